This design comes from an exercise in tuning for small area, a short achievable clock period and few clock cycles per item on the open sky130 flow, not from production work.
Where RTL was checked, it was by simulation tests only, not by an equivalence proof against the original.
Runs are listed by start time; runs that overlapped did not see each other's results, and the first one shown may already differ from the original design.
The series may have gaps, and a smaller design here may also do less where the tests do not look.
For run 8, only the layout was checked, not whether the RTL still works.

File: constraint.sdc
create_clock -name core_clock -period 15.0 [get_ports {clock}]
set_input_delay 3.0000 -clock core_clock [delete_from_list [all_inputs] [get_ports {clock}]]
set_output_delay 3.0000 -clock core_clock [all_outputs]
set_load 0.01 [all_outputs]
File: config.mk
export PLATFORM = sky130hd
export DESIGN_NAME = Det
export DESIGN_NICKNAME = Det
export VERILOG_FILES = /design/flow/design.v
export SDC_FILE = /design/flow/constraint.sdc
export NUM_CORES = 4
export LEC_CHECK = 0
export CAP_MARGIN = 20
export CORE_MARGIN = 2
export CORE_UTILIZATION = 40
export SLEW_MARGIN = 20
File: design.v
module Det (clock, reset,go,readAddress, writeAddress,
	    WE,readbus,writebus,overflow,finished);
	input clock;
	input reset;
	input go;
	input 	   [31:0] 	readbus;         
	output reg [31:0]	writebus;  	     
	output reg [6:0] 	readAddress; 	 
	output     [6:0]	writeAddress; 	 
	output reg WE;
	output     overflow; 	 
	output reg finished;	 
    localparam WRITE_ADDRESS_POSITION = 7'd14;
    localparam COUNTER_INIT_VALUE     = 3'd4;
    reg [2:0] counter;   
    reg signed  [15:0] A, B, C;
    wire signed [31:0] BC, subtrahend, minuend, diff;
    reg signed  [31:0] FnMinusOne, FnMinusTwo;
    reg [2:0]  state;
    localparam WAIT          = 0;
    localparam ODD_A         = 1;    
    localparam ODD_B         = 2;    
    localparam EVEN_A        = 3;    
    localparam EVEN_B        = 4;    
    localparam WRITE_TO_SRAM = 5;
    localparam DONE          = 6;
    assign writeAddress = WRITE_ADDRESS_POSITION;
    always@(posedge clock) begin
        if(!reset) begin
            state       <= WAIT;
            WE          <= 0;
            finished    <= 0;
            readAddress <= 0;
        end
        else begin
            case(state)
                WAIT, DONE: begin
                    WE          <= 0;
                    finished    <= 0;
                    readAddress <= 0;
                    A           <= 0;
                    B           <= 0;
                    C           <= 0;
                    FnMinusOne  <= 1;
                    FnMinusTwo  <= 0;
                    counter     <= COUNTER_INIT_VALUE;
                    if(go) state <= ODD_A;
                    else   state <= WAIT;
                end
                ODD_A: begin
                    A           <= readbus[31:16];
                    state       <= ODD_B;
                end
                ODD_B: begin
                    B           <= readbus[15:0];
                    FnMinusOne  <= diff;
                    FnMinusTwo  <= FnMinusOne;
                    readAddress <= readAddress + 1;
                    state       <= EVEN_A;
                end
                EVEN_A: begin
                    C           <= readbus[31:16];
                    A           <= readbus[15:0];
                    readAddress <= readAddress + 1;
                    state       <= EVEN_B;
                end
                EVEN_B: begin
                    B           <= readbus[31:16];
                    C           <= readbus[15:0];
                    FnMinusOne  <= diff;
                    FnMinusTwo  <= FnMinusOne;
                    readAddress <= readAddress + 1;
                    counter     <= counter - 1;
                    if (counter == 0) begin
                        writebus <= diff;
                        WE       <= 1;
                        state    <= WRITE_TO_SRAM;
                    end
                    else begin
                        state    <= ODD_A;
                    end
                end
                WRITE_TO_SRAM: begin
                    WE       <= 0;
                    finished <= 1;
                    state    <= DONE;
                end
                default: state <= WAIT;
            endcase
        end
    end
    assign BC           = B * C;
    assign minuend      = FnMinusOne * A;
    assign subtrahend   = BC * FnMinusTwo;
    assign diff         = minuend - subtrahend;
    assign overflow     = 0;
endmodule
File: run.sh
#!/bin/bash
# synth_recipe.tcl (not shown) runs the flow's synth.tcl, then flattens the netlist and writes it again
# the make line also repeats each setting of config.mk as NAME=value (left out here)
make -C /OpenROAD-flow-scripts/flow DESIGN_CONFIG=/design/flow/config.mk WORK_HOME=/design/flow/orfs CLKGATE_MAP_FILE= SYNTH_SCRIPT=/design/flow/synth_recipe.tcl finish
==> metrics.md, run 1 <==
| Metric | Value |
|---|---|
| Final ANT Viol Nets | `0` |
| Hold Crit Class | `register to register` |
| Iter 0 DRT Violations | `slightly below 2k` |
| Root Buffer Master | `clkbuf_16` |
| Distinct cells, synth | `65` |
| CTS buffer count | `17` |
| Hold Path Sink | `finished` |
| Detailed-route via count | `just under 30k` |
| Worst rel slew slack | `roughly 31%` |
| Die area | `0.1112 mm2` |
| Area leader, netlist | `fa_1` |
| Overall routed net length | `~120,000 um` |
| RD Place Congestion | `slightly below 0.9` |
| Asr flop ratio synth | `0%` |
| Critical R2R Capture | `FnMinusOne[31]` |
| Vias/cell | `~5.0` |
| Final worst path period share | `between 90% and 100%` |
| Fraction of layout cells with a size suffix above 1 | `roughly 4.3%` |
| Synthesized flop and latch total | `159` |
| CTS clk-pin slew, worst paths | `about 0.08 ns` |
| Synth Warn # | `1` |
| Clock latency (worst-skew pair) | `between 0.5 and 0.6 ns` |
| Post-synth top flop | `edfxtp_1` |
| Crit. End Element | `register` |
| GR peak layer | `met2` |
| Die width | `333.4 um` |
| HP Start | `finished` |
| Largest stage delay, worst path | `between 0.5 and 0.6 ns` |
| # H-tree levels | `4` |
| Final Non-Filler Cells | `5,912` |
| CP max-delay cell | `fa_1` |
| Area grow syn2layout | `7.897%` |
| Setup TNS | `0 ns` |
| Vias in the first global route | `31.43k` |
| Yosys top cell area share | `between 40 and 50%` |
| All-Layer GR Usage | `between 20% and 30%` |
| Placed Area | `between 0.04 and 0.05 mm2` |
| Critical Path AT | `roughly 15 ns` |
| Post-synth EDFFs | `~150` |
| Remaining Overflow, GRT | `0` |
| CTS sink cnt | `159` |
| Clk_skew | `0.02820 ns` |
| CP Launch Type | `register` |
| Wirelength per Cell | `19.98 um` |
| Most common cell after layout, fill and taps aside | `inv_1` |
| Total of max-cap violations | `0` |
| Post-synthesis average cell area | `approximately 9.7 um2` |
| Core box area | `between 0.1 and 0.15 mm2` |
| # setup viols final | `0` |
| Most frequent cells in the layout | `inv_1 (1,074), fa_1 (1,030), nand2_1 (635)` |
| # IOs | `84` |
| Die Ht | `~330 um` |
| Met1 Usage GRT | `32.80%` |
| FF-to-FF path depth | `47` |
| Reg-to-reg slack, setup | `0.54 ns` |
| Pin count of the biggest net entering global routing | `slightly below 50` |
| Post-Syn Instances | `~4.5k` |
| Cells after DPL | `5,839` |
| Hold Slack | `about 0.50 ns` |
| CP Class | `register to register` |
| DRC Markers | `0` |
| Worst slew pin tran | `1.035 ns` |
| TritonCTS clock tree | `done` |
| Area contributors post-synth | `fa_1 (48%), edfxtp_1 (10%), inv_1 (9.3%), ha_1 (8.1%), and2_1 (6.8%)` |
| # nets final | `5,840` |
| Outcome | `finished clean` |
| CP Max Fanout | `10` |
| Antenna violations before repair | `5` |
| Initial Util | `about 40%` |
| Port buffer count | `75` |
| Cell mode on critical path | `fa_1` |
| Post-layout instance area | `~0.047 mm2` |
| Row count | `120` |
| GR Util met2 | `between 30% and 40%` |
| Hold Fails Final Rpt | `0` |
| Met3 Use GR | `approximately 3.6%` |
| Hold depth | `2` |
| Fillers | `roughly 10k` |
| TritonRoute pass-1 iters | `8` |
| Tmin final | `approximately 14 ns` |
| Post-Syn Area | `~0.043 mm2` |
| Fmax | `69.14 MHz` |
| Final slew viol count | `0` |
| Max Buffers Root-to-Sink | `2` |
| Critical Path RT | `about 15 ns` |
| First-pass GRT wire length | `188,100 um` |
| HPWL Detailed | `a little under 100,000 um` |
| Reg-to-reg startpoint | `C[5]` |
| Seq/Total Area, Yosys | `a little over a tenth` |
==> how the worst max path moves through the flow <==
stage | start | endpoint | slack, ns
final | C[5] | FnMinusOne[31] | 0.54
after CTS | C[1] | FnMinusOne[31] | 0.27
after floorplan | C[1] | FnMinusOne[31] | 1.30
after global placement | C[2] | FnMinusOne[31] | 0.45
after global routing | C[1] | FnMinusOne[31] | -0.01
after detailed placement | B[9] | FnMinusOne[31] | 0.28
==> Yosys cell counts, types with 38 or more instances <==
cell,count
ha_1,280
a22o_1,48
inv_1,1075
fa_1,1031
xnor2_1,108
nor2b_1,90
nor2_1,41
clkbuf_1,197
and2_1,470
nand2_1,636
edfxtp_1,147
a21oi_1,47
and3_1,38
==> critical path, delay by kind of cell, from the launching register on <==
kind,cells,cell delay [ns]
adder cells (fa/ha/maj),16,7.81
XOR/XNOR,14,3.42
AO/OA/AOI/OAI,5,1.18
buffers and inverters,10,1.04
flip-flops,1,0.58
AND/OR/NAND/NOR,2,0.16
==> metal layers <==
metal  routed length [um]  vias up
li1                     -    13060
met1                53550    15680
met2                53940     1005
met3                 8913       72
met4                 1745        0
met5                    0        -
==> cell families (layout without fill, tap and decap cells) <==
logic type                 Yosys count  count (layout)  synth area share, %
and+or+nand+nor                   1354            1354                15.59
other                                2              10              0.01730
xor gates and xnor gates           147             147                3.239
buffers and inverters             1288            1312                11.23
AOI/OAI and AO/OA                  212             212                3.502
DFF                                159             159                10.72
muxes                                3               3              0.06917
adders and majority gates         1312            1312                55.63
==> per-stage QoR <==
stage                     util [%]  setup WS [ns]
after floorplan                  -          1.302
after global placement       42.73         0.4451
after detailed placement     42.73         0.2777
after CTS                    43.27         0.2702
after global routing         43.63       -0.01002
final                        43.63         0.5359
==> area by class of cell <==
class                           instances  area (um2)  share of cell area [%]
Timing Repair Buffer                  205        1762                   3.761
Clock inverter                         11       85.08                  0.1816
Tap cell                             1403        1755                   3.748
Sequential cell                       159        4654                   9.936
Antenna cell                            2       5.005                 0.01068
Inverter                             1075        4039                   8.622
Multi-Input combinational cell       3036       34050                   72.69
Clock buffer                           21       493.0                   1.052
==> sequential cells by signal, summed over array words and instances (netlist names) <==
name and flops:
state 3, WE 1, readAddress 7, C 16, A 16, counter 3
FnMinusTwo 32, writebus 32, B 16, finished 1, FnMinusOne 32
==> repair_timing <==
action,CTS,global route
hold buffers,0,0
hold endpoints to repair,0,0
setup buffers,0,39
setup endpoints to repair,0,2
resized for setup,0,12
Testbench counts, summed over its fixed seeds: cycles 7,048, dets 320.
Power of run 1 is left out: the tool's default activity adds up to more than one toggle a clock period on the data nets, which glitch-free logic cannot reach.
==> run 2, diff against run 1 <==
==> design.v (replaced) <==
module Det (clock, reset, go, readAddress, writeAddress,
            WE, readbus, writebus, overflow, finished);
    input clock;
    input reset;
    input go;
    input      [31:0] readbus;
    output     [31:0] writebus;
    output     [6:0]  readAddress;
    output     [6:0]  writeAddress;
    output reg WE;
    output     overflow;
    output reg finished;
    assign writeAddress = 7'd14;
    assign overflow     = 1'b0;
    reg  [3:0] cnt;
    reg        pA, pB, pC;           
    wire       start = (cnt == 4'd0) & go;
    wire       last  = (cnt == 4'd15);
    assign readAddress = {3'd0, cnt};
    always @(posedge clock) begin
        if (!reset) begin
            cnt      <= 4'd0;
            pA       <= 1'b0;
            pB       <= 1'b0;
            pC       <= 1'b0;
            WE       <= 1'b0;
            finished <= 1'b0;
        end else begin
            if (start || cnt != 4'd0) cnt <= cnt + 4'd1;
            pA       <= start | (pC & ~last);
            pB       <= pA;
            pC       <= pB;
            WE       <= last;
            finished <= last;
        end
    end
    reg [31:0] H;
    reg [15:0] G;
    reg [23:0] OP1, OP2;             
    function [23:0] benc;            
        input [15:0] y;
        input        ng;
        integer i;
        reg y0, y1, y2;
        begin
            for (i = 0; i < 8; i = i + 1) begin
                y2 = y[2*i+1];
                y1 = y[2*i];
                y0 = (i == 0) ? 1'b0 : y[2*i-1];
                benc[3*i]   = y1 ^ y0;
                benc[3*i+1] = (y2 & ~y1 & ~y0) | (~y2 & y1 & y0);
                benc[3*i+2] = y2 ^ ng;
            end
        end
    endfunction
    wire ldA = start | pC;           
    always @(posedge clock) begin
        if (!reset) begin
            H <= 32'd0;
        end else begin
            if (ldA) begin
                OP1 <= benc(H[31:16], 1'b0);         
                OP2 <= benc(readbus[15:0], 1'b0);    
                G   <= readbus[31:16];               
                if (last) H <= 32'd0;
            end
            if (pA) begin
                OP1 <= benc(H[15:0], 1'b1);          
                OP2 <= benc(G, 1'b0);                
                H   <= readbus;                      
            end
            if (pB) begin
                OP1 <= benc(H[31:16], 1'b1);         
                OP2 <= benc(H[15:0], 1'b0);          
                H   <= readbus;                      
            end
        end
    end
    reg [31:0] F1, F2, Xb;
    wire [31:0] s1, c1, s2, c2;
    boothtree u1 (.op(OP1), .x(F2), .s(s1), .c(c1));
    boothtree u2 (.op(OP2), .x(F1), .s(s2), .c(c2));
    wire        g   = ~pA;
    wire [31:0] t2s = s2 & {32{g}};
    wire [31:0] t2c = c2 & {32{g}};
    wire [31:0] ua  = s1 ^ c1 ^ t2s;
    wire [31:0] ub  = {((s1 & c1) | (s1 & t2s) | (c1 & t2s)), 1'b0};
    wire [31:0] va  = ua ^ ub ^ t2c;
    wire [31:0] vb  = {((ua & ub) | (ua & t2c) | (ub & t2c)), 1'b0};
    wire [31:0] R1  = va + vb;
    wire [31:0] R2  = s2 + c2;
    assign writebus = F1;
    always @(posedge clock) begin
        if (start) begin
            F1 <= 32'd1;
            F2 <= 32'd0;
        end else begin
            if (pA) begin
                F2 <= R1;
                Xb <= R2;
            end
            if (pB) begin
                F1 <= R1;
                F2 <= Xb;
            end
            if (pC) begin
                F1 <= R1;
                F2 <= F1;
            end
        end
    end
endmodule
module boothtree (op, x, s, c);
    input  [23:0] op;
    input  [31:0] x;
    output [31:0] s, c;
    wire [31:0] r [0:8];
    genvar i;
    generate
        for (i = 0; i < 8; i = i + 1) begin : rows
            wire one = op[3*i];
            wire two = op[3*i+1];
            wire neg = op[3*i+2];
            wire [31:0] m = ({32{one}} & x) | ({32{two}} & {x[30:0], 1'b0});
            wire [31:0] p = (m ^ {32{neg}}) << (2*i);
            if (i == 0) begin : r0
                assign r[0] = p;
            end else begin : rn
                assign r[i] = p | ({31'd0, op[3*(i-1)+2]} << (2*i-2));
            end
        end
    endgenerate
    assign r[8] = {31'd0, op[23]} << 14;
    function [63:0] csa;
        input [31:0] a, b, d;
        begin
            csa[31:0]  = a ^ b ^ d;
            csa[63:32] = {((a & b) | (a & d) | (b & d)), 1'b0};
        end
    endfunction
    wire [63:0] l1a = csa(r[0], r[1], r[2]);
    wire [63:0] l1b = csa(r[3], r[4], r[5]);
    wire [63:0] l1c = csa(r[6], r[7], r[8]);
    wire [63:0] l2a = csa(l1a[31:0], l1a[63:32], l1b[31:0]);
    wire [63:0] l2b = csa(l1b[63:32], l1c[31:0], l1c[63:32]);
    wire [63:0] l3  = csa(l2a[31:0], l2a[63:32], l2b[31:0]);
    wire [63:0] l4  = csa(l3[31:0], l3[63:32], l2b[63:32]);
    assign s = l4[31:0];
    assign c = l4[63:32];
endmodule
==> run 2 against run 1 <==
Still clean on timing, DRC and antenna; final cell count is 32% lower; synthesized cell count is 28% lower; die area is 34% lower; global-route usage is 1.6 points higher; clock skew is 0.011 ns lower; via count is 25% lower; hold slack worse by 0.019 ns.
==> metrics.md, run 2 <==
| Metric | Value |
|---|---|
| Final worst path period share | `49.57% (-47 points)` |
| CTS buffer count | `17 (unchanged)` |
| Worst Setup SP | `OP2[13]` |
| Max Buffers Root-to-Sink | `2 (unchanged)` |
| First-pass GRT wire length | `135,800 um (-28%)` |
| Reg-to-reg slack, setup | `7.56 ns (+7.03 ns)` |
| Post-synth top flop | `dfxtp_1` |
| CTS clk-pin slew, worst paths | `0.09 ns (about the same)` |
| Port buffer count | `72 (-4.0%)` |
| Clk_skew | `0.01722 ns (-0.01099 ns)` |
| Antenna violations before repair | `0 (-5)` |
| Hold Crit Class | `register to register` |
| All-Layer GR Usage | `23.73% (+1.6 points)` |
| Synthesized flop and latch total | `200 (+26%)` |
| Post-synth EDFFs | `96 (-35%)` |
| Yosys top cell area share | `22.44% (-25 points)` |
| CP Max Fanout | `23 (+13)` |
| Die width | `270.7 um (-19%)` |
| Fmax | `134.5 MHz (+95%)` |
| Root Buffer Master | `clkbuf_16` |
| TritonCTS clock tree | `done` |
| Count leader, synth | `inv_1` |
| # H-tree levels | `4 (unchanged)` |
| Row count | `97 (-19%)` |
| CP Launch Type | `register` |
| Postcts setup bufs | `0 (unchanged)` |
| Critical Path AT | `7.83 ns (-6.90 ns)` |
| # setup viols final | `0 (unchanged)` |
| Cell mode on critical path | `fa_1` |
| FF-to-FF path depth | `23 (-51%)` |
| Worst slew pin tran | `1.108 ns (+0.07318 ns)` |
| # nets final | `3,539 (-39%)` |
| Critical R2R Capture | `F2[31]` |
| Area leader, netlist | `fa_1` |
| Total of max-cap violations | `0 (unchanged)` |
| Detailed-route via count | `22.49k (-25%)` |
| Footprint of the multi-input gates | `0.02056 mm2 (-40%)` |
| Tmin final | `7.436 ns (-7.028 ns)` |
| Distinct cells, synth | `69 (+6.2%)` |
| Diode count | `0 (-2)` |
| Final ANT Viol Nets | `0 (unchanged)` |
| Iter 0 DRT Violations | `2,252 (+13%)` |
| Outcome | `finished clean` |
| Crit-path cells | `a22oi_1, xnor2_1, fa_1, inv_1, fa_1, inv_1, fa_1, inv_1, fa_1, or2_2, fa_1, inv_1, fa_1, ha_1, a211o_1, a21oi_1, o31a_1, o211ai_1, o21a_1, a311oi_2, xnor2_1, o31ai_1, o2bb2ai_1` |
| TritonRoute pass-1 iters | `7 (-1)` |
| Most common cell after layout, fill and taps aside | `inv_1` |
| Final slew viol count | `0 (unchanged)` |
| Core box area | `0.07027 mm2 (-35%)` |
| Overall routed net length | `87,150 um (-26%)` |
| Asr flop ratio synth | `0% (unchanged)` |
| Setup TNS | `0 ns (unchanged)` |
| Synth cell count leaders | `inv_1 (451), a22oi_1 (417), xnor2_1 (407), fa_1 (319), clkbuf_1 (224)` |
| Vias/cell | `5.626 (+12%)` |
| Area contributors post-synth | `fa_1 (22%), xnor2_1 (13%), a22oi_1 (11%), edfxtp_1 (10%), dfxtp_1 (7.3%)` |
| Die Ht | `270.7 um (-19%)` |
| Seq/Total Area, Yosys | `17.45% (+6.7 points)` |
| Clock latency (worst-skew pair) | `0.47 ns (-0.05 ns)` |
| # IOs | `84 (unchanged)` |
| Post-cts resize count | `0 (unchanged)` |
| Initial Util | `40.49% (+0.054 points)` |
| Post-Syn Instances | `3,208 (-28%)` |
| Fillers | `6,951 (-33%)` |
| Wirelength per Cell | `21.80 um (+9.1%)` |
| HPWL Detailed | `63,440 um (-35%)` |
| Post-Syn Area | `0.02846 mm2 (-34%)` |
| Most frequent cells in the layout | `inv_1 (450), a22oi_1 (417), xnor2_1 (407)` |
| Setup crit end | `F2[31]` |
| Largest stage delay, worst path | `1.08 ns (+0.49 ns)` |
| CP max-delay cell | `edfxtp_1` |
| Reg-to-reg startpoint | `OP2[13]` |
| Critical Path RT | `15.39 ns (+0.13 ns)` |
| DRC Markers | `0 (unchanged)` |
| RD Place Congestion | `0.8778 (-1.5%)` |
| Die area | `0.07329 mm2 (-34%)` |
| Hold Fails Final Rpt | `0 (unchanged)` |
| RSZ-0062 raised after global routing | `false` |
| Vias in the first global route | `22.47k (-29%)` |
| Hold-fix buffers, CTS | `0 (unchanged)` |
| Synth Warn # | `2 (+1)` |
| Remaining Overflow, GRT | `0 (unchanged)` |
| Area grow syn2layout | `5.936%` |
| Register area | `0.004970 mm2 (+6.8%)` |
| Pin count of the biggest net entering global routing | `76 (+55%)` |
| Crit. End Element | `register` |
| Worst rel slew slack | `26.11% (-4.5 points)` |
| CP Class | `register to register` |
| Fraction of layout cells with a size suffix above 1 | `4.547% (+0.22 points)` |
| Post-synthesis average cell area | `8.870 um2 (-8.5%)` |
| CTS sink cnt | `200 (+26%)` |
==> run 2: cell count changes in the layout (fill, tap and decap cells not counted), sizes merged, moves of 63 or more <==
| cell | previous run | this run |
|---|---|---|
| dfxtp | 12 | 104 |
| nor2 | 41 | 104 |
| fa | 1031 | 319 |
| inv | 1083 | 455 |
| a22oi | 0 | 418 |
| ha | 280 | 141 |
| nand2 | 636 | 201 |
| xnor2 | 109 | 407 |
| buf | 129 | 52 |
| and2 | 470 | 12 |
==> run 2: cell type report <==
| class | count | share of cell area, % |
|---|---|---|
| clock buffer | 18 | 1.424 |
| multi-input combinational | 2248 | 68.22 |
| tap | 940 | 3.902 |
| timing repair buffer | 124 | 3.736 |
| clock inverter | 14 | 0.5935 |
| inverter | 453 | 5.641 |
| sequential | 200 | 16.49 |
==> run 2: routing by layer <==
metal / up-vias / global-route usage, % / part of all wire (%)
met2: 975 / 38.98 / 47
met4: 0 / 6.514 / 2.7
li1: 10210 / - / -
met3: 124 / 3.133 / 7.3
met1: 11180 / 32.78 / 43
met5: - / 0 / 0
==> run 2: worst min path at each step <==
stage	startpoint	endpoint	slack, ns	depth (start not counted)
6_report	F1[9]	F1[9]	0.48	2
5_1_grt	F1[9]	F1[9]	0.52	2
4_1_cts	F1[9]	F1[9]	0.48	2
3_5_place_dp	F1[9]	F1[9]	0.47	2
3_3_place_gp	F1[9]	F1[9]	0.44	2
2_1_floorplan	Xb[26]	F2[26]	0.45	2
==> run 2: worst max-delay path, delay by kind of cell, from the launching register on <==
family	cells	cell delay [ns]
xor gates and xnor gates	2	0.35
buffers and inverters	4	0.22
DFF	1	1.08
adders and majority gates	7	3.35
and+or+nand+nor	1	0.31
AOI/OAI and AO/OA	9	2.03
==> run 2: stage by stage <==
step	utilization (%)	setup WS [ns]	instance area (um2)	instances	hold slack [ns]
after floorplan	-	8.210	28490	3217	0.4533
after global placement	41.99	7.757	29510	3963	0.4414
after detailed placement	41.99	7.709	29510	3963	0.4667
after CTS	42.86	7.643	30120	3995	0.4786
after global routing	42.90	7.261	30150	3997	0.5175
final	42.90	7.564	30150	3997	0.4807
==> run 2: cell families (layout without fill, tap and decap cells) <==
logic type,count (synthesis),in the layout,share of synthesized area [%]
xor gates and xnor gates,502,502,15.65
DFF,200,200,17.45
muxes,34,34,1.214
buffers and inverters,769,609,10.47
adders and majority gates,460,460,28.64
AOI/OAI and AO/OA,749,749,18.41
and+or+nand+nor,492,492,8.148
other,2,11,0.02639
Testbench counts for the RTL of run 2, summed over its fixed seeds: cycles 5,128, dets 320.
Power of run 2 is left out for the same reason.
--- run 3: outline of the changes from run 2 ---
design.v: 150 -> 1950 lines; modules unchanged: 0
  Det: edited, 112 -> 1938 lines, shown in part
  fa: new, 6 lines
  ha: new, 6 lines
  removed: boothtree
==> module Det, changes in run 3, first 60 of 1987 lines <==
@@ -7,35 +7,35 @@
     output     [31:0] writebus;
     output     [6:0]  readAddress;
     output     [6:0]  writeAddress;
-    output reg WE;
+    output     WE;
     output     overflow;
-    output reg finished;
+    output     finished;
     assign writeAddress = 7'd14;
     assign overflow     = 1'b0;
     reg  [3:0] cnt;
     reg        pA, pB, pC;           
+    reg        done;                 
     wire       start = (cnt == 4'd0) & go;
     wire       last  = (cnt == 4'd15);
     assign readAddress = {3'd0, cnt};
+    assign WE          = done;
+    assign finished    = done;
     always @(posedge clock) begin
         if (!reset) begin
-            cnt      <= 4'd0;
-            pA       <= 1'b0;
-            pB       <= 1'b0;
-            pC       <= 1'b0;
-            WE       <= 1'b0;
-            finished <= 1'b0;
+            cnt  <= 4'd0;
+            pA   <= 1'b0;
+            pB   <= 1'b0;
+            pC   <= 1'b0;
+            done <= 1'b0;
         end else begin
             if (start || cnt != 4'd0) cnt <= cnt + 4'd1;
-            pA       <= start | (pC & ~last);
-            pB       <= pA;
-            pC       <= pB;
-            WE       <= last;
-            finished <= last;
+            pA   <= start | (pC & ~last);
+            pB   <= pA;
+            pC   <= pB;
+            done <= last;
         end
     end
-    reg [31:0] H;
-    reg [15:0] G;
+    reg [31:0] P;
     reg [23:0] OP1, OP2;             
     function [23:0] benc;            
         input [15:0] y;
@@ -53,60 +53,1886 @@
             end
         end
     endfunction
-    wire ldA = start | pC;           
     always @(posedge clock) begin
-        if (!reset) begin
-            H <= 32'd0;
+        P[31:16] <= readbus[31:16];
==> module fa as of run 3 <==
module fa (a, b, c, s, co);
    input  a, b, c;
    output s, co;
    assign s  = a ^ b ^ c;
    assign co = (a & b) | (a & c) | (b & c);
endmodule
==> module ha as of run 3 <==
module ha (a, b, s, co);
    input  a, b;
    output s, co;
    assign s  = a ^ b;
    assign co = a & b;
endmodule
--- a/config.mk
+++ b/config.mk
@@ -9,3 +9,4 @@
 export CORE_MARGIN = 2
 export CORE_UTILIZATION = 40
 export SLEW_MARGIN = 20
+export SYNTH_HIERARCHICAL = 1
==> run 3 against run 2 <==
Still clean; count of clock-buffer cells in the layout down 1; sequential cell count fell by 16; non-clock buffer count grew 3; clock skew up 0.0015 ns; hold slack worse by 0.021 ns; routed wire length is 6.3% lower; worst setup slack improved by 0.37 ns; critical path depth fell by 4; final cell count fell by 17%; critical endpoint is now F2[31].
==> metrics.md, run 3 <==
| Metric | Value |
|---|---|
| Initial Util | `40.56% (+0.064 points)` |
| Synth Warn # | `7 (+5)` |
| Die Ht | `254.4 um (-6.0%)` |
| CP Max Fanout | `19 (-17%)` |
| Worst rel slew slack | `29.85% (+3.7 points)` |
| RSZ-0062 raised after global routing | `false` |
| Max Buffers Root-to-Sink | `2 (unchanged)` |
| CTS clk-pin slew, worst paths | `0.08 ns (about the same)` |
| Uppermost layer routed | `met4` |
| Postcts setup bufs | `0 (unchanged)` |
| Vias/cell | `6.099 (+8.4%)` |
| Yosys top cell area share | `26.90% (+4.5 points)` |
| Port buffer count | `72 (unchanged)` |
| Wirelength per Cell | `24.53 um (+13%)` |
| Vias in the first global route | `21.13k (-5.9%)` |
| Hold-fix buffers, CTS | `0 (unchanged)` |
| Hold Crit Class | `register to register` |
| HPWL Detailed | `59,210 um (-6.7%)` |
| Post-synth top flop | `dfxtp_1` |
| Footprint of the multi-input gates | `0.02003 mm2 (-2.6%)` |
| Clk_skew | `0.01867 ns (+0.001455 ns)` |
| WL met2 | `36,460 um (-11%)` |
| TritonRoute pass-1 iters | `6 (-1)` |
| Total of max-cap violations | `0 (unchanged)` |
| Crit. End Element | `register` |
| Fillers | `5,925 (-15%)` |
| All-Layer GR Usage | `25.43% (+1.7 points)` |
| Root Buffer Master | `clkbuf_16` |
| Pin count of the biggest net entering global routing | `82 (+7.9%)` |
| Antenna violations before repair | `1 (+1)` |
| Row count | `91 (-6.2%)` |
| Setup WS pre-CTS | `8.059 ns (+0.3501 ns)` |
| Setup TNS | `0 ns (unchanged)` |
| Final worst-path setup slack | `7.935 ns (+0.3713 ns)` |
| Most frequent cells in the layout | `xnor2_1 (454), a22oi_1 (385), fa_1 (337)` |
| Fmax | `141.5 MHz (+5.3%)` |
| Final ANT Viol Nets | `0 (unchanged)` |
| TritonCTS clock tree | `done` |
| Die area | `0.06471 mm2 (-12%)` |
| CTS buffer count | `17 (unchanged)` |
| DRC Markers | `0 (unchanged)` |
| Diode count | `0 (unchanged)` |
| Seq/Total Area, Yosys | `15.33% (-2.1 points)` |
| Synth cell count leaders | `xnor2_1 (454), a22oi_1 (385), fa_1 (337), clkbuf_1 (228), dfxtp_1 (168)` |
| Area grow syn2layout | `6.701%` |
| Hold Slack | `0.4595 ns (-0.02113 ns)` |
| Met1 wire length | `37,400 um (-0.68%)` |
| # nets final | `2,977 (-16%)` |
| Met3 wire length | `6269 um (-0.85%)` |
| Critical Path AT | `7.39 ns (-0.44 ns)` |
| Worst slew pin tran | `1.051 ns (-0.05766 ns)` |
| Post-layout instance area | `0.02676 mm2 (-11%)` |
| Clock latency (worst-skew pair) | `0.46 ns (about the same)` |
| Count leader, synth | `xnor2_1` |
| Die width | `254.4 um (-6.0%)` |
| Asr flop ratio synth | `0% (unchanged)` |
| # H-tree levels | `4 (unchanged)` |
| Post-synthesis average cell area | `9.563 um2 (+7.8%)` |
| Remaining Overflow, GRT | `0 (unchanged)` |
| Distinct cells, synth | `64 (-7.2%)` |
| Register area | `0.003859 mm2 (-22%)` |
| # IOs | `84 (unchanged)` |
| Post-Syn Instances | `2,622 (-18%)` |
| Area contributors post-synth | `fa_1 (27%), xnor2_1 (16%), dfxtp_1 (13%), a22oi_1 (12%), ha_1 (6.3%)` |
| CP Class | `register to register` |
| First-pass GRT wire length | `127,000 um (-6.5%)` |
| Placed Area | `0.02614 mm2 (-11%)` |
| Hold Fails Final Rpt | `0 (unchanged)` |
| Synthesized flop and latch total | `184 (-8.0%)` |
| # setup viols final | `0 (unchanged)` |
| RD Place Congestion | `0.9424 (+7.4%)` |
| Most common cell after layout, fill and taps aside | `xnor2_1` |
| Tmin final | `7.065 ns (-0.3713 ns)` |
| Critical Path RT | `15.33 ns (-0.06 ns)` |
| Overall routed net length | `81,660 um (-6.3%)` |
| Post-synth EDFFs | `16 (-83%)` |
| CTS sink cnt | `184 (-8.0%)` |
| CP Launch Type | `register` |
| Post-Syn Area | `0.02508 mm2 (-12%)` |
| Post-cts resize count | `0 (unchanged)` |
| Final worst path period share | `47.10% (-2.5 points)` |
| Area leader, netlist | `fa_1` |
| Fraction of layout cells with a size suffix above 1 | `4.655% (+0.11 points)` |
| Detailed-route via count | `20.30k (-9.7%)` |
| Core box area | `0.06183 mm2 (-12%)` |
| Outcome | `finished clean` |
| Iter 0 DRT Violations | `2,249 (-0.13%)` |
| Final slew viol count | `0 (unchanged)` |
run 3: changes by cell type in the layout (fill, tap and decap cells not counted), sizes merged, moves of 23 or more:
cell / previous run / this run
nand2: 201 / 148
edfxtp: 96 / 16
inv: 455 / 27
xnor2: 407 / 454
dfxtp: 104 / 168
or2: 23 / 0
nor2: 104 / 63
a22oi: 418 / 386
a211oi: 5 / 31
xor2: 91 / 29
nor2b: 57 / 89
run 3: area by class of cell:
class / count / share of cell area (%)
Multi-Input combinational cell: 2131 / 74.86
Sequential cell: 184 / 14.42
Timing Repair Buffer: 127 / 4.237
Tap cell: 837 / 3.914
Clock buffer: 17 / 1.590
Clock inverter: 15 / 0.7248
Inverter: 18 / 0.2525
run 3: cell families (layout without fill, tap and decap cells):
| family | Yosys count | after routing | synth area share (%) |
|---|---|---|---|
| compound gates | 719 | 719 | 19.65 |
| xor+xnor | 483 | 483 | 16.87 |
| fa+ha+maj | 463 | 463 | 33.19 |
| simple gates | 411 | 411 | 8.213 |
| buf+inv | 316 | 177 | 4.935 |
| flops | 184 | 184 | 15.33 |
| mux | 44 | 44 | 1.781 |
| other cells | 2 | 11 | 0.02995 |
run 3: worst paths after layout:
kind              startpoint     end  slack (ns)  cells after the start
setup reg to reg      F1[16]  F2[31]        7.94                     19
hold reg to reg           pC      pA        0.46                      2
hold / removal            pC      pA        0.46                      2
setup / recovery      F1[16]  F2[31]        7.94                     19
run 3: stage by stage:
step,util [%],cells
after floorplan,-,2631
after global placement,42.27,3297
after detailed placement,42.27,3297
after CTS,43.28,3329
after global routing,43.28,3329
final,43.28,3329
run 3: Yosys stat by module (local to each module, per instance):
module | flip-flops and latches | cells inside | copies in the design | cell area (um2)
fa | 0 | 1 | 336 | 20.02
Det | 184 | 2224 | 1 | 17570
ha | 0 | 1 | 62 | 12.51
run 3: critical path, cell delays in order, from the launching register on:
cell,delay [ns]
dfxtp_1,1.02
a22oi_1,0.25
xnor2_1,0.28
fa_1,0.49
fa_1,0.42
fa_1,0.52
fa_1,0.43
ha_1,0.24
nor2b_1,0.16
fa_1,0.53
fa_1,0.43
ha_1,0.37
a21o_1,0.22
a21o_1,0.17
a21o_1,0.21
a31o_2,0.27
or4b_1,0.50
o21bai_1,0.20
xnor2_1,0.14
o21ai_1,0.07
run 3: routing by layer:
metal	global-route usage (%)	vias up
met4	7.412	0
met5	0	-
met3	3.695	133
met2	38.93	1088
li1	-	8785
met1	37.15	10300
Testbench counts for the RTL of run 3, summed over its fixed seeds: cycles 5,128, dets 320.
Power of run 3 is left out for the same reason.
==> run 4, diff against run 3 <==
--- a/config.mk
+++ b/config.mk
@@ -5,6 +5,7 @@
 export SDC_FILE = /design/flow/constraint.sdc
 export NUM_CORES = 4
 export LEC_CHECK = 0
+export ABC_CLOCK_PERIOD_IN_PS = 5000
 export CAP_MARGIN = 20
 export CORE_MARGIN = 2
 export CORE_UTILIZATION = 40
==> run 4 against run 3 <==
Area after synthesis stayed put; via count unchanged; clock skew unchanged; routed wire length unchanged; final cell count did not move; critical endpoint unchanged; non-clock buffer count unchanged; global-route usage unchanged; still clean; maximum frequency unchanged.
==> metrics.md, run 4 <==
| Metric | Value |
|---|---|
| Outcome | `finished clean` |
| Fraction of layout cells with a size suffix above 1 | `4.655% (unchanged)` |
| Register area | `0.003859 mm2 (unchanged)` |
| Post-cts resize count | `0 (unchanged)` |
| CP Launch Type | `register` |
| # setup viols final | `0 (unchanged)` |
| Crit-path cells | `a22oi_1, xnor2_1, fa_1, fa_1, fa_1, fa_1, ha_1, nor2b_1, fa_1, fa_1, ha_1, a21o_1, a21o_1, a21o_1, a31o_2, or4b_1, o21bai_1, xnor2_1, o21ai_1` |
| Worst Setup SP | `F1[16]` |
| Vias in the first global route | `21.13k (unchanged)` |
| Total of max-cap violations | `0 (unchanged)` |
| CP Max Fanout | `19 (unchanged)` |
| Asr flop ratio synth | `0% (unchanged)` |
| Fmax | `141.5 MHz (unchanged)` |
| Tmin final | `7.065 ns (unchanged)` |
| CP bufs+invs | `0 (unchanged)` |
| Worst rel slew slack | `29.85% (unchanged)` |
| Top delay family on crit path | `adder cells` |
| Most frequent cells in the layout | `xnor2_1 (454), a22oi_1 (385), fa_1 (337)` |
| Row count | `91 (unchanged)` |
| Initial Util | `40.56% (unchanged)` |
| First-pass GRT wire length | `127,000 um (unchanged)` |
| Distinct cells, synth | `64 (unchanged)` |
| Detailed-route via count | `20.30k (unchanged)` |
| Synthesized flop and latch total | `184 (unchanged)` |
| Post-Syn Instances | `2,622 (unchanged)` |
| Remaining Overflow, GRT | `0 (unchanged)` |
| Critical Path RT | `15.33 ns (about the same)` |
| Hold-fix buffers, CTS | `0 (unchanged)` |
| Seq/Total Area, Yosys | `15.33% (unchanged)` |
| Hold depth | `2 (unchanged)` |
| Overall routed net length | `81,660 um (unchanged)` |
| Final slew viol count | `0 (unchanged)` |
| TritonCTS clock tree | `done` |
| CP Class | `register to register` |
| # nets final | `2,977 (unchanged)` |
| DRC Markers | `0 (unchanged)` |
| Hold Slack | `0.4595 ns (unchanged)` |
| Footprint of the multi-input gates | `0.02003 mm2 (unchanged)` |
| Post-synth top flop | `dfxtp_1` |
| Antenna violations before repair | `1 (unchanged)` |
| Postcts setup bufs | `0 (unchanged)` |
| Post-synthesis average cell area | `9.563 um2 (unchanged)` |
| Diode count | `0 (unchanged)` |
| Critical R2R Capture | `F2[31]` |
| Iter 0 DRT Violations | `2,249 (unchanged)` |
| Area contributors post-synth | `fa_1 (27%), xnor2_1 (16%), dfxtp_1 (13%), a22oi_1 (12%), ha_1 (6.3%)` |
| Wirelength per Cell | `24.53 um (unchanged)` |
| RD Place Congestion | `0.9424 (unchanged)` |
| CTS sink cnt | `184 (unchanged)` |
| Die width | `254.4 um (unchanged)` |
| Root Buffer Master | `clkbuf_16` |
| Final worst path period share | `47.10% (unchanged)` |
| Most common cell after layout, fill and taps aside | `xnor2_1` |
| Clk_skew | `0.01867 ns (unchanged)` |
| Reg-to-reg startpoint | `F1[16]` |
| Largest stage delay, worst path | `1.02 ns (about the same)` |
| Post-synth EDFFs | `16 (unchanged)` |
| WP depth | `19 (unchanged)` |
| Yosys top cell area share | `26.90% (unchanged)` |
| All-Layer GR Usage | `25.43% (unchanged)` |
| Area leader, netlist | `fa_1` |
| Reg-to-reg slack, setup | `7.94 ns (about the same)` |
| Count leader, synth | `xnor2_1` |
| Core box area | `0.06183 mm2 (unchanged)` |
| FF-to-FF path depth | `19 (unchanged)` |
| RSZ-0062 raised after global routing | `false` |
| Critical Path AT | `7.39 ns (about the same)` |
| Hold Fails Final Rpt | `0 (unchanged)` |
| # H-tree levels | `4 (unchanged)` |
| Clock latency (worst-skew pair) | `0.46 ns (about the same)` |
| Vias/cell | `6.099 (unchanged)` |
| Fillers | `5,925 (unchanged)` |
| CTS clk-pin slew, worst paths | `0.08 ns (about the same)` |
| Pin count of the biggest net entering global routing | `82 (unchanged)` |
| Setup TNS | `0 ns (unchanged)` |
| Post-Syn Area | `0.02508 mm2 (unchanged)` |
| Synth Warn # | `7 (unchanged)` |
| Max Buffers Root-to-Sink | `2 (unchanged)` |
| # IOs | `84 (unchanged)` |
| Setup crit end | `F2[31]` |
| Synth cell count leaders | `xnor2_1 (454), a22oi_1 (385), fa_1 (337), clkbuf_1 (228), dfxtp_1 (168)` |
| Die Ht | `254.4 um (unchanged)` |
| Hold Crit Class | `register to register` |
| Cell mode on critical path | `fa_1` |
| Port buffer count | `72 (unchanged)` |
| Worst slew pin tran | `1.051 ns (unchanged)` |
| CP max-delay cell | `dfxtp_1` |
| Final ANT Viol Nets | `0 (unchanged)` |
| Area grow syn2layout | `6.701% (unchanged)` |
| Placed Area | `0.02614 mm2 (unchanged)` |
| Die area | `0.06471 mm2 (unchanged)` |
| Post-layout instance area | `0.02676 mm2 (unchanged)` |
| HPWL Detailed | `59,210 um (unchanged)` |
| TritonRoute pass-1 iters | `6 (unchanged)` |
| CTS buffer count | `17 (unchanged)` |
| Crit. End Element | `register` |
## run 4: cells by family after synthesis
family | share of synthesized area, %
mux | 1.781
fa+ha+maj | 33.19
compound gates | 19.65
flops | 15.33
other cells | 0.02995
buf+inv | 4.935
simple gates | 8.213
xor+xnor | 16.87
## run 4: metrics by stage
step	utilization, %	setup slack (ns)	cells
CTS	43.28	8.053	3329
floorplan	-	8.408	2631
global placement	42.27	8.175	3297
finish	43.28	7.935	3329
detailed placement	42.27	8.059	3297
global route	43.28	7.733	3329
## run 4: metal layers
layer  GRT usage (%)  part of all wire, %  up-vias
met5               0                    0        -
met4           7.412                  1.9        0
met3           3.695                  7.7      133
met2           38.93                   45     1088
met1           37.15                   46    10300
li1                -                    -     8785
## run 4: area by class of cell
cell class / count / area share, %
clock inverter: 15 / 0.7248
inverter: 18 / 0.2525
multi-input combinational: 2131 / 74.86
timing repair buffer: 127 / 4.237
clock buffer: 17 / 1.590
sequential: 184 / 14.42
tap: 837 / 3.914
## run 4: tightest hold or removal path: stages (launching register included)
cell and delay (ns):
dfxtp_1 0.32, nand2_1 0.05, a21oi_1 0.05
## run 4: worst min path at each step
stage | startpoint | to | slack [ns]
final | pC | pA | 0.46
after global routing | pC | pA | 0.49
after CTS | pC | pA | 0.47
after detailed placement | pC | pA | 0.45
after global placement | pC | pA | 0.44
after floorplan | P[16] | OP2[0] | 0.43
## run 4: modules after synthesis (local to each module, per instance)
module	copies in the design	flip-flops and latches	cell area [um2]
Det	1	184	17570
ha	62	0	12.51
fa	336	0	20.02
Power of run 4 is left out for the same reason.
==> run 5, diff against run 4 <==
==> flow/run.sh (new file) <==
#!/bin/bash
# Standard ORFS layout, with repair_timing aiming for extra setup slack
# (the clock period and constraints are the design's own).
set -euo pipefail
export SETUP_SLACK_MARGIN=${FLOW_SETUP_MARGIN:-10}
bash standard.sh > standard.log 2>&1
==> standard.sh (new file) <==
#!/bin/bash
# synth_recipe.tcl (not shown) runs the flow's synth.tcl, then flattens the netlist and writes it again
# the make line also repeats each setting of config.mk as NAME=value (left out here)
make -C /OpenROAD-flow-scripts/flow DESIGN_CONFIG=/design/flow/config.mk WORK_HOME=/design/flow/orfs CLKGATE_MAP_FILE= SYNTH_SCRIPT=/design/flow/synth_recipe.tcl "${@:-finish}"
--- a/config.mk
+++ b/config.mk
@@ -5,7 +5,6 @@
 export SDC_FILE = /design/flow/constraint.sdc
 export NUM_CORES = 4
 export LEC_CHECK = 0
-export ABC_CLOCK_PERIOD_IN_PS = 5000
 export CAP_MARGIN = 20
 export CORE_MARGIN = 2
 export CORE_UTILIZATION = 40
removed: run.sh
==> run 5 against run 4 <==
Maximum frequency grew 13%; register-to-register slack gained 0.81 ns; non-clock buffer count grew 152; worst setup slack gained 0.81 ns; still clean; first-iteration DRC count shrank 0.98%; synthesized cell count is the same; final cell count grew 4.6%; area after synthesis is the same; hold slack gained 0.048 ns; via count grew 5.4%.
==> metrics.md, run 5 <==
| Metric | Value |
|---|---|
| Yosys top cell area share | `26.90% (unchanged)` |
| Vias/cell | `6.147 (+0.80%)` |
| Worst slew pin tran | `0.8831 ns (-0.1676 ns)` |
| CP Class | `register to register` |
| Antenna violations before repair | `1 (unchanged)` |
| CP bufs+invs | `1 (+1)` |
| Fillers | `5,498 (-7.2%)` |
| DRC Markers | `0 (unchanged)` |
| Count leader, synth | `xnor2_1` |
| Worst Setup SP | `F1[8]` |
| Wirelength per Cell | `26.78 um (+9.2%)` |
| Final ANT Viol Nets | `0 (unchanged)` |
| Distinct cells, synth | `64 (unchanged)` |
| Final slew viol count | `0 (unchanged)` |
| Core box area | `0.06183 mm2 (unchanged)` |
| First-pass GRT wire length | `139,100 um (+9.6%)` |
| Critical Path AT | `6.61 ns (-0.78 ns)` |
| Hold Crit Class | `register to register` |
| Post-Syn Area | `0.02508 mm2 (unchanged)` |
| Die area | `0.06471 mm2 (unchanged)` |
| Die width | `254.4 um (unchanged)` |
| Max Buffers Root-to-Sink | `2 (unchanged)` |
| CP Max Fanout | `7 (-12)` |
| Cell mode on critical path | `fa_1` |
| # nets final | `3,129 (+5.1%)` |
| Hold Fails Final Rpt | `0 (unchanged)` |
| Footprint of the multi-input gates | `0.02191 mm2 (+9.4%)` |
| Register area | `0.004073 mm2 (+5.5%)` |
| Crit. End Element | `register` |
| Post-synthesis average cell area | `9.563 um2 (unchanged)` |
| CP max-delay cell | `fa_1` |
| RD Place Congestion | `0.9745 (+3.4%)` |
| Top delay family on crit path | `adder cells` |
| Total of max-cap violations | `0 (unchanged)` |
| Worst rel slew slack | `40.98% (+11 points)` |
| Port buffer count | `72 (unchanged)` |
| Initial Util | `40.56% (unchanged)` |
| Final worst path period share | `41.68% (-5.4 points)` |
| Synth Warn # | `7 (unchanged)` |
| Fraction of layout cells with a size suffix above 1 | `23.79% (+19 points)` |
| Clk_skew | `0.02166 ns (+0.002992 ns)` |
| CTS sink cnt | `184 (unchanged)` |
| Tmin final | `6.252 ns (-0.8127 ns)` |
| Critical Path RT | `15.36 ns (+0.03 ns)` |
| CTS clk-pin slew, worst paths | `0.10 ns (+0.02 ns)` |
| Area grow syn2layout | `23.39%` |
| Largest stage delay, worst path | `0.57 ns (-0.45 ns)` |
| Fmax | `159.9 MHz (+13%)` |
| Pin count of the biggest net entering global routing | `78 (-4.9%)` |
| Iter 0 DRT Violations | `2,227 (-0.98%)` |
| Setup TNS | `0 ns (unchanged)` |
| Most frequent cells in the layout | `xnor2_1 (433), a22oi_1 (340), fa_1 (296)` |
| Vias in the first global route | `22.13k (+4.7%)` |
| Post-synth EDFFs | `16 (unchanged)` |
| Reg-to-reg startpoint | `F1[8]` |
| Remaining Overflow, GRT | `0 (unchanged)` |
| Area leader, netlist | `fa_1` |
| CTS buffer count | `17 (unchanged)` |
| All-Layer GR Usage | `28.69% (+3.3 points)` |
| # H-tree levels | `4 (unchanged)` |
| Detailed-route via count | `21.40k (+5.4%)` |
| Row count | `91 (unchanged)` |
| CP Launch Type | `register` |
| RSZ-0062 raised after global routing | `true` |
| # IOs | `84 (unchanged)` |
| Most common cell after layout, fill and taps aside | `xnor2_1` |
| Clock latency (worst-skew pair) | `0.50 ns (+0.04 ns)` |
| Synthesized flop and latch total | `184 (unchanged)` |
| HPWL Detailed | `62,020 um (+4.8%)` |
| Overall routed net length | `93,220 um (+14%)` |
| Diode count | `0 (unchanged)` |
| Root Buffer Master | `clkbuf_16` |
| Asr flop ratio synth | `0% (unchanged)` |
| Post-synth top flop | `dfxtp_1` |
| TritonRoute pass-1 iters | `6 (unchanged)` |
| TritonCTS clock tree | `done` |
| Crit-path cells | `buf_4, a22oi_2, xnor2_2, fa_1, fa_2, fa_1, fa_1, ha_2, nor2b_4, fa_1, fa_1, ha_4, a21o_1, a21o_1, a21o_1, a31o_4, or4b_4, o21bai_1, xnor2_1, o21ai_1` |
| Seq/Total Area, Yosys | `15.33% (unchanged)` |
| Hold-fix buffers, CTS | `0 (unchanged)` |
| Die Ht | `254.4 um (unchanged)` |
| HP Start | `P[16]` |
| Synth cell count leaders | `xnor2_1 (454), a22oi_1 (385), fa_1 (337), clkbuf_1 (228), dfxtp_1 (168)` |
| Area contributors post-synth | `fa_1 (27%), xnor2_1 (16%), dfxtp_1 (13%), a22oi_1 (12%), ha_1 (6.3%)` |
| Post-Syn Instances | `2,622 (unchanged)` |
| Outcome | `finished clean` |
| # setup viols final | `0 (unchanged)` |
==> run 5: cell counts after synthesis <==
Identical to the previous run, type by type.
==> run 5: timing repair <==
| item | 4_1_cts | 5_1_grt |
|---|---|---|
| endpoints found under the setup margin | 81 | 56 |
| buffers inserted | 99 | 50 |
| pin swaps | 115 | 112 |
| gates resized for setup | 430 | 127 |
| gates cloned | 12 | 1 |
==> run 5: area by class of cell <==
type,count,share of cell area (%)
clock buffer,17,1.375
sequential,184,13.16
timing repair buffer,279,10.28
tap,837,3.385
inverter,18,0.2184
clock inverter,15,0.7643
multi-input combinational,2131,70.82
==> run 5: final timing paths <==
| check | slack (ns) | cells past startpoint | endpoint |
|---|---|---|---|
| worst max-delay path | 8.75 | 20 | F2[31] |
| worst min-delay path | 0.51 | 2 | OP2[0] |
| worst max register to register | 8.75 | 20 | F2[31] |
| worst min register to register | 0.51 | 2 | OP2[0] |
==> run 5: modules after synthesis (local to each module, per instance) <==
module,flops+latches,cell area [um2],cells inside
Det,184,17570,2224
fa,0,20.02,1
ha,0,12.51,1
==> run 5: routing by layer <==
layer	part of all wire [%]	wire [um]	track usage, %	up-vias
met2	47	43570	45.97	1168
met1	40	37370	37.15	10880
li1	-	-	-	9121
met4	5.1	4769	14.07	0
met3	8.1	7515	5.532	235
met5	0	0	0	-
==> run 5: worst min-delay path, stage by stage, from the launching register on <==
cell and delay [ns]:
dfxtp_1 0.34, nand2_1 0.06, o21ai_0 0.07
==> run 5: cells by family after synthesis <==
kind of cell,share of synthesized area (%)
buffers and inverters,4.935
xor gates and xnor gates,16.87
and+or+nand+nor,8.213
AOI/OAI and AO/OA,19.65
other,0.02995
adders and majority gates,33.19
muxes,1.781
DFF,15.33
==> run 5: metrics by stage <==
step	util, %	hold WS [ns]	setup slack, ns	area (um2)	std cells
2_1_floorplan	-	0.4283	8.966	25810	2631
3_3_place_gp	42.47	0.4544	7.960	26260	3286
3_5_place_dp	42.52	0.4729	8.001	26290	3287
4_1_cts	48.35	0.5026	8.802	29890	3430
5_1_grt	50.05	0.5237	8.599	30940	3481
6_report	50.05	0.5076	8.748	30940	3481
Power of run 5 is left out for the same reason.
==> run 6, diff against run 5 <==
==> flow/run.sh (replaced) <==
#!/bin/bash
# Standard ORFS layout, with repair_timing aiming for extra setup slack
# (the clock period and constraints are the design's own).
set -euo pipefail
export SETUP_SLACK_MARGIN=${FLOW_SETUP_MARGIN:-9.5}
bash standard.sh > standard.log 2>&1
==> run 6 against run 5 <==
Still clean; critical path depth unchanged; worst setup slack lost 0.0020 ns; routed wire length shrank 5.0%; final cell count is 1.9% lower; maximum frequency about the same; register-to-register slack is essentially flat; clock skew shrank 0.0010 ns; critical path type unchanged.
==> metrics.md, run 6 <==
| Metric | Value |
|---|---|
| Outcome | `finished clean` |
| Post-synth EDFFs | `16 (unchanged)` |
| Clock latency (worst-skew pair) | `0.48 ns (-0.02 ns)` |
| Reg-to-reg startpoint | `OP2[3]` |
| Reg-to-reg slack, setup | `8.75 ns (about the same)` |
| CTS sink cnt | `184 (unchanged)` |
| Simple-gate share of the synthesized area | `8.213% (unchanged)` |
| CP bufs+invs | `1 (unchanged)` |
| Post-layout instance area | `0.02936 mm2 (-5.1%)` |
| Vias in the first global route | `21.78k (-1.6%)` |
| Synth cell count leaders | `xnor2_1 (454), a22oi_1 (385), fa_1 (337), clkbuf_1 (228), dfxtp_1 (168)` |
| Portion of netlist area occupied by mux cells | `1.781% (unchanged)` |
| Area leader, netlist | `fa_1` |
| Most common cell after layout, fill and taps aside | `xnor2_1` |
| Detailed-route via count | `20.98k (-2.0%)` |
| Vias/cell | `6.141 (-0.10%)` |
| HP Start | `P[16]` |
| Critical R2R Capture | `F2[31]` |
| Synth Warn # | `7 (unchanged)` |
| Initial Util | `40.56% (unchanged)` |
| First-pass GRT wire length | `133,700 um (-3.9%)` |
| Total of max-cap violations | `0 (unchanged)` |
| Wirelength per Cell | `25.92 um (-3.2%)` |
| # H-tree levels | `4 (unchanged)` |
| Setup TNS | `0 ns (unchanged)` |
| Tmin final | `6.254 ns (+0.001990 ns)` |
| Post-Synth Adder-Cell Area | `33.19% (unchanged)` |
| Final ANT Viol Nets | `0 (unchanged)` |
| Compound-cell area share of the yosys netlist | `19.65% (unchanged)` |
| CP Class | `register to register` |
| Final worst path period share | `41.69% (about the same)` |
| Die area | `0.06471 mm2 (unchanged)` |
| Root Buffer Master | `clkbuf_16` |
| Overall routed net length | `88,540 um (-5.0%)` |
| Hold Crit Class | `register to register` |
| Final slew viol count | `0 (unchanged)` |
| # setup viols final | `0 (unchanged)` |
| Synthesized flop and latch total | `184 (unchanged)` |
| Fraction of layout cells with a size suffix above 1 | `17.80% (-6.0 points)` |
| Hold Path Sink | `OP2[0]` |
| RSZ-0062 raised after global routing | `true` |
| CP Max Fanout | `10 (+3)` |
| Port buffer count | `72 (unchanged)` |
| # IOs | `84 (unchanged)` |
| DRC Markers | `0 (unchanged)` |
| Critical Path AT | `6.60 ns (about the same)` |
| Seq/Total Area, Yosys | `15.33% (unchanged)` |
| CP Launch Type | `register` |
| Worst slew pin tran | `0.8273 ns (-0.05578 ns)` |
| Area grow syn2layout | `17.09%` |
| Die width | `254.4 um (unchanged)` |
| Iter 0 DRT Violations | `2,102 (-5.6%)` |
| Crit. End Element | `register` |
| Remaining Overflow, GRT | `0 (unchanged)` |
| Hold Fails Final Rpt | `0 (unchanged)` |
| RD Place Congestion | `0.9293 (-4.6%)` |
| CTS clk-pin slew, worst paths | `0.07 ns (-0.03 ns)` |
| Worst rel slew slack | `44.84% (+3.9 points)` |
| Yosys top cell area share | `26.90% (unchanged)` |
| Antenna violations before repair | `1 (unchanged)` |
| Count leader, synth | `xnor2_1` |
| Most frequent cells in the layout | `xnor2_1 (438), a22oi_1 (348), fa_1 (299)` |
| Top delay family on crit path | `adder cells` |
| Core box area | `0.06183 mm2 (unchanged)` |
| Largest family of logic cells by synthesized area | `adder cells` |
| Post-synth top flop | `dfxtp_1` |
| Asr flop ratio synth | `0% (unchanged)` |
| Fillers | `5,720 (+4.0%)` |
| Fmax | `159.9 MHz (about the same)` |
| CTS buffer count | `17 (unchanged)` |
| TritonRoute pass-1 iters | `6 (unchanged)` |
| Die Ht | `254.4 um (unchanged)` |
| Xor and xnor area share after synthesis | `16.87% (unchanged)` |
| Clk_skew | `0.02064 ns (-0.001022 ns)` |
| Hold Slack | `0.4687 ns (-0.03885 ns)` |
| Critical Path RT | `15.35 ns (about the same)` |
| Placed Area | `0.02622 mm2 (-0.28%)` |
| Post-synthesis average cell area | `9.563 um2 (unchanged)` |
| TritonCTS clock tree | `done` |
| FF-to-FF path depth | `20 (unchanged)` |
| Post-Syn Instances | `2,622 (unchanged)` |
| Distinct cells, synth | `64 (unchanged)` |
| HPWL Detailed | `58,770 um (-5.3%)` |
| Largest stage delay, worst path | `0.55 ns (-0.02 ns)` |
| Max Buffers Root-to-Sink | `2 (unchanged)` |
| All-Layer GR Usage | `27.43% (-1.3 points)` |
| Hold depth | `2 (unchanged)` |
| Crit-path cells | `buf_12, a22oi_1, xnor2_1, fa_2, fa_2, fa_2, fa_1, ha_1, nor2b_2, fa_1, fa_1, ha_2, a21o_1, a21o_1, a21o_1, a31o_4, or4b_1, o21bai_1, xnor2_1, o21ai_1` |
| Pin count of the biggest net entering global routing | `181 (+130%)` |
| Row count | `91 (unchanged)` |
| # nets final | `3,063 (-2.1%)` |
| Area contributors post-synth | `fa_1 (27%), xnor2_1 (16%), dfxtp_1 (13%), a22oi_1 (12%), ha_1 (6.3%)` |
| CP max-delay cell | `fa_2` |
| Post-Syn Area | `0.02508 mm2 (unchanged)` |
==> run 6: worst max-delay path by stage <==
stage,startpoint,to,slack (ns),cells after the start
after floorplan,F1[17],F2[31],8.97,21
final,OP2[3],F2[31],8.75,20
after global placement,OP1[12],F2[27],8.09,18
after global routing,OP2[0],F2[27],8.52,22
after detailed placement,OP1[12],F2[27],8.06,18
after CTS,OP2[0],F2[31],8.81,20
==> run 6: per-layer routing <==
layer | global-route usage (%) | vias to the layer above | part of all wire (%)
met5 | 0 | - | 0
met4 | 11.48 | 0 | 4.3
met3 | 5.297 | 220 | 8.2
met2 | 45.36 | 1105 | 48
met1 | 35.07 | 10660 | 40
li1 | - | 8990 | -
==> run 6: tightest hold or removal path, cell delays in order (launching register included) <==
cell	delay, ns
dfxtp_1	0.33
nand2_1	0.05
o21ai_0	0.05
==> run 6: stage by stage <==
step           setup slack, ns  utilization (%)  cells
2_1_floorplan            8.966                -   2631
3_3_place_gp             8.089            42.40   3292
3_5_place_dp             8.059            42.40   3292
4_1_cts                  8.809            46.40   3390
5_1_grt                  8.519            47.49   3415
6_report                 8.746            47.49   3416
==> run 6: kinds of logic (layout without fill, tap and decap cells) <==
group	count (synthesis)	in the layout
simple gates	411	411
mux	44	44
compound gates	719	719
flops	184	184
buf+inv	316	263
fa+ha+maj	463	463
other cells	2	12
xor+xnor	483	483
==> run 6: Yosys stat by module (local to each module, per instance) <==
module	cell area, um2	flops+latches
Det	17570	184
fa	20.02	0
ha	12.51	0
==> run 6: what timing repair did <==
item / in CTS / in global routing
endpoints found under the hold margin: 0 / 0
resized for setup: 310 / 107
pin swaps: 66 / 53
setup buffers: 55 / 25
gates cloned: 11 / 0
setup endpoints to repair: 53 / 47
hold buffers: 0 / 0
==> run 6: final cells by class <==
cell class	count	area, um2	share of cell area, %
diodes	1	2.502	0.008523
flip-flops and latches	184	4053	13.80
clock buffers	19	452.9	1.543
well taps	837	1047	3.567
multi-input cells	2131	21160	72.07
inverters	18	67.56	0.2301
clock inverters	13	135.1	0.4602
repair buffers	213	2441	8.314
Power of run 6 is left out for the same reason.
==> run 7, diff against run 6 <==
==> flow/run.sh (replaced) <==
#!/bin/bash
# Standard ORFS layout, with repair_timing aiming for extra setup slack
# (the clock period and constraints are the design's own).
set -euo pipefail
export SETUP_SLACK_MARGIN=${FLOW_SETUP_MARGIN:-8.5}
bash standard.sh > standard.log 2>&1
==> run 7 against run 6 <==
Still clean on timing, DRC and antenna; via count shrank 0.91%; utilization down 2.5 points; hold slack got worse by 0.013 ns; clock skew fell by 0.0084 ns; synthesized cell count stayed put; critical path type unchanged.
==> metrics.md, run 7 <==
| Metric | Value |
|---|---|
| Yosys top cell area share | `26.90% (unchanged)` |
| Row count | `91 (unchanged)` |
| All-Layer GR Usage | `25.45% (-2.0 points)` |
| Worst rel slew slack | `43.40% (-1.4 points)` |
| Post-layout instance area | `0.02779 mm2 (-5.3%)` |
| Die width | `254.4 um (unchanged)` |
| Root Buffer Master | `clkbuf_16` |
| # IOs | `84 (unchanged)` |
| Crit. End Element | `register` |
| Tmin final | `6.435 ns (+0.1807 ns)` |
| CP bufs+invs | `1 (unchanged)` |
| CP Launch Type | `register` |
| Reg-to-reg startpoint | `OP2[0]` |
| DRC Markers | `0 (unchanged)` |
| Uppermost layer routed | `met4` |
| Core box area | `0.06183 mm2 (unchanged)` |
| Hold-fix buffers, CTS | `0 (unchanged)` |
| Critical Path AT | `6.76 ns (+0.16 ns)` |
| Met3 wire length | `8154 um (+12%)` |
| Die area | `0.06471 mm2 (unchanged)` |
| HP Start | `pC` |
| Cells after DPL | `3,297 (+0.15%)` |
| CTS sink cnt | `184 (unchanged)` |
| Cell mode on critical path | `fa_1` |
| Post-synth EDFFs | `16 (unchanged)` |
| TritonCTS clock tree | `done` |
| Met1 wire length | `37,170 um (+6.3%)` |
| Fmax | `155.4 MHz (-2.8%)` |
| Overall routed net length | `86,000 um (-2.9%)` |
| Largest stage delay, worst path | `0.57 ns (+0.02 ns)` |
| HPWL Detailed | `59,190 um (+0.73%)` |
| Area grow syn2layout | `10.83%` |
| Post-synth top flop | `dfxtp_1` |
| Hold Crit Class | `register to register` |
| CTS buffer count | `17 (unchanged)` |
| Critical R2R Capture | `F2[31]` |
| Port buffer count | `72 (unchanged)` |
| Outcome | `finished clean` |
| Most frequent cells in the layout | `xnor2_1 (453), a22oi_1 (372), fa_1 (328)` |
| Hold depth | `2 (unchanged)` |
| Iter 0 DRT Violations | `2,600 (+24%)` |
| Final ANT Viol Nets | `0 (unchanged)` |
| Final worst path period share | `42.90% (+1.2 points)` |
| Fillers | `5,807 (+1.5%)` |
| Total of max-cap violations | `0 (unchanged)` |
| Clock latency (worst-skew pair) | `0.46 ns (-0.02 ns)` |
| Crit-path cells | `buf_12, a22oi_1, xnor2_1, fa_1, fa_1, fa_1, fa_1, ha_1, nor2b_2, fa_1, fa_1, ha_2, a21o_1, a21o_1, a21o_1, a31o_2, or4b_1, o21bai_1, xnor2_1, o21ai_1` |
| FF-to-FF path depth | `20 (unchanged)` |
| Synth cell count leaders | `xnor2_1 (454), a22oi_1 (385), fa_1 (337), clkbuf_1 (228), dfxtp_1 (168)` |
| Detailed-route via count | `20.79k (-0.91%)` |
| Reg-to-reg slack, setup | `8.57 ns (-0.18 ns)` |
| # setup viols final | `0 (unchanged)` |
| CP Class | `register to register` |
| Remaining Overflow, GRT | `0 (unchanged)` |
| Max Buffers Root-to-Sink | `2 (unchanged)` |
| Critical Path RT | `15.33 ns (-0.02 ns)` |
| Pin count of the biggest net entering global routing | `118 (-35%)` |
| Setup TNS | `0 ns (unchanged)` |
| Distinct cells, synth | `64 (unchanged)` |
| Post-Syn Instances | `2,622 (unchanged)` |
| Clk_skew | `0.01223 ns (-0.008415 ns)` |
| Seq/Total Area, Yosys | `15.33% (unchanged)` |
| WL met2 | `38,460 um (-9.5%)` |
| Post-Syn Area | `0.02508 mm2 (unchanged)` |
| Final slew viol count | `0 (unchanged)` |
| Antenna violations before repair | `5 (+4)` |
| Setup WS pre-CTS | `8.031 ns (-0.02784 ns)` |
| Asr flop ratio synth | `0% (unchanged)` |
| Initial Util | `40.56% (unchanged)` |
| Worst slew pin tran | `0.8469 ns (+0.01954 ns)` |
| Count leader, synth | `xnor2_1` |
| TritonRoute pass-1 iters | `7 (+1)` |
| First-pass GRT wire length | `127,100 um (-4.9%)` |
| Synth Warn # | `7 (unchanged)` |
| Final worst-path setup slack | `8.565 ns (-0.1807 ns)` |
| Synthesized flop and latch total | `184 (unchanged)` |
| Top delay family on crit path | `adder cells` |
| Fraction of layout cells with a size suffix above 1 | `9.617% (-8.2 points)` |
| # nets final | `2,991 (-2.4%)` |
| Vias in the first global route | `21.33k (-2.0%)` |
| # H-tree levels | `4 (unchanged)` |
| CP max-delay cell | `fa_1` |
| CTS clk-pin slew, worst paths | `0.08 ns (about the same)` |
| Vias/cell | `6.215 (+1.2%)` |
| Most common cell after layout, fill and taps aside | `xnor2_1` |
| Hold Path Sink | `pA` |
| Final Non-Filler Cells | `3,345 (-2.1%)` |
| Placed Area | `0.02615 mm2 (-0.25%)` |
| Area contributors post-synth | `fa_1 (27%), xnor2_1 (16%), dfxtp_1 (13%), a22oi_1 (12%), ha_1 (6.3%)` |
| Post-synthesis average cell area | `9.563 um2 (unchanged)` |
| Die Ht | `254.4 um (unchanged)` |
| RSZ-0062 raised after global routing | `true` |
| RD Place Congestion | `0.9269 (-0.26%)` |
| Wirelength per Cell | `25.71 um (-0.81%)` |
| Area leader, netlist | `fa_1` |
| Hold Fails Final Rpt | `0 (unchanged)` |
| CP Max Fanout | `16 (+6)` |
[run 7: tightest hold or removal path, delay by kind of cell (launching register included)]
kind,cells,cell delay (ns)
compound gates,1,0.05
flops,1,0.32
simple gates,1,0.05
[run 7: stage by stage]
step	util, %	hold slack, ns
final	44.95	0.4558
after global routing	44.94	0.4826
after CTS	43.84	0.4539
after detailed placement	42.29	0.4402
after global placement	42.29	0.4388
after floorplan	-	0.4283
[run 7: area by class of cell]
class	instances	area, um2	area share (%)
Clock inverter	15	196.4	0.7069
Multi-Input combinational cell	2131	20300	73.05
Clock buffer	17	425.4	1.531
Sequential cell	184	4036	14.52
Tap cell	837	1047	3.768
Timing Repair Buffer	141	1710	6.155
Inverter	18	67.56	0.2431
Antenna cell	2	5.005	0.01801
[run 7: repair_timing]
| action | CTS | global route |
|---|---|---|
| setup endpoints to repair | 21 | 16 |
| setup buffers | 1 | 3 |
| resized for setup | 112 | 125 |
| pin swaps | 1 | 12 |
| cloned | 1 | 9 |
[run 7: cell families (layout without fill, tap and decap cells)]
logic type	Yosys count	count (layout)	share of synthesized area, %
flip-flops	184	184	15.33
adder cells (fa/ha/maj)	463	463	33.19
buffers and inverters	316	191	4.935
multiplexers	44	44	1.781
XOR/XNOR	483	483	16.87
AO/OA/AOI/OAI	719	719	19.65
AND/OR/NAND/NOR	411	411	8.213
other	2	13	0.02995
[run 7: per-layer routing]
metal	GRT usage [%]	up-vias
met2	39.11	1222
met1	36.90	10550
li1	-	8825
met4	6.891	0
met5	0	-
met3	4.256	189
[run 7: worst max-delay path by stage]
stage,startpoint,endpoint,slack [ns],cells after the start
after floorplan,OP1[8],F1[31],8.49,19
after CTS,OP1[4],F1[31],8.49,19
after global routing,OP2[0],F2[31],8.45,20
after detailed placement,F1[13],F1[31],8.03,18
after global placement,F1[13],F1[31],8.15,19
final,OP2[0],F2[31],8.57,20
[run 7: per-module statistics from Yosys, one instance, submodules excluded]
module / area [um2] / cells / flip-flops and latches / copies in the design
Det: 17570 / 2224 / 184 / 1
fa: 20.02 / 1 / 0 / 336
ha: 12.51 / 1 / 0 / 62
Power of run 7 is left out for the same reason.
==> run 8, diff against run 7 <==
--- a/design.v
+++ b/design.v
@@ -1924,7 +1924,437 @@
     assign mmb[30] = m_fs333;
     assign mma[31] = m_fc333;
     assign mmb[31] = m_fs335;
-    assign R1 = mma + mmb;
+    wire [31:0] R1_p, R1_g;
+    ha R1_h0 (.a(mma[0]), .b(mmb[0]), .s(R1_p[0]), .co(R1_g[0]));
+    ha R1_h1 (.a(mma[1]), .b(mmb[1]), .s(R1_p[1]), .co(R1_g[1]));
+    ha R1_h2 (.a(mma[2]), .b(mmb[2]), .s(R1_p[2]), .co(R1_g[2]));
+    ha R1_h3 (.a(mma[3]), .b(mmb[3]), .s(R1_p[3]), .co(R1_g[3]));
+    ha R1_h4 (.a(mma[4]), .b(mmb[4]), .s(R1_p[4]), .co(R1_g[4]));
+    ha R1_h5 (.a(mma[5]), .b(mmb[5]), .s(R1_p[5]), .co(R1_g[5]));
+    ha R1_h6 (.a(mma[6]), .b(mmb[6]), .s(R1_p[6]), .co(R1_g[6]));
+    ha R1_h7 (.a(mma[7]), .b(mmb[7]), .s(R1_p[7]), .co(R1_g[7]));
+    ha R1_h8 (.a(mma[8]), .b(mmb[8]), .s(R1_p[8]), .co(R1_g[8]));
+    ha R1_h9 (.a(mma[9]), .b(mmb[9]), .s(R1_p[9]), .co(R1_g[9]));
+    ha R1_h10 (.a(mma[10]), .b(mmb[10]), .s(R1_p[10]), .co(R1_g[10]));
+    ha R1_h11 (.a(mma[11]), .b(mmb[11]), .s(R1_p[11]), .co(R1_g[11]));
+    ha R1_h12 (.a(mma[12]), .b(mmb[12]), .s(R1_p[12]), .co(R1_g[12]));
+    ha R1_h13 (.a(mma[13]), .b(mmb[13]), .s(R1_p[13]), .co(R1_g[13]));
+    ha R1_h14 (.a(mma[14]), .b(mmb[14]), .s(R1_p[14]), .co(R1_g[14]));
+    ha R1_h15 (.a(mma[15]), .b(mmb[15]), .s(R1_p[15]), .co(R1_g[15]));
+    ha R1_h16 (.a(mma[16]), .b(mmb[16]), .s(R1_p[16]), .co(R1_g[16]));
+    ha R1_h17 (.a(mma[17]), .b(mmb[17]), .s(R1_p[17]), .co(R1_g[17]));
+    ha R1_h18 (.a(mma[18]), .b(mmb[18]), .s(R1_p[18]), .co(R1_g[18]));
+    ha R1_h19 (.a(mma[19]), .b(mmb[19]), .s(R1_p[19]), .co(R1_g[19]));
+    ha R1_h20 (.a(mma[20]), .b(mmb[20]), .s(R1_p[20]), .co(R1_g[20]));
+    ha R1_h21 (.a(mma[21]), .b(mmb[21]), .s(R1_p[21]), .co(R1_g[21]));
+    ha R1_h22 (.a(mma[22]), .b(mmb[22]), .s(R1_p[22]), .co(R1_g[22]));
+    ha R1_h23 (.a(mma[23]), .b(mmb[23]), .s(R1_p[23]), .co(R1_g[23]));
+    ha R1_h24 (.a(mma[24]), .b(mmb[24]), .s(R1_p[24]), .co(R1_g[24]));
+    ha R1_h25 (.a(mma[25]), .b(mmb[25]), .s(R1_p[25]), .co(R1_g[25]));
+    ha R1_h26 (.a(mma[26]), .b(mmb[26]), .s(R1_p[26]), .co(R1_g[26]));
+    ha R1_h27 (.a(mma[27]), .b(mmb[27]), .s(R1_p[27]), .co(R1_g[27]));
+    ha R1_h28 (.a(mma[28]), .b(mmb[28]), .s(R1_p[28]), .co(R1_g[28]));
+    ha R1_h29 (.a(mma[29]), .b(mmb[29]), .s(R1_p[29]), .co(R1_g[29]));
+    ha R1_h30 (.a(mma[30]), .b(mmb[30]), .s(R1_p[30]), .co(R1_g[30]));
+    ha R1_h31 (.a(mma[31]), .b(mmb[31]), .s(R1_p[31]), .co(R1_g[31]));
+    wire R1_G0;
+    gk_n R1_k0 (.gh(R1_g[1]), .ph(R1_p[1]), .gl(R1_g[0]), .go(R1_G0));
+    wire R1_G1;
+    wire R1_P1;
+    pk_n R1_k1 (.gh(R1_g[2]), .ph(R1_p[2]), .gl(R1_g[1]), .pl(R1_p[1]), .go(R1_G1), .po(R1_P1));
+    wire R1_G2;
+    wire R1_P2;
+    pk_n R1_k2 (.gh(R1_g[3]), .ph(R1_p[3]), .gl(R1_g[2]), .pl(R1_p[2]), .go(R1_G2), .po(R1_P2));
+    wire R1_G3;
+    wire R1_P3;
+    pk_n R1_k3 (.gh(R1_g[4]), .ph(R1_p[4]), .gl(R1_g[3]), .pl(R1_p[3]), .go(R1_G3), .po(R1_P3));
+    wire R1_G4;
+    wire R1_P4;
+    pk_n R1_k4 (.gh(R1_g[5]), .ph(R1_p[5]), .gl(R1_g[4]), .pl(R1_p[4]), .go(R1_G4), .po(R1_P4));
+    wire R1_G5;
+    wire R1_P5;
+    pk_n R1_k5 (.gh(R1_g[6]), .ph(R1_p[6]), .gl(R1_g[5]), .pl(R1_p[5]), .go(R1_G5), .po(R1_P5));
+    wire R1_G6;
+    wire R1_P6;
+    pk_n R1_k6 (.gh(R1_g[7]), .ph(R1_p[7]), .gl(R1_g[6]), .pl(R1_p[6]), .go(R1_G6), .po(R1_P6));
+    wire R1_G7;
+    wire R1_P7;
+    pk_n R1_k7 (.gh(R1_g[8]), .ph(R1_p[8]), .gl(R1_g[7]), .pl(R1_p[7]), .go(R1_G7), .po(R1_P7));
+    wire R1_G8;
+    wire R1_P8;
+    pk_n R1_k8 (.gh(R1_g[9]), .ph(R1_p[9]), .gl(R1_g[8]), .pl(R1_p[8]), .go(R1_G8), .po(R1_P8));
+    wire R1_G9;
+    wire R1_P9;
+    pk_n R1_k9 (.gh(R1_g[10]), .ph(R1_p[10]), .gl(R1_g[9]), .pl(R1_p[9]), .go(R1_G9), .po(R1_P9));
+    wire R1_G10;
+    wire R1_P10;
+    pk_n R1_k10 (.gh(R1_g[11]), .ph(R1_p[11]), .gl(R1_g[10]), .pl(R1_p[10]), .go(R1_G10), .po(R1_P10));
+    wire R1_G11;
+    wire R1_P11;
+    pk_n R1_k11 (.gh(R1_g[12]), .ph(R1_p[12]), .gl(R1_g[11]), .pl(R1_p[11]), .go(R1_G11), .po(R1_P11));
+    wire R1_G12;
+    wire R1_P12;
+    pk_n R1_k12 (.gh(R1_g[13]), .ph(R1_p[13]), .gl(R1_g[12]), .pl(R1_p[12]), .go(R1_G12), .po(R1_P12));
+    wire R1_G13;
+    wire R1_P13;
+    pk_n R1_k13 (.gh(R1_g[14]), .ph(R1_p[14]), .gl(R1_g[13]), .pl(R1_p[13]), .go(R1_G13), .po(R1_P13));
+    wire R1_G14;
+    wire R1_P14;
+    pk_n R1_k14 (.gh(R1_g[15]), .ph(R1_p[15]), .gl(R1_g[14]), .pl(R1_p[14]), .go(R1_G14), .po(R1_P14));
+    wire R1_G15;
+    wire R1_P15;
+    pk_n R1_k15 (.gh(R1_g[16]), .ph(R1_p[16]), .gl(R1_g[15]), .pl(R1_p[15]), .go(R1_G15), .po(R1_P15));
+    wire R1_G16;
+    wire R1_P16;
+    pk_n R1_k16 (.gh(R1_g[17]), .ph(R1_p[17]), .gl(R1_g[16]), .pl(R1_p[16]), .go(R1_G16), .po(R1_P16));
+    wire R1_G17;
+    wire R1_P17;
+    pk_n R1_k17 (.gh(R1_g[18]), .ph(R1_p[18]), .gl(R1_g[17]), .pl(R1_p[17]), .go(R1_G17), .po(R1_P17));
+    wire R1_G18;
+    wire R1_P18;
+    pk_n R1_k18 (.gh(R1_g[19]), .ph(R1_p[19]), .gl(R1_g[18]), .pl(R1_p[18]), .go(R1_G18), .po(R1_P18));
+    wire R1_G19;
+    wire R1_P19;
+    pk_n R1_k19 (.gh(R1_g[20]), .ph(R1_p[20]), .gl(R1_g[19]), .pl(R1_p[19]), .go(R1_G19), .po(R1_P19));
+    wire R1_G20;
+    wire R1_P20;
+    pk_n R1_k20 (.gh(R1_g[21]), .ph(R1_p[21]), .gl(R1_g[20]), .pl(R1_p[20]), .go(R1_G20), .po(R1_P20));
+    wire R1_G21;
+    wire R1_P21;
+    pk_n R1_k21 (.gh(R1_g[22]), .ph(R1_p[22]), .gl(R1_g[21]), .pl(R1_p[21]), .go(R1_G21), .po(R1_P21));
+    wire R1_G22;
+    wire R1_P22;
+    pk_n R1_k22 (.gh(R1_g[23]), .ph(R1_p[23]), .gl(R1_g[22]), .pl(R1_p[22]), .go(R1_G22), .po(R1_P22));
+    wire R1_G23;
+    wire R1_P23;
+    pk_n R1_k23 (.gh(R1_g[24]), .ph(R1_p[24]), .gl(R1_g[23]), .pl(R1_p[23]), .go(R1_G23), .po(R1_P23));
+    wire R1_G24;
+    wire R1_P24;
+    pk_n R1_k24 (.gh(R1_g[25]), .ph(R1_p[25]), .gl(R1_g[24]), .pl(R1_p[24]), .go(R1_G24), .po(R1_P24));
+    wire R1_G25;
+    wire R1_P25;
+    pk_n R1_k25 (.gh(R1_g[26]), .ph(R1_p[26]), .gl(R1_g[25]), .pl(R1_p[25]), .go(R1_G25), .po(R1_P25));
+    wire R1_G26;
+    wire R1_P26;
+    pk_n R1_k26 (.gh(R1_g[27]), .ph(R1_p[27]), .gl(R1_g[26]), .pl(R1_p[26]), .go(R1_G26), .po(R1_P26));
+    wire R1_G27;
+    wire R1_P27;
+    pk_n R1_k27 (.gh(R1_g[28]), .ph(R1_p[28]), .gl(R1_g[27]), .pl(R1_p[27]), .go(R1_G27), .po(R1_P27));
+    wire R1_G28;
+    wire R1_P28;
+    pk_n R1_k28 (.gh(R1_g[29]), .ph(R1_p[29]), .gl(R1_g[28]), .pl(R1_p[28]), .go(R1_G28), .po(R1_P28));
+    wire R1_G29;
+    wire R1_P29;
+    pk_n R1_k29 (.gh(R1_g[30]), .ph(R1_p[30]), .gl(R1_g[29]), .pl(R1_p[29]), .go(R1_G29), .po(R1_P29));
+    wire R1_G30;
+    wire R1_P30;
+    pk_n R1_k30 (.gh(R1_g[31]), .ph(R1_p[31]), .gl(R1_g[30]), .pl(R1_p[30]), .go(R1_G30), .po(R1_P30));
+    wire R1_i31g = ~R1_g[0];
+    wire R1_G31;
+    gk_p R1_k31 (.gh(R1_G1), .ph(R1_P1), .gl(R1_i31g), .go(R1_G31));
+    wire R1_G32;
+    gk_p R1_k32 (.gh(R1_G2), .ph(R1_P2), .gl(R1_G0), .go(R1_G32));
+    wire R1_G33;
+    wire R1_P33;
+    pk_p R1_k33 (.gh(R1_G3), .ph(R1_P3), .gl(R1_G1), .pl(R1_P1), .go(R1_G33), .po(R1_P33));
+    wire R1_G34;
+    wire R1_P34;
+    pk_p R1_k34 (.gh(R1_G4), .ph(R1_P4), .gl(R1_G2), .pl(R1_P2), .go(R1_G34), .po(R1_P34));
+    wire R1_G35;
+    wire R1_P35;
+    pk_p R1_k35 (.gh(R1_G5), .ph(R1_P5), .gl(R1_G3), .pl(R1_P3), .go(R1_G35), .po(R1_P35));
+    wire R1_G36;
+    wire R1_P36;
+    pk_p R1_k36 (.gh(R1_G6), .ph(R1_P6), .gl(R1_G4), .pl(R1_P4), .go(R1_G36), .po(R1_P36));
+    wire R1_G37;
+    wire R1_P37;
+    pk_p R1_k37 (.gh(R1_G7), .ph(R1_P7), .gl(R1_G5), .pl(R1_P5), .go(R1_G37), .po(R1_P37));
+    wire R1_G38;
+    wire R1_P38;
+    pk_p R1_k38 (.gh(R1_G8), .ph(R1_P8), .gl(R1_G6), .pl(R1_P6), .go(R1_G38), .po(R1_P38));
+    wire R1_G39;
+    wire R1_P39;
+    pk_p R1_k39 (.gh(R1_G9), .ph(R1_P9), .gl(R1_G7), .pl(R1_P7), .go(R1_G39), .po(R1_P39));
+    wire R1_G40;
+    wire R1_P40;
+    pk_p R1_k40 (.gh(R1_G10), .ph(R1_P10), .gl(R1_G8), .pl(R1_P8), .go(R1_G40), .po(R1_P40));
+    wire R1_G41;
+    wire R1_P41;
+    pk_p R1_k41 (.gh(R1_G11), .ph(R1_P11), .gl(R1_G9), .pl(R1_P9), .go(R1_G41), .po(R1_P41));
+    wire R1_G42;
+    wire R1_P42;
+    pk_p R1_k42 (.gh(R1_G12), .ph(R1_P12), .gl(R1_G10), .pl(R1_P10), .go(R1_G42), .po(R1_P42));
+    wire R1_G43;
+    wire R1_P43;
+    pk_p R1_k43 (.gh(R1_G13), .ph(R1_P13), .gl(R1_G11), .pl(R1_P11), .go(R1_G43), .po(R1_P43));
+    wire R1_G44;
+    wire R1_P44;
+    pk_p R1_k44 (.gh(R1_G14), .ph(R1_P14), .gl(R1_G12), .pl(R1_P12), .go(R1_G44), .po(R1_P44));
+    wire R1_G45;
+    wire R1_P45;
+    pk_p R1_k45 (.gh(R1_G15), .ph(R1_P15), .gl(R1_G13), .pl(R1_P13), .go(R1_G45), .po(R1_P45));
+    wire R1_G46;
+    wire R1_P46;
+    pk_p R1_k46 (.gh(R1_G16), .ph(R1_P16), .gl(R1_G14), .pl(R1_P14), .go(R1_G46), .po(R1_P46));
+    wire R1_G47;
+    wire R1_P47;
+    pk_p R1_k47 (.gh(R1_G17), .ph(R1_P17), .gl(R1_G15), .pl(R1_P15), .go(R1_G47), .po(R1_P47));
+    wire R1_G48;
+    wire R1_P48;
+    pk_p R1_k48 (.gh(R1_G18), .ph(R1_P18), .gl(R1_G16), .pl(R1_P16), .go(R1_G48), .po(R1_P48));
+    wire R1_G49;
+    wire R1_P49;
+    pk_p R1_k49 (.gh(R1_G19), .ph(R1_P19), .gl(R1_G17), .pl(R1_P17), .go(R1_G49), .po(R1_P49));
+    wire R1_G50;
+    wire R1_P50;
+    pk_p R1_k50 (.gh(R1_G20), .ph(R1_P20), .gl(R1_G18), .pl(R1_P18), .go(R1_G50), .po(R1_P50));
+    wire R1_G51;
+    wire R1_P51;
+    pk_p R1_k51 (.gh(R1_G21), .ph(R1_P21), .gl(R1_G19), .pl(R1_P19), .go(R1_G51), .po(R1_P51));
+    wire R1_G52;
+    wire R1_P52;
+    pk_p R1_k52 (.gh(R1_G22), .ph(R1_P22), .gl(R1_G20), .pl(R1_P20), .go(R1_G52), .po(R1_P52));
+    wire R1_G53;
+    wire R1_P53;
+    pk_p R1_k53 (.gh(R1_G23), .ph(R1_P23), .gl(R1_G21), .pl(R1_P21), .go(R1_G53), .po(R1_P53));
+    wire R1_G54;
+    wire R1_P54;
+    pk_p R1_k54 (.gh(R1_G24), .ph(R1_P24), .gl(R1_G22), .pl(R1_P22), .go(R1_G54), .po(R1_P54));
+    wire R1_G55;
+    wire R1_P55;
+    pk_p R1_k55 (.gh(R1_G25), .ph(R1_P25), .gl(R1_G23), .pl(R1_P23), .go(R1_G55), .po(R1_P55));
+    wire R1_G56;
+    wire R1_P56;
+    pk_p R1_k56 (.gh(R1_G26), .ph(R1_P26), .gl(R1_G24), .pl(R1_P24), .go(R1_G56), .po(R1_P56));
+    wire R1_G57;
+    wire R1_P57;
+    pk_p R1_k57 (.gh(R1_G27), .ph(R1_P27), .gl(R1_G25), .pl(R1_P25), .go(R1_G57), .po(R1_P57));
+    wire R1_G58;
+    wire R1_P58;
+    pk_p R1_k58 (.gh(R1_G28), .ph(R1_P28), .gl(R1_G26), .pl(R1_P26), .go(R1_G58), .po(R1_P58));
+    wire R1_G59;
+    wire R1_P59;
+    pk_p R1_k59 (.gh(R1_G29), .ph(R1_P29), .gl(R1_G27), .pl(R1_P27), .go(R1_G59), .po(R1_P59));
+    wire R1_G60;
+    wire R1_P60;
+    pk_p R1_k60 (.gh(R1_G30), .ph(R1_P30), .gl(R1_G28), .pl(R1_P28), .go(R1_G60), .po(R1_P60));
+    wire R1_G61;
+    gk_n R1_k61 (.gh(R1_G33), .ph(R1_P33), .gl(R1_g[0]), .go(R1_G61));
+    wire R1_i62g = ~R1_G0;
+    wire R1_G62;
+    gk_n R1_k62 (.gh(R1_G34), .ph(R1_P34), .gl(R1_i62g), .go(R1_G62));
+    wire R1_G63;
+    gk_n R1_k63 (.gh(R1_G35), .ph(R1_P35), .gl(R1_G31), .go(R1_G63));
+    wire R1_G64;
+    gk_n R1_k64 (.gh(R1_G36), .ph(R1_P36), .gl(R1_G32), .go(R1_G64));
+    wire R1_G65;
+    wire R1_P65;
+    pk_n R1_k65 (.gh(R1_G37), .ph(R1_P37), .gl(R1_G33), .pl(R1_P33), .go(R1_G65), .po(R1_P65));
+    wire R1_G66;
+    wire R1_P66;
+    pk_n R1_k66 (.gh(R1_G38), .ph(R1_P38), .gl(R1_G34), .pl(R1_P34), .go(R1_G66), .po(R1_P66));
+    wire R1_G67;
+    wire R1_P67;
+    pk_n R1_k67 (.gh(R1_G39), .ph(R1_P39), .gl(R1_G35), .pl(R1_P35), .go(R1_G67), .po(R1_P67));
+    wire R1_G68;
+    wire R1_P68;
+    pk_n R1_k68 (.gh(R1_G40), .ph(R1_P40), .gl(R1_G36), .pl(R1_P36), .go(R1_G68), .po(R1_P68));
+    wire R1_G69;
+    wire R1_P69;
+    pk_n R1_k69 (.gh(R1_G41), .ph(R1_P41), .gl(R1_G37), .pl(R1_P37), .go(R1_G69), .po(R1_P69));
+    wire R1_G70;
+    wire R1_P70;
+    pk_n R1_k70 (.gh(R1_G42), .ph(R1_P42), .gl(R1_G38), .pl(R1_P38), .go(R1_G70), .po(R1_P70));
+    wire R1_G71;
+    wire R1_P71;
+    pk_n R1_k71 (.gh(R1_G43), .ph(R1_P43), .gl(R1_G39), .pl(R1_P39), .go(R1_G71), .po(R1_P71));
+    wire R1_G72;
+    wire R1_P72;
+    pk_n R1_k72 (.gh(R1_G44), .ph(R1_P44), .gl(R1_G40), .pl(R1_P40), .go(R1_G72), .po(R1_P72));
+    wire R1_G73;
+    wire R1_P73;
+    pk_n R1_k73 (.gh(R1_G45), .ph(R1_P45), .gl(R1_G41), .pl(R1_P41), .go(R1_G73), .po(R1_P73));
+    wire R1_G74;
+    wire R1_P74;
+    pk_n R1_k74 (.gh(R1_G46), .ph(R1_P46), .gl(R1_G42), .pl(R1_P42), .go(R1_G74), .po(R1_P74));
+    wire R1_G75;
+    wire R1_P75;
+    pk_n R1_k75 (.gh(R1_G47), .ph(R1_P47), .gl(R1_G43), .pl(R1_P43), .go(R1_G75), .po(R1_P75));
+    wire R1_G76;
+    wire R1_P76;
+    pk_n R1_k76 (.gh(R1_G48), .ph(R1_P48), .gl(R1_G44), .pl(R1_P44), .go(R1_G76), .po(R1_P76));
+    wire R1_G77;
+    wire R1_P77;
+    pk_n R1_k77 (.gh(R1_G49), .ph(R1_P49), .gl(R1_G45), .pl(R1_P45), .go(R1_G77), .po(R1_P77));
+    wire R1_G78;
+    wire R1_P78;
+    pk_n R1_k78 (.gh(R1_G50), .ph(R1_P50), .gl(R1_G46), .pl(R1_P46), .go(R1_G78), .po(R1_P78));
+    wire R1_G79;
+    wire R1_P79;
+    pk_n R1_k79 (.gh(R1_G51), .ph(R1_P51), .gl(R1_G47), .pl(R1_P47), .go(R1_G79), .po(R1_P79));
+    wire R1_G80;
+    wire R1_P80;
+    pk_n R1_k80 (.gh(R1_G52), .ph(R1_P52), .gl(R1_G48), .pl(R1_P48), .go(R1_G80), .po(R1_P80));
+    wire R1_G81;
+    wire R1_P81;
+    pk_n R1_k81 (.gh(R1_G53), .ph(R1_P53), .gl(R1_G49), .pl(R1_P49), .go(R1_G81), .po(R1_P81));
+    wire R1_G82;
+    wire R1_P82;
+    pk_n R1_k82 (.gh(R1_G54), .ph(R1_P54), .gl(R1_G50), .pl(R1_P50), .go(R1_G82), .po(R1_P82));
+    wire R1_G83;
+    wire R1_P83;
+    pk_n R1_k83 (.gh(R1_G55), .ph(R1_P55), .gl(R1_G51), .pl(R1_P51), .go(R1_G83), .po(R1_P83));
+    wire R1_G84;
+    wire R1_P84;
+    pk_n R1_k84 (.gh(R1_G56), .ph(R1_P56), .gl(R1_G52), .pl(R1_P52), .go(R1_G84), .po(R1_P84));
+    wire R1_G85;
+    wire R1_P85;
+    pk_n R1_k85 (.gh(R1_G57), .ph(R1_P57), .gl(R1_G53), .pl(R1_P53), .go(R1_G85), .po(R1_P85));
+    wire R1_G86;
+    wire R1_P86;
+    pk_n R1_k86 (.gh(R1_G58), .ph(R1_P58), .gl(R1_G54), .pl(R1_P54), .go(R1_G86), .po(R1_P86));
+    wire R1_G87;
+    wire R1_P87;
+    pk_n R1_k87 (.gh(R1_G59), .ph(R1_P59), .gl(R1_G55), .pl(R1_P55), .go(R1_G87), .po(R1_P87));
+    wire R1_G88;
+    wire R1_P88;
+    pk_n R1_k88 (.gh(R1_G60), .ph(R1_P60), .gl(R1_G56), .pl(R1_P56), .go(R1_G88), .po(R1_P88));
+    wire R1_i89g = ~R1_g[0];
+    wire R1_G89;
+    gk_p R1_k89 (.gh(R1_G65), .ph(R1_P65), .gl(R1_i89g), .go(R1_G89));
+    wire R1_G90;
+    gk_p R1_k90 (.gh(R1_G66), .ph(R1_P66), .gl(R1_G0), .go(R1_G90));
+    wire R1_i91g = ~R1_G31;
+    wire R1_G91;
+    gk_p R1_k91 (.gh(R1_G67), .ph(R1_P67), .gl(R1_i91g), .go(R1_G91));
+    wire R1_i92g = ~R1_G32;
+    wire R1_G92;
+    gk_p R1_k92 (.gh(R1_G68), .ph(R1_P68), .gl(R1_i92g), .go(R1_G92));
+    wire R1_G93;
+    gk_p R1_k93 (.gh(R1_G69), .ph(R1_P69), .gl(R1_G61), .go(R1_G93));
+    wire R1_G94;
+    gk_p R1_k94 (.gh(R1_G70), .ph(R1_P70), .gl(R1_G62), .go(R1_G94));
+    wire R1_G95;
+    gk_p R1_k95 (.gh(R1_G71), .ph(R1_P71), .gl(R1_G63), .go(R1_G95));
+    wire R1_G96;
+    gk_p R1_k96 (.gh(R1_G72), .ph(R1_P72), .gl(R1_G64), .go(R1_G96));
+    wire R1_G97;
+    wire R1_P97;
+    pk_p R1_k97 (.gh(R1_G73), .ph(R1_P73), .gl(R1_G65), .pl(R1_P65), .go(R1_G97), .po(R1_P97));
+    wire R1_G98;
+    wire R1_P98;
+    pk_p R1_k98 (.gh(R1_G74), .ph(R1_P74), .gl(R1_G66), .pl(R1_P66), .go(R1_G98), .po(R1_P98));
+    wire R1_G99;
+    wire R1_P99;
+    pk_p R1_k99 (.gh(R1_G75), .ph(R1_P75), .gl(R1_G67), .pl(R1_P67), .go(R1_G99), .po(R1_P99));
+    wire R1_G100;
+    wire R1_P100;
+    pk_p R1_k100 (.gh(R1_G76), .ph(R1_P76), .gl(R1_G68), .pl(R1_P68), .go(R1_G100), .po(R1_P100));
+    wire R1_G101;
+    wire R1_P101;
+    pk_p R1_k101 (.gh(R1_G77), .ph(R1_P77), .gl(R1_G69), .pl(R1_P69), .go(R1_G101), .po(R1_P101));
+    wire R1_G102;
+    wire R1_P102;
+    pk_p R1_k102 (.gh(R1_G78), .ph(R1_P78), .gl(R1_G70), .pl(R1_P70), .go(R1_G102), .po(R1_P102));
+    wire R1_G103;
+    wire R1_P103;
+    pk_p R1_k103 (.gh(R1_G79), .ph(R1_P79), .gl(R1_G71), .pl(R1_P71), .go(R1_G103), .po(R1_P103));
+    wire R1_G104;
+    wire R1_P104;
+    pk_p R1_k104 (.gh(R1_G80), .ph(R1_P80), .gl(R1_G72), .pl(R1_P72), .go(R1_G104), .po(R1_P104));
+    wire R1_G105;
+    wire R1_P105;
+    pk_p R1_k105 (.gh(R1_G81), .ph(R1_P81), .gl(R1_G73), .pl(R1_P73), .go(R1_G105), .po(R1_P105));
+    wire R1_G106;
+    wire R1_P106;
+    pk_p R1_k106 (.gh(R1_G82), .ph(R1_P82), .gl(R1_G74), .pl(R1_P74), .go(R1_G106), .po(R1_P106));
+    wire R1_G107;
+    wire R1_P107;
+    pk_p R1_k107 (.gh(R1_G83), .ph(R1_P83), .gl(R1_G75), .pl(R1_P75), .go(R1_G107), .po(R1_P107));
+    wire R1_G108;
+    wire R1_P108;
+    pk_p R1_k108 (.gh(R1_G84), .ph(R1_P84), .gl(R1_G76), .pl(R1_P76), .go(R1_G108), .po(R1_P108));
+    wire R1_G109;
+    wire R1_P109;
+    pk_p R1_k109 (.gh(R1_G85), .ph(R1_P85), .gl(R1_G77), .pl(R1_P77), .go(R1_G109), .po(R1_P109));
+    wire R1_G110;
+    wire R1_P110;
+    pk_p R1_k110 (.gh(R1_G86), .ph(R1_P86), .gl(R1_G78), .pl(R1_P78), .go(R1_G110), .po(R1_P110));
+    wire R1_G111;
+    wire R1_P111;
+    pk_p R1_k111 (.gh(R1_G87), .ph(R1_P87), .gl(R1_G79), .pl(R1_P79), .go(R1_G111), .po(R1_P111));
+    wire R1_G112;
+    wire R1_P112;
+    pk_p R1_k112 (.gh(R1_G88), .ph(R1_P88), .gl(R1_G80), .pl(R1_P80), .go(R1_G112), .po(R1_P112));
+    wire R1_G113;
+    gk_n R1_k113 (.gh(R1_G97), .ph(R1_P97), .gl(R1_g[0]), .go(R1_G113));
+    wire R1_i114g = ~R1_G0;
+    wire R1_G114;
+    gk_n R1_k114 (.gh(R1_G98), .ph(R1_P98), .gl(R1_i114g), .go(R1_G114));
+    wire R1_G115;
+    gk_n R1_k115 (.gh(R1_G99), .ph(R1_P99), .gl(R1_G31), .go(R1_G115));
+    wire R1_G116;
+    gk_n R1_k116 (.gh(R1_G100), .ph(R1_P100), .gl(R1_G32), .go(R1_G116));
+    wire R1_i117g = ~R1_G61;
+    wire R1_G117;
+    gk_n R1_k117 (.gh(R1_G101), .ph(R1_P101), .gl(R1_i117g), .go(R1_G117));
+    wire R1_i118g = ~R1_G62;
+    wire R1_G118;
+    gk_n R1_k118 (.gh(R1_G102), .ph(R1_P102), .gl(R1_i118g), .go(R1_G118));
+    wire R1_i119g = ~R1_G63;
+    wire R1_G119;
+    gk_n R1_k119 (.gh(R1_G103), .ph(R1_P103), .gl(R1_i119g), .go(R1_G119));
+    wire R1_i120g = ~R1_G64;
+    wire R1_G120;
+    gk_n R1_k120 (.gh(R1_G104), .ph(R1_P104), .gl(R1_i120g), .go(R1_G120));
+    wire R1_G121;
+    gk_n R1_k121 (.gh(R1_G105), .ph(R1_P105), .gl(R1_G89), .go(R1_G121));
+    wire R1_G122;
+    gk_n R1_k122 (.gh(R1_G106), .ph(R1_P106), .gl(R1_G90), .go(R1_G122));
+    wire R1_G123;
+    gk_n R1_k123 (.gh(R1_G107), .ph(R1_P107), .gl(R1_G91), .go(R1_G123));
+    wire R1_G124;
+    gk_n R1_k124 (.gh(R1_G108), .ph(R1_P108), .gl(R1_G92), .go(R1_G124));
+    wire R1_G125;
+    gk_n R1_k125 (.gh(R1_G109), .ph(R1_P109), .gl(R1_G93), .go(R1_G125));
+    wire R1_G126;
+    gk_n R1_k126 (.gh(R1_G110), .ph(R1_P110), .gl(R1_G94), .go(R1_G126));
+    wire R1_G127;
+    gk_n R1_k127 (.gh(R1_G111), .ph(R1_P111), .gl(R1_G95), .go(R1_G127));
+    wire R1_G128;
+    gk_n R1_k128 (.gh(R1_G112), .ph(R1_P112), .gl(R1_G96), .go(R1_G128));
+    assign R1[0] = R1_p[0];
+    assign R1[1] = R1_p[1] ^ R1_g[0];
+    assign R1[2] = ~(R1_p[2] ^ R1_G0);
+    assign R1[3] = R1_p[3] ^ R1_G31;
+    assign R1[4] = R1_p[4] ^ R1_G32;
+    assign R1[5] = ~(R1_p[5] ^ R1_G61);
+    assign R1[6] = ~(R1_p[6] ^ R1_G62);
+    assign R1[7] = ~(R1_p[7] ^ R1_G63);
+    assign R1[8] = ~(R1_p[8] ^ R1_G64);
+    assign R1[9] = R1_p[9] ^ R1_G89;
+    assign R1[10] = R1_p[10] ^ R1_G90;
+    assign R1[11] = R1_p[11] ^ R1_G91;
+    assign R1[12] = R1_p[12] ^ R1_G92;
+    assign R1[13] = R1_p[13] ^ R1_G93;
+    assign R1[14] = R1_p[14] ^ R1_G94;
+    assign R1[15] = R1_p[15] ^ R1_G95;
+    assign R1[16] = R1_p[16] ^ R1_G96;
+    assign R1[17] = ~(R1_p[17] ^ R1_G113);
+    assign R1[18] = ~(R1_p[18] ^ R1_G114);
+    assign R1[19] = ~(R1_p[19] ^ R1_G115);
+    assign R1[20] = ~(R1_p[20] ^ R1_G116);
+    assign R1[21] = ~(R1_p[21] ^ R1_G117);
+    assign R1[22] = ~(R1_p[22] ^ R1_G118);
+    assign R1[23] = ~(R1_p[23] ^ R1_G119);
+    assign R1[24] = ~(R1_p[24] ^ R1_G120);
+    assign R1[25] = ~(R1_p[25] ^ R1_G121);
+    assign R1[26] = ~(R1_p[26] ^ R1_G122);
+    assign R1[27] = ~(R1_p[27] ^ R1_G123);
+    assign R1[28] = ~(R1_p[28] ^ R1_G124);
+    assign R1[29] = ~(R1_p[29] ^ R1_G125);
+    assign R1[30] = ~(R1_p[30] ^ R1_G126);
+    assign R1[31] = ~(R1_p[31] ^ R1_G127);
     assign R2 = t2a + t2b;
     assign writebus = F1;
     always @(posedge clock) begin
@@ -1948,3 +2378,25 @@
     assign s  = a ^ b;
     assign co = a & b;
 endmodule
+module pk_n (gh, ph, gl, pl, go, po);
+    input  gh, ph, gl, pl;
+    output go, po;
+    assign go = ~(gh | (ph & gl));
+    assign po = ~(ph & pl);
+endmodule
+module pk_p (gh, ph, gl, pl, go, po);
+    input  gh, ph, gl, pl;
+    output go, po;
+    assign go = ~(gh & (ph | gl));
+    assign po = ~(ph | pl);
+endmodule
+module gk_n (gh, ph, gl, go);
+    input  gh, ph, gl;
+    output go;
+    assign go = ~(gh | (ph & gl));
+endmodule
+module gk_p (gh, ph, gl, go);
+    input  gh, ph, gl;
+    output go;
+    assign go = ~(gh & (ph | gl));
+endmodule
==> run 8 against run 7 <==
Sequential share of layout area down 0.25 points; non-clock buffer count fell by 17; via count is 0.27% lower; critical path depth shrank 1; first-iteration DRC count is 13% lower; area after synthesis grew 2.5%; die area up 2.5%; hold slack gained 0.0036 ns; sequential cell count unchanged; largest cell class unchanged.
==> metrics.md, run 8 <==
| Metric | Value |
|---|---|
| Distinct cells, synth | `64 (unchanged)` |
| Vias in the first global route | `21.32k (-0.056%)` |
| DRC Markers | `0 (unchanged)` |
| RSZ-0062 raised after global routing | `true` |
| CTS buffer count | `17 (unchanged)` |
| Final worst path period share | `41.80% (-1.1 points)` |
| Crit. End Element | `register` |
| CP Class | `register to register` |
| # nets final | `3,062 (+2.4%)` |
| CP Max Fanout | `19 (+3)` |
| Top delay family on crit path | `adder cells` |
| Post-synth EDFFs | `16 (unchanged)` |
| Final slew viol count | `0 (unchanged)` |
| Core box area | `0.06331 mm2 (+2.4%)` |
| Synth Warn # | `7 (unchanged)` |
| Iter 0 DRT Violations | `2,268 (-13%)` |
| Hold Fails Final Rpt | `0 (unchanged)` |
| Post-Syn Instances | `2,702 (+3.1%)` |
| Post-Syn Area | `0.02571 mm2 (+2.5%)` |
| First-pass GRT wire length | `133,700 um (+5.2%)` |
| Die width | `257.5 um (+1.2%)` |
| Final ANT Viol Nets | `0 (unchanged)` |
| Tmin final | `6.269 ns (-0.1654 ns)` |
| # IOs | `84 (unchanged)` |
| Synth cell count leaders | `xnor2_1 (450), a22oi_1 (383), fa_1 (336), clkbuf_1 (221), nand2_1 (181)` |
| WP depth | `19 (-5.0%)` |
| Row count | `92 (+1.1%)` |
| TritonRoute pass-1 iters | `7 (unchanged)` |
| Worst Setup SP | `F1[12]` |
| All-Layer GR Usage | `26.06% (+0.61 points)` |
| Die area | `0.06632 mm2 (+2.5%)` |
| Max Buffers Root-to-Sink | `2 (unchanged)` |
| Seq/Total Area, Yosys | `14.95% (-0.38 points)` |
| Outcome | `finished clean` |
| Most common cell after layout, fill and taps aside | `xnor2_1` |
| Met1 Usage GRT | `38.76% (+1.9 points)` |
| Crit-path cells | `a22oi_1, xnor2_1, fa_1, fa_1, fa_1, fa_1, ha_1, nor2b_1, fa_1, fa_1, ha_1, nand2_1, nor2_1, nand2_1, nor2_1, a21oi_2, xnor2_2, nand2_1, o21ai_0` |
| Overall routed net length | `86,590 um (+0.69%)` |
| Vias/cell | `6.055 (-2.6%)` |
| Cell mode on critical path | `fa_1` |
| Fraction of layout cells with a size suffix above 1 | `10.94% (+1.3 points)` |
| Die Ht | `257.5 um (+1.2%)` |
| Critical Path AT | `6.60 ns (-0.16 ns)` |
| # setup viols final | `0 (unchanged)` |
| HP Start | `pC` |
| Area contributors post-synth | `fa_1 (26%), xnor2_1 (15%), dfxtp_1 (13%), a22oi_1 (11%), ha_1 (6.2%)` |
| HPWL Detailed | `65,270 um (+10%)` |
| CTS sink cnt | `184 (unchanged)` |
| Post-layout instance area | `0.02756 mm2 (-0.84%)` |
| Count leader, synth | `xnor2_1` |
| Clock latency (worst-skew pair) | `0.47 ns (about the same)` |
| CP bufs+invs | `0 (-1)` |
| Port buffer count | `72 (unchanged)` |
| CP Launch Type | `register` |
| Largest stage delay, worst path | `0.62 ns (+0.05 ns)` |
| Total of max-cap violations | `0 (unchanged)` |
| Root Buffer Master | `clkbuf_16` |
| Most frequent cells in the layout | `xnor2_1 (447), a22oi_1 (383), fa_1 (336)` |
| Clk_skew | `0.01946 ns (+0.007236 ns)` |
| Yosys top cell area share | `26.16% (-0.74 points)` |
| Area grow syn2layout | `7.173%` |
| Synthesized flop and latch total | `184 (unchanged)` |
| Hold-fix buffers, CTS | `0 (unchanged)` |
| Placed Area | `0.02676 mm2 (+2.3%)` |
| Post-synth top flop | `dfxtp_1` |
| Area leader, netlist | `fa_1` |
| Antenna violations before repair | `3 (-2)` |
| RD Place Congestion | `0.9031 (-2.6%)` |
| Hold depth | `2 (unchanged)` |
| CTS clk-pin slew, worst paths | `0.09 ns (about the same)` |
| Critical Path RT | `15.33 ns (about the same)` |
| Pin count of the biggest net entering global routing | `100 (-15%)` |
| Reg-to-reg startpoint | `F1[12]` |
| TritonCTS clock tree | `done` |
| # H-tree levels | `4 (unchanged)` |
| CP max-delay cell | `dfxtp_2` |
| Postcts setup bufs | `0 (-1)` |
| Worst rel slew slack | `32.80% (-11 points)` |
| Initial Util | `40.61% (+0.054 points)` |
| Detailed-route via count | `20.73k (-0.27%)` |
| Worst slew pin tran | `1.008 ns (+0.1611 ns)` |
| Hold Crit Class | `register to register` |
| Setup TNS | `0 ns (unchanged)` |
| Remaining Overflow, GRT | `0 (unchanged)` |
| GR peak layer | `met2` |
| Wirelength per Cell | `25.29 um (-1.6%)` |
| FF-to-FF path depth | `19 (-5.0%)` |
| Post-synthesis average cell area | `9.516 um2 (-0.50%)` |
| GR Util met2 | `39.65% (+0.54 points)` |
| Asr flop ratio synth | `0% (unchanged)` |
| Met3 Use GR | `3.887% (-0.37 points)` |
| Fmax | `159.5 MHz (+2.6%)` |
## run 8: changes by cell type in the layout (fill, tap and decap cells not counted), moves of 22 or more
cell	change
dfxtp_2	+22
nand2_1	+34
a21oi_1	-28
o21ai_2	+42
nor2_1	+33
a21oi_2	+71
dfxtp_4	-35
## run 8: path summary, 6_finish.rpt
check | endpoint | slack, ns
worst min-delay path | pA | 0.46
worst max register to register | F2[27] | 8.73
worst max-delay path | F2[27] | 8.73
worst min register to register | pA | 0.46
## run 8: layout make-up
| type | instances | area, um2 |
|---|---|---|
| fill | 6117 | 35750 |
| multi-input combinational | 2213 | 20680 |
| sequential | 184 | 3933 |
| antenna | 1 | 2.502 |
| timing repair buffer | 124 | 1177 |
| clock buffer | 18 | 439.2 |
| tap | 846 | 1059 |
| inverter | 24 | 90.09 |
| clock inverter | 14 | 172.7 |
## run 8: stage by stage
stage                     setup WS, ns  util, %  hold slack (ns)  cells
after global placement           8.116    42.26           0.4501   3391
after detailed placement         8.174    42.27           0.4509   3391
after CTS                        8.501    43.31           0.4659   3423
after global routing             8.496    43.52           0.4955   3423
final                            8.731    43.53           0.4594   3424
after floorplan                  9.128        -           0.4283   2711
## run 8: cell families (layout without fill, tap and decap cells)
logic type                 count (synthesis)  after routing  share of synthesized area [%]
muxes                                     43             43                          1.674
and+or+nand+nor                          457            457                          8.467
xor gates and xnor gates                 481            481                          16.41
AOI/OAI and AO/OA                        758            758                          21.21
DFF                                      184            184                          14.95
adders and majority gates                463            463                          32.34
buffers and inverters                    314            180                          4.915
other                                      2             12                        0.02921
## run 8: repair_timing
action	in CTS	in global routing
endpoints found under the setup margin	27	27
endpoints found under the hold margin	0	0
gates resized for setup	36	44
## run 8: routing by layer
layer	part of all wire (%)	routed length [um]	up-vias
li1	-	-	9025
met1	46	39760	10500
met2	44	38100	1073
met3	7.9	6833	132
met4	2.2	1895	2
met5	0.0092	8	-
## run 8: per-module statistics from Yosys (local to each module, per instance)
module / flops+latches / times used
Det: 184 / 1
fa: 0 / 336
gk_n: 0 / 20
gk_p: 0 / 10
ha: 0 / 94
pk_n: 0 / 52
pk_p: 0 / 42
## run 8: tightest hold or removal path, cell delays in order, from the launching register on
cell	delay (ns)
dfxtp_1	0.32
nand2_1	0.05
a21oi_1	0.05
Power of run 8 is left out for the same reason.
==> run 9: too many edits to list; what changed since run 8 <==
design.v: 2402 -> 2281 lines; modules unchanged: 6
  Det: edited, 2368 -> 2247 lines, shown in part
==> module Det, changes in run 9, first 51 of 3196 lines <==
@@ -15,7 +15,8 @@
     reg  [3:0] cnt;
     reg        pA, pB, pC;           
     reg        done;                 
-    wire       start = (cnt == 4'd0) & go;
+    wire       idle  = (cnt == 4'd0);
+    wire       start = idle & go;
     wire       last  = (cnt == 4'd15);
     assign readAddress = {3'd0, cnt};
     assign WE          = done;
@@ -28,7 +29,7 @@
             pC   <= 1'b0;
             done <= 1'b0;
         end else begin
-            if (start || cnt != 4'd0) cnt <= cnt + 4'd1;
+            if (start || !idle) cnt <= cnt + 4'd1;
             pA   <= start | (pC & ~last);
             pB   <= pA;
             pC   <= pB;
@@ -36,7 +37,7 @@
         end
     end
     reg [31:0] P;
-    reg [23:0] OP1, OP2;             
+    reg [23:0] OPm, OPn;             
     function [23:0] benc;            
         input [15:0] y;
         input        ng;
@@ -53,1877 +54,1758 @@
             end
         end
     endfunction
+    wire zop = ~reset | last | (idle & ~go);
     always @(posedge clock) begin
         P[31:16] <= readbus[31:16];
         if (!pC) P[15:0] <= readbus[15:0];
-        if (pA) begin
-            OP1 <= benc(P[15:0], 1'b1);                  
-            OP2 <= benc(P[31:16], 1'b0);                 
+        if (zop) begin
+            OPm <= 24'd0;
+            OPn <= 24'd0;
+        end else if (pA) begin
+            OPm <= benc(P[15:0], 1'b1);                  
+            OPn <= benc(P[31:16], 1'b0);                 
         end else if (pB) begin
-            OP1 <= benc(P[31:16], 1'b1);                 
-            OP2 <= benc(P[15:0], 1'b0);                  
+            OPm <= benc(P[15:0], 1'b0);                  
+            OPn <= benc(P[31:16], 1'b1);                 
         end else begin
==> flow/run.sh (replaced) <==
#!/bin/bash
# Standard ORFS layout, with repair_timing aiming for extra setup slack
# (the clock period and constraints are the design's own).
set -euo pipefail
export SETUP_SLACK_MARGIN=${FLOW_SETUP_MARGIN:-9}
bash standard.sh > standard.log 2>&1
==> run 9 against run 8 <==
Clock skew increased by 0.00069 ns; register-to-register slack improved by 0.41 ns; global-route usage decreased by 1.4 points; final cell count decreased by 8.8%; via count decreased by 8.9%; area after synthesis decreased by 5.5%; largest cell class unchanged; highest routed layer is now met4.
==> metrics.md, run 9 <==
| Metric | Value |
|---|---|
| TritonCTS clock tree | `done` |
| Iter 0 DRT Violations | `1,503 (-34%)` |
| Setup WS pre-CTS | `8.573 ns (+0.3990 ns)` |
| Vias in the first global route | `19.86k (-6.9%)` |
| Hold Crit Class | `register to register` |
| # nets final | `2,797 (-8.7%)` |
| Seq/Total Area, Yosys | `15.82% (+0.87 points)` |
| Vias/cell | `6.048 (-0.11%)` |
| # setup viols final | `0 (unchanged)` |
| # H-tree levels | `4 (unchanged)` |
| First-pass GRT wire length | `119,500 um (-11%)` |
| Placed Area | `0.02520 mm2 (-5.8%)` |
| Area contributors post-synth | `fa_1 (28%), xnor2_1 (17%), dfxtp_1 (14%), a22oi_1 (12%), ha_1 (4.9%)` |
| Worst Setup SP | `M[3]` |
| Reg-to-reg slack, setup | `9.14 ns (+0.41 ns)` |
| Tmin final | `5.856 ns (-0.4135 ns)` |
| Max Buffers Root-to-Sink | `2 (unchanged)` |
| Synth Warn # | `7 (unchanged)` |
| Clk_skew | `0.02015 ns (+0.0006875 ns)` |
| CP Max Fanout | `18 (-1)` |
| Synthesized flop and latch total | `184 (unchanged)` |
| CTS clk-pin slew, worst paths | `0.09 ns (about the same)` |
| Distinct cells, synth | `58 (-9.4%)` |
| Critical R2R Capture | `M[31]` |
| CTS buffer count | `17 (unchanged)` |
| Setup TNS | `0 ns (unchanged)` |
| Final slew viol count | `0 (unchanged)` |
| Worst rel slew slack | `23.35% (-9.5 points)` |
| Total of max-cap violations | `0 (unchanged)` |
| Reg-to-reg startpoint | `M[3]` |
| Die Ht | `250.4 um (-2.8%)` |
| Antenna violations before repair | `0 (-3)` |
| Fraction of layout cells with a size suffix above 1 | `11.66% (+0.72 points)` |
| Root Buffer Master | `clkbuf_16` |
| # IOs | `84 (unchanged)` |
| Diode count | `0 (-1)` |
| FF-to-FF path depth | `17 (-2)` |
| CP Launch Type | `register` |
| Remaining Overflow, GRT | `0 (unchanged)` |
| Postcts setup bufs | `0 (unchanged)` |
| Row count | `90 (-2.2%)` |
| Most frequent cells in the layout | `xnor2_1 (462), a22oi_1 (384), fa_1 (338)` |
| Post-Syn Area | `0.02429 mm2 (-5.5%)` |
| Pin count of the biggest net entering global routing | `65 (-35%)` |
| Post-synth EDFFs | `16 (unchanged)` |
| Post-layout instance area | `0.02601 mm2 (-5.6%)` |
| Detailed-route via count | `18.89k (-8.9%)` |
| Overall routed net length | `76,930 um (-11%)` |
| Area grow syn2layout | `7.093% (about the same)` |
| Critical Path RT | `15.37 ns (+0.04 ns)` |
| DRC Markers | `0 (unchanged)` |
| Synth cell count leaders | `xnor2_1 (462), a22oi_1 (384), fa_1 (338), clkbuf_1 (202), dfxtp_1 (168)` |
| Final design utilization | `43.18% (-0.35 points)` |
| Post-synthesis average cell area | `9.842 um2 (+3.4%)` |
| Die area | `0.06272 mm2 (-5.4%)` |
| Final worst-path setup slack | `9.144 ns (+0.4135 ns)` |
| RSZ-0062 raised after global routing | `true` |
| Clock latency (worst-skew pair) | `0.50 ns (+0.03 ns)` |
| Critical Path AT | `6.23 ns (-0.37 ns)` |
| Hold-fix buffers, CTS | `0 (unchanged)` |
| Area leader, netlist | `fa_1` |
| TritonRoute pass-1 iters | `6 (-1)` |
| Wirelength per Cell | `24.63 um (-2.6%)` |
| CP Class | `register to register` |
| All-Layer GR Usage | `24.70% (-1.4 points)` |
| Post-Syn Instances | `2,468 (-8.7%)` |
| Final ANT Viol Nets | `0 (unchanged)` |
| Asr flop ratio synth | `0% (unchanged)` |
| Final worst path period share | `39.04% (-2.8 points)` |
| Outcome | `finished clean` |
| HPWL Detailed | `56,700 um (-13%)` |
| Port buffer count | `72 (unchanged)` |
| Core box area | `0.06025 mm2 (-4.8%)` |
| Fmax | `170.8 MHz (+7.1%)` |
| RD Place Congestion | `0.9969 (+10%)` |
| Setup crit end | `M[31]` |
| Post-synth top flop | `dfxtp_1` |
| Crit. End Element | `register` |
| Yosys top cell area share | `27.86% (+1.7 points)` |
| Most common cell after layout, fill and taps aside | `xnor2_1` |
| CTS sink cnt | `184 (unchanged)` |
| Worst slew pin tran | `1.145 ns (+0.1366 ns)` |
| Count leader, synth | `xnor2_1` |
| Die width | `250.4 um (-2.8%)` |
| Initial Util | `40.32% (-0.29 points)` |
| Hold Fails Final Rpt | `0 (unchanged)` |
run 9: cell families after synthesis:
logic type	share of synthesized area, %
adder cells (fa/ha/maj)	32.80
AND/OR/NAND/NOR	6.943
multiplexers	1.566
flip-flops	15.82
AO/OA/AOI/OAI	20.28
buffers and inverters	4.775
XOR/XNOR	17.78
other	0.03092
run 9: routing by layer:
metal | global-route usage, % | routed length [um] | vias up
met5 | 0 | 0 | -
met4 | 9.547 | 2484 | 0
met3 | 4.666 | 6054 | 169
met2 | 39.78 | 35930 | 938
met1 | 32.88 | 32460 | 9620
li1 | - | - | 8160
run 9: worst max-delay path, cell delays in order, from the launching register on:
cell	delay, ns
dfxtp_2	0.66
a22oi_1	0.16
xnor2_1	0.30
fa_1	0.49
fa_1	0.51
fa_1	0.41
ha_1	0.19
ha_1	0.24
nor2b_1	0.17
fa_1	0.54
fa_1	0.42
ha_1	0.42
nand2_1	0.15
nor2_1	0.31
nand2_1	0.16
o21ai_1	0.34
a21oi_2	0.10
xnor2_1	0.14
run 9: what timing repair did:
item | 4_1_cts | 5_1_grt
setup endpoints to repair | 16 | 16
gates resized for setup | 30 | 46
pin swaps | 0 | 0
run 9: worst min-delay path by stage:
stage               start      to  cells past startpoint
floorplan           P[16]  OPn[1]                      1
global placement    P[16]  OPn[1]                      1
detailed placement  P[16]  OPn[1]                      1
CTS                 P[16]  OPn[1]                      1
global route        P[16]  OPn[1]                      1
finish              P[16]  OPn[1]                      1
run 9: Yosys stat by module, one instance, submodules excluded:
module	cell area, um2	flops+latches
pk_p	12.51	0
fa	20.02	0
gk_p	5.005	0
Det	15330	184
pk_n	12.51	0
ha	12.51	0
gk_n	8.758	0
run 9: layout make-up:
| cell class | instances | area, um2 |
|---|---|---|
| multi-input cells | 2000 | 19340 |
| flip-flops and latches | 184 | 3950 |
| clock buffers | 17 | 425.4 |
| fillers | 5656 | 34230 |
| clock inverters | 15 | 225.2 |
| well taps | 782 | 978.4 |
| inverters | 21 | 78.83 |
| repair buffers | 104 | 1013 |
run 9: metrics by stage:
| stage | hold WS, ns | instances |
|---|---|---|
| after global routing | 0.4356 | 3123 |
| after detailed placement | 0.4170 | 3091 |
| after CTS | 0.4298 | 3123 |
| after global placement | 0.4118 | 3091 |
| final | 0.4240 | 3123 |
| after floorplan | 0.3979 | 2477 |
Testbench counts for the RTL of run 9, summed over its fixed seeds: cycles 5,128, dets 320.
Power of run 9 is left out for the same reason.
==> run 10, diff against run 9 <==
==> flow/run.sh (replaced) <==
#!/bin/bash
# Standard ORFS layout, with repair_timing aiming for extra setup slack
# (the clock period and constraints are the design's own).
set -euo pipefail
export SETUP_SLACK_MARGIN=${FLOW_SETUP_MARGIN:-10}
bash standard.sh > standard.log 2>&1
==> run 10 against run 9 <==
Still clean; global-route usage up 1.4 points; maximum frequency rose by 6.4%; sequential share of layout area shrank 1.0 points; sequential cell count stayed put; final cell count is 2.8% higher; count of clock-buffer cells in the layout unchanged; synthesized cell count is the same; non-clock buffer count is 88 higher; die area unchanged; highest routed layer unchanged.
==> metrics.md, run 10 <==
| Metric | Value |
|---|---|
| Outcome | `finished clean` |
| Critical Path RT | `15.40 ns (+0.03 ns)` |
| Row count | `90 (unchanged)` |
| Worst rel slew slack | `47.30% (+24 points)` |
| CP Class | `register to register` |
| Hold Path Sink | `N[29]` |
| Hold depth | `1 (unchanged)` |
| Pin count of the biggest net entering global routing | `60 (-7.7%)` |
| Final design utilization | `47.55% (+4.4 points)` |
| Diode count | `0 (unchanged)` |
| HPWL Detailed | `57,030 um (+0.58%)` |
| Asr flop ratio synth | `0% (unchanged)` |
| Post-synthesis average cell area | `9.842 um2 (unchanged)` |
| Antenna violations before repair | `0 (unchanged)` |
| Area grow syn2layout | `17.94%` |
| HP Start | `Xb[29]` |
| Synthesized flop and latch total | `184 (unchanged)` |
| Critical Path AT | `5.90 ns (-0.33 ns)` |
| # IOs | `84 (unchanged)` |
| Compound-cell area share of the yosys netlist | `20.28% (unchanged)` |
| First-pass GRT wire length | `124,800 um (+4.4%)` |
| Die area | `0.06272 mm2 (unchanged)` |
| DRC Markers | `0 (unchanged)` |
| Most frequent cells in the layout | `xnor2_1 (451), a22oi_1 (344), fa_1 (287)` |
| Seq/Total Area, Yosys | `15.82% (unchanged)` |
| Clock latency (worst-skew pair) | `0.49 ns (about the same)` |
| Post-synth top flop | `dfxtp_1` |
| Die width | `250.4 um (unchanged)` |
| Detailed-route via count | `19.62k (+3.9%)` |
| Port buffer count | `72 (unchanged)` |
| Largest family of logic cells by synthesized area | `adder cells` |
| All-Layer GR Usage | `26.12% (+1.4 points)` |
| Wirelength per Cell | `25.95 um (+5.4%)` |
| Fmax | `181.8 MHz (+6.4%)` |
| TritonCTS clock tree | `done` |
| Yosys top cell area share | `27.86% (unchanged)` |
| Crit. End Element | `register` |
| Vias in the first global route | `20.11k (+1.3%)` |
| Iter 0 DRT Violations | `1,911 (+27%)` |
| Root Buffer Master | `clkbuf_16` |
| Die Ht | `250.4 um (unchanged)` |
| Clk_skew | `0.01236 ns (-0.007792 ns)` |
| Count leader, synth | `xnor2_1` |
| Overall routed net length | `83,340 um (+8.3%)` |
| Xor and xnor area share after synthesis | `17.78% (unchanged)` |
| Total of max-cap violations | `0 (unchanged)` |
| RSZ-0062 raised after global routing | `true` |
| Max Buffers Root-to-Sink | `2 (unchanged)` |
| Hold-fix buffers, CTS | `0 (unchanged)` |
| Post-synth EDFFs | `16 (unchanged)` |
| Fillers | `5,401 (-4.5%)` |
| CTS buffer count | `17 (unchanged)` |
| CTS clk-pin slew, worst paths | `0.08 ns (about the same)` |
| Post-Syn Instances | `2,468 (unchanged)` |
| Final worst path period share | `36.68% (-2.4 points)` |
| CP Launch Type | `register` |
| Final slew viol count | `0 (unchanged)` |
| Reg-to-reg startpoint | `OPm[0]` |
| Area leader, netlist | `fa_1` |
| # setup viols final | `0 (unchanged)` |
| Portion of netlist area occupied by mux cells | `1.566% (unchanged)` |
| Distinct cells, synth | `58 (unchanged)` |
| Area contributors post-synth | `fa_1 (28%), xnor2_1 (17%), dfxtp_1 (14%), a22oi_1 (12%), ha_1 (4.9%)` |
| Post-Syn Area | `0.02429 mm2 (unchanged)` |
| Synth Warn # | `7 (unchanged)` |
| Final ANT Viol Nets | `0 (unchanged)` |
| Vias/cell | `6.109 (+1.0%)` |
| Most common cell after layout, fill and taps aside | `xnor2_1` |
| Tmin final | `5.501 ns (-0.3545 ns)` |
| RD Place Congestion | `0.9459 (-5.1%)` |
| Setup TNS | `0 ns (unchanged)` |
| Fraction of layout cells with a size suffix above 1 | `26.27% (+15 points)` |
| Core box area | `0.06025 mm2 (unchanged)` |
| Remaining Overflow, GRT | `0 (unchanged)` |
| FF-to-FF path depth | `18 (+1)` |
| Critical R2R Capture | `M[18]` |
| CP Max Fanout | `8 (-10)` |
| Hold Fails Final Rpt | `0 (unchanged)` |
| Hold Crit Class | `register to register` |
| # H-tree levels | `4 (unchanged)` |
| Post-Synth Adder-Cell Area | `32.80% (unchanged)` |
| Synth cell count leaders | `xnor2_1 (462), a22oi_1 (384), fa_1 (338), clkbuf_1 (202), dfxtp_1 (168)` |
| Worst slew pin tran | `0.7906 ns (-0.3540 ns)` |
| Simple-gate share of the synthesized area | `6.943% (unchanged)` |
| Initial Util | `40.32% (unchanged)` |
| CTS sink cnt | `184 (unchanged)` |
| TritonRoute pass-1 iters | `6 (unchanged)` |
| Reg-to-reg slack, setup | `9.50 ns (+0.35 ns)` |
| # nets final | `2,885 (+3.1%)` |
-- run 10: cells by family after synthesis --
logic type | Yosys count
compound gates | 658
simple gates | 370
mux | 34
fa+ha+maj | 434
other cells | 2
flops | 184
xor+xnor | 493
buf+inv | 293
-- run 10: how the worst max path moves through the flow --
| stage | start | cells past startpoint | to | slack, ns |
|---|---|---|---|---|
| floorplan | go | 10 | M[31] | 9.87 |
| global placement | OPm[9] | 17 | M[31] | 8.84 |
| detailed placement | OPm[9] | 17 | M[31] | 8.77 |
| CTS | OPm[6] | 18 | M[31] | 9.55 |
| global route | OPm[0] | 18 | M[31] | 9.39 |
| finish | OPm[0] | 18 | M[18] | 9.50 |
-- run 10: stage by stage --
stage,instance area (um2),hold WS (ns),setup slack (ns),instances
3_3_place_gp,25670,0.4430,8.836,3089
6_report,28650,0.4549,9.499,3211
5_1_grt,28650,0.4602,9.386,3211
2_1_floorplan,25220,0.3979,9.874,2477
4_1_cts,27700,0.4543,9.550,3178
3_5_place_dp,25670,0.4415,8.767,3089
-- run 10: per-module statistics from Yosys (local to each module, per instance) --
module | cells inside | flops+latches | cell area (um2)
Det | 1849 | 184 | 15330
fa | 1 | 0 | 20.02
ha | 1 | 0 | 12.51
pk_n | 2 | 0 | 12.51
pk_p | 2 | 0 | 12.51
gk_n | 1 | 0 | 8.758
gk_p | 1 | 0 | 5.005
-- run 10: what timing repair did --
action | CTS | global route
resized for setup | 228 | 167
gates cloned | 6 | 2
endpoints found under the setup margin | 72 | 36
pin swaps | 34 | 56
buffers inserted | 51 | 31
-- run 10: layer usage --
| layer | GRT usage, % | up-vias | share of wire [%] |
|---|---|---|---|
| met4 | 10.81 | 0 | 4.1 |
| li1 | - | 8365 | - |
| met5 | 0 | - | 0 |
| met2 | 41.06 | 1133 | 46 |
| met1 | 35.29 | 9903 | 41 |
| met3 | 5.061 | 214 | 8.9 |
-- run 10: layout make-up --
class,count,area [um2],area share [%]
well taps,782,978.4,3.415
clock inverters,15,178.9,0.6245
repair buffers,192,2101,7.333
clock buffers,17,425.4,1.485
inverters,21,78.83,0.2751
flip-flops and latches,184,4054,14.15
multi-input cells,2000,20830,72.72
-- run 10: critical path: stages (launching register included) --
cell and delay (ns):
dfxtp_4 0.44, buf_12 0.18, a22oi_2 0.09, xnor2_1 0.17, fa_2 0.42, fa_1 0.55
fa_1 0.44, fa_1 0.50, ha_2 0.19, nor2b_4 0.18, fa_1 0.47, fa_1 0.49
ha_4 0.31, a21oi_4 0.19, o21ai_4 0.12, a21oi_4 0.23, o21ai_2 0.09, a21oi_2 0.20
xnor2_1 0.16
Power of run 10 is left out for the same reason.
==> run 11, diff against run 10 <==
==> flow/run.sh (replaced) <==
#!/bin/bash
# Standard ORFS layout, with repair_timing aiming for extra setup slack
# (the clock period and constraints are the design's own).
set -euo pipefail
export SETUP_SLACK_MARGIN=${FLOW_SETUP_MARGIN:-9}
bash standard.sh > standard.log 2>&1
--- a/config.mk
+++ b/config.mk
@@ -5,6 +5,7 @@
 export SDC_FILE = /design/flow/constraint.sdc
 export NUM_CORES = 4
 export LEC_CHECK = 0
+export ABC_AREA = 1
 export CAP_MARGIN = 20
 export CORE_MARGIN = 2
 export CORE_UTILIZATION = 40
==> run 11 against run 10 <==
Critical path depth rose by 2; worst setup slack got worse by 0.47 ns; still clean; global-route usage rose by 3.3 points; maximum frequency fell by 7.9%; via count rose by 7.7%; final area fell by 5.4%; sequential cell count did not move; sequential share of layout area rose by 0.23 points.
==> metrics.md, run 11 <==
| Metric | Value |
|---|---|
| Outcome | `finished clean` |
| DRC Markers | `0 (unchanged)` |
| Max Buffers Root-to-Sink | `2 (unchanged)` |
| Vias/cell | `6.022 (-1.4%)` |
| Critical R2R Capture | `M[26]` |
| Area leader, netlist | `fa_1` |
| Worst rel slew slack | `24.07% (-23 points)` |
| TritonCTS clock tree | `done` |
| TritonRoute pass-1 iters | `7 (+1)` |
| Post-Syn Instances | `2,722 (+10%)` |
| # setup viols final | `0 (unchanged)` |
| FF-to-FF path depth | `20 (+2)` |
| CP Launch Type | `register` |
| Tmin final | `5.975 ns (+0.4734 ns)` |
| Synth Warn # | `7 (unchanged)` |
| First-pass GRT wire length | `137,000 um (+9.8%)` |
| Most common cell after layout, fill and taps aside | `xor2_1` |
| HPWL Detailed | `69,790 um (+22%)` |
| Hold Fails Final Rpt | `0 (unchanged)` |
| # IOs | `84 (unchanged)` |
| Fillers | `5,775 (+6.9%)` |
| Final worst path period share | `39.83% (+3.2 points)` |
| Fmax | `167.4 MHz (-7.9%)` |
| Most frequent cells in the layout | `xor2_1 (408), o22ai_1 (381), fa_1 (332)` |
| Setup crit end | `M[26]` |
| Seq/Total Area, Yosys | `15.90% (+0.077 points)` |
| CP Max Fanout | `6 (-2)` |
| Post-synth top flop | `dfxtp_1` |
| Root Buffer Master | `clkbuf_16` |
| Reg-to-reg slack, setup | `9.03 ns (-0.47 ns)` |
| Hold Crit Class | `register to register` |
| Critical Path AT | `6.37 ns (+0.47 ns)` |
| Die Ht | `249.8 um (-0.24%)` |
| Clock latency (worst-skew pair) | `0.50 ns (about the same)` |
| Crit. End Element | `register` |
| Overall routed net length | `93,350 um (+12%)` |
| Area contributors post-synth | `fa_1 (28%), xor2_1 (15%), dfxtp_1 (14%), o22ai_1 (9.9%), ha_1 (5.0%)` |
| Final slew viol count | `0 (unchanged)` |
| # H-tree levels | `4 (unchanged)` |
| Initial Util | `40.28% (-0.045 points)` |
| Worst Setup SP | `M[17]` |
| Clk_skew | `0.02496 ns (+0.01260 ns)` |
| # nets final | `3,183 (+10%)` |
| Critical Path RT | `15.39 ns (about the same)` |
| Post-synth EDFFs | `16 (unchanged)` |
| Pin count of the biggest net entering global routing | `67 (+12%)` |
| Row count | `90 (unchanged)` |
| Synthesized flop and latch total | `184 (unchanged)` |
| CTS buffer count | `17 (unchanged)` |
| Final ANT Viol Nets | `0 (unchanged)` |
| Synth cell count leaders | `xor2_1 (410), o22ai_1 (382), fa_1 (338), nand2_1 (261), inv_1 (207)` |
| CP Class | `register to register` |
| CTS sink cnt | `184 (unchanged)` |
| CTS clk-pin slew, worst paths | `0.09 ns (about the same)` |
| Area grow syn2layout | `12.09%` |
| RSZ-0062 raised after global routing | `true` |
| All-Layer GR Usage | `29.41% (+3.3 points)` |
| Distinct cells, synth | `46 (-21%)` |
| Antenna violations before repair | `1 (+1)` |
| Worst slew pin tran | `1.139 ns (+0.3484 ns)` |
| Yosys top cell area share | `27.99% (+0.14 points)` |
| Reg-to-reg startpoint | `M[17]` |
| Die area | `0.06242 mm2 (-0.48%)` |
| Final design utilization | `45.14% (-2.4 points)` |
| Die width | `249.8 um (-0.24%)` |
| Detailed-route via count | `21.13k (+7.7%)` |
| Asr flop ratio synth | `0% (unchanged)` |
| Diode count | `0 (unchanged)` |
| Count leader, synth | `xor2_1` |
| Core box area | `0.06002 mm2 (-0.37%)` |
| Fraction of layout cells with a size suffix above 1 | `15.11% (-11 points)` |
| Post-synthesis average cell area | `8.881 um2 (-9.8%)` |
| Setup TNS | `0 ns (unchanged)` |
| Remaining Overflow, GRT | `0 (unchanged)` |
| RD Place Congestion | `1.010 (+6.8%)` |
| Iter 0 DRT Violations | `2,499 (+31%)` |
| Port buffer count | `72 (unchanged)` |
| Vias in the first global route | `21.15k (+5.2%)` |
| Wirelength per Cell | `26.60 um (+2.5%)` |
| Total of max-cap violations | `0 (unchanged)` |
| Post-Syn Area | `0.02417 mm2 (-0.48%)` |
[run 11: routing by layer]
| layer | up-vias | wire [um] | global-route usage [%] |
|---|---|---|---|
| li1 | 9057 | - | - |
| met3 | 262 | 8329 | 5.298 |
| met4 | 0 | 5054 | 13.32 |
| met1 | 10470 | 37480 | 39.11 |
| met5 | - | 0 | 0 |
| met2 | 1339 | 42480 | 46.65 |
[run 11: area by class of cell]
type | instances | area (um2) | area share, %
Tap cell | 782 | 978.4 | 3.611
Sequential cell | 184 | 3896 | 14.38
Multi-Input combinational cell | 2110 | 19090 | 70.45
Timing Repair Buffer | 149 | 1409 | 5.200
Inverter | 245 | 1072 | 3.958
Clock inverter | 15 | 175.2 | 0.6465
Timing Repair inverter | 7 | 50.05 | 0.1847
Clock buffer | 17 | 425.4 | 1.570
[run 11: Yosys stat by module, one instance, submodules excluded]
module,times used,area [um2],flops+latches
Det,1,15220,184
fa,338,20.02,0
gk_n,20,8.758,0
gk_p,10,5.005,0
ha,63,12.51,0
pk_n,52,12.51,0
pk_p,42,12.51,0
[run 11: worst max-delay path, stage by stage (launching register included)]
cell	delay, ns
dfxtp_4	0.42
clkinvlp_4	0.16
buf_4	0.18
o22ai_1	0.18
xor2_1	0.25
fa_1	0.48
fa_1	0.43
fa_1	0.47
fa_2	0.61
ha_2	0.26
inv_1	0.11
nor2_1	0.14
fa_1	0.44
fa_1	0.50
ha_4	0.35
nand2_2	0.12
nor2_4	0.15
nand2_1	0.12
nor2_2	0.17
a21oi_4	0.09
xnor2_2	0.22
[run 11: metrics by stage]
| step | instance area (um2) | setup WS (ns) | hold slack (ns) | cells |
|---|---|---|---|---|
| 3_5_place_dp | 25250 | 8.175 | 0.4150 | 3417 |
| 3_3_place_gp | 25250 | 8.111 | 0.4161 | 3417 |
| 5_1_grt | 27090 | 8.905 | 0.4541 | 3509 |
| 6_report | 27090 | 9.025 | 0.4345 | 3509 |
| 2_1_floorplan | 24210 | 9.544 | 0.4056 | 2731 |
| 4_1_cts | 26390 | 8.946 | 0.4358 | 3485 |
[run 11: how the worst min path moves through the flow]
stage / startpoint / to / slack [ns] / cells past startpoint
after CTS: Xb[26] / N[26] / 0.44 / 2
final: Xb[26] / N[26] / 0.43 / 2
after detailed placement: Xb[26] / N[26] / 0.42 / 2
after global routing: P[16] / OPn[0] / 0.45 / 2
after global placement: Xb[17] / N[17] / 0.42 / 2
after floorplan: Xb[0] / N[0] / 0.41 / 2
[run 11: kinds of logic (layout without fill, tap and decap cells)]
family	count (synthesis)	count (layout)	synth area share, %
other	2	11	0.03107
AND/OR/NAND/NOR	530	530	9.022
adder cells (fa/ha/maj)	434	434	32.96
XOR/XNOR	454	454	16.45
buffers and inverters	437	433	7.319
flip-flops	184	184	15.90
AO/OA/AOI/OAI	681	681	18.32
[run 11: what timing repair did]
action | 4_1_cts | 5_1_grt
hold buffers | 0 | 0
gates resized for setup | 89 | 121
buffers inserted | 31 | 22
setup endpoints to repair | 21 | 20
endpoints found under the hold margin | 0 | 0
pin swaps | 1 | 6
gates cloned | 5 | 2
Power of run 11 is left out for the same reason.
==> run 12, diff against run 11 <==
==> flow/run.sh (replaced) <==
#!/bin/bash
# Standard ORFS layout, with repair_timing aiming for extra setup slack
# (the clock period and constraints are the design's own) and the smallest
# buffer on each port.
set -euo pipefail
export SETUP_SLACK_MARGIN=${FLOW_SETUP_MARGIN:-9}
export BUFFER_PORTS_ARGS="-buffer_cell sky130_fd_sc_hd__buf_1"
bash standard.sh > standard.log 2>&1
--- a/config.mk
+++ b/config.mk
@@ -5,9 +5,8 @@
 export SDC_FILE = /design/flow/constraint.sdc
 export NUM_CORES = 4
 export LEC_CHECK = 0
-export ABC_AREA = 1
 export CAP_MARGIN = 20
 export CORE_MARGIN = 2
-export CORE_UTILIZATION = 40
+export CORE_UTILIZATION = 65
 export SLEW_MARGIN = 20
 export SYNTH_HIERARCHICAL = 1
==> run 12 against run 11 <==
Still clean; non-clock buffer count decreased by 26; worst setup slack better by 0.15 ns; maximum frequency increased by 2.7%; register-to-register slack better by 0.15 ns; global-route usage grew 10 points; sequential cell count did not move; critical path depth is 5 lower; count of clock-buffer cells in the layout up 2; clock skew shrank 0.0017 ns; area after synthesis increased by 0.49%; final area shrank 7.1%.
==> metrics.md, run 12 <==
| Metric | Value |
|---|---|
| Synth Warn # | `7 (unchanged)` |
| Overall routed net length | `74,640 um (-20%)` |
| Port buffer count | `72 (unchanged)` |
| Antenna violations before repair | `0 (-1)` |
| Area contributors post-synth | `fa_1 (28%), xnor2_1 (17%), dfxtp_1 (14%), a22oi_1 (12%), ha_1 (4.9%)` |
| Row count | `70 (-22%)` |
| Area grow syn2layout | `3.605%` |
| Critical Path AT | `6.11 ns (-0.26 ns)` |
| CP Launch Type | `register` |
| # nets final | `2,816 (-12%)` |
| Fraction of layout cells with a size suffix above 1 | `11.78% (-3.3 points)` |
| Fillers | `2,936 (-49%)` |
| Count leader, synth | `xnor2_1` |
| Final ANT Viol Nets | `0 (unchanged)` |
| Worst slew pin tran | `0.9893 ns (-0.1497 ns)` |
| CP bufs+invs | `1 (-2)` |
| Die width | `197.3 um (-21%)` |
| Wirelength per Cell | `26.39 um (-0.78%)` |
| CTS buffer count | `17 (unchanged)` |
| Crit. End Element | `register` |
| Iter 0 DRT Violations | `2,044 (-18%)` |
| Area leader, netlist | `fa_1` |
| Post-synth top flop | `dfxtp_1` |
| Remaining Overflow, GRT | `0 (unchanged)` |
| Clk_skew | `0.02324 ns (-0.001718 ns)` |
| TritonCTS clock tree | `done` |
| Final worst path period share | `38.80% (-1.0 points)` |
| Cell mode on critical path | `fa_1` |
| Total of max-cap violations | `0 (unchanged)` |
| Post-synth EDFFs | `16 (unchanged)` |
| Diode count | `0 (unchanged)` |
| CP Class | `register to register` |
| Die area | `0.03893 mm2 (-38%)` |
| Hold Crit Class | `register to register` |
| Core box area | `0.03670 mm2 (-39%)` |
| RD Place Congestion | `1.008 (-0.20%)` |
| Outcome | `finished clean` |
| Post-Syn Instances | `2,468 (-9.3%)` |
| # setup viols final | `0 (unchanged)` |
| All-Layer GR Usage | `39.83% (+10 points)` |
| Post-Syn Area | `0.02429 mm2 (+0.49%)` |
| Root Buffer Master | `clkbuf_16` |
| Asr flop ratio synth | `0% (unchanged)` |
| Initial Util | `66.19% (+26 points)` |
| Most common cell after layout, fill and taps aside | `xnor2_1` |
| # H-tree levels | `4 (unchanged)` |
| Vias in the first global route | `20.18k (-4.6%)` |
| Worst rel slew slack | `33.96% (+9.9 points)` |
| Max Buffers Root-to-Sink | `2 (unchanged)` |
| Final slew viol count | `0 (unchanged)` |
| CTS sink cnt | `184 (unchanged)` |
| CP max-delay cell | `fa_1` |
| Synth cell count leaders | `xnor2_1 (462), a22oi_1 (384), fa_1 (338), clkbuf_1 (202), dfxtp_1 (168)` |
| Critical Path RT | `15.29 ns (-0.10 ns)` |
| RSZ-0062 raised after global routing | `true` |
| Synthesized flop and latch total | `184 (unchanged)` |
| Pin count of the biggest net entering global routing | `49 (-27%)` |
| Setup TNS | `0 ns (unchanged)` |
| # IOs | `84 (unchanged)` |
| Detailed-route via count | `19.34k (-8.5%)` |
| Tmin final | `5.820 ns (-0.1544 ns)` |
| CP Max Fanout | `31 (+25)` |
| Seq/Total Area, Yosys | `15.82% (-0.077 points)` |
| Distinct cells, synth | `58 (+26%)` |
| Vias/cell | `6.840 (+14%)` |
| Yosys top cell area share | `27.86% (-0.14 points)` |
| Fmax | `171.8 MHz (+2.7%)` |
| CTS clk-pin slew, worst paths | `0.08 ns (about the same)` |
| Postcts setup bufs | `0 (-100%)` |
| Clock latency (worst-skew pair) | `0.48 ns (-0.02 ns)` |
| HPWL Detailed | `54,290 um (-22%)` |
| Crit-path cells | `buf_6, a22oi_1, xnor2_1, fa_1, fa_1, fa_1, nor2b_1, fa_1, fa_1, ha_1, nand2_1, nor2_1, nand2_1, o21ai_1, xor2_1` |
| Die Ht | `197.3 um (-21%)` |
| Top delay family on crit path | `adder cells` |
| First-pass GRT wire length | `116,800 um (-15%)` |
| Largest stage delay, worst path | `0.65 ns (+0.04 ns)` |
| Post-synthesis average cell area | `9.842 um2 (+11%)` |
| TritonRoute pass-1 iters | `9 (+2)` |
| Hold Fails Final Rpt | `0 (unchanged)` |
| Most frequent cells in the layout | `xnor2_1 (462), a22oi_1 (384), fa_1 (338)` |
| DRC Markers | `0 (unchanged)` |
[run 12: cell count changes in the layout (fill, tap and decap cells not counted), sizes merged, moves of 72 or more]
cell,previous run,this run
a22oi,0,385
clkdlybuf4s50,72,0
inv,215,28
nand2,275,112
nor2b,0,72
o22ai,382,0
xnor2,44,462
xor2,410,31
[run 12: routing by layer]
layer	GRT usage, %	share of wire [%]	vias up	routed length (um)
met5	0	0	-	0
met1	50.80	37	9598	27410
met4	24.17	6.3	0	4728
met2	63.16	47	1273	35290
met3	7.581	9.7	275	7205
li1	-	-	8197	-
[run 12: metrics by stage]
stage          worst slack [ns]  utilization (%)  cell area, um2  hold slack (ns)  instances
2_1_floorplan             9.331                -           24320           0.3979       2477
3_3_place_gp              8.881            66.75           24490           0.4106       2796
3_5_place_dp              8.832            66.75           24490           0.4154       2796
4_1_cts                   9.025            68.34           25080           0.4286       2828
5_1_grt                   8.983            68.58           25170           0.4541       2828
6_report                  9.180            68.58           25170           0.4247       2828
[run 12: Yosys stat by module, one instance, submodules excluded]
module,copies in the design,area [um2],flip-flops and latches
Det,1,15330,184
fa,338,20.02,0
gk_p,10,5.005,0
ha,63,12.51,0
pk_n,52,12.51,0
gk_n,20,8.758,0
pk_p,42,12.51,0
[run 12: path summary, 6_finish.rpt]
path / start / endpoint / slack (ns) / cells after the start
hold / removal: P[16] / OPn[1] / 0.42 / 1
setup reg to reg: OPm[1] / M[10] / 9.18 / 15
hold reg to reg: P[16] / OPn[1] / 0.42 / 1
setup / recovery: OPm[1] / M[10] / 9.18 / 15
[run 12: final cells by class]
type | instances | area [um2] | area share (%)
inverters | 21 | 78.83 | 0.3132
clock inverters | 13 | 132.6 | 0.5270
clock buffers | 19 | 442.9 | 1.760
well taps | 468 | 585.6 | 2.327
multi-input cells | 2000 | 19330 | 76.80
repair buffers | 123 | 695.7 | 2.764
flip-flops and latches | 184 | 3902 | 15.51
[run 12: logic make-up (layout without fill, tap and decap cells)]
group / Yosys count / after routing / synth area share (%)
flops: 184 / 184 / 15.82
other cells: 2 / 11 / 0.03092
mux: 34 / 34 / 1.566
buf+inv: 293 / 176 / 4.775
xor+xnor: 493 / 493 / 17.78
simple gates: 370 / 370 / 6.943
fa+ha+maj: 434 / 434 / 32.80
compound gates: 658 / 658 / 20.28
[run 12: repair_timing]
item / 4_1_cts / 5_1_grt
pin swaps: 0 / 0
hold buffers: 0 / 0
resized for setup: 7 / 41
endpoints found under the setup margin: 13 / 18
gates cloned: 0 / 0
Power of run 12 is left out for the same reason.
==> run 13, diff against run 12 <==
==> flow/run.sh (replaced) <==
#!/bin/bash
# Standard ORFS layout, with repair_timing aiming for extra setup slack
# (the clock period and constraints are the design's own), the smallest
# buffer on each port, and ABC sizing cells for a 1 fF output load.
set -euo pipefail
export SETUP_SLACK_MARGIN=${FLOW_SETUP_MARGIN:-9}
export BUFFER_PORTS_ARGS="-buffer_cell sky130_fd_sc_hd__buf_1"
bash standard.sh ABC_LOAD_IN_FF=1 finish > standard.log 2>&1
==> run 13 against run 12 <==
Still clean; die area fell by 1.7%; global-route usage fell by 1.0 points; non-clock buffer count fell by 9; hold slack improved by 0.015 ns; routed wire length fell by 1.7%; maximum frequency fell by 1.5%; area after synthesis fell by 1.7%; final area fell by 1.5%; critical endpoint is now M[30].
==> metrics.md, run 13 <==
| Metric | Value |
|---|---|
| Antenna violations before repair | `1 (+1)` |
| TritonRoute pass-1 iters | `9 (unchanged)` |
| Overall routed net length | `73,360 um (-1.7%)` |
| Count leader, synth | `xnor2_1` |
| Hold-fix buffers, CTS | `0 (unchanged)` |
| Post-Syn Instances | `2,468 (unchanged)` |
| Tmin final | `5.911 ns (+0.09003 ns)` |
| Die width | `195.7 um (-0.84%)` |
| Total of max-cap violations | `0 (unchanged)` |
| # nets final | `2,807 (-0.32%)` |
| Footprint of the multi-input gates | `0.01892 mm2 (-2.1%)` |
| Fmax | `169.2 MHz (-1.5%)` |
| Critical Path AT | `6.30 ns (+0.19 ns)` |
| CP Max Fanout | `18 (-42%)` |
| Yosys top cell area share | `28.34% (+0.49 points)` |
| Pin count of the biggest net entering global routing | `82 (+67%)` |
| Core box area | `0.03635 mm2 (-0.95%)` |
| Root Buffer Master | `clkbuf_16` |
| Final slew viol count | `0 (unchanged)` |
| Worst rel slew slack | `38.60% (+4.6 points)` |
| Wirelength per Cell | `26.02 um (-1.4%)` |
| Synth Warn # | `7 (unchanged)` |
| CTS clk-pin slew, worst paths | `0.09 ns (about the same)` |
| Post-synth top flop | `dfxtp_1` |
| Remaining Overflow, GRT | `0 (unchanged)` |
| Most frequent cells in the layout | `xnor2_1 (462), a22oi_1 (384), fa_1 (338)` |
| Vias/cell | `6.858 (+0.27%)` |
| Port buffer count | `72 (unchanged)` |
| # setup viols final | `0 (unchanged)` |
| Iter 0 DRT Violations | `2,263 (+11%)` |
| Die area | `0.03828 mm2 (-1.7%)` |
| Post-synth EDFFs | `16 (unchanged)` |
| Seq/Total Area, Yosys | `16.10% (+0.28 points)` |
| CP Launch Type | `register` |
| Register area | `0.003934 mm2 (+0.80%)` |
| Diode count | `0 (unchanged)` |
| CTS buffer count | `17 (unchanged)` |
| HPWL Detailed | `52,970 um (-2.4%)` |
| Row count | `70 (unchanged)` |
| First-pass GRT wire length | `114,100 um (-2.3%)` |
| CP Class | `register to register` |
| Clk_skew | `0.02032 ns (-0.002922 ns)` |
| Vias in the first global route | `19.99k (-0.92%)` |
| CTS sink cnt | `184 (unchanged)` |
| All-Layer GR Usage | `38.82% (-1.0 points)` |
| Detailed-route via count | `19.33k (-0.052%)` |
| Hold Crit Class | `register to register` |
| TritonCTS clock tree | `done` |
| # H-tree levels | `4 (unchanged)` |
| Die Ht | `195.7 um (-0.84%)` |
| Final worst path period share | `39.40% (+0.60 points)` |
| Max Buffers Root-to-Sink | `2 (unchanged)` |
| Setup TNS | `0 ns (unchanged)` |
| Most common cell after layout, fill and taps aside | `xnor2_1` |
| Initial Util | `65.68% (-0.51 points)` |
| Area contributors post-synth | `fa_1 (28%), xnor2_1 (17%), dfxtp_1 (14%), a22oi_1 (12%), ha_1 (5.0%)` |
| Critical Path RT | `15.39 ns (+0.10 ns)` |
| Post-synthesis average cell area | `9.673 um2 (-1.7%)` |
| GR Util met2 | `63.08% (-0.077 points)` |
| RD Place Congestion | `1.020 (+1.2%)` |
| Outcome | `finished clean` |
| GR peak layer | `met2` |
| Met3 Use GR | `5.914% (-1.7 points)` |
| Distinct cells, synth | `57 (-1.7%)` |
| Synth cell count leaders | `xnor2_1 (462), a22oi_1 (384), fa_1 (338), clkbuf_1 (201), dfxtp_1 (168)` |
| # IOs | `84 (unchanged)` |
| RSZ-0062 raised after global routing | `false` |
| Area leader, netlist | `fa_1` |
| Final ANT Viol Nets | `0 (unchanged)` |
| Hold Fails Final Rpt | `0 (unchanged)` |
| Synthesized flop and latch total | `184 (unchanged)` |
| Cells after DPL | `2,786 (-0.36%)` |
| Area grow syn2layout | `3.847%` |
| DRC Markers | `0 (unchanged)` |
| Worst slew pin tran | `0.9210 ns (-0.06829 ns)` |
| Met1 Usage GRT | `50.96% (+0.16 points)` |
| Post-Syn Area | `0.02387 mm2 (-1.7%)` |
| Fraction of layout cells with a size suffix above 1 | `6.976% (-4.8 points)` |
| Clock latency (worst-skew pair) | `0.47 ns (about the same)` |
| Final Non-Filler Cells | `2,819 (-0.32%)` |
| Crit. End Element | `register` |
| Asr flop ratio synth | `0% (unchanged)` |
| Fillers | `2,935 (-0.034%)` |
run 13: changes by cell type after synthesis, sizes merged:
cell    previous run  this run
buf               69        70
clkbuf           203       202
run 13: logic make-up after synthesis:
kind of cell             synth area share, %
XOR/XNOR                               18.09
flip-flops                             16.10
other                                0.03146
buffers and inverters                  4.905
AND/OR/NAND/NOR                        7.065
multiplexers                           1.593
adder cells (fa/ha/maj)                33.37
AO/OA/AOI/OAI                          18.85
run 13: critical path, stage by stage (launching register included):
cell and delay [ns]:
dfxtp_2 0.67, a22oi_1 0.19, xnor2_1 0.17, fa_1 0.40
fa_1 0.43, fa_1 0.47, fa_1 0.60, nor2b_1 0.24
fa_1 0.46, fa_1 0.45, ha_1 0.40, a21oi_1 0.26
o21ai_1 0.14, a21oi_1 0.28, o21ai_1 0.19, a21oi_2 0.29
xnor2_1 0.18
run 13: what timing repair did:
item	CTS	global route
resized for setup	37	33
setup endpoints to repair	13	13
endpoints found under the hold margin	0	0
setup buffers	0	1
run 13: Yosys stat by module, one instance, submodules excluded, a selection:
| module | cells | area (um2) |
|---|---|---|
| Det | 1849 | 15350 |
| fa | 1 | 20.02 |
| ha | 1 | 12.51 |
| pk_p | 2 | 8.758 |
| pk_n | 2 | 8.758 |
| gk_n | 1 | 5.005 |
run 13: layout make-up:
type	count	area share [%]
multi-input cells	2000	76.32
flip-flops and latches	184	15.87
repair buffers	114	2.614
well taps	468	2.362
clock buffers	17	1.716
clock inverters	15	0.8024
inverters	21	0.3179
run 13: worst paths after layout:
kind	cells past startpoint	slack, ns	end	from
worst max-delay path	16	9.09	M[30]	M[7]
worst min-delay path	1	0.44	OPn[1]	P[16]
worst max register to register	16	9.09	M[30]	M[7]
worst min register to register	1	0.44	OPn[1]	P[16]
run 13: metal layers:
metal / vias to the layer above / part of all wire (%)
met5: - / 0
met4: 0 / 5.4
met3: 252 / 9.1
met2: 1266 / 47
met1: 9630 / 38
li1: 8185 / -
run 13: through the flow:
| step | instance area, um2 | util (%) | hold WS [ns] | setup WS [ns] |
|---|---|---|---|---|
| after floorplan | 23910 | - | 0.3979 | 9.378 |
| after global placement | 23990 | 66.01 | 0.4268 | 8.614 |
| after detailed placement | 23990 | 66.01 | 0.4278 | 8.600 |
| after CTS | 24690 | 67.92 | 0.4418 | 9.062 |
| after global routing | 24790 | 68.21 | 0.4675 | 8.991 |
| final | 24790 | 68.21 | 0.4397 | 9.089 |
Power of run 13 is left out for the same reason.
==> run 14, diff against run 13 <==
==> flow/run.sh (replaced) <==
#!/bin/bash
# Standard ORFS layout, with repair_timing aiming for extra setup slack
# (the clock period and constraints are the design's own), the smallest
# buffer on each port, and ABC sizing cells for a 1 fF output load.
set -euo pipefail
export SETUP_SLACK_MARGIN=${FLOW_SETUP_MARGIN:-9.5}
export BUFFER_PORTS_ARGS="-buffer_cell sky130_fd_sc_hd__buf_1"
bash standard.sh ABC_LOAD_IN_FF=1 finish > standard.log 2>&1
==> run 14 against run 13 <==
Critical endpoint is now M[26]; final cell count increased by 1.4%; clock skew grew 0.00081 ns; register-to-register slack better by 0.43 ns; highest routed layer is now met5; critical path depth up 2; area after synthesis unchanged; still clean on timing, DRC and antenna; count of clock-buffer cells in the layout increased by 1; routed wire length rose by 4.4%.
==> metrics.md, run 14 <==
| Metric | Value |
|---|---|
| Outcome | `finished clean` |
| Port buffer count | `72 (unchanged)` |
| # IOs | `84 (unchanged)` |
| TritonCTS clock tree | `done` |
| Synthesized flop and latch total | `184 (unchanged)` |
| Worst rel slew slack | `36.04% (-2.6 points)` |
| Critical Path RT | `15.34 ns (-0.05 ns)` |
| # H-tree levels | `4 (unchanged)` |
| Area leader, netlist | `fa_1` |
| Hold-fix buffers, CTS | `0 (unchanged)` |
| DRC Markers | `0 (unchanged)` |
| Worst slew pin tran | `0.9594 ns (+0.03840 ns)` |
| Synth cell count leaders | `xnor2_1 (462), a22oi_1 (384), fa_1 (338), clkbuf_1 (201), dfxtp_1 (168)` |
| Vias/cell | `6.912 (+0.78%)` |
| Antenna violations before repair | `2 (+1)` |
| Clock latency (worst-skew pair) | `0.46 ns (about the same)` |
| Post-Synth Adder-Cell Area | `33.37% (unchanged)` |
| Most common cell after layout, fill and taps aside | `xnor2_1` |
| Portion of netlist area occupied by mux cells | `1.593% (unchanged)` |
| Final worst path period share | `36.56% (-2.8 points)` |
| # setup viols final | `0 (unchanged)` |
| CTS sink cnt | `184 (unchanged)` |
| Diode count | `0 (unchanged)` |
| Core box area | `0.03635 mm2 (unchanged)` |
| Tmin final | `5.484 ns (-0.4264 ns)` |
| # nets final | `2,847 (+1.4%)` |
| CP Class | `register to register` |
| Die area | `0.03828 mm2 (unchanged)` |
| Die width | `195.7 um (unchanged)` |
| Row count | `70 (unchanged)` |
| Post-synth top flop | `dfxtp_1` |
| Xor and xnor area share after synthesis | `18.09% (unchanged)` |
| Compound-cell area share of the yosys netlist | `18.85% (unchanged)` |
| Simple-gate share of the synthesized area | `7.065% (unchanged)` |
| Fillers | `2,619 (-11%)` |
| Detailed-route via count | `19.76k (+2.2%)` |
| Overall routed net length | `76,580 um (+4.4%)` |
| Setup WS pre-CTS | `8.382 ns (-0.2187 ns)` |
| Seq/Total Area, Yosys | `16.10% (unchanged)` |
| Vias in the first global route | `20.26k (+1.3%)` |
| Pin count of the biggest net entering global routing | `82 (unchanged)` |
| Post-Syn Area | `0.02387 mm2 (unchanged)` |
| Max Buffers Root-to-Sink | `2 (unchanged)` |
| Iter 0 DRT Violations | `2,243 (-0.88%)` |
| Crit. End Element | `register` |
| Hold Slack | `0.4324 ns (-0.007343 ns)` |
| RD Place Congestion | `1.008 (-1.2%)` |
| All-Layer GR Usage | `39.50% (+0.68 points)` |
| Post-Syn Instances | `2,468 (unchanged)` |
| Remaining Overflow, GRT | `0 (unchanged)` |
| CTS buffer count | `17 (unchanged)` |
| TritonRoute pass-1 iters | `9 (unchanged)` |
| CTS clk-pin slew, worst paths | `0.08 ns (about the same)` |
| Clk_skew | `0.02113 ns (+0.0008123 ns)` |
| Largest family of logic cells by synthesized area | `adder cells` |
| Root Buffer Master | `clkbuf_16` |
| Asr flop ratio synth | `0% (unchanged)` |
| Post-synth EDFFs | `16 (unchanged)` |
| RSZ-0062 raised after global routing | `true` |
| Area contributors post-synth | `fa_1 (28%), xnor2_1 (17%), dfxtp_1 (14%), a22oi_1 (12%), ha_1 (5.0%)` |
| Setup TNS | `0 ns (unchanged)` |
| Fmax | `182.3 MHz (+7.8%)` |
| Synth Warn # | `7 (unchanged)` |
| Yosys top cell area share | `28.34% (unchanged)` |
| Final worst-path setup slack | `9.516 ns (+0.4264 ns)` |
| CP Max Fanout | `7 (-11)` |
| Die Ht | `195.7 um (unchanged)` |
| Hold Crit Class | `register to register` |
| Total of max-cap violations | `0 (unchanged)` |
| Cells after DPL | `2,792 (+0.22%)` |
| First-pass GRT wire length | `115,400 um (+1.1%)` |
| Critical Path AT | `5.82 ns (-0.48 ns)` |
| Final slew viol count | `0 (unchanged)` |
| HPWL Detailed | `53,010 um (about the same)` |
| Final Non-Filler Cells | `2,859 (+1.4%)` |
| Hold Fails Final Rpt | `0 (unchanged)` |
| CP Launch Type | `register` |
| Fraction of layout cells with a size suffix above 1 | `19.03% (+12 points)` |
| Initial Util | `65.68% (unchanged)` |
| Count leader, synth | `xnor2_1` |
| Final ANT Viol Nets | `0 (unchanged)` |
| Most frequent cells in the layout | `xnor2_1 (452), a22oi_1 (345), fa_1 (316)` |
| Distinct cells, synth | `57 (unchanged)` |
| Wirelength per Cell | `26.79 um (+2.9%)` |
| Post-synthesis average cell area | `9.673 um2 (unchanged)` |
| Area grow syn2layout | `11.77%` |
run 14: path summary, 6_finish.rpt:
kind                             start  endpoint  slack (ns)  cells after the start
worst max-delay path            OPm[6]     M[26]        9.52                     18
worst min-delay path             P[16]    OPn[1]        0.43                      1
worst max register to register  OPm[6]     M[26]        9.52                     18
worst min register to register   P[16]    OPn[1]        0.43                      1
run 14: stage by stage:
stage,utilization (%),cell area (um2)
global placement,66.15,24040
detailed placement,66.15,24040
global route,73.41,26680
finish,73.41,26680
CTS,69.27,25180
floorplan,-,23920
run 14: layout make-up:
class | count | area [um2] | share of cell area, %
Clock buffer | 18 | 450.4 | 1.688
Clock inverter | 14 | 172.7 | 0.6471
Inverter | 21 | 78.83 | 0.2954
Multi-Input combinational cell | 2000 | 20160 | 75.56
Sequential cell | 184 | 3984 | 14.93
Tap cell | 468 | 585.6 | 2.195
Timing Repair Buffer | 154 | 1251 | 4.689
run 14: worst max-delay path, cell delays in order (launching register included):
cell and delay (ns):
dfxtp_4 0.40, buf_12 0.16, a22oi_1 0.23, xnor2_1 0.11
fa_1 0.42, fa_1 0.48, fa_1 0.54, fa_1 0.44
ha_2 0.22, nor2b_2 0.16, fa_1 0.59, fa_2 0.49
ha_4 0.33, nand2_2 0.12, nor2_4 0.18, nand2_1 0.11
o21ai_1 0.16, a21oi_2 0.06, xnor2_1 0.14
run 14: cell families (layout without fill, tap and decap cells):
kind of cell / Yosys count / count (layout)
AOI/OAI and AO/OA: 658 / 658
xor gates and xnor gates: 493 / 493
adders and majority gates: 434 / 434
buffers and inverters: 293 / 207
DFF: 184 / 184
muxes: 34 / 34
other: 2 / 11
and+or+nand+nor: 370 / 370
run 14: metal layers:
metal  part of all wire [%]  vias to the layer above  global-route usage [%]
met5                  0.012                        -                       0
met4                    6.5                        2                   22.17
met3                     10                      325                   8.166
met2                     47                     1369                   62.67
met1                     37                     9791                   50.88
li1                       -                     8273                       -
run 14: Yosys stat by module (local to each module, per instance):
module  copies in the design  cells inside
Det                        1          1849
pk_p                      42             2
gk_p                      10             1
gk_n                      20             1
ha                        63             1
fa                       338             1
pk_n                      52             2
run 14: repair_timing:
item / 4_1_cts / 5_1_grt
gates cloned: 3 / 4
resized for setup: 130 / 284
setup endpoints to repair: 31 / 23
pin swaps: 2 / 64
setup buffers: 2 / 26
Power of run 14 is left out for the same reason.
==> run 15, diff against run 14 <==
--- a/design.v
+++ b/design.v
@@ -1806,437 +1806,469 @@
     assign mmb[30] = m_fs329;
     assign mma[31] = m_fc329;
     assign mmb[31] = m_fs337;
-    wire [31:0] R1_p, R1_g;
-    ha R1_h0 (.a(mma[0]), .b(mmb[0]), .s(R1_p[0]), .co(R1_g[0]));
-    ha R1_h1 (.a(mma[1]), .b(mmb[1]), .s(R1_p[1]), .co(R1_g[1]));
-    ha R1_h2 (.a(mma[2]), .b(mmb[2]), .s(R1_p[2]), .co(R1_g[2]));
-    ha R1_h3 (.a(mma[3]), .b(mmb[3]), .s(R1_p[3]), .co(R1_g[3]));
-    ha R1_h4 (.a(mma[4]), .b(mmb[4]), .s(R1_p[4]), .co(R1_g[4]));
-    ha R1_h5 (.a(mma[5]), .b(mmb[5]), .s(R1_p[5]), .co(R1_g[5]));
-    ha R1_h6 (.a(mma[6]), .b(mmb[6]), .s(R1_p[6]), .co(R1_g[6]));
-    ha R1_h7 (.a(mma[7]), .b(mmb[7]), .s(R1_p[7]), .co(R1_g[7]));
-    ha R1_h8 (.a(mma[8]), .b(mmb[8]), .s(R1_p[8]), .co(R1_g[8]));
-    ha R1_h9 (.a(mma[9]), .b(mmb[9]), .s(R1_p[9]), .co(R1_g[9]));
-    ha R1_h10 (.a(mma[10]), .b(mmb[10]), .s(R1_p[10]), .co(R1_g[10]));
-    ha R1_h11 (.a(mma[11]), .b(mmb[11]), .s(R1_p[11]), .co(R1_g[11]));
-    ha R1_h12 (.a(mma[12]), .b(mmb[12]), .s(R1_p[12]), .co(R1_g[12]));
-    ha R1_h13 (.a(mma[13]), .b(mmb[13]), .s(R1_p[13]), .co(R1_g[13]));
-    ha R1_h14 (.a(mma[14]), .b(mmb[14]), .s(R1_p[14]), .co(R1_g[14]));
-    ha R1_h15 (.a(mma[15]), .b(mmb[15]), .s(R1_p[15]), .co(R1_g[15]));
-    ha R1_h16 (.a(mma[16]), .b(mmb[16]), .s(R1_p[16]), .co(R1_g[16]));
-    ha R1_h17 (.a(mma[17]), .b(mmb[17]), .s(R1_p[17]), .co(R1_g[17]));
-    ha R1_h18 (.a(mma[18]), .b(mmb[18]), .s(R1_p[18]), .co(R1_g[18]));
-    ha R1_h19 (.a(mma[19]), .b(mmb[19]), .s(R1_p[19]), .co(R1_g[19]));
-    ha R1_h20 (.a(mma[20]), .b(mmb[20]), .s(R1_p[20]), .co(R1_g[20]));
-    ha R1_h21 (.a(mma[21]), .b(mmb[21]), .s(R1_p[21]), .co(R1_g[21]));
-    ha R1_h22 (.a(mma[22]), .b(mmb[22]), .s(R1_p[22]), .co(R1_g[22]));
-    ha R1_h23 (.a(mma[23]), .b(mmb[23]), .s(R1_p[23]), .co(R1_g[23]));
-    ha R1_h24 (.a(mma[24]), .b(mmb[24]), .s(R1_p[24]), .co(R1_g[24]));
-    ha R1_h25 (.a(mma[25]), .b(mmb[25]), .s(R1_p[25]), .co(R1_g[25]));
-    ha R1_h26 (.a(mma[26]), .b(mmb[26]), .s(R1_p[26]), .co(R1_g[26]));
-    ha R1_h27 (.a(mma[27]), .b(mmb[27]), .s(R1_p[27]), .co(R1_g[27]));
-    ha R1_h28 (.a(mma[28]), .b(mmb[28]), .s(R1_p[28]), .co(R1_g[28]));
-    ha R1_h29 (.a(mma[29]), .b(mmb[29]), .s(R1_p[29]), .co(R1_g[29]));
-    ha R1_h30 (.a(mma[30]), .b(mmb[30]), .s(R1_p[30]), .co(R1_g[30]));
-    ha R1_h31 (.a(mma[31]), .b(mmb[31]), .s(R1_p[31]), .co(R1_g[31]));
+    wire [31:0] R1_pn, R1_gn;
+    xn2 R1_x0 (.a(mma[0]), .b(mmb[0]), .y(R1_pn[0]));
+    nd2 R1_n0 (.a(mma[0]), .b(mmb[0]), .y(R1_gn[0]));
+    xn2 R1_x1 (.a(mma[1]), .b(mmb[1]), .y(R1_pn[1]));
+    nd2 R1_n1 (.a(mma[1]), .b(mmb[1]), .y(R1_gn[1]));
+    xn2 R1_x2 (.a(mma[2]), .b(mmb[2]), .y(R1_pn[2]));
+    nd2 R1_n2 (.a(mma[2]), .b(mmb[2]), .y(R1_gn[2]));
+    xn2 R1_x3 (.a(mma[3]), .b(mmb[3]), .y(R1_pn[3]));
+    nd2 R1_n3 (.a(mma[3]), .b(mmb[3]), .y(R1_gn[3]));
+    xn2 R1_x4 (.a(mma[4]), .b(mmb[4]), .y(R1_pn[4]));
+    nd2 R1_n4 (.a(mma[4]), .b(mmb[4]), .y(R1_gn[4]));
+    xn2 R1_x5 (.a(mma[5]), .b(mmb[5]), .y(R1_pn[5]));
+    nd2 R1_n5 (.a(mma[5]), .b(mmb[5]), .y(R1_gn[5]));
+    xn2 R1_x6 (.a(mma[6]), .b(mmb[6]), .y(R1_pn[6]));
+    nd2 R1_n6 (.a(mma[6]), .b(mmb[6]), .y(R1_gn[6]));
+    xn2 R1_x7 (.a(mma[7]), .b(mmb[7]), .y(R1_pn[7]));
+    nd2 R1_n7 (.a(mma[7]), .b(mmb[7]), .y(R1_gn[7]));
+    xn2 R1_x8 (.a(mma[8]), .b(mmb[8]), .y(R1_pn[8]));
+    nd2 R1_n8 (.a(mma[8]), .b(mmb[8]), .y(R1_gn[8]));
+    xn2 R1_x9 (.a(mma[9]), .b(mmb[9]), .y(R1_pn[9]));
+    nd2 R1_n9 (.a(mma[9]), .b(mmb[9]), .y(R1_gn[9]));
+    xn2 R1_x10 (.a(mma[10]), .b(mmb[10]), .y(R1_pn[10]));
+    nd2 R1_n10 (.a(mma[10]), .b(mmb[10]), .y(R1_gn[10]));
+    xn2 R1_x11 (.a(mma[11]), .b(mmb[11]), .y(R1_pn[11]));
+    nd2 R1_n11 (.a(mma[11]), .b(mmb[11]), .y(R1_gn[11]));
+    xn2 R1_x12 (.a(mma[12]), .b(mmb[12]), .y(R1_pn[12]));
+    nd2 R1_n12 (.a(mma[12]), .b(mmb[12]), .y(R1_gn[12]));
+    xn2 R1_x13 (.a(mma[13]), .b(mmb[13]), .y(R1_pn[13]));
+    nd2 R1_n13 (.a(mma[13]), .b(mmb[13]), .y(R1_gn[13]));
+    xn2 R1_x14 (.a(mma[14]), .b(mmb[14]), .y(R1_pn[14]));
+    nd2 R1_n14 (.a(mma[14]), .b(mmb[14]), .y(R1_gn[14]));
+    xn2 R1_x15 (.a(mma[15]), .b(mmb[15]), .y(R1_pn[15]));
+    nd2 R1_n15 (.a(mma[15]), .b(mmb[15]), .y(R1_gn[15]));
+    xn2 R1_x16 (.a(mma[16]), .b(mmb[16]), .y(R1_pn[16]));
+    nd2 R1_n16 (.a(mma[16]), .b(mmb[16]), .y(R1_gn[16]));
+    xn2 R1_x17 (.a(mma[17]), .b(mmb[17]), .y(R1_pn[17]));
+    nd2 R1_n17 (.a(mma[17]), .b(mmb[17]), .y(R1_gn[17]));
+    xn2 R1_x18 (.a(mma[18]), .b(mmb[18]), .y(R1_pn[18]));
+    nd2 R1_n18 (.a(mma[18]), .b(mmb[18]), .y(R1_gn[18]));
+    xn2 R1_x19 (.a(mma[19]), .b(mmb[19]), .y(R1_pn[19]));
+    nd2 R1_n19 (.a(mma[19]), .b(mmb[19]), .y(R1_gn[19]));
+    xn2 R1_x20 (.a(mma[20]), .b(mmb[20]), .y(R1_pn[20]));
+    nd2 R1_n20 (.a(mma[20]), .b(mmb[20]), .y(R1_gn[20]));
+    xn2 R1_x21 (.a(mma[21]), .b(mmb[21]), .y(R1_pn[21]));
+    nd2 R1_n21 (.a(mma[21]), .b(mmb[21]), .y(R1_gn[21]));
+    xn2 R1_x22 (.a(mma[22]), .b(mmb[22]), .y(R1_pn[22]));
+    nd2 R1_n22 (.a(mma[22]), .b(mmb[22]), .y(R1_gn[22]));
+    xn2 R1_x23 (.a(mma[23]), .b(mmb[23]), .y(R1_pn[23]));
+    nd2 R1_n23 (.a(mma[23]), .b(mmb[23]), .y(R1_gn[23]));
+    xn2 R1_x24 (.a(mma[24]), .b(mmb[24]), .y(R1_pn[24]));
+    nd2 R1_n24 (.a(mma[24]), .b(mmb[24]), .y(R1_gn[24]));
+    xn2 R1_x25 (.a(mma[25]), .b(mmb[25]), .y(R1_pn[25]));
+    nd2 R1_n25 (.a(mma[25]), .b(mmb[25]), .y(R1_gn[25]));
+    xn2 R1_x26 (.a(mma[26]), .b(mmb[26]), .y(R1_pn[26]));
+    nd2 R1_n26 (.a(mma[26]), .b(mmb[26]), .y(R1_gn[26]));
+    xn2 R1_x27 (.a(mma[27]), .b(mmb[27]), .y(R1_pn[27]));
+    nd2 R1_n27 (.a(mma[27]), .b(mmb[27]), .y(R1_gn[27]));
+    xn2 R1_x28 (.a(mma[28]), .b(mmb[28]), .y(R1_pn[28]));
+    nd2 R1_n28 (.a(mma[28]), .b(mmb[28]), .y(R1_gn[28]));
+    xn2 R1_x29 (.a(mma[29]), .b(mmb[29]), .y(R1_pn[29]));
+    nd2 R1_n29 (.a(mma[29]), .b(mmb[29]), .y(R1_gn[29]));
+    xn2 R1_x30 (.a(mma[30]), .b(mmb[30]), .y(R1_pn[30]));
+    nd2 R1_n30 (.a(mma[30]), .b(mmb[30]), .y(R1_gn[30]));
+    xn2 R1_x31 (.a(mma[31]), .b(mmb[31]), .y(R1_pn[31]));
+    nd2 R1_n31 (.a(mma[31]), .b(mmb[31]), .y(R1_gn[31]));
     wire R1_G0;
-    gk_n R1_k0 (.gh(R1_g[1]), .ph(R1_p[1]), .gl(R1_g[0]), .go(R1_G0));
+    gk_p R1_k0 (.gh(R1_gn[1]), .ph(R1_pn[1]), .gl(R1_gn[0]), .go(R1_G0));
     wire R1_G1;
     wire R1_P1;
-    pk_n R1_k1 (.gh(R1_g[2]), .ph(R1_p[2]), .gl(R1_g[1]), .pl(R1_p[1]), .go(R1_G1), .po(R1_P1));
+    pk_p R1_k1 (.gh(R1_gn[2]), .ph(R1_pn[2]), .gl(R1_gn[1]), .pl(R1_pn[1]), .go(R1_G1), .po(R1_P1));
     wire R1_G2;
     wire R1_P2;
-    pk_n R1_k2 (.gh(R1_g[3]), .ph(R1_p[3]), .gl(R1_g[2]), .pl(R1_p[2]), .go(R1_G2), .po(R1_P2));
+    pk_p R1_k2 (.gh(R1_gn[3]), .ph(R1_pn[3]), .gl(R1_gn[2]), .pl(R1_pn[2]), .go(R1_G2), .po(R1_P2));
     wire R1_G3;
     wire R1_P3;
-    pk_n R1_k3 (.gh(R1_g[4]), .ph(R1_p[4]), .gl(R1_g[3]), .pl(R1_p[3]), .go(R1_G3), .po(R1_P3));
+    pk_p R1_k3 (.gh(R1_gn[4]), .ph(R1_pn[4]), .gl(R1_gn[3]), .pl(R1_pn[3]), .go(R1_G3), .po(R1_P3));
     wire R1_G4;
     wire R1_P4;
-    pk_n R1_k4 (.gh(R1_g[5]), .ph(R1_p[5]), .gl(R1_g[4]), .pl(R1_p[4]), .go(R1_G4), .po(R1_P4));
+    pk_p R1_k4 (.gh(R1_gn[5]), .ph(R1_pn[5]), .gl(R1_gn[4]), .pl(R1_pn[4]), .go(R1_G4), .po(R1_P4));
     wire R1_G5;
     wire R1_P5;
-    pk_n R1_k5 (.gh(R1_g[6]), .ph(R1_p[6]), .gl(R1_g[5]), .pl(R1_p[5]), .go(R1_G5), .po(R1_P5));
+    pk_p R1_k5 (.gh(R1_gn[6]), .ph(R1_pn[6]), .gl(R1_gn[5]), .pl(R1_pn[5]), .go(R1_G5), .po(R1_P5));
     wire R1_G6;
     wire R1_P6;
-    pk_n R1_k6 (.gh(R1_g[7]), .ph(R1_p[7]), .gl(R1_g[6]), .pl(R1_p[6]), .go(R1_G6), .po(R1_P6));
+    pk_p R1_k6 (.gh(R1_gn[7]), .ph(R1_pn[7]), .gl(R1_gn[6]), .pl(R1_pn[6]), .go(R1_G6), .po(R1_P6));
     wire R1_G7;
     wire R1_P7;
-    pk_n R1_k7 (.gh(R1_g[8]), .ph(R1_p[8]), .gl(R1_g[7]), .pl(R1_p[7]), .go(R1_G7), .po(R1_P7));
+    pk_p R1_k7 (.gh(R1_gn[8]), .ph(R1_pn[8]), .gl(R1_gn[7]), .pl(R1_pn[7]), .go(R1_G7), .po(R1_P7));
     wire R1_G8;
     wire R1_P8;
-    pk_n R1_k8 (.gh(R1_g[9]), .ph(R1_p[9]), .gl(R1_g[8]), .pl(R1_p[8]), .go(R1_G8), .po(R1_P8));
+    pk_p R1_k8 (.gh(R1_gn[9]), .ph(R1_pn[9]), .gl(R1_gn[8]), .pl(R1_pn[8]), .go(R1_G8), .po(R1_P8));
     wire R1_G9;
     wire R1_P9;
-    pk_n R1_k9 (.gh(R1_g[10]), .ph(R1_p[10]), .gl(R1_g[9]), .pl(R1_p[9]), .go(R1_G9), .po(R1_P9));
+    pk_p R1_k9 (.gh(R1_gn[10]), .ph(R1_pn[10]), .gl(R1_gn[9]), .pl(R1_pn[9]), .go(R1_G9), .po(R1_P9));
     wire R1_G10;
     wire R1_P10;
-    pk_n R1_k10 (.gh(R1_g[11]), .ph(R1_p[11]), .gl(R1_g[10]), .pl(R1_p[10]), .go(R1_G10), .po(R1_P10));
+    pk_p R1_k10 (.gh(R1_gn[11]), .ph(R1_pn[11]), .gl(R1_gn[10]), .pl(R1_pn[10]), .go(R1_G10), .po(R1_P10));
     wire R1_G11;
     wire R1_P11;
-    pk_n R1_k11 (.gh(R1_g[12]), .ph(R1_p[12]), .gl(R1_g[11]), .pl(R1_p[11]), .go(R1_G11), .po(R1_P11));
+    pk_p R1_k11 (.gh(R1_gn[12]), .ph(R1_pn[12]), .gl(R1_gn[11]), .pl(R1_pn[11]), .go(R1_G11), .po(R1_P11));
     wire R1_G12;
     wire R1_P12;
-    pk_n R1_k12 (.gh(R1_g[13]), .ph(R1_p[13]), .gl(R1_g[12]), .pl(R1_p[12]), .go(R1_G12), .po(R1_P12));
+    pk_p R1_k12 (.gh(R1_gn[13]), .ph(R1_pn[13]), .gl(R1_gn[12]), .pl(R1_pn[12]), .go(R1_G12), .po(R1_P12));
     wire R1_G13;
     wire R1_P13;
-    pk_n R1_k13 (.gh(R1_g[14]), .ph(R1_p[14]), .gl(R1_g[13]), .pl(R1_p[13]), .go(R1_G13), .po(R1_P13));
+    pk_p R1_k13 (.gh(R1_gn[14]), .ph(R1_pn[14]), .gl(R1_gn[13]), .pl(R1_pn[13]), .go(R1_G13), .po(R1_P13));
     wire R1_G14;
     wire R1_P14;
-    pk_n R1_k14 (.gh(R1_g[15]), .ph(R1_p[15]), .gl(R1_g[14]), .pl(R1_p[14]), .go(R1_G14), .po(R1_P14));
+    pk_p R1_k14 (.gh(R1_gn[15]), .ph(R1_pn[15]), .gl(R1_gn[14]), .pl(R1_pn[14]), .go(R1_G14), .po(R1_P14));
     wire R1_G15;
     wire R1_P15;
-    pk_n R1_k15 (.gh(R1_g[16]), .ph(R1_p[16]), .gl(R1_g[15]), .pl(R1_p[15]), .go(R1_G15), .po(R1_P15));
+    pk_p R1_k15 (.gh(R1_gn[16]), .ph(R1_pn[16]), .gl(R1_gn[15]), .pl(R1_pn[15]), .go(R1_G15), .po(R1_P15));
     wire R1_G16;
     wire R1_P16;
-    pk_n R1_k16 (.gh(R1_g[17]), .ph(R1_p[17]), .gl(R1_g[16]), .pl(R1_p[16]), .go(R1_G16), .po(R1_P16));
+    pk_p R1_k16 (.gh(R1_gn[17]), .ph(R1_pn[17]), .gl(R1_gn[16]), .pl(R1_pn[16]), .go(R1_G16), .po(R1_P16));
     wire R1_G17;
     wire R1_P17;
-    pk_n R1_k17 (.gh(R1_g[18]), .ph(R1_p[18]), .gl(R1_g[17]), .pl(R1_p[17]), .go(R1_G17), .po(R1_P17));
+    pk_p R1_k17 (.gh(R1_gn[18]), .ph(R1_pn[18]), .gl(R1_gn[17]), .pl(R1_pn[17]), .go(R1_G17), .po(R1_P17));
     wire R1_G18;
     wire R1_P18;
-    pk_n R1_k18 (.gh(R1_g[19]), .ph(R1_p[19]), .gl(R1_g[18]), .pl(R1_p[18]), .go(R1_G18), .po(R1_P18));
+    pk_p R1_k18 (.gh(R1_gn[19]), .ph(R1_pn[19]), .gl(R1_gn[18]), .pl(R1_pn[18]), .go(R1_G18), .po(R1_P18));
     wire R1_G19;
     wire R1_P19;
-    pk_n R1_k19 (.gh(R1_g[20]), .ph(R1_p[20]), .gl(R1_g[19]), .pl(R1_p[19]), .go(R1_G19), .po(R1_P19));
+    pk_p R1_k19 (.gh(R1_gn[20]), .ph(R1_pn[20]), .gl(R1_gn[19]), .pl(R1_pn[19]), .go(R1_G19), .po(R1_P19));
     wire R1_G20;
     wire R1_P20;
-    pk_n R1_k20 (.gh(R1_g[21]), .ph(R1_p[21]), .gl(R1_g[20]), .pl(R1_p[20]), .go(R1_G20), .po(R1_P20));
+    pk_p R1_k20 (.gh(R1_gn[21]), .ph(R1_pn[21]), .gl(R1_gn[20]), .pl(R1_pn[20]), .go(R1_G20), .po(R1_P20));
     wire R1_G21;
     wire R1_P21;
-    pk_n R1_k21 (.gh(R1_g[22]), .ph(R1_p[22]), .gl(R1_g[21]), .pl(R1_p[21]), .go(R1_G21), .po(R1_P21));
+    pk_p R1_k21 (.gh(R1_gn[22]), .ph(R1_pn[22]), .gl(R1_gn[21]), .pl(R1_pn[21]), .go(R1_G21), .po(R1_P21));
     wire R1_G22;
     wire R1_P22;
-    pk_n R1_k22 (.gh(R1_g[23]), .ph(R1_p[23]), .gl(R1_g[22]), .pl(R1_p[22]), .go(R1_G22), .po(R1_P22));
+    pk_p R1_k22 (.gh(R1_gn[23]), .ph(R1_pn[23]), .gl(R1_gn[22]), .pl(R1_pn[22]), .go(R1_G22), .po(R1_P22));
     wire R1_G23;
     wire R1_P23;
-    pk_n R1_k23 (.gh(R1_g[24]), .ph(R1_p[24]), .gl(R1_g[23]), .pl(R1_p[23]), .go(R1_G23), .po(R1_P23));
+    pk_p R1_k23 (.gh(R1_gn[24]), .ph(R1_pn[24]), .gl(R1_gn[23]), .pl(R1_pn[23]), .go(R1_G23), .po(R1_P23));
     wire R1_G24;
     wire R1_P24;
-    pk_n R1_k24 (.gh(R1_g[25]), .ph(R1_p[25]), .gl(R1_g[24]), .pl(R1_p[24]), .go(R1_G24), .po(R1_P24));
+    pk_p R1_k24 (.gh(R1_gn[25]), .ph(R1_pn[25]), .gl(R1_gn[24]), .pl(R1_pn[24]), .go(R1_G24), .po(R1_P24));
     wire R1_G25;
     wire R1_P25;
-    pk_n R1_k25 (.gh(R1_g[26]), .ph(R1_p[26]), .gl(R1_g[25]), .pl(R1_p[25]), .go(R1_G25), .po(R1_P25));
+    pk_p R1_k25 (.gh(R1_gn[26]), .ph(R1_pn[26]), .gl(R1_gn[25]), .pl(R1_pn[25]), .go(R1_G25), .po(R1_P25));
     wire R1_G26;
     wire R1_P26;
-    pk_n R1_k26 (.gh(R1_g[27]), .ph(R1_p[27]), .gl(R1_g[26]), .pl(R1_p[26]), .go(R1_G26), .po(R1_P26));
+    pk_p R1_k26 (.gh(R1_gn[27]), .ph(R1_pn[27]), .gl(R1_gn[26]), .pl(R1_pn[26]), .go(R1_G26), .po(R1_P26));
     wire R1_G27;
     wire R1_P27;
-    pk_n R1_k27 (.gh(R1_g[28]), .ph(R1_p[28]), .gl(R1_g[27]), .pl(R1_p[27]), .go(R1_G27), .po(R1_P27));
+    pk_p R1_k27 (.gh(R1_gn[28]), .ph(R1_pn[28]), .gl(R1_gn[27]), .pl(R1_pn[27]), .go(R1_G27), .po(R1_P27));
     wire R1_G28;
     wire R1_P28;
-    pk_n R1_k28 (.gh(R1_g[29]), .ph(R1_p[29]), .gl(R1_g[28]), .pl(R1_p[28]), .go(R1_G28), .po(R1_P28));
+    pk_p R1_k28 (.gh(R1_gn[29]), .ph(R1_pn[29]), .gl(R1_gn[28]), .pl(R1_pn[28]), .go(R1_G28), .po(R1_P28));
     wire R1_G29;
     wire R1_P29;
-    pk_n R1_k29 (.gh(R1_g[30]), .ph(R1_p[30]), .gl(R1_g[29]), .pl(R1_p[29]), .go(R1_G29), .po(R1_P29));
+    pk_p R1_k29 (.gh(R1_gn[30]), .ph(R1_pn[30]), .gl(R1_gn[29]), .pl(R1_pn[29]), .go(R1_G29), .po(R1_P29));
     wire R1_G30;
     wire R1_P30;
-    pk_n R1_k30 (.gh(R1_g[31]), .ph(R1_p[31]), .gl(R1_g[30]), .pl(R1_p[30]), .go(R1_G30), .po(R1_P30));
-    wire R1_i31g = ~R1_g[0];
+    pk_p R1_k30 (.gh(R1_gn[31]), .ph(R1_pn[31]), .gl(R1_gn[30]), .pl(R1_pn[30]), .go(R1_G30), .po(R1_P30));
+    wire R1_i31g = ~R1_gn[0];
     wire R1_G31;
-    gk_p R1_k31 (.gh(R1_G1), .ph(R1_P1), .gl(R1_i31g), .go(R1_G31));
+    gk_n R1_k31 (.gh(R1_G1), .ph(R1_P1), .gl(R1_i31g), .go(R1_G31));
     wire R1_G32;
-    gk_p R1_k32 (.gh(R1_G2), .ph(R1_P2), .gl(R1_G0), .go(R1_G32));
+    gk_n R1_k32 (.gh(R1_G2), .ph(R1_P2), .gl(R1_G0), .go(R1_G32));
     wire R1_G33;
     wire R1_P33;
-    pk_p R1_k33 (.gh(R1_G3), .ph(R1_P3), .gl(R1_G1), .pl(R1_P1), .go(R1_G33), .po(R1_P33));
+    pk_n R1_k33 (.gh(R1_G3), .ph(R1_P3), .gl(R1_G1), .pl(R1_P1), .go(R1_G33), .po(R1_P33));
     wire R1_G34;
     wire R1_P34;
-    pk_p R1_k34 (.gh(R1_G4), .ph(R1_P4), .gl(R1_G2), .pl(R1_P2), .go(R1_G34), .po(R1_P34));
+    pk_n R1_k34 (.gh(R1_G4), .ph(R1_P4), .gl(R1_G2), .pl(R1_P2), .go(R1_G34), .po(R1_P34));
     wire R1_G35;
     wire R1_P35;
-    pk_p R1_k35 (.gh(R1_G5), .ph(R1_P5), .gl(R1_G3), .pl(R1_P3), .go(R1_G35), .po(R1_P35));
+    pk_n R1_k35 (.gh(R1_G5), .ph(R1_P5), .gl(R1_G3), .pl(R1_P3), .go(R1_G35), .po(R1_P35));
     wire R1_G36;
     wire R1_P36;
-    pk_p R1_k36 (.gh(R1_G6), .ph(R1_P6), .gl(R1_G4), .pl(R1_P4), .go(R1_G36), .po(R1_P36));
+    pk_n R1_k36 (.gh(R1_G6), .ph(R1_P6), .gl(R1_G4), .pl(R1_P4), .go(R1_G36), .po(R1_P36));
     wire R1_G37;
     wire R1_P37;
-    pk_p R1_k37 (.gh(R1_G7), .ph(R1_P7), .gl(R1_G5), .pl(R1_P5), .go(R1_G37), .po(R1_P37));
+    pk_n R1_k37 (.gh(R1_G7), .ph(R1_P7), .gl(R1_G5), .pl(R1_P5), .go(R1_G37), .po(R1_P37));
     wire R1_G38;
     wire R1_P38;
-    pk_p R1_k38 (.gh(R1_G8), .ph(R1_P8), .gl(R1_G6), .pl(R1_P6), .go(R1_G38), .po(R1_P38));
+    pk_n R1_k38 (.gh(R1_G8), .ph(R1_P8), .gl(R1_G6), .pl(R1_P6), .go(R1_G38), .po(R1_P38));
     wire R1_G39;
     wire R1_P39;
-    pk_p R1_k39 (.gh(R1_G9), .ph(R1_P9), .gl(R1_G7), .pl(R1_P7), .go(R1_G39), .po(R1_P39));
+    pk_n R1_k39 (.gh(R1_G9), .ph(R1_P9), .gl(R1_G7), .pl(R1_P7), .go(R1_G39), .po(R1_P39));
     wire R1_G40;
     wire R1_P40;
-    pk_p R1_k40 (.gh(R1_G10), .ph(R1_P10), .gl(R1_G8), .pl(R1_P8), .go(R1_G40), .po(R1_P40));
+    pk_n R1_k40 (.gh(R1_G10), .ph(R1_P10), .gl(R1_G8), .pl(R1_P8), .go(R1_G40), .po(R1_P40));
     wire R1_G41;
     wire R1_P41;
-    pk_p R1_k41 (.gh(R1_G11), .ph(R1_P11), .gl(R1_G9), .pl(R1_P9), .go(R1_G41), .po(R1_P41));
+    pk_n R1_k41 (.gh(R1_G11), .ph(R1_P11), .gl(R1_G9), .pl(R1_P9), .go(R1_G41), .po(R1_P41));
     wire R1_G42;
     wire R1_P42;
-    pk_p R1_k42 (.gh(R1_G12), .ph(R1_P12), .gl(R1_G10), .pl(R1_P10), .go(R1_G42), .po(R1_P42));
+    pk_n R1_k42 (.gh(R1_G12), .ph(R1_P12), .gl(R1_G10), .pl(R1_P10), .go(R1_G42), .po(R1_P42));
     wire R1_G43;
     wire R1_P43;
-    pk_p R1_k43 (.gh(R1_G13), .ph(R1_P13), .gl(R1_G11), .pl(R1_P11), .go(R1_G43), .po(R1_P43));
+    pk_n R1_k43 (.gh(R1_G13), .ph(R1_P13), .gl(R1_G11), .pl(R1_P11), .go(R1_G43), .po(R1_P43));
     wire R1_G44;
     wire R1_P44;
-    pk_p R1_k44 (.gh(R1_G14), .ph(R1_P14), .gl(R1_G12), .pl(R1_P12), .go(R1_G44), .po(R1_P44));
+    pk_n R1_k44 (.gh(R1_G14), .ph(R1_P14), .gl(R1_G12), .pl(R1_P12), .go(R1_G44), .po(R1_P44));
     wire R1_G45;
     wire R1_P45;
-    pk_p R1_k45 (.gh(R1_G15), .ph(R1_P15), .gl(R1_G13), .pl(R1_P13), .go(R1_G45), .po(R1_P45));
+    pk_n R1_k45 (.gh(R1_G15), .ph(R1_P15), .gl(R1_G13), .pl(R1_P13), .go(R1_G45), .po(R1_P45));
     wire R1_G46;
     wire R1_P46;
-    pk_p R1_k46 (.gh(R1_G16), .ph(R1_P16), .gl(R1_G14), .pl(R1_P14), .go(R1_G46), .po(R1_P46));
+    pk_n R1_k46 (.gh(R1_G16), .ph(R1_P16), .gl(R1_G14), .pl(R1_P14), .go(R1_G46), .po(R1_P46));
     wire R1_G47;
     wire R1_P47;
-    pk_p R1_k47 (.gh(R1_G17), .ph(R1_P17), .gl(R1_G15), .pl(R1_P15), .go(R1_G47), .po(R1_P47));
+    pk_n R1_k47 (.gh(R1_G17), .ph(R1_P17), .gl(R1_G15), .pl(R1_P15), .go(R1_G47), .po(R1_P47));
     wire R1_G48;
     wire R1_P48;
-    pk_p R1_k48 (.gh(R1_G18), .ph(R1_P18), .gl(R1_G16), .pl(R1_P16), .go(R1_G48), .po(R1_P48));
+    pk_n R1_k48 (.gh(R1_G18), .ph(R1_P18), .gl(R1_G16), .pl(R1_P16), .go(R1_G48), .po(R1_P48));
     wire R1_G49;
     wire R1_P49;
-    pk_p R1_k49 (.gh(R1_G19), .ph(R1_P19), .gl(R1_G17), .pl(R1_P17), .go(R1_G49), .po(R1_P49));
+    pk_n R1_k49 (.gh(R1_G19), .ph(R1_P19), .gl(R1_G17), .pl(R1_P17), .go(R1_G49), .po(R1_P49));
     wire R1_G50;
     wire R1_P50;
-    pk_p R1_k50 (.gh(R1_G20), .ph(R1_P20), .gl(R1_G18), .pl(R1_P18), .go(R1_G50), .po(R1_P50));
+    pk_n R1_k50 (.gh(R1_G20), .ph(R1_P20), .gl(R1_G18), .pl(R1_P18), .go(R1_G50), .po(R1_P50));
     wire R1_G51;
     wire R1_P51;
-    pk_p R1_k51 (.gh(R1_G21), .ph(R1_P21), .gl(R1_G19), .pl(R1_P19), .go(R1_G51), .po(R1_P51));
+    pk_n R1_k51 (.gh(R1_G21), .ph(R1_P21), .gl(R1_G19), .pl(R1_P19), .go(R1_G51), .po(R1_P51));
     wire R1_G52;
     wire R1_P52;
-    pk_p R1_k52 (.gh(R1_G22), .ph(R1_P22), .gl(R1_G20), .pl(R1_P20), .go(R1_G52), .po(R1_P52));
+    pk_n R1_k52 (.gh(R1_G22), .ph(R1_P22), .gl(R1_G20), .pl(R1_P20), .go(R1_G52), .po(R1_P52));
     wire R1_G53;
     wire R1_P53;
-    pk_p R1_k53 (.gh(R1_G23), .ph(R1_P23), .gl(R1_G21), .pl(R1_P21), .go(R1_G53), .po(R1_P53));
+    pk_n R1_k53 (.gh(R1_G23), .ph(R1_P23), .gl(R1_G21), .pl(R1_P21), .go(R1_G53), .po(R1_P53));
     wire R1_G54;
     wire R1_P54;
-    pk_p R1_k54 (.gh(R1_G24), .ph(R1_P24), .gl(R1_G22), .pl(R1_P22), .go(R1_G54), .po(R1_P54));
+    pk_n R1_k54 (.gh(R1_G24), .ph(R1_P24), .gl(R1_G22), .pl(R1_P22), .go(R1_G54), .po(R1_P54));
     wire R1_G55;
     wire R1_P55;
-    pk_p R1_k55 (.gh(R1_G25), .ph(R1_P25), .gl(R1_G23), .pl(R1_P23), .go(R1_G55), .po(R1_P55));
+    pk_n R1_k55 (.gh(R1_G25), .ph(R1_P25), .gl(R1_G23), .pl(R1_P23), .go(R1_G55), .po(R1_P55));
     wire R1_G56;
     wire R1_P56;
-    pk_p R1_k56 (.gh(R1_G26), .ph(R1_P26), .gl(R1_G24), .pl(R1_P24), .go(R1_G56), .po(R1_P56));
+    pk_n R1_k56 (.gh(R1_G26), .ph(R1_P26), .gl(R1_G24), .pl(R1_P24), .go(R1_G56), .po(R1_P56));
     wire R1_G57;
     wire R1_P57;
-    pk_p R1_k57 (.gh(R1_G27), .ph(R1_P27), .gl(R1_G25), .pl(R1_P25), .go(R1_G57), .po(R1_P57));
+    pk_n R1_k57 (.gh(R1_G27), .ph(R1_P27), .gl(R1_G25), .pl(R1_P25), .go(R1_G57), .po(R1_P57));
     wire R1_G58;
     wire R1_P58;
-    pk_p R1_k58 (.gh(R1_G28), .ph(R1_P28), .gl(R1_G26), .pl(R1_P26), .go(R1_G58), .po(R1_P58));
+    pk_n R1_k58 (.gh(R1_G28), .ph(R1_P28), .gl(R1_G26), .pl(R1_P26), .go(R1_G58), .po(R1_P58));
     wire R1_G59;
     wire R1_P59;
-    pk_p R1_k59 (.gh(R1_G29), .ph(R1_P29), .gl(R1_G27), .pl(R1_P27), .go(R1_G59), .po(R1_P59));
+    pk_n R1_k59 (.gh(R1_G29), .ph(R1_P29), .gl(R1_G27), .pl(R1_P27), .go(R1_G59), .po(R1_P59));
     wire R1_G60;
     wire R1_P60;
-    pk_p R1_k60 (.gh(R1_G30), .ph(R1_P30), .gl(R1_G28), .pl(R1_P28), .go(R1_G60), .po(R1_P60));
+    pk_n R1_k60 (.gh(R1_G30), .ph(R1_P30), .gl(R1_G28), .pl(R1_P28), .go(R1_G60), .po(R1_P60));
     wire R1_G61;
-    gk_n R1_k61 (.gh(R1_G33), .ph(R1_P33), .gl(R1_g[0]), .go(R1_G61));
+    gk_p R1_k61 (.gh(R1_G33), .ph(R1_P33), .gl(R1_gn[0]), .go(R1_G61));
     wire R1_i62g = ~R1_G0;
     wire R1_G62;
-    gk_n R1_k62 (.gh(R1_G34), .ph(R1_P34), .gl(R1_i62g), .go(R1_G62));
+    gk_p R1_k62 (.gh(R1_G34), .ph(R1_P34), .gl(R1_i62g), .go(R1_G62));
     wire R1_G63;
-    gk_n R1_k63 (.gh(R1_G35), .ph(R1_P35), .gl(R1_G31), .go(R1_G63));
+    gk_p R1_k63 (.gh(R1_G35), .ph(R1_P35), .gl(R1_G31), .go(R1_G63));
     wire R1_G64;
-    gk_n R1_k64 (.gh(R1_G36), .ph(R1_P36), .gl(R1_G32), .go(R1_G64));
+    gk_p R1_k64 (.gh(R1_G36), .ph(R1_P36), .gl(R1_G32), .go(R1_G64));
     wire R1_G65;
     wire R1_P65;
-    pk_n R1_k65 (.gh(R1_G37), .ph(R1_P37), .gl(R1_G33), .pl(R1_P33), .go(R1_G65), .po(R1_P65));
+    pk_p R1_k65 (.gh(R1_G37), .ph(R1_P37), .gl(R1_G33), .pl(R1_P33), .go(R1_G65), .po(R1_P65));
     wire R1_G66;
     wire R1_P66;
-    pk_n R1_k66 (.gh(R1_G38), .ph(R1_P38), .gl(R1_G34), .pl(R1_P34), .go(R1_G66), .po(R1_P66));
+    pk_p R1_k66 (.gh(R1_G38), .ph(R1_P38), .gl(R1_G34), .pl(R1_P34), .go(R1_G66), .po(R1_P66));
     wire R1_G67;
     wire R1_P67;
-    pk_n R1_k67 (.gh(R1_G39), .ph(R1_P39), .gl(R1_G35), .pl(R1_P35), .go(R1_G67), .po(R1_P67));
+    pk_p R1_k67 (.gh(R1_G39), .ph(R1_P39), .gl(R1_G35), .pl(R1_P35), .go(R1_G67), .po(R1_P67));
     wire R1_G68;
     wire R1_P68;
-    pk_n R1_k68 (.gh(R1_G40), .ph(R1_P40), .gl(R1_G36), .pl(R1_P36), .go(R1_G68), .po(R1_P68));
+    pk_p R1_k68 (.gh(R1_G40), .ph(R1_P40), .gl(R1_G36), .pl(R1_P36), .go(R1_G68), .po(R1_P68));
     wire R1_G69;
     wire R1_P69;
-    pk_n R1_k69 (.gh(R1_G41), .ph(R1_P41), .gl(R1_G37), .pl(R1_P37), .go(R1_G69), .po(R1_P69));
+    pk_p R1_k69 (.gh(R1_G41), .ph(R1_P41), .gl(R1_G37), .pl(R1_P37), .go(R1_G69), .po(R1_P69));
     wire R1_G70;
     wire R1_P70;
-    pk_n R1_k70 (.gh(R1_G42), .ph(R1_P42), .gl(R1_G38), .pl(R1_P38), .go(R1_G70), .po(R1_P70));
+    pk_p R1_k70 (.gh(R1_G42), .ph(R1_P42), .gl(R1_G38), .pl(R1_P38), .go(R1_G70), .po(R1_P70));
     wire R1_G71;
     wire R1_P71;
-    pk_n R1_k71 (.gh(R1_G43), .ph(R1_P43), .gl(R1_G39), .pl(R1_P39), .go(R1_G71), .po(R1_P71));
+    pk_p R1_k71 (.gh(R1_G43), .ph(R1_P43), .gl(R1_G39), .pl(R1_P39), .go(R1_G71), .po(R1_P71));
     wire R1_G72;
     wire R1_P72;
-    pk_n R1_k72 (.gh(R1_G44), .ph(R1_P44), .gl(R1_G40), .pl(R1_P40), .go(R1_G72), .po(R1_P72));
+    pk_p R1_k72 (.gh(R1_G44), .ph(R1_P44), .gl(R1_G40), .pl(R1_P40), .go(R1_G72), .po(R1_P72));
     wire R1_G73;
     wire R1_P73;
-    pk_n R1_k73 (.gh(R1_G45), .ph(R1_P45), .gl(R1_G41), .pl(R1_P41), .go(R1_G73), .po(R1_P73));
+    pk_p R1_k73 (.gh(R1_G45), .ph(R1_P45), .gl(R1_G41), .pl(R1_P41), .go(R1_G73), .po(R1_P73));
     wire R1_G74;
     wire R1_P74;
-    pk_n R1_k74 (.gh(R1_G46), .ph(R1_P46), .gl(R1_G42), .pl(R1_P42), .go(R1_G74), .po(R1_P74));
+    pk_p R1_k74 (.gh(R1_G46), .ph(R1_P46), .gl(R1_G42), .pl(R1_P42), .go(R1_G74), .po(R1_P74));
     wire R1_G75;
     wire R1_P75;
-    pk_n R1_k75 (.gh(R1_G47), .ph(R1_P47), .gl(R1_G43), .pl(R1_P43), .go(R1_G75), .po(R1_P75));
+    pk_p R1_k75 (.gh(R1_G47), .ph(R1_P47), .gl(R1_G43), .pl(R1_P43), .go(R1_G75), .po(R1_P75));
     wire R1_G76;
     wire R1_P76;
-    pk_n R1_k76 (.gh(R1_G48), .ph(R1_P48), .gl(R1_G44), .pl(R1_P44), .go(R1_G76), .po(R1_P76));
+    pk_p R1_k76 (.gh(R1_G48), .ph(R1_P48), .gl(R1_G44), .pl(R1_P44), .go(R1_G76), .po(R1_P76));
     wire R1_G77;
     wire R1_P77;
-    pk_n R1_k77 (.gh(R1_G49), .ph(R1_P49), .gl(R1_G45), .pl(R1_P45), .go(R1_G77), .po(R1_P77));
+    pk_p R1_k77 (.gh(R1_G49), .ph(R1_P49), .gl(R1_G45), .pl(R1_P45), .go(R1_G77), .po(R1_P77));
     wire R1_G78;
     wire R1_P78;
-    pk_n R1_k78 (.gh(R1_G50), .ph(R1_P50), .gl(R1_G46), .pl(R1_P46), .go(R1_G78), .po(R1_P78));
+    pk_p R1_k78 (.gh(R1_G50), .ph(R1_P50), .gl(R1_G46), .pl(R1_P46), .go(R1_G78), .po(R1_P78));
     wire R1_G79;
     wire R1_P79;
-    pk_n R1_k79 (.gh(R1_G51), .ph(R1_P51), .gl(R1_G47), .pl(R1_P47), .go(R1_G79), .po(R1_P79));
+    pk_p R1_k79 (.gh(R1_G51), .ph(R1_P51), .gl(R1_G47), .pl(R1_P47), .go(R1_G79), .po(R1_P79));
     wire R1_G80;
     wire R1_P80;
-    pk_n R1_k80 (.gh(R1_G52), .ph(R1_P52), .gl(R1_G48), .pl(R1_P48), .go(R1_G80), .po(R1_P80));
+    pk_p R1_k80 (.gh(R1_G52), .ph(R1_P52), .gl(R1_G48), .pl(R1_P48), .go(R1_G80), .po(R1_P80));
     wire R1_G81;
     wire R1_P81;
-    pk_n R1_k81 (.gh(R1_G53), .ph(R1_P53), .gl(R1_G49), .pl(R1_P49), .go(R1_G81), .po(R1_P81));
+    pk_p R1_k81 (.gh(R1_G53), .ph(R1_P53), .gl(R1_G49), .pl(R1_P49), .go(R1_G81), .po(R1_P81));
     wire R1_G82;
     wire R1_P82;
-    pk_n R1_k82 (.gh(R1_G54), .ph(R1_P54), .gl(R1_G50), .pl(R1_P50), .go(R1_G82), .po(R1_P82));
+    pk_p R1_k82 (.gh(R1_G54), .ph(R1_P54), .gl(R1_G50), .pl(R1_P50), .go(R1_G82), .po(R1_P82));
     wire R1_G83;
     wire R1_P83;
-    pk_n R1_k83 (.gh(R1_G55), .ph(R1_P55), .gl(R1_G51), .pl(R1_P51), .go(R1_G83), .po(R1_P83));
+    pk_p R1_k83 (.gh(R1_G55), .ph(R1_P55), .gl(R1_G51), .pl(R1_P51), .go(R1_G83), .po(R1_P83));
     wire R1_G84;
     wire R1_P84;
-    pk_n R1_k84 (.gh(R1_G56), .ph(R1_P56), .gl(R1_G52), .pl(R1_P52), .go(R1_G84), .po(R1_P84));
+    pk_p R1_k84 (.gh(R1_G56), .ph(R1_P56), .gl(R1_G52), .pl(R1_P52), .go(R1_G84), .po(R1_P84));
     wire R1_G85;
     wire R1_P85;
-    pk_n R1_k85 (.gh(R1_G57), .ph(R1_P57), .gl(R1_G53), .pl(R1_P53), .go(R1_G85), .po(R1_P85));
+    pk_p R1_k85 (.gh(R1_G57), .ph(R1_P57), .gl(R1_G53), .pl(R1_P53), .go(R1_G85), .po(R1_P85));
     wire R1_G86;
     wire R1_P86;
-    pk_n R1_k86 (.gh(R1_G58), .ph(R1_P58), .gl(R1_G54), .pl(R1_P54), .go(R1_G86), .po(R1_P86));
+    pk_p R1_k86 (.gh(R1_G58), .ph(R1_P58), .gl(R1_G54), .pl(R1_P54), .go(R1_G86), .po(R1_P86));
     wire R1_G87;
     wire R1_P87;
-    pk_n R1_k87 (.gh(R1_G59), .ph(R1_P59), .gl(R1_G55), .pl(R1_P55), .go(R1_G87), .po(R1_P87));
+    pk_p R1_k87 (.gh(R1_G59), .ph(R1_P59), .gl(R1_G55), .pl(R1_P55), .go(R1_G87), .po(R1_P87));
     wire R1_G88;
     wire R1_P88;
-    pk_n R1_k88 (.gh(R1_G60), .ph(R1_P60), .gl(R1_G56), .pl(R1_P56), .go(R1_G88), .po(R1_P88));
-    wire R1_i89g = ~R1_g[0];
+    pk_p R1_k88 (.gh(R1_G60), .ph(R1_P60), .gl(R1_G56), .pl(R1_P56), .go(R1_G88), .po(R1_P88));
+    wire R1_i89g = ~R1_gn[0];
     wire R1_G89;
-    gk_p R1_k89 (.gh(R1_G65), .ph(R1_P65), .gl(R1_i89g), .go(R1_G89));
+    gk_n R1_k89 (.gh(R1_G65), .ph(R1_P65), .gl(R1_i89g), .go(R1_G89));
     wire R1_G90;
-    gk_p R1_k90 (.gh(R1_G66), .ph(R1_P66), .gl(R1_G0), .go(R1_G90));
+    gk_n R1_k90 (.gh(R1_G66), .ph(R1_P66), .gl(R1_G0), .go(R1_G90));
     wire R1_i91g = ~R1_G31;
     wire R1_G91;
-    gk_p R1_k91 (.gh(R1_G67), .ph(R1_P67), .gl(R1_i91g), .go(R1_G91));
+    gk_n R1_k91 (.gh(R1_G67), .ph(R1_P67), .gl(R1_i91g), .go(R1_G91));
     wire R1_i92g = ~R1_G32;
     wire R1_G92;
-    gk_p R1_k92 (.gh(R1_G68), .ph(R1_P68), .gl(R1_i92g), .go(R1_G92));
+    gk_n R1_k92 (.gh(R1_G68), .ph(R1_P68), .gl(R1_i92g), .go(R1_G92));
     wire R1_G93;
-    gk_p R1_k93 (.gh(R1_G69), .ph(R1_P69), .gl(R1_G61), .go(R1_G93));
+    gk_n R1_k93 (.gh(R1_G69), .ph(R1_P69), .gl(R1_G61), .go(R1_G93));
     wire R1_G94;
-    gk_p R1_k94 (.gh(R1_G70), .ph(R1_P70), .gl(R1_G62), .go(R1_G94));
+    gk_n R1_k94 (.gh(R1_G70), .ph(R1_P70), .gl(R1_G62), .go(R1_G94));
     wire R1_G95;
-    gk_p R1_k95 (.gh(R1_G71), .ph(R1_P71), .gl(R1_G63), .go(R1_G95));
+    gk_n R1_k95 (.gh(R1_G71), .ph(R1_P71), .gl(R1_G63), .go(R1_G95));
     wire R1_G96;
-    gk_p R1_k96 (.gh(R1_G72), .ph(R1_P72), .gl(R1_G64), .go(R1_G96));
+    gk_n R1_k96 (.gh(R1_G72), .ph(R1_P72), .gl(R1_G64), .go(R1_G96));
     wire R1_G97;
     wire R1_P97;
-    pk_p R1_k97 (.gh(R1_G73), .ph(R1_P73), .gl(R1_G65), .pl(R1_P65), .go(R1_G97), .po(R1_P97));
+    pk_n R1_k97 (.gh(R1_G73), .ph(R1_P73), .gl(R1_G65), .pl(R1_P65), .go(R1_G97), .po(R1_P97));
     wire R1_G98;
     wire R1_P98;
-    pk_p R1_k98 (.gh(R1_G74), .ph(R1_P74), .gl(R1_G66), .pl(R1_P66), .go(R1_G98), .po(R1_P98));
+    pk_n R1_k98 (.gh(R1_G74), .ph(R1_P74), .gl(R1_G66), .pl(R1_P66), .go(R1_G98), .po(R1_P98));
     wire R1_G99;
     wire R1_P99;
-    pk_p R1_k99 (.gh(R1_G75), .ph(R1_P75), .gl(R1_G67), .pl(R1_P67), .go(R1_G99), .po(R1_P99));
+    pk_n R1_k99 (.gh(R1_G75), .ph(R1_P75), .gl(R1_G67), .pl(R1_P67), .go(R1_G99), .po(R1_P99));
     wire R1_G100;
     wire R1_P100;
-    pk_p R1_k100 (.gh(R1_G76), .ph(R1_P76), .gl(R1_G68), .pl(R1_P68), .go(R1_G100), .po(R1_P100));
+    pk_n R1_k100 (.gh(R1_G76), .ph(R1_P76), .gl(R1_G68), .pl(R1_P68), .go(R1_G100), .po(R1_P100));
     wire R1_G101;
     wire R1_P101;
-    pk_p R1_k101 (.gh(R1_G77), .ph(R1_P77), .gl(R1_G69), .pl(R1_P69), .go(R1_G101), .po(R1_P101));
+    pk_n R1_k101 (.gh(R1_G77), .ph(R1_P77), .gl(R1_G69), .pl(R1_P69), .go(R1_G101), .po(R1_P101));
     wire R1_G102;
     wire R1_P102;
-    pk_p R1_k102 (.gh(R1_G78), .ph(R1_P78), .gl(R1_G70), .pl(R1_P70), .go(R1_G102), .po(R1_P102));
+    pk_n R1_k102 (.gh(R1_G78), .ph(R1_P78), .gl(R1_G70), .pl(R1_P70), .go(R1_G102), .po(R1_P102));
     wire R1_G103;
     wire R1_P103;
-    pk_p R1_k103 (.gh(R1_G79), .ph(R1_P79), .gl(R1_G71), .pl(R1_P71), .go(R1_G103), .po(R1_P103));
+    pk_n R1_k103 (.gh(R1_G79), .ph(R1_P79), .gl(R1_G71), .pl(R1_P71), .go(R1_G103), .po(R1_P103));
     wire R1_G104;
     wire R1_P104;
-    pk_p R1_k104 (.gh(R1_G80), .ph(R1_P80), .gl(R1_G72), .pl(R1_P72), .go(R1_G104), .po(R1_P104));
+    pk_n R1_k104 (.gh(R1_G80), .ph(R1_P80), .gl(R1_G72), .pl(R1_P72), .go(R1_G104), .po(R1_P104));
     wire R1_G105;
     wire R1_P105;
-    pk_p R1_k105 (.gh(R1_G81), .ph(R1_P81), .gl(R1_G73), .pl(R1_P73), .go(R1_G105), .po(R1_P105));
+    pk_n R1_k105 (.gh(R1_G81), .ph(R1_P81), .gl(R1_G73), .pl(R1_P73), .go(R1_G105), .po(R1_P105));
     wire R1_G106;
     wire R1_P106;
-    pk_p R1_k106 (.gh(R1_G82), .ph(R1_P82), .gl(R1_G74), .pl(R1_P74), .go(R1_G106), .po(R1_P106));
+    pk_n R1_k106 (.gh(R1_G82), .ph(R1_P82), .gl(R1_G74), .pl(R1_P74), .go(R1_G106), .po(R1_P106));
     wire R1_G107;
     wire R1_P107;
-    pk_p R1_k107 (.gh(R1_G83), .ph(R1_P83), .gl(R1_G75), .pl(R1_P75), .go(R1_G107), .po(R1_P107));
+    pk_n R1_k107 (.gh(R1_G83), .ph(R1_P83), .gl(R1_G75), .pl(R1_P75), .go(R1_G107), .po(R1_P107));
     wire R1_G108;
     wire R1_P108;
-    pk_p R1_k108 (.gh(R1_G84), .ph(R1_P84), .gl(R1_G76), .pl(R1_P76), .go(R1_G108), .po(R1_P108));
+    pk_n R1_k108 (.gh(R1_G84), .ph(R1_P84), .gl(R1_G76), .pl(R1_P76), .go(R1_G108), .po(R1_P108));
     wire R1_G109;
     wire R1_P109;
-    pk_p R1_k109 (.gh(R1_G85), .ph(R1_P85), .gl(R1_G77), .pl(R1_P77), .go(R1_G109), .po(R1_P109));
+    pk_n R1_k109 (.gh(R1_G85), .ph(R1_P85), .gl(R1_G77), .pl(R1_P77), .go(R1_G109), .po(R1_P109));
     wire R1_G110;
     wire R1_P110;
-    pk_p R1_k110 (.gh(R1_G86), .ph(R1_P86), .gl(R1_G78), .pl(R1_P78), .go(R1_G110), .po(R1_P110));
+    pk_n R1_k110 (.gh(R1_G86), .ph(R1_P86), .gl(R1_G78), .pl(R1_P78), .go(R1_G110), .po(R1_P110));
     wire R1_G111;
     wire R1_P111;
-    pk_p R1_k111 (.gh(R1_G87), .ph(R1_P87), .gl(R1_G79), .pl(R1_P79), .go(R1_G111), .po(R1_P111));
+    pk_n R1_k111 (.gh(R1_G87), .ph(R1_P87), .gl(R1_G79), .pl(R1_P79), .go(R1_G111), .po(R1_P111));
     wire R1_G112;
     wire R1_P112;
-    pk_p R1_k112 (.gh(R1_G88), .ph(R1_P88), .gl(R1_G80), .pl(R1_P80), .go(R1_G112), .po(R1_P112));
+    pk_n R1_k112 (.gh(R1_G88), .ph(R1_P88), .gl(R1_G80), .pl(R1_P80), .go(R1_G112), .po(R1_P112));
     wire R1_G113;
-    gk_n R1_k113 (.gh(R1_G97), .ph(R1_P97), .gl(R1_g[0]), .go(R1_G113));
+    gk_p R1_k113 (.gh(R1_G97), .ph(R1_P97), .gl(R1_gn[0]), .go(R1_G113));
     wire R1_i114g = ~R1_G0;
     wire R1_G114;
-    gk_n R1_k114 (.gh(R1_G98), .ph(R1_P98), .gl(R1_i114g), .go(R1_G114));
+    gk_p R1_k114 (.gh(R1_G98), .ph(R1_P98), .gl(R1_i114g), .go(R1_G114));
     wire R1_G115;
-    gk_n R1_k115 (.gh(R1_G99), .ph(R1_P99), .gl(R1_G31), .go(R1_G115));
+    gk_p R1_k115 (.gh(R1_G99), .ph(R1_P99), .gl(R1_G31), .go(R1_G115));
     wire R1_G116;
-    gk_n R1_k116 (.gh(R1_G100), .ph(R1_P100), .gl(R1_G32), .go(R1_G116));
+    gk_p R1_k116 (.gh(R1_G100), .ph(R1_P100), .gl(R1_G32), .go(R1_G116));
     wire R1_i117g = ~R1_G61;
     wire R1_G117;
-    gk_n R1_k117 (.gh(R1_G101), .ph(R1_P101), .gl(R1_i117g), .go(R1_G117));
+    gk_p R1_k117 (.gh(R1_G101), .ph(R1_P101), .gl(R1_i117g), .go(R1_G117));
     wire R1_i118g = ~R1_G62;
     wire R1_G118;
-    gk_n R1_k118 (.gh(R1_G102), .ph(R1_P102), .gl(R1_i118g), .go(R1_G118));
+    gk_p R1_k118 (.gh(R1_G102), .ph(R1_P102), .gl(R1_i118g), .go(R1_G118));
     wire R1_i119g = ~R1_G63;
     wire R1_G119;
-    gk_n R1_k119 (.gh(R1_G103), .ph(R1_P103), .gl(R1_i119g), .go(R1_G119));
+    gk_p R1_k119 (.gh(R1_G103), .ph(R1_P103), .gl(R1_i119g), .go(R1_G119));
     wire R1_i120g = ~R1_G64;
     wire R1_G120;
-    gk_n R1_k120 (.gh(R1_G104), .ph(R1_P104), .gl(R1_i120g), .go(R1_G120));
+    gk_p R1_k120 (.gh(R1_G104), .ph(R1_P104), .gl(R1_i120g), .go(R1_G120));
     wire R1_G121;
-    gk_n R1_k121 (.gh(R1_G105), .ph(R1_P105), .gl(R1_G89), .go(R1_G121));
+    gk_p R1_k121 (.gh(R1_G105), .ph(R1_P105), .gl(R1_G89), .go(R1_G121));
     wire R1_G122;
-    gk_n R1_k122 (.gh(R1_G106), .ph(R1_P106), .gl(R1_G90), .go(R1_G122));
+    gk_p R1_k122 (.gh(R1_G106), .ph(R1_P106), .gl(R1_G90), .go(R1_G122));
     wire R1_G123;
-    gk_n R1_k123 (.gh(R1_G107), .ph(R1_P107), .gl(R1_G91), .go(R1_G123));
+    gk_p R1_k123 (.gh(R1_G107), .ph(R1_P107), .gl(R1_G91), .go(R1_G123));
     wire R1_G124;
-    gk_n R1_k124 (.gh(R1_G108), .ph(R1_P108), .gl(R1_G92), .go(R1_G124));
+    gk_p R1_k124 (.gh(R1_G108), .ph(R1_P108), .gl(R1_G92), .go(R1_G124));
     wire R1_G125;
-    gk_n R1_k125 (.gh(R1_G109), .ph(R1_P109), .gl(R1_G93), .go(R1_G125));
+    gk_p R1_k125 (.gh(R1_G109), .ph(R1_P109), .gl(R1_G93), .go(R1_G125));
     wire R1_G126;
-    gk_n R1_k126 (.gh(R1_G110), .ph(R1_P110), .gl(R1_G94), .go(R1_G126));
+    gk_p R1_k126 (.gh(R1_G110), .ph(R1_P110), .gl(R1_G94), .go(R1_G126));
     wire R1_G127;
-    gk_n R1_k127 (.gh(R1_G111), .ph(R1_P111), .gl(R1_G95), .go(R1_G127));
+    gk_p R1_k127 (.gh(R1_G111), .ph(R1_P111), .gl(R1_G95), .go(R1_G127));
     wire R1_G128;
-    gk_n R1_k128 (.gh(R1_G112), .ph(R1_P112), .gl(R1_G96), .go(R1_G128));
-    assign R1[0] = R1_p[0];
-    assign R1[1] = R1_p[1] ^ R1_g[0];
-    assign R1[2] = ~(R1_p[2] ^ R1_G0);
-    assign R1[3] = R1_p[3] ^ R1_G31;
-    assign R1[4] = R1_p[4] ^ R1_G32;
-    assign R1[5] = ~(R1_p[5] ^ R1_G61);
-    assign R1[6] = ~(R1_p[6] ^ R1_G62);
-    assign R1[7] = ~(R1_p[7] ^ R1_G63);
-    assign R1[8] = ~(R1_p[8] ^ R1_G64);
-    assign R1[9] = R1_p[9] ^ R1_G89;
-    assign R1[10] = R1_p[10] ^ R1_G90;
-    assign R1[11] = R1_p[11] ^ R1_G91;
-    assign R1[12] = R1_p[12] ^ R1_G92;
-    assign R1[13] = R1_p[13] ^ R1_G93;
-    assign R1[14] = R1_p[14] ^ R1_G94;
-    assign R1[15] = R1_p[15] ^ R1_G95;
-    assign R1[16] = R1_p[16] ^ R1_G96;
-    assign R1[17] = ~(R1_p[17] ^ R1_G113);
-    assign R1[18] = ~(R1_p[18] ^ R1_G114);
-    assign R1[19] = ~(R1_p[19] ^ R1_G115);
-    assign R1[20] = ~(R1_p[20] ^ R1_G116);
-    assign R1[21] = ~(R1_p[21] ^ R1_G117);
-    assign R1[22] = ~(R1_p[22] ^ R1_G118);
-    assign R1[23] = ~(R1_p[23] ^ R1_G119);
-    assign R1[24] = ~(R1_p[24] ^ R1_G120);
-    assign R1[25] = ~(R1_p[25] ^ R1_G121);
-    assign R1[26] = ~(R1_p[26] ^ R1_G122);
-    assign R1[27] = ~(R1_p[27] ^ R1_G123);
-    assign R1[28] = ~(R1_p[28] ^ R1_G124);
-    assign R1[29] = ~(R1_p[29] ^ R1_G125);
-    assign R1[30] = ~(R1_p[30] ^ R1_G126);
-    assign R1[31] = ~(R1_p[31] ^ R1_G127);
+    gk_p R1_k128 (.gh(R1_G112), .ph(R1_P112), .gl(R1_G96), .go(R1_G128));
+    assign R1[0] = ~R1_pn[0];
+    assign R1[1] = R1_pn[1] ^ R1_gn[0];
+    assign R1[2] = ~(R1_pn[2] ^ R1_G0);
+    assign R1[3] = R1_pn[3] ^ R1_G31;
+    assign R1[4] = R1_pn[4] ^ R1_G32;
+    assign R1[5] = ~(R1_pn[5] ^ R1_G61);
+    assign R1[6] = ~(R1_pn[6] ^ R1_G62);
+    assign R1[7] = ~(R1_pn[7] ^ R1_G63);
+    assign R1[8] = ~(R1_pn[8] ^ R1_G64);
+    assign R1[9] = R1_pn[9] ^ R1_G89;
+    assign R1[10] = R1_pn[10] ^ R1_G90;
+    assign R1[11] = R1_pn[11] ^ R1_G91;
+    assign R1[12] = R1_pn[12] ^ R1_G92;
+    assign R1[13] = R1_pn[13] ^ R1_G93;
+    assign R1[14] = R1_pn[14] ^ R1_G94;
+    assign R1[15] = R1_pn[15] ^ R1_G95;
+    assign R1[16] = R1_pn[16] ^ R1_G96;
+    assign R1[17] = ~(R1_pn[17] ^ R1_G113);
+    assign R1[18] = ~(R1_pn[18] ^ R1_G114);
+    assign R1[19] = ~(R1_pn[19] ^ R1_G115);
+    assign R1[20] = ~(R1_pn[20] ^ R1_G116);
+    assign R1[21] = ~(R1_pn[21] ^ R1_G117);
+    assign R1[22] = ~(R1_pn[22] ^ R1_G118);
+    assign R1[23] = ~(R1_pn[23] ^ R1_G119);
+    assign R1[24] = ~(R1_pn[24] ^ R1_G120);
+    assign R1[25] = ~(R1_pn[25] ^ R1_G121);
+    assign R1[26] = ~(R1_pn[26] ^ R1_G122);
+    assign R1[27] = ~(R1_pn[27] ^ R1_G123);
+    assign R1[28] = ~(R1_pn[28] ^ R1_G124);
+    assign R1[29] = ~(R1_pn[29] ^ R1_G125);
+    assign R1[30] = ~(R1_pn[30] ^ R1_G126);
+    assign R1[31] = ~(R1_pn[31] ^ R1_G127);
     assign R2 = t2a + t2b;
     assign writebus = M;
     always @(posedge clock) begin
@@ -2279,3 +2311,13 @@
     output go;
     assign go = ~(gh & (ph | gl));
 endmodule
+module xn2 (a, b, y);
+    input  a, b;
+    output y;
+    assign y = ~(a ^ b);
+endmodule
+module nd2 (a, b, y);
+    input  a, b;
+    output y;
+    assign y = ~(a & b);
+endmodule
==> flow/run.sh (replaced) <==
#!/bin/bash
# Standard ORFS layout, with repair_timing aiming for extra setup slack
# (the clock period and constraints are the design's own), the smallest
# buffer on each port, and ABC sizing cells for a 1 fF output load.
set -euo pipefail
export SETUP_SLACK_MARGIN=${FLOW_SETUP_MARGIN:-9}
export BUFFER_PORTS_ARGS="-buffer_cell sky130_fd_sc_hd__buf_1"
bash standard.sh ABC_LOAD_IN_FF=1 finish > standard.log 2>&1
--- a/config.mk
+++ b/config.mk
@@ -8,5 +8,6 @@
 export CAP_MARGIN = 20
 export CORE_MARGIN = 2
 export CORE_UTILIZATION = 65
+export PLACE_DENSITY = 0.85
 export SLEW_MARGIN = 20
 export SYNTH_HIERARCHICAL = 1
==> run 15 against run 14 <==
Still clean; via count about the same; sequential share of layout area is 0.82 points higher; sequential cell count unchanged; count of clock-buffer cells in the layout is 1 lower; final cell count about the same; area after synthesis unchanged; die area did not move; routed wire length decreased by 3.9%; utilization shrank 4.9 points; hold slack improved by 0.0059 ns; critical endpoint is now M[27]; highest routed layer is now met4.
==> metrics.md, run 15 <==
| Metric | Value |
|---|---|
| Outcome | `finished clean` |
| Final worst path period share | `39.20% (+2.6 points)` |
| # IOs | `84 (unchanged)` |
| Crit-path cells | `buf_6, a22oi_1, xnor2_1, fa_1, fa_1, fa_1, fa_1, ha_1, nor2b_1, fa_1, fa_1, xnor2_2, nor2_1, nand2_1, nor2_1, nand2_1, o21ai_1, xnor2_1` |
| Hold Fails Final Rpt | `0 (unchanged)` |
| Post-synth top flop | `dfxtp_1` |
| Distinct cells, synth | `57 (unchanged)` |
| CP Launch Type | `register` |
| Remaining Overflow, GRT | `0 (unchanged)` |
| Yosys top cell area share | `28.34% (unchanged)` |
| Root Buffer Master | `clkbuf_16` |
| RD Place Congestion | `1.007 (about the same)` |
| Detailed-route via count | `19.76k (-0.025%)` |
| Total of max-cap violations | `0 (unchanged)` |
| CP Max Fanout | `28 (+21)` |
| Area grow syn2layout | `4.235%` |
| Row count | `70 (unchanged)` |
| CTS buffer count | `17 (unchanged)` |
| Overall routed net length | `73,580 um (-3.9%)` |
| Post-Syn Instances | `2,500 (+1.3%)` |
| Max Buffers Root-to-Sink | `2 (unchanged)` |
| CP max-delay cell | `fa_1` |
| Cells after DPL | `2,825 (+1.2%)` |
| Hold-fix buffers, CTS | `0 (unchanged)` |
| Tmin final | `5.880 ns (+0.3961 ns)` |
| Initial Util | `65.68% (unchanged)` |
| Post-Syn Area | `0.02387 mm2 (unchanged)` |
| Most common cell after layout, fill and taps aside | `xnor2_1` |
| Final ANT Viol Nets | `0 (unchanged)` |
| Die Ht | `195.7 um (unchanged)` |
| Iter 0 DRT Violations | `2,695 (+20%)` |
| Critical Path RT | `15.34 ns (about the same)` |
| Antenna violations before repair | `0 (-2)` |
| Seq/Total Area, Yosys | `16.10% (unchanged)` |
| Clk_skew | `0.01925 ns (-0.001882 ns)` |
| Hold Slack | `0.4382 ns (+0.005870 ns)` |
| TritonRoute pass-1 iters | `10 (+1)` |
| Final Non-Filler Cells | `2,857 (-0.070%)` |
| Core box area | `0.03635 mm2 (unchanged)` |
| Die width | `195.7 um (unchanged)` |
| All-Layer GR Usage | `38.92% (-0.58 points)` |
| Diode count | `0 (unchanged)` |
| Crit. End Element | `register` |
| Vias in the first global route | `20.49k (+1.1%)` |
| # H-tree levels | `4 (unchanged)` |
| # nets final | `2,813 (-1.2%)` |
| Post-synthesis average cell area | `9.550 um2 (-1.3%)` |
| Final slew viol count | `0 (unchanged)` |
| Port buffer count | `72 (unchanged)` |
| Most frequent cells in the layout | `xnor2_1 (483), a22oi_1 (384), fa_1 (338)` |
| Fraction of layout cells with a size suffix above 1 | `7.493% (-12 points)` |
| Reg-to-reg slack, setup | `9.12 ns (-0.40 ns)` |
| Setup TNS | `0 ns (unchanged)` |
| Asr flop ratio synth | `0% (unchanged)` |
| CTS sink cnt | `184 (unchanged)` |
| Vias/cell | `6.915 (about the same)` |
| Synth cell count leaders | `xnor2_1 (494), a22oi_1 (384), fa_1 (338), clkbuf_1 (209), dfxtp_1 (168)` |
| Area leader, netlist | `fa_1` |
| Worst slew pin tran | `0.9226 ns (-0.03673 ns)` |
| Postcts setup bufs | `0 (-2)` |
| Die area | `0.03828 mm2 (unchanged)` |
| # setup viols final | `0 (unchanged)` |
| Largest stage delay, worst path | `0.53 ns (-0.06 ns)` |
| Worst rel slew slack | `38.41% (+2.4 points)` |
| CP bufs+invs | `1 (unchanged)` |
| Count leader, synth | `xnor2_1` |
| Pin count of the biggest net entering global routing | `65 (-21%)` |
| Top delay family on crit path | `adder cells` |
| CP Class | `register to register` |
| Clock latency (worst-skew pair) | `0.46 ns (about the same)` |
| Fmax | `170.1 MHz (-6.7%)` |
| HPWL Detailed | `53,490 um (+0.90%)` |
| Fillers | `2,740 (+4.6%)` |
| Post-synth EDFFs | `16 (unchanged)` |
| Synthesized flop and latch total | `184 (unchanged)` |
| Critical Path AT | `6.22 ns (+0.40 ns)` |
| Wirelength per Cell | `25.75 um (-3.9%)` |
| Synth Warn # | `7 (unchanged)` |
| Area contributors post-synth | `fa_1 (28%), xnor2_1 (18%), dfxtp_1 (14%), a22oi_1 (12%), ha_1 (3.4%)` |
| CTS clk-pin slew, worst paths | `0.09 ns (about the same)` |
| Hold Crit Class | `register to register` |
| RSZ-0062 raised after global routing | `true` |
| Cell mode on critical path | `fa_1` |
| DRC Markers | `0 (unchanged)` |
| First-pass GRT wire length | `115,100 um (-0.30%)` |
| TritonCTS clock tree | `done` |
run 15: cell count changes in the layout (fill, tap and decap cells not counted), sizes merged:
cell      before  now
ha            96   64
o21ai         80  100
buf          149  120
clkinvlp       1    0
inv           29   30
clkbuf        23   17
a21oi        123  103
xnor2        462  494
nand2        112  133
bufinv         1    0
clkinv         4    7
nor2         138  148
run 15: area by class of cell:
type	count	area, um2	area share [%]
clock buffers	17	425.4	1.709
clock inverters	15	176.4	0.7089
inverters	22	82.58	0.3318
multi-input cells	2031	18990	76.33
flip-flops and latches	184	3919	15.75
well taps	468	585.6	2.353
repair buffers	120	701.9	2.821
run 15: cells by family after synthesis:
logic type / count (synthesis) / share of synthesized area, %
other: 2 / 0.03146
buffers and inverters: 294 / 4.921
flip-flops: 184 / 16.10
adder cells (fa/ha/maj): 402 / 31.70
AO/OA/AOI/OAI: 658 / 18.85
multiplexers: 34 / 1.593
AND/OR/NAND/NOR: 401 / 7.552
XOR/XNOR: 525 / 19.26
run 15: through the flow:
step | instance area (um2) | setup WS [ns] | util (%)
after floorplan | 23910 | 9.396 | -
after global placement | 24040 | 8.760 | 66.14
after detailed placement | 24040 | 8.810 | 66.14
after CTS | 24680 | 8.994 | 67.90
after global routing | 24890 | 9.002 | 68.46
final | 24890 | 9.120 | 68.46
run 15: routing by layer:
metal / GRT usage, % / routed length [um] / vias up
met2: 63.47 / 35110 / 1486
met1: 49.91 / 26820 / 9688
met5: 0 / 0 / -
met3: 7.684 / 7610 / 318
met4: 19.36 / 4037 / 0
li1: - / - / 8263
run 15: repair_timing:
item / 4_1_cts / 5_1_grt
endpoints found under the setup margin: 14 / 18
gates resized for setup: 23 / 58
gates cloned: 0 / 0
run 15: path summary, 6_finish.rpt:
check,start,endpoint,cells past startpoint
worst max-delay path,OPm[6],M[27],18
worst min-delay path,P[16],OPn[1],1
worst max register to register,OPm[6],M[27],18
worst min register to register,P[16],OPn[1],1
run 15: modules after synthesis (local to each module, per instance):
module | times used | cells inside | flip-flops and latches
Det | 1 | 1850 | 184
fa | 338 | 1 | 0
ha | 31 | 1 | 0
pk_n | 42 | 2 | 0
pk_p | 52 | 2 | 0
xn2 | 32 | 1 | 0
gk_n | 10 | 1 | 0
gk_p | 20 | 1 | 0
nd2 | 31 | 1 | 0
Testbench counts for the RTL of run 15, summed over its fixed seeds: cycles 5,128, dets 320.
Power of run 15 is left out for the same reason.
==> run 16, diff against run 15 <==
--- a/config.mk
+++ b/config.mk
@@ -8,6 +8,5 @@
 export CAP_MARGIN = 20
 export CORE_MARGIN = 2
 export CORE_UTILIZATION = 65
-export PLACE_DENSITY = 0.85
 export SLEW_MARGIN = 20
 export SYNTH_HIERARCHICAL = 1
==> run 16 against run 15 <==
Synthesized cell count unchanged; via count decreased by 1.6%; hold slack worse by 0.011 ns; critical path type unchanged; die area unchanged; count of clock-buffer cells in the layout unchanged; critical path depth decreased by 1.
==> metrics.md, run 16 <==
| Metric | Value |
|---|---|
| Reg-to-reg slack, setup | `9.12 ns (about the same)` |
| Uppermost layer routed | `met4` |
| CTS clk-pin slew, worst paths | `0.08 ns (about the same)` |
| # nets final | `2,810 (-0.11%)` |
| Met1 wire length | `26,790 um (-0.10%)` |
| Clock latency (worst-skew pair) | `0.46 ns (about the same)` |
| Outcome | `finished clean` |
| Clk_skew | `0.01738 ns (-0.001868 ns)` |
| Hold Fails Final Rpt | `0 (unchanged)` |
| All-Layer GR Usage | `38.56% (-0.36 points)` |
| Post-Syn Instances | `2,500 (unchanged)` |
| Critical R2R Capture | `M[31]` |
| Vias/cell | `6.811 (-1.5%)` |
| Crit. End Element | `register` |
| Overall routed net length | `72,350 um (-1.7%)` |
| Critical Path AT | `6.23 ns (about the same)` |
| Setup TNS | `0 ns (unchanged)` |
| Top delay family on crit path | `adder cells` |
| Post-synthesis average cell area | `9.550 um2 (unchanged)` |
| # IOs | `84 (unchanged)` |
| Synth cell count leaders | `xnor2_1 (494), a22oi_1 (384), fa_1 (338), clkbuf_1 (209), dfxtp_1 (168)` |
| Crit-path cells | `a22oi_1, xnor2_1, fa_1, fa_1, fa_1, fa_1, ha_1, nor2b_1, fa_1, fa_1, xnor2_2, o21ai_1, a21oi_1, o21ai_1, a21oi_1, o21ai_1, xnor2_1` |
| Cell mode on critical path | `fa_1` |
| Post-layout instance area | `0.02482 mm2 (-0.26%)` |
| Hold Path Sink | `OPn[1]` |
| Postcts setup bufs | `0 (unchanged)` |
| # H-tree levels | `4 (unchanged)` |
| Seq/Total Area, Yosys | `16.10% (unchanged)` |
| CP bufs+invs | `0 (-1)` |
| CP Launch Type | `register` |
| Antenna violations before repair | `2 (+2)` |
| Core box area | `0.03635 mm2 (unchanged)` |
| Largest stage delay, worst path | `0.66 ns (+0.13 ns)` |
| Count leader, synth | `xnor2_1` |
| # setup viols final | `0 (unchanged)` |
| Vias in the first global route | `20.09k (-1.9%)` |
| Most common cell after layout, fill and taps aside | `xnor2_1` |
| First-pass GRT wire length | `113,300 um (-1.5%)` |
| Fillers | `2,962 (+8.1%)` |
| TritonCTS clock tree | `done` |
| Remaining Overflow, GRT | `0 (unchanged)` |
| FF-to-FF path depth | `17 (-1)` |
| Wirelength per Cell | `25.35 um (-1.6%)` |
| Fmax | `170.0 MHz (about the same)` |
| Fraction of layout cells with a size suffix above 1 | `7.376% (-0.12 points)` |
| Synth Warn # | `7 (unchanged)` |
| Post-synth EDFFs | `16 (unchanged)` |
| Worst slew pin tran | `0.9224 ns (-0.0002654 ns)` |
| RSZ-0062 raised after global routing | `true` |
| Port buffer count | `72 (unchanged)` |
| Die area | `0.03828 mm2 (unchanged)` |
| Row count | `70 (unchanged)` |
| CTS sink cnt | `184 (unchanged)` |
| Yosys top cell area share | `28.34% (unchanged)` |
| Asr flop ratio synth | `0% (unchanged)` |
| Final slew viol count | `0 (unchanged)` |
| Iter 0 DRT Violations | `2,334 (-13%)` |
| Met3 wire length | `6780 um (-11%)` |
| Die width | `195.7 um (unchanged)` |
| CP max-delay cell | `dfxtp_2` |
| Final ANT Viol Nets | `0 (unchanged)` |
| DRC Markers | `0 (unchanged)` |
| Placed Area | `0.02402 mm2 (about the same)` |
| Die Ht | `195.7 um (unchanged)` |
| Final worst path period share | `39.21% (about the same)` |
| Pin count of the biggest net entering global routing | `51 (-22%)` |
| TritonRoute pass-1 iters | `6 (-4)` |
| Detailed-route via count | `19.44k (-1.6%)` |
| Critical Path RT | `15.34 ns (about the same)` |
| Worst rel slew slack | `38.51% (+0.10 points)` |
| Area contributors post-synth | `fa_1 (28%), xnor2_1 (18%), dfxtp_1 (14%), a22oi_1 (12%), ha_1 (3.4%)` |
| HPWL Detailed | `52,880 um (-1.1%)` |
| Total of max-cap violations | `0 (unchanged)` |
| Hold Crit Class | `register to register` |
| Post-synth top flop | `dfxtp_1` |
| Post-Syn Area | `0.02387 mm2 (unchanged)` |
| Max Buffers Root-to-Sink | `2 (unchanged)` |
| RD Place Congestion | `1.031 (+2.3%)` |
| Reg-to-reg startpoint | `M[10]` |
| HP Start | `P[16]` |
| CTS buffer count | `17 (unchanged)` |
| Distinct cells, synth | `57 (unchanged)` |
| Area grow syn2layout | `3.962%` |
| Tmin final | `5.881 ns (+0.001050 ns)` |
| Root Buffer Master | `clkbuf_16` |
| WL met2 | `34,890 um (-0.62%)` |
| Area leader, netlist | `fa_1` |
| CP Class | `register to register` |
| CP Max Fanout | `18 (-36%)` |
| Hold depth | `1 (unchanged)` |
| Most frequent cells in the layout | `xnor2_1 (484), a22oi_1 (384), fa_1 (338)` |
| Synthesized flop and latch total | `184 (unchanged)` |
| Diode count | `0 (unchanged)` |
| Initial Util | `65.68% (unchanged)` |
==> run 16: cell counts after synthesis <==
Identical to the previous run, type by type.
==> run 16: metal layers <==
metal,up-vias,track usage [%]
li1,8252,-
met1,9667,49.34
met2,1278,63.80
met3,243,6.172
met4,0,19.87
met5,-,0
==> run 16: area by class of cell <==
| type | instances | area (um2) | area share, % |
|---|---|---|---|
| clock buffers | 17 | 425.4 | 1.714 |
| clock inverters | 15 | 188.9 | 0.7612 |
| inverters | 22 | 82.58 | 0.3327 |
| multi-input cells | 2031 | 18970 | 76.44 |
| flip-flops and latches | 184 | 3924 | 15.81 |
| well taps | 468 | 585.6 | 2.359 |
| repair buffers | 117 | 641.9 | 2.586 |
==> run 16: worst max path at each step <==
stage	start	end	slack, ns	depth (start not counted)
6_report	M[10]	M[31]	9.12	17
5_1_grt	OPm[0]	M[24]	8.92	18
4_1_cts	OPn[9]	M[31]	9.00	15
3_5_place_dp	M[16]	M[31]	8.70	17
3_3_place_gp	M[16]	M[27]	8.76	17
2_1_floorplan	OPm[8]	M[26]	9.40	18
==> run 16: what timing repair did <==
item,in CTS,in global routing
hold buffers,0,0
gates cloned,0,0
gates resized for setup,23,42
endpoints found under the setup margin,15,17
pin swaps,0,1
==> run 16: cell families after synthesis <==
kind of cell	after synthesis	share of synthesized area (%)
other cells	2	0.03146
mux	34	1.593
flops	184	16.10
compound gates	658	18.85
simple gates	401	7.552
xor+xnor	525	19.26
fa+ha+maj	402	31.70
buf+inv	294	4.921
==> run 16: modules after synthesis, one instance, submodules excluded <==
module,copies in the design,cell area [um2]
fa,338,20.02
nd2,31,3.754
gk_n,10,5.005
pk_p,52,8.758
pk_n,42,8.758
xn2,32,8.758
Det,1,15350
gk_p,20,5.005
ha,31,12.51
==> run 16: stage by stage <==
step | worst slack [ns] | hold slack, ns | util [%] | std cells
after detailed placement | 8.696 | 0.4187 | 66.09 | 2822
after floorplan | 9.396 | 0.3979 | - | 2509
after global routing | 8.923 | 0.4641 | 68.29 | 2854
after CTS | 9.001 | 0.4312 | 67.90 | 2854
after global placement | 8.759 | 0.4121 | 66.09 | 2822
final | 9.119 | 0.4273 | 68.29 | 2854
==> run 16: worst reg2reg max path, delay by kind of cell, from the launching register on <==
family | cells | cell delay (ns)
XOR/XNOR | 3 | 0.72
AO/OA/AOI/OAI | 6 | 1.03
adder cells (fa/ha/maj) | 7 | 3.04
AND/OR/NAND/NOR | 1 | 0.32
flip-flops | 1 | 0.66
Power of run 16 is left out for the same reason.
==> run 17, diff against run 16 <==
==> flow/run.sh (replaced) <==
#!/bin/bash
# Standard ORFS layout, with repair_timing aiming for extra setup slack
# (the clock period and constraints are the design's own), the smallest
# buffer on each port, ABC sizing cells for a 1 fF output load, and a clock
# tree of smaller buffers without dummy loads.
set -euo pipefail
export SETUP_SLACK_MARGIN=${FLOW_SETUP_MARGIN:-9}
export BUFFER_PORTS_ARGS="-buffer_cell sky130_fd_sc_hd__buf_1"
export CTS_ARGS="-sink_clustering_enable -repair_clock_nets -dont_use_dummy_load -root_buf sky130_fd_sc_hd__clkbuf_8 -buf_list sky130_fd_sc_hd__clkbuf_8"
bash standard.sh ABC_LOAD_IN_FF=1 finish > standard.log 2>&1
==> run 17 against run 16 <==
Synthesized cell count unchanged; register-to-register slack gained 0.04 ns; global-route usage shrank 0.37 points; utilization down 1.0 points; routed wire length is 0.28% lower; non-clock buffer count did not move; count of clock-buffer cells in the layout stayed put; critical endpoint unchanged.
==> metrics.md, run 17 <==
| Metric | Value |
|---|---|
| Outcome | `finished clean` |
| Postcts setup bufs | `0 (unchanged)` |
| Final ANT Viol Nets | `0 (unchanged)` |
| FF-to-FF path depth | `18 (+1)` |
| HP Start | `P[16]` |
| Post-synthesis average cell area | `9.550 um2 (unchanged)` |
| Root Buffer Master | `clkbuf_8` |
| Die width | `195.7 um (unchanged)` |
| Hold depth | `1 (unchanged)` |
| Worst slew pin tran | `0.9134 ns (-0.009015 ns)` |
| Most common cell after layout, fill and taps aside | `xnor2_1` |
| Final Non-Filler Cells | `2,840 (-0.49%)` |
| Fmax | `171.1 MHz (+0.62%)` |
| TritonRoute pass-1 iters | `8 (+2)` |
| Critical R2R Capture | `M[31]` |
| Initial Util | `65.68% (unchanged)` |
| Clk_skew | `0.04003 ns (+0.02265 ns)` |
| TritonCTS clock tree | `done` |
| Reg-to-reg startpoint | `M[1]` |
| Fraction of layout cells with a size suffix above 1 | `6.959% (-0.42 points)` |
| Tmin final | `5.845 ns (-0.03595 ns)` |
| CTS buffer count | `17 (unchanged)` |
| CP Class | `register to register` |
| HPWL Detailed | `52,880 um (unchanged)` |
| Area contributors post-synth | `fa_1 (28%), xnor2_1 (18%), dfxtp_1 (14%), a22oi_1 (12%), ha_1 (3.4%)` |
| Synth cell count leaders | `xnor2_1 (494), a22oi_1 (384), fa_1 (338), clkbuf_1 (209), dfxtp_1 (168)` |
| Hold-fix buffers, CTS | `0 (unchanged)` |
| Crit. End Element | `register` |
| Yosys top cell area share | `28.34% (unchanged)` |
| Hold Path Sink | `OPn[1]` |
| Antenna violations before repair | `1 (-1)` |
| Iter 0 DRT Violations | `2,307 (-1.2%)` |
| Setup TNS | `0 ns (unchanged)` |
| Clock latency (worst-skew pair) | `0.51 ns (+0.05 ns)` |
| Vias in the first global route | `19.96k (-0.66%)` |
| GR Util met2 | `63.19% (-0.61 points)` |
| Post-synth top flop | `dfxtp_1` |
| # nets final | `2,810 (unchanged)` |
| Met3 Use GR | `5.828% (-0.34 points)` |
| CP Launch Type | `register` |
| Asr flop ratio synth | `0% (unchanged)` |
| Hold Crit Class | `register to register` |
| RSZ-0062 raised after global routing | `false` |
| Critical Path RT | `15.36 ns (+0.02 ns)` |
| Post-Syn Area | `0.02387 mm2 (unchanged)` |
| # H-tree levels | `4 (unchanged)` |
| Max Buffers Root-to-Sink | `2 (unchanged)` |
| # setup viols final | `0 (unchanged)` |
| # IOs | `84 (unchanged)` |
| Post-layout instance area | `0.02446 mm2 (-1.5%)` |
| Worst rel slew slack | `39.11% (+0.60 points)` |
| Cells after DPL | `2,822 (unchanged)` |
| Placed Area | `0.02402 mm2 (unchanged)` |
| Synthesized flop and latch total | `184 (unchanged)` |
| Most frequent cells in the layout | `xnor2_1 (482), a22oi_1 (384), fa_1 (338)` |
| Wirelength per Cell | `25.40 um (+0.21%)` |
| Critical Path AT | `6.21 ns (-0.02 ns)` |
| Synth Warn # | `7 (unchanged)` |
| Die Ht | `195.7 um (unchanged)` |
| Final slew viol count | `0 (unchanged)` |
| CTS clk-pin slew, worst paths | `0.11 ns (+0.03 ns)` |
| Vias/cell | `6.829 (+0.25%)` |
| Pin count of the biggest net entering global routing | `51 (unchanged)` |
| RD Place Congestion | `1.031 (unchanged)` |
| Total of max-cap violations | `0 (unchanged)` |
| CTS sink cnt | `184 (unchanged)` |
| Area grow syn2layout | `2.437%` |
| Post-synth EDFFs | `16 (unchanged)` |
| Core box area | `0.03635 mm2 (unchanged)` |
| Port buffer count | `72 (unchanged)` |
| Area leader, netlist | `fa_1` |
| Hold Fails Final Rpt | `0 (unchanged)` |
| Row count | `70 (unchanged)` |
| Reg-to-reg slack, setup | `9.15 ns (+0.04 ns)` |
| Seq/Total Area, Yosys | `16.10% (unchanged)` |
| First-pass GRT wire length | `112,400 um (-0.85%)` |
| Post-Syn Instances | `2,500 (unchanged)` |
| CP Max Fanout | `14 (-4)` |
| Met1 Usage GRT | `49.24% (-0.10 points)` |
| Final worst path period share | `38.97% (-0.24 points)` |
| Detailed-route via count | `19.39k (-0.24%)` |
| GR peak layer | `met2` |
| Distinct cells, synth | `57 (unchanged)` |
| All-Layer GR Usage | `38.19% (-0.37 points)` |
| Die area | `0.03828 mm2 (unchanged)` |
| Overall routed net length | `72,150 um (-0.28%)` |
| Remaining Overflow, GRT | `0 (unchanged)` |
| DRC Markers | `0 (unchanged)` |
| Count leader, synth | `xnor2_1` |
## run 17: cell count changes in the layout (fill, tap and decap cells not counted), moves of 2 or more
cell | before | now
clkbuf_8 | 0 | 17
nor2b_1 | 70 | 68
clkinv_8 | 7 | 0
xnor2_1 | 484 | 482
inv_8 | 3 | 0
inv_6 | 3 | 0
xnor2_2 | 10 | 12
nor2b_2 | 2 | 4
clkbuf_16 | 17 | 0
## run 17: critical path, cell delays in order, from the launching register on
cell and delay (ns):
dfxtp_1 0.47, buf_4 0.30, a22oi_1 0.14, xnor2_1 0.17, fa_1 0.44, fa_1 0.60
fa_1 0.42, ha_1 0.20, ha_1 0.21, nor2b_1 0.17, fa_1 0.53, fa_1 0.44
xnor2_1 0.42, nor2_1 0.15, a21oi_1 0.29, o21ai_1 0.15, a21oi_1 0.31, o21ai_1 0.16
xnor2_1 0.15
## run 17: timing repair
action | 4_1_cts | 5_1_grt
gates cloned | 0 | 0
pin swaps | 0 | 2
endpoints found under the setup margin | 15 | 17
resized for setup | 24 | 44
## run 17: layout make-up
| class | instances | area (um2) |
|---|---|---|
| Multi-Input combinational cell | 2031 | 18990 |
| Antenna cell | 1 | 2.502 |
| Timing Repair Buffer | 117 | 638.1 |
| Inverter | 22 | 82.58 |
| Fill cell | 3020 | 11890 |
| Tap cell | 468 | 585.6 |
| Clock buffer | 17 | 234.0 |
| Sequential cell | 184 | 3921 |
## run 17: stage by stage
stage          util (%)  hold WS, ns  worst slack (ns)
2_1_floorplan         -       0.3979             9.396
3_3_place_gp      66.09       0.4121             8.759
3_5_place_dp      66.09       0.4187             8.696
4_1_cts           66.86       0.4375             9.006
5_1_grt           67.28       0.4697             8.990
6_report          67.28       0.4362             9.155
## run 17: logic make-up (layout without fill, tap and decap cells)
| kind of cell | Yosys count | count (layout) | share of synthesized area, % |
|---|---|---|---|
| adder cells (fa/ha/maj) | 402 | 402 | 31.70 |
| buffers and inverters | 294 | 156 | 4.921 |
| flip-flops | 184 | 184 | 16.10 |
| XOR/XNOR | 525 | 525 | 19.26 |
| AND/OR/NAND/NOR | 401 | 401 | 7.552 |
| multiplexers | 34 | 34 | 1.593 |
| AO/OA/AOI/OAI | 658 | 658 | 18.85 |
| other | 2 | 12 | 0.03146 |
## run 17: per-layer routing
| layer | part of all wire (%) | up-vias |
|---|---|---|
| li1 | - | 8240 |
| met1 | 37 | 9694 |
| met2 | 48 | 1217 |
| met3 | 9.1 | 242 |
| met4 | 5.5 | 0 |
| met5 | 0 | - |
## run 17: per-module statistics from Yosys, one instance, submodules excluded, a selection
module / flip-flops and latches / copies in the design / cell area, um2 / cells inside
pk_p: 0 / 52 / 8.758 / 2
fa: 0 / 338 / 20.02 / 1
xn2: 0 / 32 / 8.758 / 1
gk_n: 0 / 10 / 5.005 / 1
pk_n: 0 / 42 / 8.758 / 2
nd2: 0 / 31 / 3.754 / 1
gk_p: 0 / 20 / 5.005 / 1
## run 17: worst max path at each step
stage               depth (start not counted)  endpoint    from  slack (ns)
floorplan                                  18     M[26]  OPm[8]        9.40
global placement                           17     M[27]   M[16]        8.76
detailed placement                         17     M[31]   M[16]        8.70
CTS                                        17     M[28]   M[24]        9.01
global route                               18     M[23]  OPm[1]        8.99
finish                                     18     M[31]    M[1]        9.15
Power of run 17 is left out for the same reason.

re-timing with driven ports:
The flow's constraints put no driver on any port. The routed layouts listed below were extracted and timed again, unchanged, in two steps.
Step 1 sets driving cells, clkbuf_16 on the clock port and buf_2 on the other inputs (assumed; they add their load-dependent delay and slew).
Step 2 adds t to the input delays and takes it off the output delays; t is the mean of the earliest and latest rising clock arrival at the registers after step 1. Input paths then give back, and output paths get back, about the clock's delay inside the block.
Three values: ideal, step 1, step 2; two values: the first two.
run | shift t [ns] | slack for setup (ns) | pins driven straight from the clock port
run 1 | 0.564 | 0.536 / 0.536 / 0.536 | 1
run 2 | 0.522 | 7.564 / 7.564 / 7.564 | 1
run 3 | 0.506 | 7.935 / 7.935 / 7.935 | 1
run 4 | 0.506 | 7.935 / 7.935 / 7.935 | 1
run 5 | 0.550 | 8.748 / 8.748 / 8.748 | 1
run 6 | 0.526 | 8.746 / 8.746 / 8.746 | 1
run 7 | 0.508 | 8.565 / 8.565 / 8.565 | 1
run 8 | 0.516 | 8.731 / 8.731 / 8.731 | 1
run 9 | 0.544 | 9.144 / 9.144 / 8.722 | 1
run 10 | 0.544 | 9.499 / 9.499 / 9.449 | 1
run 11 | 0.552 | 9.025 / 9.025 / 8.556 | 1
run 12 | 0.524 | 9.180 / 9.180 / 8.867 | 1
run 13 | 0.516 | 9.089 / 9.089 / 8.615 | 1
run 14 | 0.510 | 9.516 / 9.516 / 9.075 | 1
run 15 | 0.510 | 9.120 / 9.120 / 8.782 | 1
run 16 | 0.516 | 9.119 / 9.119 / 8.759 | 1
run 17 | 0.541 | 9.155 / 9.155 / 8.741 | 1
After both steps setup and hold are still met in every run listed. The setup slack of run 13, which loses most, moves by 0.000 ns with the drivers and by -0.474 ns with both steps.
